Background: an optimization exercise with open tools, aiming at small area. Do not read the settings as production practice.
RTL that was checked went through simulation tests only; none was proved equivalent to the original.
Runs are listed by start time; runs that overlapped did not see each other's results, and the first one shown may already differ from the original design.
Not every run is shown, and edits may drop behaviour that the tests do not exercise.
Only the layout flow was run in runs 3 and 4; the RTL was not checked for function there.
No driver is modelled on the clock port, so clocking that relies on it looks cheaper here than on a real chip.
Power and IR drop assume default switching activity.

===== design/flow/run.sh =====
#!/bin/bash
# synth_recipe.tcl (not shown) runs the flow's synth.tcl, then flattens the netlist and writes it again
# the make line also repeats each setting of config.mk as NAME=value (left out here)
make -C /OpenROAD-flow-scripts/flow DESIGN_CONFIG=/design/flow/config.mk WORK_HOME=/design/flow/orfs CLKGATE_MAP_FILE= SYNTH_SCRIPT=/design/flow/synth_recipe.tcl finish

===== design/flow/config.mk =====
export PLATFORM = sky130hd
export DESIGN_NAME = rs_alu
export DESIGN_NICKNAME = rs_alu
export VERILOG_FILES = /design/flow/design.v
export SDC_FILE = /design/flow/constraint.sdc
export NUM_CORES = 4
export LEC_CHECK = 0
export CAP_MARGIN = 20
export CORE_MARGIN = 2
export CORE_UTILIZATION = 40
export SLEW_MARGIN = 20

===== design/flow/constraint.sdc =====
create_clock -name core_clock -period 8.0 [get_ports {clk}]
set_input_delay 1.6000 -clock core_clock [delete_from_list [all_inputs] [get_ports {clk}]]
set_output_delay 1.6000 -clock core_clock [all_outputs]
set_load 0.01 [all_outputs]

===== design/flow/design.v =====
module rs_alu(
	input clk,
	input rst,
	output [31:0] PC_out,
	output [3:0] rob_id_out,	
	output [16:0] EX_ctrl_out,  
	output [5:0] p_rs_out,   
	output [5:0] p_rt_out,   
	output [15:0] imm_bits_out,
	output [5:0] p_rd_out,	 
	output stl_dec_rs_alu_full,  
	input [3:0] num_rob_entry,  
	input [31:0] PC_in, 
	input [16:0] EX_ctrl_in,  
	input [5:0] p_rs_in, 	 
	input [5:0] p_rt_in, 	 
	input p_rs_rdy_in,	 
	input p_rt_rdy_in,	 
	input rs_read,
	input rt_read,
	input [15:0] imm_bits_in,
	input [5:0] p_rd_new, 	 
	input alloc_RS_en, 	 
	input stall_issue,	 
	output wire issue_en,	 
	input recover,			
	input [3:0] rec_rob_entry,  
	input stall_hazard,
	input bus_en,
	input [5:0] tag		 
);
	reg [3:0] alloc_index;  
	wire [2:0] alloc_index_3b;
	reg [2:0] issue_index; reg [2:0] flush_index;
	reg flush_hit;  
	reg valid[0:8];
	reg [3:0] rob_id[0:8];  
	reg [5:0] prf_rs[0:8];  
	reg [5:0] prf_rt[0:8];  
	reg [5:0] prf_rd[0:8];  
	reg [15:0] imm_bits[0:8];  
	reg [16:0] ex_ctrl[0:8]; 	
	reg [31:0] PC[0:8];   
	reg prf_rs_rdy[0:8];  
	reg prf_rt_rdy[0:8];  
	always@( posedge clk or negedge rst) begin
		if( ~rst) begin
			alloc_index <= 4'd0;
		end else begin
			if( stall_hazard == 1'b1) 
				alloc_index <= alloc_index;
			else begin
				if( recover==1'b1)
					alloc_index <= flush_hit ? alloc_index - 1 : alloc_index;
				else begin
				case( {alloc_RS_en, issue_en})
				2'b00: alloc_index <= alloc_index;
				2'b01: alloc_index <= alloc_index - 1;
				2'b10: alloc_index <= alloc_index + 1;
				2'b11: alloc_index <= alloc_index;	
				endcase
				end
			end
		end
	end
	assign alloc_index_3b = alloc_index[2:0];
	always@( *) begin
	flush_hit = recover && ((valid[0] && rec_rob_entry == rob_id[0]) || (valid[1] && rec_rob_entry == rob_id[1]) ||
	                        (valid[2] && rec_rob_entry == rob_id[2]) || (valid[3] && rec_rob_entry == rob_id[3]) ||
	                        (valid[4] && rec_rob_entry == rob_id[4]) || (valid[5] && rec_rob_entry == rob_id[5]) ||
	                        (valid[6] && rec_rob_entry == rob_id[6]) || (valid[7] && rec_rob_entry == rob_id[7]));
	end
	always@( *) begin
	if( recover == 1'b1) begin
		if( valid[0] == 1'b1 && rec_rob_entry == rob_id[0]) flush_index = 3'b000;
		else if( valid[1] == 1'b1 && rec_rob_entry == rob_id[1]) flush_index = 3'b001;
		else if( valid[2] == 1'b1 && rec_rob_entry == rob_id[2]) flush_index = 3'b010;
		else if( valid[3] == 1'b1 && rec_rob_entry == rob_id[3]) flush_index = 3'b011;
		else if( valid[4] == 1'b1 && rec_rob_entry == rob_id[4]) flush_index = 3'b100;
		else if( valid[5] == 1'b1 && rec_rob_entry == rob_id[5]) flush_index = 3'b101;
		else if( valid[6] == 1'b1 && rec_rob_entry == rob_id[6]) flush_index = 3'b110;
		else if( valid[7] == 1'b1 && rec_rob_entry == rob_id[7]) flush_index = 3'b111;
		else flush_index = 3'b000;
	end else flush_index = 3'b000;
	end
	always@( posedge clk or negedge rst) begin
			if( ~rst) begin
				valid[8] <= 1'b0;
				for( integer i=0; i<8; i=i+1) valid[i] <= 1'b0;
			end else begin
				valid[8] <= 1'b0;
	   	for( integer i=0; i<8; i=i+1) begin
			if( recover == 1'b1) begin
				if( flush_hit && (i==flush_index || i>flush_index)) begin					
					if( i < alloc_index-1 ) valid[i] <= valid[i+1];
					else valid[i] <= 1'b0;
				end else valid[i] <= valid[i];
			end 	
			else if( ((i == issue_index || i > issue_index) && i < alloc_index) && issue_en == 1'b1) begin
				if( i == alloc_index-1 || i==7) begin 
					if( alloc_RS_en) valid[i] <= 1'b1;
					else valid[i] <= 1'b0;
				end else
					valid[i] <= valid[i+1];
			end else if( i == alloc_index_3b && alloc_index[3] == 1'b0 && alloc_RS_en == 1'b1 && issue_en == 1'b0)
				valid[i] <= 1'b1;
			else
				valid[i] <= valid[i];
	   	end  
			end
	end  
	always@( posedge clk or negedge rst) begin
			if( ~rst) begin
				rob_id[8] <= 4'd0;
				for( integer i=0; i<8; i=i+1) rob_id[i] <= 4'd0;
			end else begin
				rob_id[8] <= 4'd0;
	   	for( integer i=0; i<8; i=i+1) begin
			if( recover == 1'b1) begin
				if( flush_hit && (i == flush_index || i>flush_index)) begin
					if( i < alloc_index-1) rob_id[i] <= rob_id[i+1];
					else rob_id[i] <= 4'd0;
				end else rob_id[i] <= rob_id[i];
			end 	
			else if( ((i == issue_index || i > issue_index) && i < alloc_index) && issue_en == 1'b1) begin
				if( i == alloc_index-1 || i==7)  
					if( alloc_RS_en) rob_id[i] <= num_rob_entry;  
					else rob_id[i] <= 4'd0;
				else
					rob_id[i] <= rob_id[i+1];
			end else if( i == alloc_index_3b && alloc_index[3] == 1'b0 && alloc_RS_en == 1'b1 && issue_en == 1'b0)
				rob_id[i] <= num_rob_entry;  
			else
				rob_id[i] <= rob_id[i];
	   	end  
			end
	end  
	always@( posedge clk or negedge rst) begin
			if( ~rst) begin
				prf_rs[8] <= 6'd00;  
				for( integer i=0; i<8; i=i+1) prf_rs[i] <= 6'd0;
			end else begin
				prf_rs[8] <= 6'd00;
	   	for( integer i=0; i<8; i=i+1) begin
			if( recover == 1'b1) begin
				if( flush_hit && (i == flush_index || i>flush_index)) begin
					if( i < alloc_index-1) prf_rs[i] <= prf_rs[i+1];
					else prf_rs[i] <= 6'd0;
				end else prf_rs[i] <= prf_rs[i];
			end 	
			else if( ((i == issue_index || i > issue_index) && i < alloc_index) && issue_en == 1'b1) begin
				if( i == alloc_index-1 || i==7)  
					if( alloc_RS_en) prf_rs[i] <= p_rs_in;  
					else prf_rs[i] <= 6'd0;
				else
					prf_rs[i] <= prf_rs[i+1];
			end else if( i == alloc_index_3b && alloc_index[3] == 1'b0 && alloc_RS_en == 1'b1 && issue_en == 1'b0)
				prf_rs[i] <= p_rs_in;  
			else
				prf_rs[i] <= prf_rs[i];
	   	end  
			end
	end  
	always@( posedge clk or negedge rst) begin
			if( ~rst) begin
				prf_rt[8] <= 6'd00;  
				for( integer i=0; i<8; i=i+1) prf_rt[i] <= 6'd0;
			end else begin
				prf_rt[8] <= 6'd00;
	   	for( integer i=0; i<8; i=i+1) begin
			if( recover == 1'b1) begin
				if( flush_hit && (i == flush_index || i>flush_index)) begin
					if( i < alloc_index-1) prf_rt[i] <= prf_rt[i+1];
					else prf_rt[i] <= 6'd0;
				end else prf_rt[i] <= prf_rt[i];
			end 	
			else if( ((i == issue_index || i > issue_index) && i < alloc_index) && issue_en == 1'b1) begin
				if( i == alloc_index-1 || i==7)  
					if( alloc_RS_en) prf_rt[i] <= p_rt_in;  
					else prf_rt[i] <= 6'd0;
				else
					prf_rt[i] <= prf_rt[i+1];
			end else if( i == alloc_index_3b && alloc_index[3] == 1'b0 && alloc_RS_en == 1'b1 && issue_en == 1'b0)
				prf_rt[i] <= p_rt_in;  
			else
				prf_rt[i] <= prf_rt[i];
	   	end  
			end
	end  
	always@( posedge clk or negedge rst) begin
			if( ~rst) begin
				prf_rd[8] <= 6'd00;  
				for( integer i=0; i<8; i=i+1) prf_rd[i] <= 4'd0;
			end else begin
				prf_rd[8] <= 6'd00;
	   	for( integer i=0; i<8; i=i+1) begin
			if( recover == 1'b1) begin
				if( flush_hit && (i == flush_index || i>flush_index)) begin
					if( i < alloc_index-1) prf_rd[i] <= prf_rd[i+1];
					else prf_rd[i] <= 4'd0;
				end else prf_rd[i] <= prf_rd[i];
			end 	
			else if( ((i == issue_index || i > issue_index) && i < alloc_index) && issue_en == 1'b1) begin
				if( i == alloc_index-1 || i==7)  
					if( alloc_RS_en) prf_rd[i] <= p_rd_new;
					else prf_rd[i] <= 4'd0;
				else
					prf_rd[i] <= prf_rd[i+1];
			end else if( i == alloc_index_3b && alloc_index[3] == 1'b0 && alloc_RS_en == 1'b1 && issue_en == 1'b0)
				prf_rd[i] <= p_rd_new;
			else
				prf_rd[i] <= prf_rd[i];
	   	end  
			end
	end  
	always@( posedge clk or negedge rst) begin
			if( ~rst) begin
				imm_bits[8] <= 6'd00;  
				for( integer i=0; i<8; i=i+1) imm_bits[i] <= 4'd0;
			end else begin
				imm_bits[8] <= 6'd00;
	   	for( integer i=0; i<8; i=i+1) begin
			if( recover == 1'b1) begin
				if( flush_hit && (i == flush_index || i>flush_index)) begin
					if( i < alloc_index-1) imm_bits[i] <= imm_bits[i+1];
					else imm_bits[i] <= 4'd0;
				end else imm_bits[i] <= imm_bits[i];
			end 	
			else if( ((i == issue_index || i > issue_index) && i < alloc_index) && issue_en == 1'b1) begin
				if( i == alloc_index-1 || i==7)  
					if( alloc_RS_en) imm_bits[i] <= imm_bits_in;
					else imm_bits[i] <= 4'd0;
				else
					imm_bits[i] <= imm_bits[i+1];
			end else if( i == alloc_index_3b && alloc_index[3] == 1'b0 && alloc_RS_en == 1'b1 && issue_en == 1'b0)
				imm_bits[i] <= imm_bits_in;
			else
				imm_bits[i] <= imm_bits[i];
	   	end  
			end
	end  
	always@( posedge clk or negedge rst) begin
			if( ~rst) begin
				ex_ctrl[8] <= 17'd0;  
				for( integer i=0; i<8; i=i+1) ex_ctrl[i] <= 17'd0;
			end else begin
				ex_ctrl[8] <= 17'd0;
	   	for( integer i=0; i<8; i=i+1) begin
			if( recover == 1'b1) begin
				if( flush_hit && (i == flush_index || i>flush_index)) begin
					if( i < alloc_index-1) ex_ctrl[i] <= ex_ctrl[i+1];
					else ex_ctrl[i] <= 17'd0;
				end else ex_ctrl[i] <= ex_ctrl[i];
			end 	
			else if( ((i == issue_index || i > issue_index) && i < alloc_index) && issue_en == 1'b1) begin
				if( i == alloc_index-1 || i==7)  
					if( alloc_RS_en) ex_ctrl[i] <= EX_ctrl_in;
					else ex_ctrl[i] <= 17'd0;
				else
					ex_ctrl[i] <= ex_ctrl[i+1];
			end else if( i == alloc_index_3b && alloc_index[3] == 1'b0 && alloc_RS_en == 1'b1 && issue_en == 1'b0)
				ex_ctrl[i] <= EX_ctrl_in;
			else
				ex_ctrl[i] <= ex_ctrl[i];
	   	end  
			end
	end  
	always@( posedge clk or negedge rst) begin
			if( ~rst) begin
				PC[8] <= 32'd0;  
				for( integer i=0; i<8; i=i+1) PC[i] <= 32'd0;
			end else begin
				PC[8] <= 32'd0;
	   	for( integer i=0; i<8; i=i+1) begin
			if( recover == 1'b1) begin
				if( flush_hit && (i == flush_index || i>flush_index)) begin
					if( i < alloc_index-1) PC[i] <= PC[i+1];
					else PC[i] <= 32'd0;
				end else PC[i] <= PC[i];
			end 	
			else if( ((i == issue_index || i > issue_index) && i < alloc_index) && issue_en == 1'b1) begin
				if( i == alloc_index-1 || i==7)  
					if( alloc_RS_en) PC[i] <= PC_in;
					else PC[i] <= 32'd0;
				else
					PC[i] <= PC[i+1];
			end else if( i == alloc_index_3b && alloc_index[3] == 1'b0 && alloc_RS_en == 1'b1 && issue_en == 1'b0)
				PC[i] <= PC_in;
			else
				PC[i] <= PC[i];
	   	end  
			end
	end  
	always@( posedge clk or negedge rst) begin
			if( ~rst) begin
				prf_rs_rdy[8] <= 1'b0;  
				for( integer i=0; i<8; i=i+1) prf_rs_rdy[i] <= 1'b0;
			end else begin
				prf_rs_rdy[8] <= 1'b0;
	   	for( integer i=0; i<8; i=i+1) begin
			if( recover == 1'b1) begin
				if( flush_hit && (i == flush_index || i>flush_index)) begin
					if( i < alloc_index-1) prf_rs_rdy[i] <= prf_rs_rdy[i+1];
					else prf_rs_rdy[i] <= 1'b0;
				end else prf_rs_rdy[i] <= prf_rs_rdy[i];
			end 
			else if( issue_en == 1'b1) begin	
			    if( i >= issue_index && i < alloc_index) begin
				if( bus_en==1'b1) begin
					if( i != alloc_index-1) begin
						if( tag == prf_rs[i+1]) prf_rs_rdy[i] <= 1'b1;  
						else prf_rs_rdy[i] <= prf_rs_rdy[i+1];  
					end else begin
						if( alloc_RS_en==1'b1) begin
							if( tag == p_rs_in) prf_rs_rdy[i] <= 1'b1;  
							else prf_rs_rdy[i] <= p_rs_rdy_in | (~rs_read);
						end else	
							prf_rs_rdy[i] <= 1'b0;
					end
				end else begin
					if( i != alloc_index-1)
						prf_rs_rdy[i] <= prf_rs_rdy[i+1];  
					else begin
						if( alloc_RS_en==1'b1) prf_rs_rdy[i] <= p_rs_rdy_in | (~rs_read);  
						else prf_rs_rdy[i] <= 1'b0;
					end
				end
			    end else if( i < issue_index) begin
				if(bus_en==1'b1 && tag == prf_rs[i]) prf_rs_rdy[i] <= 1'b1;
				else prf_rs_rdy[i] <= prf_rs_rdy[i]; 								
			    end else begin
				prf_rs_rdy[i] <= prf_rs_rdy[i]; 		
			    end 	
			end else begin  
				if( bus_en==1'b1) begin
					if( i < alloc_index)
						if( tag == prf_rs[i]) prf_rs_rdy[i] <= 1'b1;  
						else prf_rs_rdy[i] <= prf_rs_rdy[i];
					else if( i==alloc_index && alloc_RS_en == 1'b1)
						if( tag == p_rs_in) prf_rs_rdy[i] <= 1'b1;
						else prf_rs_rdy[i] <= p_rs_rdy_in | (~rs_read);  
					else  
						prf_rs_rdy[i] <= prf_rs_rdy[i];	 
				end else begin
					if( i==alloc_index && alloc_RS_en == 1'b1)
						prf_rs_rdy[i] <= p_rs_rdy_in | (~rs_read);  
					else
						prf_rs_rdy[i] <= prf_rs_rdy[i];	 
				end
			end
	   	end  
			end
	end
	always@( posedge clk or negedge rst) begin
			if( ~rst) begin
				prf_rt_rdy[8] <= 1'b0;  
				for( integer i=0; i<8; i=i+1) prf_rt_rdy[i] <= 1'b0;
			end else begin
				prf_rt_rdy[8] <= 1'b0;
	   	for( integer i=0; i<8; i=i+1) begin
			if( recover == 1'b1) begin
				if( flush_hit && (i == flush_index || i>flush_index)) begin
					if( i < alloc_index-1) prf_rt_rdy[i] <= prf_rt_rdy[i+1];
					else prf_rt_rdy[i] <= 1'b0;
				end else prf_rt_rdy[i] <= prf_rt_rdy[i];
			end
			else if( issue_en == 1'b1) begin	
			    if( i >= issue_index && i < alloc_index) begin
				if( bus_en==1'b1) begin
					if( i != alloc_index-1) begin
						if( tag == prf_rt[i+1]) prf_rt_rdy[i] <= 1'b1;  
						else prf_rt_rdy[i] <= prf_rt_rdy[i+1];  
					end else begin
						if( alloc_RS_en==1'b1) begin
							if( tag == p_rt_in) prf_rt_rdy[i] <= 1'b1;  
							else prf_rt_rdy[i] <= p_rt_rdy_in | (~rt_read);
						end else	
							prf_rt_rdy[i] <= 1'b0;
					end
				end else begin
					if( i != alloc_index-1)
						prf_rt_rdy[i] <= prf_rt_rdy[i+1];  
					else begin
						if( alloc_RS_en==1'b1) prf_rt_rdy[i] <= p_rt_rdy_in | (~rt_read);  
						else prf_rt_rdy[i] <= 1'b0;
					end
				end
			    end else if( i < issue_index) begin
				if(bus_en==1'b1 && tag == prf_rt[i]) prf_rt_rdy[i] <= 1'b1;
				else prf_rt_rdy[i] <= prf_rt_rdy[i]; 								
			    end else begin
				prf_rt_rdy[i] <= prf_rt_rdy[i]; 		
			    end 	
			end else begin  
				if( bus_en==1'b1) begin
					if( i < alloc_index)
						if( tag == prf_rt[i]) prf_rt_rdy[i] <= 1'b1;  
						else prf_rt_rdy[i] <= prf_rt_rdy[i];
					else if( i==alloc_index && alloc_RS_en == 1'b1)
						if( tag == p_rt_in) prf_rt_rdy[i] <= 1'b1;
						else prf_rt_rdy[i] <= p_rt_rdy_in | (~rt_read);  
					else  
						prf_rt_rdy[i] <= prf_rt_rdy[i];	 
				end else begin
					if( i==alloc_index && alloc_RS_en == 1'b1)
						prf_rt_rdy[i] <= p_rt_rdy_in | (~rt_read);  
					else
						prf_rt_rdy[i] <= prf_rt_rdy[i];	 
				end
			end
	   	end  
			end
	end
	reg inst_rdy[0:7];  
	wire is_inst_rdy;
	genvar k;
	generate for( k=0; k<8; k=k+1) begin : inst_rdy_block
		always@( valid[k], prf_rs_rdy[k], prf_rt_rdy[k]) begin
			inst_rdy[k] = valid[k] & prf_rs_rdy[k] & prf_rt_rdy[k];
		end
	end
	endgenerate
	assign is_inst_rdy = inst_rdy[0] | inst_rdy[1] | inst_rdy[2] | inst_rdy[3] | inst_rdy[4] | inst_rdy[5] | inst_rdy[6] | inst_rdy[7] ;
	assign issue_en = (recover | stall_hazard | stall_issue) ? (1'b0) : ( is_inst_rdy);
	always@( inst_rdy[0], inst_rdy[1], inst_rdy[2], inst_rdy[3], inst_rdy[4], inst_rdy[5], inst_rdy[6], inst_rdy[7]) begin
		if( inst_rdy[0]) issue_index = 3'b000;
		else if( inst_rdy[1]) issue_index = 3'b001;
		else if( inst_rdy[2]) issue_index = 3'b010;
		else if( inst_rdy[3]) issue_index = 3'b011;
		else if( inst_rdy[4]) issue_index = 3'b100;
		else if( inst_rdy[5]) issue_index = 3'b101;
		else if( inst_rdy[6]) issue_index = 3'b110;
		else if( inst_rdy[7]) issue_index = 3'b111;
		else issue_index = 3'b000;
	end
	assign p_rs_out = prf_rs[issue_index];
	assign p_rt_out = prf_rt[issue_index];
	assign p_rd_out = prf_rd[issue_index];
	assign EX_ctrl_out = ex_ctrl[issue_index];
	assign imm_bits_out = imm_bits[issue_index];
	assign rob_id_out = rob_id[issue_index];
	assign PC_out = PC[issue_index];	
	assign stl_dec_rs_alu_full = valid[0] & valid[1] & valid[2] & valid[3] & valid[4] & valid[5] & valid[6] & valid[7];
endmodule

==> run summary, run 1 <==
# setup viols final: 0
Die Ht: 320.7 um
DR WL met3: 15070 um
max-cap violation count: 0
Seq. cell area: 0.01812 mm2
Avg Inst Size Synth: 8.887 um2
Post-CTS Resized: 0
GR Overflow Total: 0
Setup crit start kind: flip-flop
latest clock arrival within the worst-skew pair: 0.67 ns
initial core utilization: 40.24%
yosys warns: 12
Peak supply drop: 0.3346 mV
CTS HTree Levels: 3
met2 WL post-DR: 71080 um
switch share: 45.50%
first-pass GRT wire length: 236400 um
pwr dens: 512.6 mW/mm2
Layout fillers: 9582
syn_nets: 4635
mux cell area share after synthesis: 5.211%
EDFF count, synth: 0
fraction of layout cells with a size suffix above 1: 8.831%
DIE AREA: 0.1029 mm2
Setup CP Type: reg -> out
postcts setup bufs: 0
hpwl dp: 92790 um
post-synthesis xor/xnor area fraction: 3.121%
DRT met1 WL: 67870 um
CTS tree: built
root buffer cell: clkbuf_16
Post-synth ARST share: 100.0%
combinational family with the most area after synthesis: compound AO/OA/AOI/OAI gates
HP Class: reg -> reg
crit end category: primary output
Syn Inst Count: 4515
layout net count: 4567
Yosys cell types: 84
status: no timing/DRC/antenna violations
Final Wtd Congestion: 0.9821
Iteration-0 DRC Markers: 5003
Post-CTS Hold Buffers: 0
first drt pass iteration count: 10
Clock transition at path regs: 0.05 ns
Num CTS Buffers: 86
RSZ-0062 raised after global routing: false
Hold Vio Cnt, Final: 0
number of I/O pins: 197
Worst Path Arrival: 4.77 ns
crit-path max FO: 55
Final min period: 6.373 ns
clock group share of total power: 18.0%
Slew @ Worst Pin: 1.221 ns
Comb pwr share: 51.6%
synth-to-layout area growth: 14.96%
internal power: 12890 uW
compound-gate portion of the synthesized area: 27.33%
Flop pwr share: 30.4%
post-synthesis adder-cell area fraction: 0.3742%
clk sinks: 724
Seq/Total Area, Yosys: 45.15%
setup TNS: 0 ns
via total after detailed routing: 37340
Post-Synth Simple-Gate Area: 13.17%
Die Span X: 320.7 um
DRC Markers: 0
Slew headroom: 18.61%
Final ANT Viol Nets: 0
largest net degree at the start of global routing: 150
Slew Limit Fails: 0
initial antenna violation count: 5
Post-Syn Area: 0.04012 mm2
final cell count without fillers: 5820
CP required: 6.40 ns
period utilization: 79.67%
vias in the first global route: 35866
top sig layer: met5
PortBufs: 196
synth top area cells: dfrtp_1 (45%), a22oi_1 (9.8%), a21oi_1 (6.1%), nor2_1 (5.5%), nand2_1 (4.7%)
multi-input logic area: 0.02003 mm2
dpl cells: 5657
Synth top area share: 45.15%
Vias per Instance: 6.416
FF+latch count, synth: 724
Routed wire per std cell: 27.35 um
drt total wl: 159200 um
clock skew: 0.02764 ns
fmax: 156.9 MHz
Max Root-Sink Buffers: 3
Rows: 116
core footprint: 0.09971 mm2
Leakage: 0.01869 uW
GRT Total Usage: 30.21%
top_reg_cell synth: dfrtp_1
area leader, netlist: dfrtp_1
P_sw: 10760 uW
## flip-flops by register name, summed over array words and instances (netlist names)
name         cells
PC             256
ex_ctrl        136
imm_bits       128
prf_rd          48
prf_rs          48
prf_rt          48
rob_id          32
prf_rs_rdy       8
prf_rt_rdy       8
valid            8
alloc_index      4
## critical path, stage by stage (launching register included)
cell and delay, ns:
dfrtp_1 0.48, nand3_1 0.36, and4_2 0.37, nand3_1 0.23
a21oi_4 0.19, buf_4 0.84, nand2_1 0.12, a31oi_1 0.80
clkdlybuf4s50_1 0.70
## final timing paths
path | startpoint | depth (start not counted) | endpoint | slack (ns)
setup / recovery | valid[2] | 8 | p_rt_out[5] | 1.63
hold / removal | PC[1][9] | 2 | PC[1][9] | 0.51
setup reg to reg | alloc_index[0] | 10 | rob_id[2][3] | 2.78
hold reg to reg | PC[1][9] | 2 | PC[1][9] | 0.51
max in group asynchronous | rst | 2 | valid[3] | 5.53
min in group asynchronous | rst | 1 | PC[5][6] | 0.97
## synthesized netlist by cell type (6+ instances only)
cell      instances
dfrtp_1         724
nor2_1          587
a22oi_1         526
nand2_1         505
a21oi_1         492
clkbuf_1        278
o21ai_0         112
inv_1           103
a31oi_1         101
mux2_2          100
buf_2            97
mux2i_1          95
a22o_1           89
a221oi_1         88
a222oi_1         87
xnor2_1          80
xor2_1           63
nor2b_1          62
buf_1            50
nor3_1           31
nand3_1          26
nand4_1          24
o21ai_1          20
nor4_1           13
ha_1             12
a21o_1           11
and3_1           10
buf_4             9
a211oi_1          7
and2_1            7
buf_6             7
o211ai_1          7
o22ai_1           6
## layout by cell type, fill, tap and decap left out, types with 5 or more instances in the layout
master,n
o21ai_1,18
clkbuf_1,13
buf_12,18
a21oi_4,6
a22o_1,89
nand3_1,26
clkbuf_8,15
a31oi_1,100
ha_1,12
o22ai_1,6
a221oi_1,88
nor3_1,30
clkdlybuf4s50_1,194
a222oi_1,87
a211oi_1,7
clkbuf_16,89
a21o_1,10
nand4_1,24
and3_1,10
bufinv_16,12
o21ai_0,112
nor2_4,8
inv_1,103
nor2_1,580
a21oi_1,486
buf_4,72
o211ai_1,7
nand2_1,504
mux2_2,100
mux2i_1,95
dfrtp_1,724
xnor2_1,80
nor4_1,12
and2_1,5
clkinv_2,20
xor2_1,63
nor2b_1,62
a22oi_1,526
## per-layer routing
| metal | GRT usage (%) | vias to the layer above |
|---|---|---|
| met5 | 0 | - |
| met4 | 11.06 | 4 |
| met3 | 5.784 | 319 |
| met2 | 46.08 | 2109 |
| met1 | 42.60 | 18595 |
| li1 | - | 16313 |
## kinds of logic (layout without fill, tap and decap cells)
logic type,count (synthesis),count (layout)
AND/OR/NAND/NOR,1289,1289
XOR/XNOR,143,143
multiplexers,196,196
AO/OA/AOI/OAI,1604,1604
adder cells (fa/ha/maj),12,12
other,0,4
buffers and inverters,547,550
flip-flops,724,724
## power groups by stage
stage,Sequential (uW),Clock [uW],Combinational [uW]
6_report,7190,4260,12200
5_1_grt,7420,4460,13000
4_1_cts,7130,4320,12000
3_5_place_dp,7160,0,12000
3_3_place_gp,7150,0,11900
2_1_floorplan,6640,0,7350
## layout make-up
class	count	area share [%]
antenna	4	0.02170
clock buffer	117	5.382
inverter	104	0.8463
tap	1298	3.521
multi-input combinational	3244	43.42
timing repair buffer	287	6.315
clock inverter	42	1.212
sequential	724	39.28
## metrics by stage
stage / power [uW] / hold slack [ns] / worst slack (ns) / cell area, um2 / utilization [%]
2_1_floorplan: 13990 / 0.4723 / 3.611 / 40120 / -
3_3_place_gp: 19010 / 0.4891 / 2.481 / 43010 / 43.14
3_5_place_dp: 19150 / 0.4966 / 2.398 / 43080 / 43.20
4_1_cts: 23490 / 0.5094 / 1.787 / 46120 / 46.25
5_1_grt: 24930 / 0.5369 / 1.622 / 46120 / 46.26
6_report: 23650 / 0.5074 / 1.627 / 46130 / 46.26
==> run 2: changes to the inputs <==
==> design/flow/design.v (replaced) <==
module rs_alu(
	input clk,
	input rst,
	output [31:0] PC_out,
	output [3:0] rob_id_out,
	output [16:0] EX_ctrl_out,
	output [5:0] p_rs_out,
	output [5:0] p_rt_out,
	output [15:0] imm_bits_out,
	output [5:0] p_rd_out,
	output stl_dec_rs_alu_full,
	input [3:0] num_rob_entry,
	input [31:0] PC_in,
	input [16:0] EX_ctrl_in,
	input [5:0] p_rs_in,
	input [5:0] p_rt_in,
	input p_rs_rdy_in,
	input p_rt_rdy_in,
	input rs_read,
	input rt_read,
	input [15:0] imm_bits_in,
	input [5:0] p_rd_new,
	input alloc_RS_en,
	input stall_issue,
	output wire issue_en,
	input recover,
	input [3:0] rec_rob_entry,
	input stall_hazard,
	input bus_en,
	input [5:0] tag
);
	localparam W = 87;
	reg [7:0] valid;
	reg [7:0] rs_rdy;
	reg [7:0] rt_rdy;
	reg [3:0] rob_id [0:7];
	reg [5:0] prf_rs [0:7];
	reg [5:0] prf_rt [0:7];
	reg [W-1:0] payload [0:7];  
	reg [7:0] age [0:7];
	reg [7:0] alloc_sel;
	always @(*) begin
		alloc_sel = 8'd0;
		for (integer i = 7; i >= 0; i = i - 1)
			if (!valid[i]) alloc_sel = 8'd1 << i;
	end
	wire [7:0] alloc_we = alloc_RS_en ? alloc_sel : 8'd0;
	function automatic older(input integer j, input integer k);
		older = (j < k) ? age[j][k] : ~age[k][j];
	endfunction
	wire [7:0] req = valid & rs_rdy & rt_rdy;
	reg [7:0] grant;
	always @(*) begin
		for (integer i = 0; i < 8; i = i + 1) begin
			grant[i] = req[i];
			for (integer j = 0; j < 8; j = j + 1)
				if (j != i && req[j] && older(j, i)) grant[i] = 1'b0;
		end
	end
	wire no_issue = recover | stall_hazard | stall_issue;
	assign issue_en = ~no_issue & (|req);
	wire [7:0] issue_clr = no_issue ? 8'd0 : grant;
	reg [7:0] flush_clr;
	always @(*) begin
		for (integer i = 0; i < 8; i = i + 1)
			flush_clr[i] = recover && valid[i] && (rob_id[i] == rec_rob_entry);
	end
	always @(posedge clk or negedge rst) begin
		if (~rst) valid <= 8'd0;
		else valid <= (valid & ~issue_clr & ~flush_clr) | alloc_we;
	end
	wire rs_rdy_new = p_rs_rdy_in | ~rs_read | (bus_en && tag == p_rs_in);
	wire rt_rdy_new = p_rt_rdy_in | ~rt_read | (bus_en && tag == p_rt_in);
	always @(posedge clk) begin
		for (integer i = 0; i < 8; i = i + 1) begin
			if (alloc_we[i]) begin
				rs_rdy[i] <= rs_rdy_new;
				rt_rdy[i] <= rt_rdy_new;
				rob_id[i] <= num_rob_entry;
				prf_rs[i] <= p_rs_in;
				prf_rt[i] <= p_rt_in;
				payload[i] <= {PC_in, EX_ctrl_in, imm_bits_in, p_rd_new};
			end else begin
				if (bus_en && tag == prf_rs[i]) rs_rdy[i] <= 1'b1;
				if (bus_en && tag == prf_rt[i]) rt_rdy[i] <= 1'b1;
			end
			for (integer k = i + 1; k < 8; k = k + 1) begin
				if (alloc_we[k]) age[i][k] <= 1'b1;
				else if (alloc_we[i]) age[i][k] <= 1'b0;
			end
		end
	end
	reg [W-1:0] pl_out;
	reg [3:0] rob_out;
	reg [5:0] rs_out, rt_out;
	always @(*) begin
		pl_out = {W{1'b0}};
		rob_out = 4'd0;
		rs_out = 6'd0;
		rt_out = 6'd0;
		for (integer i = 0; i < 8; i = i + 1) begin
			pl_out = pl_out | ({W{grant[i]}} & payload[i]);
			rob_out = rob_out | ({4{grant[i]}} & rob_id[i]);
			rs_out = rs_out | ({6{grant[i]}} & prf_rs[i]);
			rt_out = rt_out | ({6{grant[i]}} & prf_rt[i]);
		end
	end
	assign {PC_out, EX_ctrl_out, imm_bits_out, p_rd_out} = pl_out;
	assign rob_id_out = rob_out;
	assign p_rs_out = rs_out;
	assign p_rt_out = rt_out;
	assign stl_dec_rs_alu_full = &valid;
endmodule
==> run summary, run 2 <==
status: no timing/DRC/antenna violations
Num CTS Buffers: 78
initial core utilization: 40.40%
CTS HTree Levels: 3
Die Ht: 280.7 um
Post-CTS Hold Buffers: 0
switch share: 34.35%
dpl cell area: 0.03357 mm2
# setup viols final: 0
Max Root-Sink Buffers: 3
RSZ-0062 raised after global routing: false
Setup CP Type: reg -> out
DIE AREA: 0.07881 mm2
Hold Vio Cnt, Final: 0
Leakage: 0.01244 uW
max-cap violation count: 0
synth top area cells: edfxtp_1 (70%), nor3_1 (4.4%), a22oi_1 (4.3%), inv_1 (3.3%), xor2_1 (2.1%)
Clock transition at path regs: 0.06 ns
Vias per Instance: 5.686
largest register by flop count: payload
combinational family with the most area after synthesis: compound AO/OA/AOI/OAI gates
CP max-delay cell: and3_4
CTS tree: built
crit-path max FO: 45
internal power: 8397 uW
Avg Inst Size Synth: 14.33 um2
postcts setup bufs: 0
Slew headroom: 23.77%
Peak supply drop: 0.2320 mV
initial antenna violation count: 8
area leader, netlist: edfxtp_1
Final ANT Viol Nets: 0
Final min period: 5.888 ns
GR Overflow Total: 0
number of I/O pins: 197
Syn Inst Count: 2137
clk sinks: 748
post-synthesis adder-cell area fraction: 0%
Iteration-0 DRC Markers: 1887
# diodes: 0
Final Power: 12790 uW
Post-synth ARST share: 1.070%
most frequent CP cell: and3_4
FF+latch count, synth: 748
root buffer cell: clkbuf_16
fmax: 169.8 MHz
top flop regs: payload x568, prf_rs x48, prf_rt x48
Rows: 101
first drt pass iteration count: 7
Post-Syn Area: 0.03063 mm2
Routed wire per std cell: 25.74 um
compound-gate portion of the synthesized area: 9.248%
drt total wl: 86510 um
clock skew: 0.01285 ns
PortBufs: 196
design area: 0.03605 mm2
fraction of layout cells with a size suffix above 1: 8.435%
vias in the first global route: 19720
synth-to-layout area growth: 17.70%
Slew @ Worst Pin: 1.129 ns
Post-Synth Simple-Gate Area: 9.113%
Worst Path Arrival: 4.29 ns
worst path cell trace: and3_4, a2111oi_1, and3_4, buf_4, a2111oi_0, nand3_1, clkdlybuf4s50_1
Flop pwr share: 39.6%
core footprint: 0.07582 mm2
critical path buffer and inverter count: 2
Comb pwr share: 32.9%
count leader, synth: edfxtp_1
Setup crit start kind: flip-flop
CP top delay family: simple AND/OR/NAND/NOR gates
CP required: 6.40 ns
max FFs per register: 568
Crit path largest cell delay: 1.03 ns
GRT Total Usage: 21.99%
top_reg_cell synth: edfxtp_1
pwr dens: 354.8 mW/mm2
hpwl dp: 47820 um
latest clock arrival within the worst-skew pair: 0.61 ns
layout net count: 2429
HP Class: reg -> reg
Yosys cell types: 44
Seq. cell area: 0.02214 mm2
setup TNS: 0 ns
Die Span X: 280.7 um
yosys warns: 6
largest net degree at the start of global routing: 66
Slew Limit Fails: 0
commonest non-fill, non-tap cell in the layout: edfxtp_1
Final Wtd Congestion: 0.8891
Layout fillers: 6559
Synth top area share: 69.80%
commonest cells after routing, fill and taps aside: edfxtp_1 (712), nor3_1 (271), inv_1 (261)
clock group share of total power: 27.4%
P_sw: 4394 uW
first-pass GRT wire length: 127500 um
post-synthesis xor/xnor area fraction: 4.003%
Synth top cells by count: edfxtp_1 (712), nor3_1 (271), inv_1 (269)
via total after detailed routing: 19109
syn_nets: 2245
crit end category: primary output
Seq/Total Area, Yosys: 72.28%
Post-CTS Resized: 0
multi-input logic area: 0.006897 mm2
period utilization: 73.61%
EDFF count, synth: 712
mux cell area share after synthesis: 0%
DRC Markers: 0
[run 2: routing by layer]
metal / global-route usage (%) / vias up / part of all wire (%)
met5: 0 / - / 0.11
met1: 29.58 / 9667 / 42
met4: 7.158 / 14 / 2.3
li1: - / 8459 / -
met2: 35.78 / 815 / 48
met3: 4.473 / 154 / 8.0
[run 2: worst register-to-register path: stages (launching register included)]
cell     delay, ns
dfrtp_1       0.61
nand3_1       0.20
or2_2         0.33
or3_1         0.64
inv_4         0.51
buf_4         0.71
[run 2: cell type report]
| cell class | instances | share of cell area, % |
|---|---|---|
| Clock buffer | 104 | 5.886 |
| Clock inverter | 38 | 0.9440 |
| Inverter | 269 | 2.877 |
| Multi-Input combinational cell | 986 | 19.13 |
| Sequential cell | 748 | 61.41 |
| Tap cell | 978 | 3.394 |
| Timing Repair Buffer | 238 | 6.355 |
[run 2: per-stage QoR]
stage / hold slack, ns / util, % / setup WS, ns / cells
4_1_cts: 0.4708 / 47.52 / 2.139 / 3360
3_3_place_gp: 0.4543 / 44.26 / 2.726 / 3217
6_report: 0.4692 / 47.55 / 2.112 / 3361
2_1_floorplan: 0.4262 / - / 3.315 / 2137
3_5_place_dp: 0.4594 / 44.27 / 2.712 / 3218
5_1_grt: 0.4954 / 47.55 / 1.943 / 3361
[run 2: worst paths after layout]
path,startpoint,depth (start not counted),to,slack [ns]
max in group asynchronous,rst,1,valid[3],6.28
min reg2reg,age[2][5],2,age[2][5],0.47
max reg2reg,valid[2],5,payload[7][24],4.55
min,age[2][5],2,age[2][5],0.47
min in group asynchronous,rst,1,valid[6],1.35
max,valid[1],7,EX_ctrl_out[8],2.11
[run 2: cell families (layout without fill, tap and decap cells)]
| kind of cell | after synthesis | count (layout) |
|---|---|---|
| xor gates and xnor gates | 140 | 140 |
| DFF | 748 | 748 |
| buffers and inverters | 403 | 649 |
| AOI/OAI and AO/OA | 303 | 303 |
| and+or+nand+nor | 543 | 543 |
[run 2: power by group through the flow]
stage / registers (uW) / clock network (uW) / logic (uW)
floorplan: 5060 / 0 / 2150
global placement: 5120 / 0 / 4210
detailed placement: 5140 / 0 / 4220
CTS: 5060 / 3580 / 4240
global route: 5100 / 3730 / 4500
finish: 5070 / 3510 / 4210
==> run 3: changes to the inputs <==
--- a/design/flow/design.v
+++ b/design/flow/design.v
@@ -91,19 +91,14 @@
 		end
 	end
-	reg [W-1:0] pl_out;
-	reg [3:0] rob_out;
-	reg [5:0] rs_out, rt_out;
+	reg [2:0] gidx;
 	always @(*) begin
-		pl_out = {W{1'b0}};
-		rob_out = 4'd0;
-		rs_out = 6'd0;
-		rt_out = 6'd0;
-		for (integer i = 0; i < 8; i = i + 1) begin
-			pl_out = pl_out | ({W{grant[i]}} & payload[i]);
-			rob_out = rob_out | ({4{grant[i]}} & rob_id[i]);
-			rs_out = rs_out | ({6{grant[i]}} & prf_rs[i]);
-			rt_out = rt_out | ({6{grant[i]}} & prf_rt[i]);
-		end
+		gidx = 3'd0;
+		for (integer i = 7; i >= 0; i = i - 1)
+			if (grant[i]) gidx = i;
 	end
+	wire [W-1:0] pl_out = payload[gidx];
+	wire [3:0] rob_out = rob_id[gidx];
+	wire [5:0] rs_out = prf_rs[gidx];
+	wire [5:0] rt_out = prf_rt[gidx];
 	assign {PC_out, EX_ctrl_out, imm_bits_out, p_rd_out} = pl_out;
 	assign rob_id_out = rob_out;
--- a/design/flow/config.mk
+++ b/design/flow/config.mk
@@ -9,3 +9,5 @@
 export CORE_MARGIN = 2
 export CORE_UTILIZATION = 40
+export CTS_BUF_LIST = sky130_fd_sc_hd__clkbuf_4 sky130_fd_sc_hd__clkbuf_8 sky130_fd_sc_hd__clkbuf_16
+export GPL_TIMING_DRIVEN = 0
 export SLEW_MARGIN = 20
==> run summary, run 3 <==
Peak supply drop: 0.2380 mV
Iteration-0 DRC Markers: 1994
pwr dens: 398.8 mW/mm2
HP Class: reg -> reg
mux cell area share after synthesis: 2.523%
Slew headroom: 30.64%
Avg Inst Size Synth: 16.55 um2
commonest cells after routing, fill and taps aside: edfxtp_1 (712), a22oi_1 (211), clkdlybuf4s50_1 (184)
Slew Limit Fails: 0
Die Ht: 274.7 um
number of I/O pins: 197
core footprint: 0.07271 mm2
FF+latch count, synth: 748
area leader, netlist: edfxtp_1
synth top area cells: edfxtp_1 (73%), a22oi_1 (5.4%), xnor2_1 (2.9%), mux2_4 (2.4%), dfxtp_1 (1.9%)
Final ANT Viol Nets: 0
EDFF count, synth: 712
Final Wtd Congestion: 0.8569
vias in the first global route: 17646
Layout fillers: 6098
max-cap violation count: 0
clk sinks: 748
design area: 0.03518 mm2
largest register by flop count: payload
post-synthesis xor/xnor area fraction: 4.184%
via total after detailed routing: 17448
Num CTS Buffers: 78
fraction of layout cells with a size suffix above 1: 10.43%
Routed wire per std cell: 26.36 um
first-pass GRT wire length: 117300 um
compound-gate portion of the synthesized area: 10.44%
max FFs per register: 568
Clock transition at path regs: 0.06 ns
Setup CP Type: reg -> out
# setup viols final: 0
count leader, synth: edfxtp_1
Post-CTS Resized: 0
top flop regs: payload x568, prf_rs x48, prf_rt x48
first drt pass iteration count: 8
combinational family with the most area after synthesis: compound AO/OA/AOI/OAI gates
initial antenna violation count: 4
Post-synth ARST share: 1.070%
Hold Vio Cnt, Final: 0
clock skew: 0.02084 ns
DIE AREA: 0.07544 mm2
Seq/Total Area, Yosys: 75.56%
drt total wl: 80910 um
GR Overflow Total: 0
Post-Syn Area: 0.02930 mm2
Rows: 99
postcts setup bufs: 0
crit end category: primary output
FF-to-FF setup slack: 4.58 ns
Leakage: 0.01148 uW
fmax: 154.4 MHz
Synth top area share: 72.96%
crit-path max FO: 10
root buffer cell: clkbuf_16
latest clock arrival within the worst-skew pair: 0.62 ns
top_reg_cell synth: edfxtp_1
CTS HTree Levels: 3
post-synthesis adder-cell area fraction: 0%
Die Span X: 274.7 um
CP required: 6.40 ns
syn_nets: 1879
commonest non-fill, non-tap cell in the layout: edfxtp_1
Synth top cells by count: edfxtp_1 (712), a22oi_1 (211), nand3_1 (110)
largest net degree at the start of global routing: 58
CTS tree: built
synth-to-layout area growth: 20.05%
setup TNS: 0 ns
dpl cell area: 0.03271 mm2
PortBufs: 184
layout net count: 2156
DRC Markers: 0
Setup crit start kind: flip-flop
status: no timing/DRC/antenna violations
GRT Total Usage: 21.23%
period utilization: 80.97%
Max Root-Sink Buffers: 3
Post-Synth Simple-Gate Area: 4.914%
Final min period: 6.477 ns
Vias per Instance: 5.683
Slew @ Worst Pin: 1.037 ns
yosys warns: 6
Worst Path Arrival: 4.88 ns
initial core utilization: 40.30%
Post-CTS Hold Buffers: 0
RSZ-0062 raised after global routing: false
hpwl dp: 50100 um
Syn Inst Count: 1771
Yosys cell types: 44
[run 3: cell count changes after synthesis, sizes merged, moves of 16 or more]
| cell | previous run | this run |
|---|---|---|
| xnor2 | 65 | 98 |
| o21ai | 5 | 21 |
| a222oi | 0 | 50 |
| inv | 269 | 51 |
| a22oi | 175 | 211 |
| buf | 54 | 23 |
| o22a | 0 | 37 |
| xor2 | 75 | 42 |
| nor3 | 274 | 10 |
| mux2 | 0 | 50 |
| a2111oi | 89 | 2 |
| a211oi | 0 | 38 |
[run 3: critical path, stage by stage (launching register included)]
cell and delay [ns]:
dfrtp_1 0.48, nand3_2 0.25, nand4b_1 0.30, nor2_1 0.74, clkbuf_1 0.83, clkbuf_1 0.59
a22oi_1 0.21, nand3_1 0.13, o22a_1 0.18, clkdlybuf4s50_1 0.55
[run 3: cell families (layout without fill, tap and decap cells)]
logic type,count (synthesis),count (layout)
compound gates,386,386
xor+xnor,140,140
buf+inv,165,504
flops,748,748
mux,50,50
other cells,0,1
simple gates,282,282
[run 3: layout make-up]
type	instances	area (um2)	share of cell area (%)
Sequential cell	748	22140	62.94
Multi-Input combinational cell	858	6504	18.49
Clock buffer	99	2186	6.214
Timing Repair Buffer	197	2127	6.046
Tap cell	959	1200	3.411
Buffer	114	508.0	1.444
Clock inverter	43	279.0	0.7931
Inverter	51	231.5	0.6580
Antenna cell	1	2.502	0.007113
[run 3: power by group]
group | leakage, uW | internal [uW] | total, uW | switching [uW]
registers | 0.00677 | 4840 | 5020 | 185
clock network | 0.00123 | 2000 | 3480 | 1470
logic | 0.00348 | 2520 | 5530 | 3010
[run 3: path summary, 6_finish.rpt]
kind,from,endpoint,cells after the start
worst min register to register,age[4][5],age[4][5],2
worst min-delay path,age[4][5],age[4][5],2
worst max register to register,valid[2],valid[2],11
worst max-delay path,valid[6],p_rt_out[2],9
max in group asynchronous,rst,valid[2],1
min in group asynchronous,rst,valid[1],1
[run 3: layer usage]
layer,wire length (um),up-vias,share of wire (%),GRT usage (%)
met5,39,-,0.048,0
met4,1660,6,2.1,6.379
met3,5500,115,6.8,2.924
met2,39220,730,48,34.85
met1,34490,8878,43,29.51
li1,-,7719,-,-
[run 3: through the flow]
step           hold slack (ns)  utilization, %  setup slack, ns  cells  power (uW)
5_1_grt                 0.4815           48.38            1.392   3069       14600
3_3_place_gp            0.4407           44.49           0.8472   2914       10610
2_1_floorplan           0.4306               -            3.417   1771        8004
6_report                0.4604           48.38            1.523   3070       14030
3_5_place_dp            0.4507           44.98            2.198   2927       10670
4_1_cts                 0.4596           48.37            1.520   3069       14150
==> run 4: changes to the inputs <==
--- a/design/flow/config.mk
+++ b/design/flow/config.mk
@@ -9,5 +9,6 @@
 export CORE_MARGIN = 2
 export CORE_UTILIZATION = 40
-export CTS_BUF_LIST = sky130_fd_sc_hd__clkbuf_4 sky130_fd_sc_hd__clkbuf_8 sky130_fd_sc_hd__clkbuf_16
+export CTS_BUF_LIST = sky130_fd_sc_hd__clkbuf_8
+export CTS_CLUSTER_SIZE = 12
 export GPL_TIMING_DRIVEN = 0
 export SLEW_MARGIN = 20
==> run summary, run 4 <==
hpwl dp: 50100 um
top flop regs: payload x568, prf_rs x48, prf_rt x48
vias in the first global route: 18066
final cell count without fillers: 3147
DRC Markers: 0
Worst Path Arrival: 5.02 ns
Num CTS Buffers: 119
first drt pass iteration count: 10
Final ANT Viol Nets: 0
Peak supply drop: 0.2199 mV
PortBufs: 184
Final Wtd Congestion: 0.8569
fraction of layout cells with a size suffix above 1: 11.16%
synth-to-layout area growth: 19.07%
root buffer cell: clkbuf_8
area leader, netlist: edfxtp_1
Seq/Total Area, Yosys: 75.56%
first-pass GRT wire length: 118400 um
largest register by flop count: payload
syn_nets: 1879
Post-Syn Area: 0.02930 mm2
CP required: 6.40 ns
Max Root-Sink Buffers: 3
initial antenna violation count: 6
CTS tree: built
design area: 0.03489 mm2
Syn Inst Count: 1771
Post-synth ARST share: 1.070%
multi-input logic area: 0.006504 mm2
Slew headroom: 31.17%
# setup viols final: 0
EDFF count, synth: 712
Post-CTS Resized: 0
Setup CP Type: reg -> out
DIE AREA: 0.07544 mm2
Vias per Instance: 5.604
layout net count: 2197
Synth top area share: 72.96%
Seq. cell area: 0.02214 mm2
pwr dens: 388.5 mW/mm2
Iteration-0 DRC Markers: 2029
Die Span X: 274.7 um
count leader, synth: edfxtp_1
final core occ: 47.99%
Leakage: 0.01149 uW
Layout fillers: 6192
core footprint: 0.07271 mm2
GR Overflow Total: 0
Rows: 99
GRT Total Usage: 21.43%
dpl cells: 2927
Final Power: 13560 uW
CTS HTree Levels: 3
clk sinks: 748
RSZ-0062 raised after global routing: false
Final min period: 6.616 ns
clock skew: 0.04910 ns
crit end category: primary output
yosys warns: 6
setup TNS: 0 ns
Slew @ Worst Pin: 1.032 ns
Avg Inst Size Synth: 16.55 um2
dpl cell area: 0.03271 mm2
Routed wire per std cell: 25.90 um
drt total wl: 81520 um
Clock transition at path regs: 0.06 ns
commonest non-fill, non-tap cell in the layout: edfxtp_1
top_reg_cell synth: edfxtp_1
largest net degree at the start of global routing: 58
max-cap violation count: 0
number of I/O pins: 197
Slew Limit Fails: 0
max FFs per register: 568
Hold Vio Cnt, Final: 0
synth top area cells: edfxtp_1 (73%), a22oi_1 (5.4%), xnor2_1 (2.9%), mux2_4 (2.4%), dfxtp_1 (1.9%)
via total after detailed routing: 17636
fmax: 151.2 MHz
initial core utilization: 40.30%
Die Ht: 274.7 um
Synth top cells by count: edfxtp_1 (712), a22oi_1 (211), nand3_1 (110)
latest clock arrival within the worst-skew pair: 0.74 ns
Post-CTS Hold Buffers: 0
HP Class: reg -> reg
commonest cells after routing, fill and taps aside: edfxtp_1 (712), a22oi_1 (211), clkdlybuf4s50_1 (184)
period utilization: 82.70%
Setup crit start kind: flip-flop
crit-path max FO: 10
Yosys cell types: 44
status: no timing/DRC/antenna violations
postcts setup bufs: 0
FF+latch count, synth: 748
-- run 4: changes by cell type in the layout (fill, tap and decap cells not counted), sizes merged --
cell	delta
clkinv	+11
inv	+40
clkinvlp	+3
clkbuf	+20
diode	+1
bufinv	+2
-- run 4: report_power, final --
group / internal [uW] / total [uW] / switching (uW)
Sequential: 4840 / 5020 / 184
Combinational: 2520 / 5530 / 3010
Clock: 1520 / 3000 / 1490
Total: 8880 / 13600 / 4680
-- run 4: cell type report --
class | instances | share of cell area (%)
flip-flops and latches | 748 | 63.45
plain buffers | 114 | 1.456
repair buffers | 197 | 6.096
clock inverters | 99 | 1.545
well taps | 959 | 3.439
clock buffers | 119 | 4.694
diodes | 2 | 0.01434
multi-input cells | 858 | 18.64
inverters | 51 | 0.6634
-- run 4: worst max-delay path, stage by stage (launching register included) --
cell and delay [ns]:
dfrtp_1 0.48, nand3_2 0.26, nand4b_1 0.31, nor2_1 0.74, clkbuf_1 0.82, clkbuf_1 0.59, a22oi_1 0.21, nand3_1 0.13
o22a_1 0.18, clkdlybuf4s50_1 0.55
-- run 4: final timing paths --
path	startpoint	end	slack (ns)	cells past startpoint
worst min-delay path	age[1][4]	age[1][4]	0.46	2
max in group asynchronous	rst	valid[7]	6.39	1
worst min register to register	age[1][4]	age[1][4]	0.46	2
worst max register to register	valid[2]	valid[2]	4.59	11
worst max-delay path	valid[6]	p_rt_out[2]	1.38	9
min in group asynchronous	rst	valid[1]	1.23	1
-- run 4: routing by layer --
| layer | wire length, um | part of all wire, % | GRT usage (%) |
|---|---|---|---|
| met3 | 5553 | 6.8 | 3.893 |
| met1 | 34960 | 43 | 29.38 |
| met4 | 1381 | 1.7 | 5.878 |
| met5 | 53 | 0.065 | 0 |
| met2 | 39570 | 49 | 35.18 |
-- run 4: cell families after synthesis --
group                  after synthesis  synth area share [%]
AO/OA/AOI/OAI                      386                 10.44
XOR/XNOR                           140                 4.184
buffers and inverters              165                 2.387
flip-flops                         748                 75.56
multiplexers                        50                 2.523
AND/OR/NAND/NOR                    282                 4.914
-- run 4: through the flow --
stage	setup WS, ns	hold slack, ns
CTS	1.381	0.4601
global route	1.252	0.4821
global placement	0.8472	0.4407
detailed placement	2.198	0.4507
finish	1.384	0.4605
floorplan	3.417	0.4306
==> run 5: changes to the inputs <==
--- a/design/flow/design.v
+++ b/design/flow/design.v
@@ -97,8 +97,20 @@
 			if (grant[i]) gidx = i;
 	end
-	wire [W-1:0] pl_out = payload[gidx];
-	wire [3:0] rob_out = rob_id[gidx];
-	wire [5:0] rs_out = prf_rs[gidx];
-	wire [5:0] rt_out = prf_rt[gidx];
+	wire [7:0] sel = 8'd1 << gidx;
+	reg [W-1:0] pl_out;
+	reg [3:0] rob_out;
+	reg [5:0] rs_out, rt_out;
+	always @(*) begin
+		pl_out = {W{1'b0}};
+		rob_out = 4'd0;
+		rs_out = 6'd0;
+		rt_out = 6'd0;
+		for (integer i = 0; i < 8; i = i + 1) begin
+			pl_out = pl_out | ({W{sel[i]}} & payload[i]);
+			rob_out = rob_out | ({4{sel[i]}} & rob_id[i]);
+			rs_out = rs_out | ({6{sel[i]}} & prf_rs[i]);
+			rt_out = rt_out | ({6{sel[i]}} & prf_rt[i]);
+		end
+	end
 	assign {PC_out, EX_ctrl_out, imm_bits_out, p_rd_out} = pl_out;
 	assign rob_id_out = rob_out;
==> design/flow/flow/run.sh (new file) <==
#!/bin/bash
# Standard ORFS layout with three changes: port buffers use the smallest buffer,
# CTS uses mid-size clock buffers without dummy loads, and non-critical gates are
# downsized after global routing. Full make output goes to flow.log here.
set -euo pipefail
CTS="-sink_clustering_enable -repair_clock_nets -dont_use_dummy_load -buf_list sky130_fd_sc_hd__clkbuf_8 -sink_clustering_size 16"
bash standard.sh \
  "BUFFER_PORTS_ARGS=-buffer_cell sky130_fd_sc_hd__buf_1" \
  "CTS_ARGS=$CTS" \
  RECOVER_POWER=100 \
  finish > flow.log 2>&1
==> design/flow/standard.sh (new file) <==
#!/bin/bash
# synth_recipe.tcl (not shown) runs the flow's synth.tcl, then flattens the netlist and writes it again
# the make line also repeats each setting of config.mk as NAME=value (left out here)
make -C /OpenROAD-flow-scripts/flow DESIGN_CONFIG=/design/flow/config.mk WORK_HOME=/design/flow/orfs CLKGATE_MAP_FILE= SYNTH_SCRIPT=/design/flow/synth_recipe.tcl "${@:-finish}"
--- a/design/flow/config.mk
+++ b/design/flow/config.mk
@@ -9,6 +9,3 @@
 export CORE_MARGIN = 2
 export CORE_UTILIZATION = 40
-export CTS_BUF_LIST = sky130_fd_sc_hd__clkbuf_8
-export CTS_CLUSTER_SIZE = 12
-export GPL_TIMING_DRIVEN = 0
 export SLEW_MARGIN = 20
removed: design/flow/run.sh
==> run summary, run 5 <==
Layout fillers: 6105
first-pass GRT wire length: 108100 um
Clock transition at path regs: 0.06 ns
Routed wire per std cell: 25.79 um
Vias per Instance: 5.820
initial core utilization: 40.47%
compound-gate portion of the synthesized area: 11.43%
critical path buffer and inverter count: 3
clock skew: 0.05981 ns
DRC Markers: 0
Avg Inst Size Synth: 17.06 um2
syn_nets: 1775
max-cap violation count: 14
post-synthesis xor/xnor area fraction: 4.311%
combinational family with the most area after synthesis: compound AO/OA/AOI/OAI gates
max FFs per register: 568
Die Span X: 270.7 um
worst r2r src: valid[1]
latest clock arrival within the worst-skew pair: 0.73 ns
first drt pass iteration count: 7
FF-to-FF setup slack: 1.86 ns
via total after detailed routing: 16599
Post-CTS Hold Buffers: 0
drt total wl: 73570 um
CP max-delay cell: clkbuf_2
fraction of layout cells with a size suffix above 1: 8.639%
post-synthesis adder-cell area fraction: 0%
Worst Hold Path EP: age[0][7]
root buffer cell: clkbuf_8
commonest cells after routing, fill and taps aside: edfxtp_1 (712), a22oi_1 (174), clkbuf_8 (118)
FF+latch count, synth: 748
synth top area cells: edfxtp_1 (75%), a22oi_1 (4.6%), a222oi_1 (3.1%), a21o_1 (2.4%), xor2_1 (2.3%)
Seq/Total Area, Yosys: 77.85%
commonest non-fill, non-tap cell in the layout: edfxtp_1
Slew @ Worst Pin: 3.948 ns
layout net count: 2020
HP Class: reg -> reg
Final ANT Viol Nets: 0
Synth top area share: 75.17%
DIE AREA: 0.07325 mm2
fmax: 144.4 MHz
GRT Total Usage: 19.68%
Max Root-Sink Buffers: 3
period utilization: 86.55%
Post-Synth Simple-Gate Area: 4.778%
largest register by flop count: payload
top_reg_cell synth: edfxtp_1
# setup viols final: 0
Slew headroom: -163.2%
postcts setup bufs: 0
Final min period: 6.924 ns
hold slack: 0.4687 ns
Violated Checks: max-capacitance violations, max-slew violations
min-delay src: age[0][7]
CP required: 6.40 ns
PortBufs: 196
Hold Vio Cnt, Final: 0
GR Overflow Total: 0
Rows: 97
largest net degree at the start of global routing: 64
clk sinks: 748
CP top delay family: buffers and inverters
Post-CTS Resized: 0
yosys warns: 6
number of I/O pins: 197
initial antenna violation count: 1
core footprint: 0.07027 mm2
CTS tree: built
hpwl dp: 39910 um
Num CTS Buffers: 118
worst r2r dst: prf_rt[6][3]
Worst Path Arrival: 5.32 ns
Setup CP Type: reg -> out
mux cell area share after synthesis: 0%
Peak supply drop: 0.2401 mV
Syn Inst Count: 1667
top flop regs: payload x568, prf_rs x48, prf_rt x48
crit-path max FO: 47
Final Wtd Congestion: 0.8866
Crit path largest cell delay: 1.27 ns
worst path cell trace: and3_1, o2111ai_1, nor4b_1, buf_4, clkbuf_2, a222oi_1, nand3_1, a21o_1, buf_1
Synth top cells by count: edfxtp_1 (712), a22oi_1 (174), nand3_1 (112)
setup TNS: 0 ns
synth-to-layout area growth: 11.86%
Post-Syn Area: 0.02844 mm2
RSZ-0062 raised after global routing: false
Post-synth ARST share: 1.070%
count leader, synth: edfxtp_1
Leakage: 0.01035 uW
area leader, netlist: edfxtp_1
crit end category: primary output
EDFF count, synth: 712
WHS Path Cells: 2
Setup crit start kind: flip-flop
Slew Limit Fails: 638
CTS HTree Levels: 3
R2R depth: 5
vias in the first global route: 16876
pwr dens: 347.0 mW/mm2
Die Ht: 270.7 um
Yosys cell types: 44
Iteration-0 DRC Markers: 1735
status: finished with violations
[run 5: cell types whose count changed after synthesis, moves of 9 or more]
cell and change:
xor2_1 +33, a22oi_1 -37, a222oi_1 +37, o22a_1 -36, o21ai_0 -16, clkbuf_1 -12
xnor2_1 -33, mux2_4 -47, a211oi_1 -38, buf_6 -9, a21o_1 +90, nand4_1 -13
inv_1 -42
[run 5: tightest hold or removal path: cells and delay by family, from the launching register on]
family,cells,cell delay [ns]
simple gates,2,0.10
flops,1,0.32
[run 5: logic make-up (layout without fill, tap and decap cells)]
kind of cell	count (synthesis)	after routing
AO/OA/AOI/OAI	396	396
XOR/XNOR	140	140
buffers and inverters	114	357
flip-flops	748	748
other	0	2
AND/OR/NAND/NOR	269	269
[run 5: power breakdown]
group / leakage [uW] / switching, uW / total, uW / internal, uW
clock: 0.000848 / 1290 / 2580 / 1290
sequential: 0.00677 / 213 / 5100 / 4890
combinational: 0.00274 / 2280 / 3360 / 1070
total: 0.0104 / 3790 / 11000 / 7250
[run 5: worst max-delay path by stage]
stage | to | start | slack (ns) | cells past startpoint
after floorplan | payload[5][0] | alloc_RS_en | 3.40 | 4
after global placement | p_rt_out[1] | valid[0] | 2.76 | 9
after detailed placement | p_rd_out[0] | valid[0] | 2.73 | 10
after CTS | p_rd_out[0] | valid[0] | 1.96 | 10
after global routing | p_rt_out[5] | valid[1] | 0.89 | 9
final | p_rt_out[5] | valid[1] | 1.08 | 9
[run 5: layer usage]
metal  vias to the layer above  track usage, %  part of all wire (%)
met1                      8559           27.07                    43
met3                       106           3.390                   6.8
met2                       695           32.21                    48
met4                         0           5.685                   1.9
met5                         -               0                     0
li1                       7239               -                     -
[run 5: layout make-up]
class                           count  area (um2)  area share, %
Inverter                           10       47.55         0.1494
Clock buffer                      118        1624          5.105
Tap cell                          940        1176          3.697
Multi-Input combinational cell    805        5873          18.46
Antenna cell                        2       5.005        0.01573
Sequential cell                   748       22140          69.59
Timing Repair Buffer              229       948.4          2.981
[run 5: stage by stage]
stage	setup WS (ns)	cells	utilization [%]	area, um2	power [uW]
after CTS	1.959	2850	45.39	31890	11140
final	1.076	2852	45.28	31820	11040
after global routing	0.8879	2851	45.27	31810	11590
after detailed placement	2.728	2732	43.07	30270	8562
after floorplan	3.401	1667	-	28440	7203
after global placement	2.762	2732	43.07	30260	8523
==> run 6: changes to the inputs <==
--- a/design/flow/flow/run.sh
+++ b/design/flow/flow/run.sh
@@ -4,5 +4,5 @@
 # downsized after global routing. Full make output goes to flow.log here.
 set -euo pipefail
-CTS="-sink_clustering_enable -repair_clock_nets -dont_use_dummy_load -buf_list sky130_fd_sc_hd__clkbuf_8 -sink_clustering_size 16"
+CTS="-sink_clustering_enable -repair_clock_nets -dont_use_dummy_load -buf_list sky130_fd_sc_hd__clkbuf_4 -sink_clustering_size 10"
 bash standard.sh \
   "BUFFER_PORTS_ARGS=-buffer_cell sky130_fd_sc_hd__buf_1" \
==> run summary, run 6 <==
largest register by flop count: payload
Slew Limit Fails: 671
max-cap violation count: 15
switch share: 35.04%
FF+latch count, synth: 748
initial core utilization: 40.47%
HP Class: reg -> reg
drt total wl: 73890 um
internal power: 7019 uW
min-delay src: age[0][7]
R2R depth: 5
worst r2r src: valid[1]
Iteration-0 DRC Markers: 1609
Rows: 97
Slew headroom: -161.4%
worst path cell trace: and3_1, o2111ai_1, nor4b_4, buf_4, clkbuf_2, a222oi_1, nand3_1, a21o_1, buf_1
GRT Total Usage: 19.87%
synth-to-layout area growth: 11.14%
crit end category: primary output
pwr dens: 341.8 mW/mm2
Comb pwr share: 31.1%
commonest cells after routing, fill and taps aside: edfxtp_1 (712), clkbuf_4 (187), a22oi_1 (174)
status: finished with violations
syn_nets: 1775
Vias per Instance: 5.800
Avg Inst Size Synth: 17.06 um2
CTS tree: built
Hold Vio Cnt, Final: 0
crit-path max FO: 47
Num CTS Buffers: 187
top_reg_cell synth: edfxtp_1
Layout fillers: 6195
Final min period: 6.846 ns
layout net count: 2089
core footprint: 0.07027 mm2
Setup crit start kind: flip-flop
Clock transition at path regs: 0.05 ns
WHS Path Cells: 2
Leakage: 0.01037 uW
count leader, synth: edfxtp_1
first-pass GRT wire length: 108600 um
fraction of layout cells with a size suffix above 1: 11.82%
Seq/Total Area, Yosys: 77.85%
Flop pwr share: 47.2%
vias in the first global route: 17395
FF-to-FF setup slack: 1.63 ns
hpwl dp: 39910 um
# setup viols final: 0
Final Power: 10810 uW
CTS HTree Levels: 4
CP required: 6.40 ns
EDFF count, synth: 712
worst r2r dst: payload[5][39]
setup TNS: 0 ns
Crit path largest cell delay: 1.29 ns
RSZ-0062 raised after global routing: false
CP max-delay cell: clkbuf_2
DRC Markers: 0
fmax: 146.1 MHz
Post-Syn Area: 0.02844 mm2
Max Root-Sink Buffers: 3
Final ANT Viol Nets: 0
Violated Checks: max-capacitance violations, max-slew violations
initial antenna violation count: 1
Worst Path Arrival: 5.25 ns
first drt pass iteration count: 6
P_sw: 3786 uW
clk sinks: 748
PortBufs: 196
area leader, netlist: edfxtp_1
Routed wire per std cell: 25.30 um
Final Wtd Congestion: 0.8866
Slew @ Worst Pin: 3.921 ns
CP startpoint: valid[1]
Die Span X: 270.7 um
synth top area cells: edfxtp_1 (75%), a22oi_1 (4.6%), a222oi_1 (3.1%), a21o_1 (2.4%), xor2_1 (2.3%)
Synth top cells by count: edfxtp_1 (712), a22oi_1 (174), nand3_1 (112)
Post-CTS Resized: 0
largest net degree at the start of global routing: 64
Die Ht: 270.7 um
commonest non-fill, non-tap cell in the layout: edfxtp_1
root buffer cell: clkbuf_4
Yosys cell types: 44
Syn Inst Count: 1667
max FFs per register: 568
number of I/O pins: 197
Synth top area share: 75.17%
top flop regs: payload x568, prf_rs x48, prf_rt x48
postcts setup bufs: 0
via total after detailed routing: 16942
yosys warns: 6
Worst Hold Path EP: age[0][7]
DIE AREA: 0.07325 mm2
Setup CP Type: reg -> out
clock group share of total power: 21.6%
GR Overflow Total: 0
Peak supply drop: 0.2452 mV
Post-synth ARST share: 1.070%
Post-CTS Hold Buffers: 0
clock skew: 0.1060 ns
latest clock arrival within the worst-skew pair: 0.97 ns
period utilization: 85.57%
[run 6: through the flow]
stage          cells  area (um2)  utilization [%]  hold WS, ns  worst slack [ns]
3_3_place_gp    2732       30260            43.07       0.4568             2.762
6_report        2921       31610            44.98       0.4684             1.154
2_1_floorplan   1667       28440                -       0.4299             3.401
5_1_grt         2920       31610            44.98       0.4972            0.7060
3_5_place_dp    2732       30270            43.07       0.4561             2.728
4_1_cts         2919       31670            45.07       0.4476             1.589
[run 6: worst max path at each step]
stage                         end  slack (ns)
finish                p_rt_out[5]        1.15
global route        rob_id_out[2]        0.71
CTS                   p_rd_out[0]        1.59
detailed placement    p_rd_out[0]        2.73
global placement      p_rt_out[1]        2.76
floorplan           payload[5][0]        3.40
[run 6: final cells by class]
class                   count  area (um2)  share of cell area (%)
diodes                      2       5.005                 0.01583
well taps                 940        1176                   3.721
flip-flops and latches    748       22140                   70.05
repair buffers            229       947.2                   2.996
inverters                  10       47.55                  0.1504
clock buffers             187        1404                   4.441
multi-input cells         805        5888                   18.63
[run 6: kinds of logic (layout without fill, tap and decap cells)]
group	after synthesis	count (layout)	synth area share, %
AOI/OAI and AO/OA	396	396	11.43
and+or+nand+nor	269	269	4.778
buffers and inverters	114	426	1.632
other	0	2	0
xor gates and xnor gates	140	140	4.311
DFF	748	748	77.85
[run 6: power groups by stage]
stage               combinational [uW]  clock, uW  sequential, uW
finish                            3370       2340            5100
global placement                  3410          0            5120
global route                      3650       2600            5140
floorplan                         2130          0            5080
detailed placement                3430          0            5130
CTS                               3440       2430            5050
[run 6: layer usage]
layer	vias to the layer above	global-route usage [%]	wire length [um]	share of wire, %
met5	-	0	0	0
met4	0	6.572	1273	1.7
met3	105	4.580	5464	7.4
met2	762	32.13	35660	48
met1	8639	26.57	31490	43
li1	7436	-	-	-
[run 6: critical path, delay by kind of cell, from the launching register on]
family	cells	cell delay, ns
flip-flops	1	0.54
AO/OA/AOI/OAI	3	0.73
AND/OR/NAND/NOR	3	0.85
buffers and inverters	3	2.08
==> run 7: changes to the inputs <==
==> design/flow/flow/run.sh (replaced) <==
#!/bin/bash
# Standard ORFS layout with three changes: port buffers use the smallest buffer,
# CTS uses mid-size clock buffers without dummy loads, and non-critical gates are
# downsized after global routing. Full make output goes to flow.log here.
set -euo pipefail
CTS="-sink_clustering_enable -repair_clock_nets -dont_use_dummy_load -buf_list sky130_fd_sc_hd__clkbuf_4 -sink_clustering_size 9 -sink_clustering_max_diameter 80"
bash standard.sh \
  "BUFFER_PORTS_ARGS=-buffer_cell sky130_fd_sc_hd__buf_1" \
  "CTS_ARGS=$CTS" \
  finish > flow.log 2>&1
--- a/design/flow/config.mk
+++ b/design/flow/config.mk
@@ -8,4 +8,4 @@
 export CAP_MARGIN = 20
 export CORE_MARGIN = 2
-export CORE_UTILIZATION = 40
+export CORE_UTILIZATION = 45
 export SLEW_MARGIN = 20
==> run summary, run 7 <==
commonest non-fill, non-tap cell in the layout: edfxtp_1
status: no timing/DRC/antenna violations
largest register by flop count: payload
Syn Inst Count: 1667
post-synthesis adder-cell area fraction: 0%
GR Overflow Total: 0
setup TNS: 0 ns
Num CTS Buffers: 93
final core occ: 49.27%
Final ANT Viol Nets: 0
Slew Limit Fails: 0
commonest cells after routing, fill and taps aside: edfxtp_1 (712), buf_1 (196), a22oi_1 (174)
multi-input logic area: 0.005893 mm2
syn_nets: 1775
Post-synth ARST share: 1.070%
latest clock arrival within the worst-skew pair: 0.90 ns
layout net count: 1999
Avg Inst Size Synth: 17.06 um2
switch share: 36.74%
CTS HTree Levels: 3
Hold Vio Cnt, Final: 0
RSZ-0062 raised after global routing: false
max FFs per register: 568
Post-CTS Hold Buffers: 0
WHS Path Cells: 2
hpwl dp: 40430 um
initial core utilization: 45.34%
post-synthesis xor/xnor area fraction: 4.311%
Die Ht: 255.4 um
compound-gate portion of the synthesized area: 11.43%
Routed wire per std cell: 26.96 um
CTS tree: built
vias in the first global route: 16909
DRC Markers: 0
Setup crit start kind: flip-flop
yosys warns: 6
Post-Syn Area: 0.02844 mm2
Setup CP Type: reg -> out
CP required: 6.40 ns
period utilization: 74.92%
clk sinks: 748
Flop pwr share: 49.3%
Comb pwr share: 34.0%
Die Span X: 255.4 um
synth top area cells: edfxtp_1 (75%), a22oi_1 (4.6%), a222oi_1 (3.1%), a21o_1 (2.4%), xor2_1 (2.3%)
clock skew: 0.08597 ns
Yosys cell types: 44
top flop regs: payload x568, prf_rs x48, prf_rt x48
Crit path largest cell delay: 0.80 ns
Final min period: 5.993 ns
HP Class: reg -> reg
largest net degree at the start of global routing: 64
Iteration-0 DRC Markers: 1935
area leader, netlist: edfxtp_1
Synth top cells by count: edfxtp_1 (712), a22oi_1 (174), nand3_1 (112)
number of I/O pins: 197
Leakage: 0.01005 uW
design area: 0.03091 mm2
combinational family with the most area after synthesis: compound AO/OA/AOI/OAI gates
first drt pass iteration count: 8
Synth top area share: 75.17%
crit end category: primary output
Worst Path Arrival: 4.39 ns
final cell count without fillers: 2738
top_reg_cell synth: edfxtp_1
Post-Synth Simple-Gate Area: 4.778%
mux cell area share after synthesis: 0%
crit-path max FO: 55
EDFF count, synth: 712
fmax: 166.8 MHz
Max Root-Sink Buffers: 3
R2R depth: 5
Slew headroom: 35.65%
# setup viols final: 0
count leader, synth: edfxtp_1
internal power: 6469 uW
via total after detailed routing: 16460
root buffer cell: clkbuf_4
Layout fillers: 5329
first-pass GRT wire length: 109800 um
drt total wl: 73810 um
dpl cell area: 0.03018 mm2
max-cap violation count: 0
CP max-delay cell: buf_4
initial antenna violation count: 8
hold slack: 0.4710 ns
Rows: 92
Vias per Instance: 6.012
Seq/Total Area, Yosys: 77.85%
core footprint: 0.06274 mm2
Peak supply drop: 0.4361 mV
P_sw: 3757 uW
worst path cell trace: nand3_1, o2111ai_1, a2111oi_4, buf_4, buf_4, a222oi_1, nand3_1, a21o_1, buf_1
clock group share of total power: 16.7%
dpl cells: 2641
Post-CTS Resized: 0
Seq. cell area: 0.02214 mm2
fraction of layout cells with a size suffix above 1: 7.888%
pwr dens: 330.8 mW/mm2
GRT Total Usage: 22.44%
postcts setup bufs: 0
FF+latch count, synth: 748
Slew @ Worst Pin: 0.9653 ns
Clock transition at path regs: 0.12 ns
synth-to-layout area growth: 8.680%
Final Wtd Congestion: 0.9176
PortBufs: 196
DIE AREA: 0.06523 mm2
## run 7: area by class of cell
class,count,area share (%)
Sequential cell,748,71.63
Multi-Input combinational cell,805,19.07
Tap cell,846,3.425
Timing Repair Buffer,233,3.408
Clock buffer,93,2.259
Inverter,10,0.1862
Antenna cell,3,0.02429
## run 7: path summary, 6_finish.rpt
kind / slack, ns / startpoint / endpoint
setup / recovery: 2.01 / valid[7] / p_rd_out[5]
hold / removal: 0.47 / age[0][7] / age[0][7]
setup reg to reg: 4.26 / valid[1] / payload[6][42]
hold reg to reg: 0.47 / age[0][7] / age[0][7]
max in group asynchronous: 7.03 / rst / valid[5]
min in group asynchronous: 0.63 / rst / valid[0]
## run 7: per-stage QoR
| step | setup WS (ns) | power (uW) |
|---|---|---|
| final | 2.007 | 10230 |
| after global routing | 1.756 | 10740 |
| after CTS | 1.966 | 10320 |
| after detailed placement | 2.938 | 8634 |
| after global placement | 2.937 | 8611 |
| after floorplan | 3.401 | 7203 |
## run 7: kinds of logic (layout without fill, tap and decap cells)
group	after synthesis	count (layout)
AOI/OAI and AO/OA	396	396
xor gates and xnor gates	140	140
DFF	748	748
other	0	3
and+or+nand+nor	269	269
buffers and inverters	114	336
## run 7: worst max-delay path, delay by kind of cell (launching register included)
| kind | cells | cell delay, ns |
|---|---|---|
| AND/OR/NAND/NOR | 2 | 0.51 |
| buffers and inverters | 3 | 1.54 |
| AO/OA/AOI/OAI | 4 | 1.06 |
| flip-flops | 1 | 0.42 |
## run 7: power groups by stage
stage          combinational [uW]  clock (uW)  sequential, uW
2_1_floorplan                2130           0            5080
4_1_cts                      3520        1760            5040
5_1_grt                      3760        1910            5080
3_5_place_dp                 3510           0            5130
3_3_place_gp                 3500           0            5110
6_report                     3480        1710            5040
## run 7: per-layer routing
| layer | global-route usage [%] | up-vias | wire length, um | share of wire [%] |
|---|---|---|---|---|
| met2 | 35.87 | 723 | 35200 | 48 |
| met4 | 7.386 | 6 | 1693 | 2.3 |
| li1 | - | 7219 | - | - |
| met3 | 4.246 | 118 | 5774 | 7.8 |
| met5 | 0 | - | 40 | 0.054 |
| met1 | 31.15 | 8394 | 31110 | 42 |
==> run 8: changes to the inputs <==
==> design/flow/flow/run.sh (replaced) <==
#!/bin/bash
# Standard ORFS layout with three changes: port buffers use the smallest buffer,
# CTS uses mid-size clock buffers without dummy loads, and non-critical gates are
# downsized after global routing. Full make output goes to flow.log here.
set -euo pipefail
CTS="-sink_clustering_enable -repair_clock_nets -dont_use_dummy_load -buf_list sky130_fd_sc_hd__clkbuf_8 -sink_clustering_size 16 -sink_clustering_max_diameter 100"
bash standard.sh \
  "BUFFER_PORTS_ARGS=-buffer_cell sky130_fd_sc_hd__buf_1" \
  "CTS_ARGS=$CTS" \
  finish > flow.log 2>&1
==> run summary, run 8 <==
clock skew: 0.08156 ns
Leakage: 0.009999 uW
worst r2r src: valid[1]
dpl cells: 2641
yosys warns: 6
CP startpoint: valid[7]
Post-CTS Hold Buffers: 0
pwr dens: 330.5 mW/mm2
synth-to-layout area growth: 8.750%
Hold Vio Cnt, Final: 0
root buffer cell: clkbuf_8
Setup CP Type: reg -> out
core footprint: 0.06274 mm2
Layout fillers: 5282
Vias per Instance: 6.024
Slew headroom: 35.85%
Final ANT Viol Nets: 0
Avg Inst Size Synth: 17.06 um2
setup TNS: 0 ns
Seq/Total Area, Yosys: 77.85%
max FFs per register: 568
Synth top area share: 75.17%
latest clock arrival within the worst-skew pair: 0.69 ns
Slew @ Worst Pin: 0.9623 ns
min-delay src: age[0][5]
FF+latch count, synth: 748
Peak supply drop: 0.4482 mV
crit-path max FO: 55
clk sinks: 748
hpwl dp: 40430 um
top flop regs: payload x568, prf_rs x48, prf_rt x48
Seq. cell area: 0.02214 mm2
Setup crit start kind: flip-flop
Max Root-Sink Buffers: 3
Worst Path Arrival: 4.19 ns
final core occ: 49.30%
Post-Syn Area: 0.02844 mm2
synth top area cells: edfxtp_1 (75%), a22oi_1 (4.6%), a222oi_1 (3.1%), a21o_1 (2.4%), xor2_1 (2.3%)
multi-input logic area: 0.005893 mm2
commonest cells after routing, fill and taps aside: edfxtp_1 (712), buf_1 (196), a22oi_1 (174)
Iteration-0 DRC Markers: 2054
syn_nets: 1775
Clock transition at path regs: 0.10 ns
initial core utilization: 45.34%
Routed wire per std cell: 27.11 um
first-pass GRT wire length: 109000 um
GR Overflow Total: 0
largest net degree at the start of global routing: 64
top_reg_cell synth: edfxtp_1
max-cap violation count: 0
RSZ-0062 raised after global routing: false
CTS HTree Levels: 2
GRT Total Usage: 22.08%
DRC Markers: 0
DIE AREA: 0.06523 mm2
R2R depth: 5
layout net count: 1958
final cell count without fillers: 2698
Rows: 92
EDFF count, synth: 712
Synth top cells by count: edfxtp_1 (712), a22oi_1 (174), nand3_1 (112)
vias in the first global route: 16541
Yosys cell types: 44
count leader, synth: edfxtp_1
Slew Limit Fails: 0
largest register by flop count: payload
commonest non-fill, non-tap cell in the layout: edfxtp_1
Final Wtd Congestion: 0.9176
first drt pass iteration count: 9
# setup viols final: 0
CP required: 6.40 ns
Syn Inst Count: 1667
fmax: 172.8 MHz
postcts setup bufs: 0
fraction of layout cells with a size suffix above 1: 5.844%
status: no timing/DRC/antenna violations
initial antenna violation count: 8
PortBufs: 196
via total after detailed routing: 16252
Post-synth ARST share: 1.070%
WHS Path Cells: 2
drt total wl: 73150 um
Die Span X: 255.4 um
Post-CTS Resized: 0
Die Ht: 255.4 um
CTS tree: built
number of I/O pins: 197
area leader, netlist: edfxtp_1
HP Class: reg -> reg
Num CTS Buffers: 52
crit end category: primary output
Final min period: 5.786 ns
period utilization: 72.33%
==> run 8: cell type report <==
type | instances | share of cell area [%]
multi-input combinational | 805 | 19.05
clock buffer | 52 | 2.314
sequential | 748 | 71.59
timing repair buffer | 233 | 3.406
inverter | 10 | 0.1861
tap | 846 | 3.422
antenna | 4 | 0.03236
==> run 8: per-stage QoR <==
stage	total power, uW	cell area (um2)	worst slack, ns	hold slack, ns
after CTS	10310	30890	2.204	0.4761
after global placement	8611	30150	2.937	0.4505
after global routing	10720	30920	2.008	0.4887
after detailed placement	8634	30180	2.938	0.4571
after floorplan	7203	28440	3.401	0.4299
final	10220	30930	2.214	0.4747
==> run 8: worst paths after layout <==
check / endpoint / slack (ns)
setup / recovery: imm_bits_out[9] / 2.21
hold / removal: age[0][5] / 0.47
setup reg to reg: payload[6][23] / 4.32
hold reg to reg: age[0][5] / 0.47
max in group asynchronous: valid[5] / 6.83
min in group asynchronous: valid[0] / 0.86
==> run 8: cells by family (layout without fill, tap and decap cells) <==
kind of cell           Yosys count  after routing  share of synthesized area (%)
flip-flops                     748            748                          77.85
AND/OR/NAND/NOR                269            269                          4.778
XOR/XNOR                       140            140                          4.311
buffers and inverters          114            295                          1.632
AO/OA/AOI/OAI                  396            396                          11.43
other                            0              4                              0
==> run 8: where the power goes <==
| part | switching, uW | internal, uW | leakage [uW] | total [uW] |
|---|---|---|---|---|
| Clock | 1120 | 582 | 0.000374 | 1700 |
| Sequential | 212 | 4830 | 0.00677 | 5040 |
| Combinational | 2370 | 1100 | 0.00285 | 3480 |
| Total | 3700 | 6520 | 0.0100 | 10200 |
==> run 8: routing by layer <==
metal | vias to the layer above | global-route usage (%) | wire [um]
met5 | - | 0 | 38
met4 | 6 | 5.327 | 1436
met3 | 107 | 3.343 | 5201
met2 | 645 | 36.28 | 35530
met1 | 8397 | 31.14 | 30950
li1 | 7097 | - | -
==> run 8: critical path, stage by stage, from the launching register on <==
cell and delay [ns]:
dfrtp_1 0.41, nand3_1 0.39, o2111ai_1 0.23, a2111oi_4 0.44
buf_4 0.56, buf_4 0.79, a222oi_1 0.27, nand3_1 0.14
a21o_1 0.15, buf_1 0.17
==> run 9: changes to the inputs <==
==> design/flow/flow/run.sh (replaced) <==
#!/bin/bash
# The standard layout (standard.sh) with these changes:
#  - synthesis maps logic with an area-oriented ABC script (flow/synth_area.tcl,
#    flow/area.abc); registers are mapped exactly as in the standard synthesis;
#  - port buffers use the smallest buffer cell;
#  - CTS uses clkbuf_8 with sink clusters of up to 16 and no dummy loads.
# The full make output goes to flow.log in this folder; ORFS's per-step logs are
# under orfs/logs/.
set -euo pipefail
HERE=$(pwd)
CTS="-sink_clustering_enable -repair_clock_nets -dont_use_dummy_load -buf_list sky130_fd_sc_hd__clkbuf_8 -sink_clustering_size 16 -sink_clustering_max_diameter 100"
export MY_ABC_SCRIPT="$HERE/flow/area.abc"
bash standard.sh \
  "SYNTH_SCRIPT=$HERE/flow/synth_area.tcl" \
  "BUFFER_PORTS_ARGS=-buffer_cell sky130_fd_sc_hd__buf_1" \
  "CTS_ARGS=$CTS" \
  finish > flow.log 2>&1
==> design/flow/flow/area.abc (new file) <==
strash
dc2
dch -f
amap -m
==> design/flow/flow/synth_area.tcl (new file) <==
# The standard synthesis script (synth_recipe.tcl), with one change: Yosys's abc
# step maps the logic with the area-oriented ABC script named by MY_ABC_SCRIPT.
# Flip-flop mapping (dfflibmap) runs before abc and is untouched, so the registers,
# their names and their cell types are the standard synthesis's.
proc synth {args} { yosys synth -nofsm -noshare {*}$args }
proc abc {args} {
  set i [lsearch -exact $args -script]
  if {$i >= 0 && [info exists ::env(MY_ABC_SCRIPT)]} { lset args [expr {$i + 1}] $::env(MY_ABC_SCRIPT) }
  yosys abc {*}$args
}
source $::env(SCRIPTS_DIR)/synth.tcl
# left out here: clear keep_hierarchy, flatten, clean up, hide names made inside functions, write 1_2_yosys.v
--- a/design/flow/config.mk
+++ b/design/flow/config.mk
@@ -6,6 +6,6 @@
 export NUM_CORES = 4
 export LEC_CHECK = 0
-export CAP_MARGIN = 20
+export CAP_MARGIN = 10
 export CORE_MARGIN = 2
 export CORE_UTILIZATION = 45
-export SLEW_MARGIN = 20
+export SLEW_MARGIN = 10
==> run summary, run 9 <==
Setup CP Type: reg -> out
drt total wl: 76740 um
dpl ws: 2.466 ns
Avg Inst Size Synth: 17.13 um2
Rows: 90
CP required: 6.40 ns
fin worst setup slack: 1.735 ns
HP Class: reg -> reg
core footprint: 0.06047 mm2
RSZ-0062 raised after global routing: false
largest net degree at the start of global routing: 68
Leakage: 0.009173 uW
DRC Markers: 0
Worst Path Arrival: 4.66 ns
max FFs per register: 568
post-synthesis xor/xnor area fraction: 0%
root buffer cell: clkbuf_8
design area: 0.03049 mm2
Synth top area share: 77.39%
FF+latch count, synth: 748
commonest cells after routing, fill and taps aside: edfxtp_1 (712), buf_1 (196), a222oi_1 (150)
Post-Synth Simple-Gate Area: 5.394%
Iteration-0 DRC Markers: 2480
final cell count without fillers: 2679
clock skew: 0.02245 ns
synth top area cells: edfxtp_1 (77%), a222oi_1 (5.4%), dfxtp_1 (2.0%), nand2_1 (1.9%), a22oi_1 (1.3%)
Slew headroom: 18.22%
hpwl dp: 42780 um
Syn Inst Count: 1613
combinational family with the most area after synthesis: compound AO/OA/AOI/OAI gates
dpl cells: 2626
via total after detailed routing: 17317
Post-synth ARST share: 1.070%
vias in the first global route: 17031
largest register by flop count: payload
fmax: 159.6 MHz
critical path buffer and inverter count: 5
count leader, synth: edfxtp_1
period utilization: 78.31%
Clock transition at path regs: 0.11 ns
setup TNS: 0 ns
Seq/Total Area, Yosys: 80.15%
layout net count: 2006
area leader, netlist: edfxtp_1
post-synthesis adder-cell area fraction: 0%
clk sinks: 748
top_reg_cell synth: edfxtp_1
fraction of layout cells with a size suffix above 1: 5.432%
CTS HTree Levels: 2
Num CTS Buffers: 52
Final min period: 6.265 ns
Vias per Instance: 6.464
Post-CTS Hold Buffers: 0
Hold Vio Cnt, Final: 0
GR Overflow Total: 0
first drt pass iteration count: 6
postcts setup bufs: 0
initial core utilization: 45.68%
Synth top cells by count: edfxtp_1 (712), a222oi_1 (150), nand2_1 (139)
max-cap violation count: 0
initial antenna violation count: 9
Yosys cell types: 37
# setup viols final: 0
syn_nets: 1721
Routed wire per std cell: 28.64 um
Slew Limit Fails: 0
Post-Syn Area: 0.02763 mm2
final core occ: 50.43%
DIE AREA: 0.06339 mm2
Layout fillers: 5022
Die Ht: 251.8 um
worst path cell trace: nand3_1, clkinv_1, a21oi_1, o221ai_1, a2111oi_4, buf_4, buf_4, clkinv_1, o22ai_1, a221oi_1, o211ai_1, buf_1
GRT Total Usage: 23.91%
Die Span X: 251.8 um
status: no timing/DRC/antenna violations
Final ANT Viol Nets: 0
CP max-delay cell: buf_4
CP startpoint: valid[0]
Post-CTS Resized: 0
CP top delay family: buffers and inverters
Setup crit start kind: flip-flop
crit end category: primary output
compound-gate portion of the synthesized area: 13.36%
latest clock arrival within the worst-skew pair: 0.68 ns
EDFF count, synth: 712
min-delay src: age[2][5]
Final Wtd Congestion: 0.8910
first-pass GRT wire length: 111900 um
yosys warns: 6
Peak supply drop: 0.3226 mV
mux cell area share after synthesis: 0%
number of I/O pins: 197
dpl cell area: 0.02978 mm2
CTS tree: built
Crit path largest cell delay: 0.81 ns
PortBufs: 196
crit-path max FO: 59
worst r2r src: valid[0]
commonest non-fill, non-tap cell in the layout: edfxtp_1
synth-to-layout area growth: 10.39%
Slew @ Worst Pin: 1.196 ns
pwr dens: 331.1 mW/mm2
top flop regs: payload x568, prf_rs x48, prf_rt x48
Max Root-Sink Buffers: 3
[run 9: cell count changes after synthesis, moves of 37 or more]
cell	previous run	this run
a22oi_1	174	49
a21o_1	91	0
clkinv_1	0	81
clkbuf_1	79	0
xor2_1	75	0
nand3_1	112	45
xnor2_1	65	0
a222oi_1	87	150
nor2_1	5	63
nand2_1	87	139
a21oi_1	0	40
a221oi_1	0	38
o21ai_0	4	41
[run 9: kinds of logic (layout without fill, tap and decap cells)]
logic type	count (synthesis)	count (layout)
flip-flops	748	748
AO/OA/AOI/OAI	456	456
AND/OR/NAND/NOR	328	328
buffers and inverters	81	364
other	0	1
[run 9: metal layers]
| metal | global-route usage, % | vias up | part of all wire, % |
|---|---|---|---|
| met1 | 32.86 | 8740 | 41 |
| met2 | 37.94 | 914 | 46 |
| met4 | 8.233 | 16 | 3.2 |
| li1 | - | 7477 | - |
| met3 | 5.323 | 170 | 9.4 |
| met5 | 0 | - | 0.13 |
[run 9: report_power, final]
group / internal [uW] / switching (uW)
sequential: 4830 / 190
combinational: 966 / 2410
clock: 583 / 1120
total: 6380 / 3720
[run 9: worst reg2reg max path, delay by kind of cell (launching register included)]
kind / cells / cell delay, ns
buffers and inverters: 2 / 1.60
DFF: 1 / 0.48
and+or+nand+nor: 4 / 1.30
[run 9: metrics by stage]
step / hold WS [ns] / total power [uW]
after detailed placement: 0.4546 / 8498
after global routing: 0.4896 / 10550
after floorplan: 0.4327 / 6944
final: 0.4722 / 10100
after CTS: 0.4709 / 10170
after global placement: 0.4519 / 8465
[run 9: path summary, 6_finish.rpt]
| check | slack (ns) | endpoint | cells after the start |
|---|---|---|---|
| worst max-delay path | 1.74 | p_rs_out[3] | 12 |
| worst min-delay path | 0.47 | age[2][5] | 2 |
| worst max register to register | 4.18 | payload[6][22] | 6 |
| worst min register to register | 0.47 | age[2][5] | 2 |
| max in group asynchronous | 6.78 | valid[2] | 1 |
| min in group asynchronous | 0.87 | valid[0] | 1 |
[run 9: final cells by class]
| cell class | count | area (um2) | area share (%) |
|---|---|---|---|
| Tap cell | 782 | 978.4 | 3.209 |
| Inverter | 81 | 306.5 | 1.005 |
| Clock buffer | 52 | 715.7 | 2.347 |
| Sequential cell | 748 | 22140 | 72.61 |
| Antenna cell | 1 | 2.502 | 0.008206 |
| Multi-Input combinational cell | 784 | 5351 | 17.55 |
| Timing Repair Buffer | 231 | 998.5 | 3.274 |
==> run 10: changes to the inputs <==
--- a/design/flow/design.v
+++ b/design/flow/design.v
@@ -30,5 +30,5 @@
 	input [5:0] tag
 );
-	localparam W = 87;
+	localparam W = 71;
 	reg [7:0] valid;
 	reg [7:0] rs_rdy;
==> run summary, run 10 <==
top flop regs: payload x568, prf_rs x48, prf_rt x48
largest net degree at the start of global routing: 68
Rows: 90
Die Ht: 251.8 um
Seq/Total Area, Yosys: 80.15%
GRT Total Usage: 23.91%
number of I/O pins: 197
Synth top area share: 77.39%
DRC Markers: 0
Yosys cell types: 37
Peak supply drop: 0.3226 mV
first drt pass iteration count: 6
Final Wtd Congestion: 0.8910
PortBufs: 196
latest clock arrival within the worst-skew pair: 0.68 ns
CTS tree: built
pwr dens: 331.1 mW/mm2
via total after detailed routing: 17317
FF+latch count, synth: 748
DIE AREA: 0.06339 mm2
initial antenna violation count: 9
commonest cells after routing, fill and taps aside: edfxtp_1 (712), buf_1 (196), a222oi_1 (150)
Post-synth ARST share: 1.070%
commonest non-fill, non-tap cell in the layout: edfxtp_1
status: no timing/DRC/antenna violations
Leakage: 0.009173 uW
period utilization: 78.31%
core footprint: 0.06047 mm2
synth top area cells: edfxtp_1 (77%), a222oi_1 (5.4%), dfxtp_1 (2.0%), nand2_1 (1.9%), a22oi_1 (1.3%)
RSZ-0062 raised after global routing: false
HP Class: reg -> reg
Avg Inst Size Synth: 17.13 um2
top_reg_cell synth: edfxtp_1
Setup CP Type: reg -> out
Post-CTS Resized: 0
Slew Limit Fails: 0
design area: 0.03049 mm2
first-pass GRT wire length: 111900 um
dpl cells: 2626
Clock transition at path regs: 0.11 ns
fmax: 159.6 MHz
Hold Vio Cnt, Final: 0
fraction of layout cells with a size suffix above 1: 5.432%
Synth top cells by count: edfxtp_1 (712), a222oi_1 (150), nand2_1 (139)
area leader, netlist: edfxtp_1
yosys warns: 6
root buffer cell: clkbuf_8
Final min period: 6.265 ns
dpl cell area: 0.02978 mm2
initial core utilization: 45.68%
synth-to-layout area growth: 10.39%
crit-path max FO: 59
# setup viols final: 0
clock skew: 0.02245 ns
Layout fillers: 5022
postcts setup bufs: 0
setup TNS: 0 ns
syn_nets: 1721
Slew @ Worst Pin: 1.196 ns
max-cap violation count: 0
Max Root-Sink Buffers: 3
GR Overflow Total: 0
Num CTS Buffers: 52
final cell count without fillers: 2679
Vias per Instance: 6.464
Syn Inst Count: 1613
Crit path largest cell delay: 0.81 ns
CP required: 6.40 ns
hold slack: 0.4722 ns
crit end category: primary output
clk sinks: 748
Die Span X: 251.8 um
EDFF count, synth: 712
Post-CTS Hold Buffers: 0
Worst Path Arrival: 4.66 ns
CP max-delay cell: buf_4
Slew headroom: 18.22%
count leader, synth: edfxtp_1
CTS HTree Levels: 2
Post-Syn Area: 0.02763 mm2
drt total wl: 76740 um
vias in the first global route: 17031
max FFs per register: 568
largest register by flop count: payload
Final ANT Viol Nets: 0
hpwl dp: 42780 um
worst path cell trace: nand3_1, clkinv_1, a21oi_1, o221ai_1, a2111oi_4, buf_4, buf_4, clkinv_1, o22ai_1, a221oi_1, o211ai_1, buf_1
Routed wire per std cell: 28.64 um
Setup crit start kind: flip-flop
Iteration-0 DRC Markers: 2480
layout net count: 2006
[run 10: cell counts in the layout (fill, tap and decap cells not counted)]
Identical to the previous run, type by type.
[run 10: cell type report]
cell class	count	area, um2	share of cell area [%]
Tap cell	782	978.4	3.209
Clock buffer	52	715.7	2.347
Antenna cell	1	2.502	0.008206
Sequential cell	748	22140	72.61
Inverter	81	306.5	1.005
Multi-Input combinational cell	784	5351	17.55
Timing Repair Buffer	231	998.5	3.274
[run 10: cell families after synthesis]
kind of cell | Yosys count | synth area share, %
DFF | 748 | 80.15
buffers and inverters | 81 | 1.101
AOI/OAI and AO/OA | 456 | 13.36
and+or+nand+nor | 328 | 5.394
[run 10: path summary, 6_finish.rpt]
check                      slack, ns       from              to  cells past startpoint
setup / recovery                1.74   valid[0]     p_rs_out[3]                     12
hold reg to reg                 0.47  age[2][5]       age[2][5]                      2
min in group asynchronous       0.87        rst        valid[0]                      1
max in group asynchronous       6.78        rst        valid[2]                      1
hold / removal                  0.47  age[2][5]       age[2][5]                      2
setup reg to reg                4.18   valid[0]  payload[6][22]                      6
[run 10: power breakdown]
part / switching [uW] / internal (uW) / leakage [uW]
clock network: 1120 / 583 / 0.000374
logic: 2410 / 966 / 0.00203
registers: 190 / 4830 / 0.00677
[run 10: worst max-delay path: cells and delay by family (launching register included)]
kind | cells | cell delay, ns
and+or+nand+nor | 1 | 0.27
buffers and inverters | 5 | 2.12
DFF | 1 | 0.47
AOI/OAI and AO/OA | 6 | 1.10
[run 10: through the flow]
| step | util (%) | power [uW] | worst slack [ns] |
|---|---|---|---|
| floorplan | - | 6944 | -2.827 |
| global placement | 49.24 | 8465 | 2.540 |
| detailed placement | 49.24 | 8498 | 2.466 |
| CTS | 50.42 | 10170 | 1.735 |
| global route | 50.43 | 10550 | 1.520 |
| finish | 50.43 | 10100 | 1.735 |
[run 10: routing by layer]
metal	global-route usage [%]	share of wire, %	vias to the layer above
li1	-	-	7477
met4	8.233	3.2	16
met5	0	0.13	-
met1	32.86	41	8740
met3	5.323	9.4	170
met2	37.94	46	914
==> run 11: changes to the inputs <==
==> design/flow/flow/run.sh (replaced) <==
#!/bin/bash
# The standard layout (standard.sh) with these changes:
#  - synthesis maps logic with an area-oriented ABC script (flow/synth_area.tcl,
#    flow/area.abc); registers are mapped exactly as in the standard synthesis;
#  - port buffers use the smallest buffer cell;
#  - CTS uses clkbuf_4 with sink clusters of up to 8 and no dummy loads.
# The full make output goes to flow.log in this folder; ORFS's per-step logs are
# under orfs/logs/.
set -euo pipefail
HERE=$(pwd)
CTS="-sink_clustering_enable -repair_clock_nets -dont_use_dummy_load -buf_list sky130_fd_sc_hd__clkbuf_4 -sink_clustering_size 8 -sink_clustering_max_diameter 70"
export MY_ABC_SCRIPT="$HERE/flow/area.abc"
bash standard.sh \
  "SYNTH_SCRIPT=$HERE/flow/synth_area.tcl" \
  "BUFFER_PORTS_ARGS=-buffer_cell sky130_fd_sc_hd__buf_1" \
  "CTS_ARGS=$CTS" \
  finish > flow.log 2>&1
--- a/design/flow/config.mk
+++ b/design/flow/config.mk
@@ -6,6 +6,6 @@
 export NUM_CORES = 4
 export LEC_CHECK = 0
-export CAP_MARGIN = 10
+export CAP_MARGIN = 0
 export CORE_MARGIN = 2
 export CORE_UTILIZATION = 45
-export SLEW_MARGIN = 10
+export SLEW_MARGIN = 0
==> run summary, run 11 <==
commonest non-fill, non-tap cell in the layout: edfxtp_1
Post-CTS Hold Buffers: 0
latest clock arrival within the worst-skew pair: 0.90 ns
Hold Vio Cnt, Final: 0
Worst Path Arrival: 4.83 ns
R2R depth: 6
CTS HTree Levels: 3
FF-to-FF setup slack: 4.19 ns
largest net degree at the start of global routing: 68
Syn Inst Count: 1613
commonest cells after routing, fill and taps aside: edfxtp_1 (712), buf_1 (196), a222oi_1 (150)
GRT Total Usage: 24.32%
CTS tree: built
Post-synth ARST share: 1.070%
PortBufs: 196
WHS Path Cells: 2
EDFF count, synth: 712
yosys warns: 6
crit-path max FO: 59
via total after detailed routing: 17532
HP Class: reg -> reg
synth top area cells: edfxtp_1 (77%), a222oi_1 (5.4%), dfxtp_1 (2.0%), nand2_1 (1.9%), a22oi_1 (1.3%)
Max Root-Sink Buffers: 3
Setup CP Type: reg -> out
period utilization: 80.41%
mux cell area share after synthesis: 0%
worst r2r dst: payload[6][65]
synth-to-layout area growth: 10.61%
drt total wl: 77580 um
Post-Syn Area: 0.02763 mm2
Vias per Instance: 6.417
Die Ht: 251.8 um
fraction of layout cells with a size suffix above 1: 7.910%
core footprint: 0.06047 mm2
layout net count: 2057
DRC Markers: 0
max FFs per register: 568
Post-CTS Resized: 0
compound-gate portion of the synthesized area: 13.36%
combinational family with the most area after synthesis: compound AO/OA/AOI/OAI gates
Layout fillers: 5067
GR Overflow Total: 0
largest register by flop count: payload
Final min period: 6.433 ns
max-cap violation count: 0
worst r2r src: valid[0]
Slew @ Worst Pin: 1.214 ns
root buffer cell: clkbuf_4
CP required: 6.40 ns
Iteration-0 DRC Markers: 2636
setup TNS: 0 ns
Die Span X: 251.8 um
Final Power: 10150 uW
syn_nets: 1721
initial antenna violation count: 11
Peak supply drop: 0.3199 mV
post-synthesis adder-cell area fraction: 0%
pwr dens: 332.2 mW/mm2
Avg Inst Size Synth: 17.13 um2
min-delay src: age[2][5]
Slew Limit Fails: 0
Routed wire per std cell: 28.40 um
fmax: 155.5 MHz
top_reg_cell synth: edfxtp_1
top flop regs: payload x568, prf_rs x48, prf_rt x48
FF+latch count, synth: 748
# setup viols final: 0
hold slack: 0.4669 ns
area leader, netlist: edfxtp_1
Synth top cells by count: edfxtp_1 (712), a222oi_1 (150), nand2_1 (139)
Seq/Total Area, Yosys: 80.15%
postcts setup bufs: 0
initial core utilization: 45.68%
DIE AREA: 0.06339 mm2
first-pass GRT wire length: 113200 um
Worst Hold Path EP: age[2][5]
clk sinks: 748
RSZ-0062 raised after global routing: false
Leakage: 0.009273 uW
number of I/O pins: 197
Post-Synth Simple-Gate Area: 5.394%
status: no timing/DRC/antenna violations
first drt pass iteration count: 7
Rows: 90
vias in the first global route: 17490
Setup crit start kind: flip-flop
count leader, synth: edfxtp_1
Clock transition at path regs: 0.10 ns
Num CTS Buffers: 103
Slew headroom: 16.96%
post-synthesis xor/xnor area fraction: 0%
crit end category: primary output
Synth top area share: 77.39%
Final Wtd Congestion: 0.8910
clock skew: 0.07911 ns
Yosys cell types: 37
hpwl dp: 42780 um
Final ANT Viol Nets: 0
final cell count without fillers: 2732
dpl cells: 2626
run 11: cell count changes in the layout (fill, tap and decap cells not counted):
cell | before | now
clkbuf_8 | 52 | 0
clkbuf_4 | 0 | 103
diode_2 | 1 | 3
run 11: through the flow:
| step | setup WS, ns | cell area (um2) | util [%] |
|---|---|---|---|
| 2_1_floorplan | -2.827 | 27750 | - |
| 3_3_place_gp | 2.540 | 29780 | 49.24 |
| 3_5_place_dp | 2.466 | 29780 | 49.24 |
| 4_1_cts | 1.521 | 30550 | 50.52 |
| 5_1_grt | 1.313 | 30560 | 50.53 |
| 6_report | 1.567 | 30560 | 50.53 |
run 11: area by class of cell:
| class | instances | area (um2) | area share (%) |
|---|---|---|---|
| Inverter | 81 | 306.5 | 1.003 |
| Tap cell | 782 | 978.4 | 3.202 |
| Multi-Input combinational cell | 784 | 5351 | 17.51 |
| Sequential cell | 748 | 22140 | 72.46 |
| Clock buffer | 103 | 773.2 | 2.531 |
| Timing Repair Buffer | 231 | 998.5 | 3.268 |
| Antenna cell | 3 | 7.507 | 0.02457 |
run 11: metal layers:
layer / part of all wire (%) / track usage [%]
met1: 41 / 32.70
met2: 46 / 38.12
met3: 9.7 / 6.118
met4: 3.4 / 9.975
met5: 0.13 / 0
run 11: critical path: stages, from the launching register on:
cell and delay, ns:
dfrtp_1 0.46, nand3_1 0.28, clkinv_1 0.31, a21oi_1 0.22
o221ai_1 0.18, a2111oi_4 0.30, buf_4 0.48, buf_4 0.80
clkinv_1 0.32, o22ai_1 0.19, a221oi_1 0.07, o211ai_1 0.18
buf_1 0.19
run 11: worst max path at each step:
stage / endpoint / slack, ns / depth (start not counted) / from
after detailed placement: p_rs_out[3] / 2.47 / 12 / valid[0]
after global placement: p_rs_out[3] / 2.54 / 12 / valid[0]
final: p_rs_out[3] / 1.57 / 12 / valid[0]
after CTS: p_rs_out[3] / 1.52 / 12 / valid[0]
after global routing: p_rs_out[5] / 1.31 / 13 / valid[5]
after floorplan: rs_rdy[2] / -2.83 / 4 / alloc_RS_en
run 11: cell families after synthesis:
kind of cell           count (synthesis)
buffers and inverters                 81
flip-flops                           748
AND/OR/NAND/NOR                      328
AO/OA/AOI/OAI                        456
run 11: where the power goes:
group	switching [uW]	internal, uW	total (uW)
registers	190	4830	5020
clock network	1180	588	1760
logic	2400	966	3370
total	3770	6380	10200
==> run 12: changes to the inputs <==
==> design/flow/flow/run.sh (replaced) <==
#!/bin/bash
# The standard layout (standard.sh) with these changes:
#  - synthesis maps logic with an area-oriented ABC script (flow/synth_area.tcl,
#    flow/area.abc); registers are mapped exactly as in the standard synthesis;
#  - port buffers use the smallest buffer cell;
#  - CTS uses clkbuf_8 with sink clusters of up to 16 and no dummy loads.
# The full make output goes to flow.log in this folder; ORFS's per-step logs are
# under orfs/logs/.
set -euo pipefail
HERE=$(pwd)
CTS="-sink_clustering_enable -repair_clock_nets -dont_use_dummy_load -buf_list sky130_fd_sc_hd__clkbuf_8 -sink_clustering_size 16 -sink_clustering_max_diameter 100"
export MY_ABC_SCRIPT="$HERE/flow/area.abc"
bash standard.sh \
  "SYNTH_SCRIPT=$HERE/flow/synth_area.tcl" \
  "BUFFER_PORTS_ARGS=-buffer_cell sky130_fd_sc_hd__buf_1" \
  "CTS_ARGS=$CTS" \
  finish > flow.log 2>&1
--- a/design/flow/config.mk
+++ b/design/flow/config.mk
@@ -6,6 +6,7 @@
 export NUM_CORES = 4
 export LEC_CHECK = 0
-export CAP_MARGIN = 0
+export CAP_MARGIN = 10
 export CORE_MARGIN = 2
 export CORE_UTILIZATION = 45
-export SLEW_MARGIN = 0
+export GPL_TIMING_DRIVEN = 0
+export SLEW_MARGIN = 10
==> run summary, run 12 <==
combinational family with the most area after synthesis: compound AO/OA/AOI/OAI gates
hpwl dp: 53390 um
Vias per Instance: 6.403
number of I/O pins: 197
Synth top area share: 77.39%
top_reg_cell synth: edfxtp_1
PortBufs: 196
dpl ws: 1.886 ns
Max Root-Sink Buffers: 3
Slew headroom: 34.33%
first-pass GRT wire length: 114100 um
fmax: 144.2 MHz
Post-synth ARST share: 1.070%
Yosys cell types: 37
count leader, synth: edfxtp_1
Peak supply drop: 0.1923 mV
Die Span X: 251.8 um
EDFF count, synth: 712
Layout fillers: 4836
DIE AREA: 0.06339 mm2
vias in the first global route: 17382
Post-CTS Hold Buffers: 0
max FFs per register: 568
pwr dens: 331.3 mW/mm2
fraction of layout cells with a size suffix above 1: 10.62%
Post-Synth Simple-Gate Area: 5.394%
Avg Inst Size Synth: 17.13 um2
largest net degree at the start of global routing: 60
syn_nets: 1721
initial core utilization: 45.68%
commonest non-fill, non-tap cell in the layout: edfxtp_1
commonest cells after routing, fill and taps aside: edfxtp_1 (712), buf_1 (196), a222oi_1 (150)
compound-gate portion of the synthesized area: 13.36%
Routed wire per std cell: 27.80 um
yosys warns: 6
HP Class: reg -> reg
CTS tree: built
Synth top cells by count: edfxtp_1 (712), a222oi_1 (150), nand2_1 (139)
Seq/Total Area, Yosys: 80.15%
CP required: 6.40 ns
clock skew: 0.03038 ns
latest clock arrival within the worst-skew pair: 0.68 ns
post-synthesis adder-cell area fraction: 0%
crit end category: primary output
layout net count: 2116
CTS HTree Levels: 2
clk sinks: 748
fin worst setup slack: 1.066 ns
Hold Vio Cnt, Final: 0
Final Power: 10680 uW
Leakage: 0.009999 uW
Slew Limit Fails: 0
initial antenna violation count: 10
top flop regs: payload x568, prf_rs x48, prf_rt x48
Final ANT Viol Nets: 0
Final Wtd Congestion: 0.8689
DRC Markers: 0
first drt pass iteration count: 8
RSZ-0062 raised after global routing: false
area leader, netlist: edfxtp_1
GR Overflow Total: 0
Iteration-0 DRC Markers: 2801
synth top area cells: edfxtp_1 (77%), a222oi_1 (5.4%), dfxtp_1 (2.0%), nand2_1 (1.9%), a22oi_1 (1.3%)
Setup crit start kind: flip-flop
Clock transition at path regs: 0.11 ns
Rows: 90
GRT Total Usage: 24.19%
Worst Path Arrival: 5.33 ns
postcts setup bufs: 0
Syn Inst Count: 1613
core footprint: 0.06047 mm2
max-cap violation count: 0
largest register by flop count: payload
Post-Syn Area: 0.02763 mm2
Final min period: 6.934 ns
drt total wl: 77530 um
# setup viols final: 0
post-synthesis xor/xnor area fraction: 0%
FF+latch count, synth: 748
Slew @ Worst Pin: 0.9790 ns
Post-CTS Resized: 0
crit-path max FO: 15
Die Ht: 251.8 um
Num CTS Buffers: 52
via total after detailed routing: 17858
mux cell area share after synthesis: 0%
status: no timing/DRC/antenna violations
period utilization: 86.67%
root buffer cell: clkbuf_8
Setup CP Type: reg -> out
synth-to-layout area growth: 16.66%
-- run 12: area by class of cell --
type / instances / area (um2) / share of cell area, %
antenna: 1 / 2.502 / 0.007765
clock buffer: 52 / 715.7 / 2.221
inverter: 81 / 309.0 / 0.9590
multi-input combinational: 784 / 5353 / 16.61
sequential: 748 / 22140 / 68.70
tap: 782 / 978.4 / 3.036
timing repair buffer: 341 / 2728 / 8.464
-- run 12: layer usage --
layer	global-route usage [%]	routed length (um)
met4	6.999	2082
met2	39.06	36780
met1	33.33	31470
met3	5.179	7088
met5	0	113
-- run 12: power by group --
part           switching [uW]  internal [uW]  total, uW
Combinational            2530           1430       3960
Clock                    1120            583       1710
Sequential                193           4820       5010
-- run 12: logic make-up after synthesis --
family / count (synthesis)
flip-flops: 748
AND/OR/NAND/NOR: 328
buffers and inverters: 81
AO/OA/AOI/OAI: 456
-- run 12: worst paths after layout --
kind	from	end	slack [ns]	depth (start not counted)
worst max-delay path	valid[2]	imm_bits_out[1]	1.07	19
worst min-delay path	age[2][7]	age[2][7]	0.47	2
worst max register to register	valid[4]	valid[5]	4.68	8
worst min register to register	age[2][7]	age[2][7]	0.47	2
max in group asynchronous	rst	valid[0]	6.87	1
min in group asynchronous	rst	valid[3]	0.82	1
-- run 12: worst max-delay path, stage by stage, from the launching register on --
cell and delay, ns:
dfrtp_1 0.46, nand3_1 0.30, clkinv_1 0.26, a21oi_1 0.25
o221ai_1 0.20, nor3_4 0.51, buf_16 0.23, buf_8 0.20
clkinv_1 0.26, nand2_1 0.18, nor3_1 0.06, nand3_1 0.15
nor4_2 0.13, buf_4 0.26, buf_4 0.18, buf_4 0.18
buf_4 0.18, a222oi_1 0.25, nand4_1 0.19, buf_1 0.18
-- run 12: per-stage QoR --
| stage | hold slack (ns) | cells | utilization [%] | TNS, ns | instance area [um2] |
|---|---|---|---|---|---|
| floorplan | 0.4327 | 1613 | - | -395.34 | 27750 |
| global placement | 0.4463 | 2591 | 48.72 | -5265.61 | 29460 |
| detailed placement | 0.4521 | 2736 | 52.11 | 0 | 31510 |
| CTS | 0.4685 | 2788 | 53.29 | 0 | 32220 |
| global route | 0.4882 | 2789 | 53.29 | 0 | 32230 |
| finish | 0.4717 | 2789 | 53.29 | 0 | 32230 |
==> run 13: changes to the inputs <==
--- a/design/flow/config.mk
+++ b/design/flow/config.mk
@@ -8,5 +8,4 @@
 export CAP_MARGIN = 10
 export CORE_MARGIN = 2
-export CORE_UTILIZATION = 45
-export GPL_TIMING_DRIVEN = 0
+export CORE_UTILIZATION = 35
 export SLEW_MARGIN = 10
==> run summary, run 13 <==
initial core utilization: 35.14%
clk sinks: 748
synth-to-layout area growth: 11.74%
R2R depth: 10
switch share: 37.06%
Routed wire per std cell: 26.85 um
Post-CTS Hold Buffers: 0
Peak supply drop: 0.3615 mV
Comb pwr share: 33.7%
yosys warns: 6
commonest non-fill, non-tap cell in the layout: edfxtp_1
DRC Markers: 0
Flop pwr share: 49.5%
Final min period: 6.521 ns
Slew headroom: 25.51%
Post-synth ARST share: 1.070%
min-delay src: age[2][7]
multi-input logic area: 0.005351 mm2
synth top area cells: edfxtp_1 (77%), a222oi_1 (5.4%), dfxtp_1 (2.0%), nand2_1 (1.9%), a22oi_1 (1.3%)
fraction of layout cells with a size suffix above 1: 5.333%
period utilization: 81.52%
worst r2r dst: valid[4]
final core occ: 39.27%
Post-CTS Resized: 0
Syn Inst Count: 1613
HP Class: reg -> reg
count leader, synth: edfxtp_1
clock skew: 0.05368 ns
drt total wl: 79140 um
first-pass GRT wire length: 115700 um
Final Power: 10140 uW
Rows: 103
Die Span X: 284.9 um
EDFF count, synth: 712
status: no timing/DRC/antenna violations
clock group share of total power: 16.8%
root buffer cell: clkbuf_8
latest clock arrival within the worst-skew pair: 0.68 ns
fin worst setup slack: 1.479 ns
Seq. cell area: 0.02214 mm2
Num CTS Buffers: 52
initial antenna violation count: 9
largest register by flop count: payload
crit-path max FO: 53
Slew @ Worst Pin: 1.117 ns
WHS Path Cells: 2
P_sw: 3758 uW
CTS tree: built
CP required: 6.40 ns
area leader, netlist: edfxtp_1
Avg Inst Size Synth: 17.13 um2
top flop regs: payload x568, prf_rs x48, prf_rt x48
number of I/O pins: 197
DIE AREA: 0.08119 mm2
Seq/Total Area, Yosys: 80.15%
top_reg_cell synth: edfxtp_1
Worst Path Arrival: 4.92 ns
FF+latch count, synth: 748
Iteration-0 DRC Markers: 2555
crit end category: primary output
fmax: 153.3 MHz
worst r2r src: valid[0]
layout net count: 2004
Max Root-Sink Buffers: 3
dpl ws: 2.218 ns
internal power: 6381 uW
pwr dens: 328.4 mW/mm2
Slew Limit Fails: 0
PortBufs: 196
Synth top area share: 77.39%
RSZ-0062 raised after global routing: false
hpwl dp: 43880 um
Synth top cells by count: edfxtp_1 (712), a222oi_1 (150), nand2_1 (139)
Setup CP Type: reg -> out
GRT Total Usage: 18.98%
Post-Syn Area: 0.02763 mm2
# setup viols final: 0
first drt pass iteration count: 8
Final ANT Viol Nets: 0
Leakage: 0.009173 uW
Vias per Instance: 5.925
commonest cells after routing, fill and taps aside: edfxtp_1 (712), buf_1 (196), a222oi_1 (150)
Clock transition at path regs: 0.11 ns
Die Ht: 284.9 um
max-cap violation count: 0
Setup crit start kind: flip-flop
CTS HTree Levels: 2
vias in the first global route: 17275
GR Overflow Total: 0
Hold Vio Cnt, Final: 0
setup TNS: 0 ns
FF-to-FF setup slack: 4.08 ns
largest net degree at the start of global routing: 94
postcts setup bufs: 0
Yosys cell types: 37
via total after detailed routing: 17460
syn_nets: 1721
Worst Hold Path EP: age[2][7]
max FFs per register: 568
core footprint: 0.07861 mm2
Layout fillers: 7282
Final Wtd Congestion: 0.8825
run 13: area by class of cell:
class                      count  area share (%)
antenna                        3         0.02432
timing repair buffer         229           3.348
clock buffer                  52           2.318
tap                         1050           4.256
multi-input combinational    784           17.34
sequential                   748           71.72
inverter                      81          0.9930
run 13: worst max-delay path by stage:
stage,from,end,depth (start not counted)
3_3_place_gp,valid[1],p_rs_out[5],15
2_1_floorplan,alloc_RS_en,rs_rdy[2],4
4_1_cts,valid[1],p_rs_out[5],15
5_1_grt,valid[2],p_rs_out[5],17
6_report,valid[2],p_rs_out[5],17
3_5_place_dp,valid[1],p_rs_out[5],15
run 13: kinds of logic (layout without fill, tap and decap cells):
| family | after synthesis | in the layout | synth area share (%) |
|---|---|---|---|
| flip-flops | 748 | 748 | 80.15 |
| AO/OA/AOI/OAI | 456 | 456 | 13.36 |
| AND/OR/NAND/NOR | 328 | 328 | 5.394 |
| buffers and inverters | 81 | 362 | 1.101 |
| other | 0 | 3 | 0 |
run 13: critical path, stage by stage (launching register included):
cell and delay (ns):
dfrtp_1 0.44, nand3_1 0.24, clkinv_1 0.21, a21oi_1 0.18
o221ai_1 0.18, nor3_4 0.17, buf_4 0.71, clkinv_1 0.29
nand2_1 0.18, nor3_1 0.07, nand3_1 0.12, nor4_2 0.06
buf_4 0.43, clkinv_1 0.16, o22ai_1 0.08, a221oi_1 0.34
o211ai_1 0.17, buf_1 0.21
run 13: per-stage QoR:
step / instance area (um2) / hold slack (ns) / std cells
after global routing: 30870 / 0.5032 / 2946
final: 30870 / 0.4760 / 2947
after detailed placement: 30150 / 0.4644 / 2892
after global placement: 30150 / 0.4648 / 2892
after floorplan: 27750 / 0.4327 / 1613
after CTS: 30860 / 0.4823 / 2944
run 13: layer usage:
metal  GRT usage [%]  wire (um)
met1           26.04      33260
met2           30.98      37430
met3           3.168       6219
met4           5.942       2136
met5               0         92
run 13: power by group through the flow:
| stage | logic [uW] | registers (uW) | clock network (uW) |
|---|---|---|---|
| after floorplan | 1840 | 5110 | 0 |
| after global placement | 3450 | 5080 | 0 |
| after detailed placement | 3460 | 5100 | 0 |
| after CTS | 3480 | 5010 | 1760 |
| after global routing | 3680 | 5060 | 1890 |
| final | 3420 | 5020 | 1700 |
==> run 14: changes to the inputs <==
--- a/design/flow/flow/run.sh
+++ b/design/flow/flow/run.sh
@@ -9,5 +9,5 @@
 set -euo pipefail
 HERE=$(pwd)
-CTS="-sink_clustering_enable -repair_clock_nets -dont_use_dummy_load -buf_list sky130_fd_sc_hd__clkbuf_8 -sink_clustering_size 16 -sink_clustering_max_diameter 100"
+CTS="-sink_clustering_enable -repair_clock_nets -dont_use_dummy_load -buf_list sky130_fd_sc_hd__clkbuf_16 -sink_clustering_size 28 -sink_clustering_max_diameter 120"
 export MY_ABC_SCRIPT="$HERE/flow/area.abc"
 bash standard.sh \
--- a/design/flow/config.mk
+++ b/design/flow/config.mk
@@ -8,4 +8,4 @@
 export CAP_MARGIN = 10
 export CORE_MARGIN = 2
-export CORE_UTILIZATION = 35
+export CORE_UTILIZATION = 45
 export SLEW_MARGIN = 10
==> run summary, run 14 <==
top_reg_cell synth: edfxtp_1
worst r2r src: valid[0]
DRT met1 WL: 31190 um
# setup viols final: 0
Routed wire per std cell: 28.69 um
number of I/O pins: 197
Rows: 90
Seq. cell area: 0.02214 mm2
top flop regs: payload x568, prf_rs x48, prf_rt x48
fraction of layout cells with a size suffix above 1: 4.322%
initial antenna violation count: 9
Peak supply drop: 0.3162 mV
status: no timing/DRC/antenna violations
Seq/Total Area, Yosys: 80.15%
largest register by flop count: payload
postcts setup bufs: 0
period utilization: 77.45%
max-cap violation count: 0
Post-Syn Area: 0.02763 mm2
commonest cells after routing, fill and taps aside: edfxtp_1 (712), buf_1 (196), a222oi_1 (150)
root buffer cell: clkbuf_16
Synth top area share: 77.39%
hold slack: 0.4736 ns
final core occ: 50.49%
Synth top cells by count: edfxtp_1 (712), a222oi_1 (150), nand2_1 (139)
crit-path max FO: 59
Slew headroom: 17.22%
crit end category: primary output
count leader, synth: edfxtp_1
max FFs per register: 568
Setup CP Type: reg -> out
first-pass GRT wire length: 110800 um
synth-to-layout area growth: 10.51%
vias in the first global route: 16769
RSZ-0062 raised after global routing: false
Final Power: 10150 uW
Die Ht: 251.8 um
latest clock arrival within the worst-skew pair: 0.62 ns
CTS HTree Levels: 1
FF+latch count, synth: 748
HP Class: reg -> reg
largest net degree at the start of global routing: 68
CTS tree: built
met2 WL post-DR: 35310 um
fmax: 161.4 MHz
Max Root-Sink Buffers: 3
min-delay src: age[2][5]
clock skew: 0.03597 ns
syn_nets: 1721
Leakage: 0.009169 uW
Vias per Instance: 6.480
PortBufs: 196
via total after detailed routing: 17218
EDFF count, synth: 712
initial core utilization: 45.68%
Num CTS Buffers: 30
Layout fillers: 5008
core footprint: 0.06047 mm2
DIE AREA: 0.06339 mm2
WHS Path Cells: 2
DR WL met3: 7219 um
GRT Total Usage: 23.56%
layout net count: 1984
GR Overflow Total: 0
Clock transition at path regs: 0.12 ns
Post-CTS Resized: 0
Iteration-0 DRC Markers: 2712
multi-input logic area: 0.005351 mm2
commonest non-fill, non-tap cell in the layout: edfxtp_1
yosys warns: 6
pwr dens: 332.4 mW/mm2
Post-synth ARST share: 1.070%
Worst Hold Path EP: age[2][5]
Final ANT Viol Nets: 0
worst r2r dst: payload[6][14]
Yosys cell types: 37
first drt pass iteration count: 7
Setup crit start kind: flip-flop
top sig layer: met5
drt total wl: 76230 um
Avg Inst Size Synth: 17.13 um2
Slew @ Worst Pin: 1.210 ns
clk sinks: 748
R2R depth: 6
DRC Markers: 0
Final min period: 6.196 ns
Post-CTS Hold Buffers: 0
Worst Path Arrival: 4.60 ns
synth top area cells: edfxtp_1 (77%), a222oi_1 (5.4%), dfxtp_1 (2.0%), nand2_1 (1.9%), a22oi_1 (1.3%)
FF-to-FF setup slack: 4.21 ns
setup TNS: 0 ns
Syn Inst Count: 1613
hpwl dp: 42780 um
CP required: 6.40 ns
Final Wtd Congestion: 0.8910
area leader, netlist: edfxtp_1
Hold Vio Cnt, Final: 0
Die Span X: 251.8 um
Slew Limit Fails: 0
-- run 14: cell counts after synthesis --
No cell type changed its count.
-- run 14: cell families after synthesis --
logic type	count (synthesis)	share of synthesized area, %
compound gates	456	13.36
buf+inv	81	1.101
simple gates	328	5.394
flops	748	80.15
-- run 14: worst max path at each step --
stage,depth (start not counted),endpoint,startpoint,slack (ns)
2_1_floorplan,4,rs_rdy[2],alloc_RS_en,-2.83
3_3_place_gp,12,p_rs_out[3],valid[0],2.54
3_5_place_dp,12,p_rs_out[3],valid[0],2.47
4_1_cts,12,p_rs_out[3],valid[0],1.78
5_1_grt,13,p_rs_out[5],valid[5],1.57
6_report,12,p_rs_out[3],valid[0],1.80
-- run 14: through the flow --
step                instances  worst slack [ns]  cell area (um2)
floorplan                1613            -2.827            27750
global placement         2626             2.540            29780
detailed placement       2626             2.466            29780
CTS                      2656             1.780            30530
global route             2657             1.570            30530
finish                   2657             1.804            30530
-- run 14: per-layer routing --
layer	up-vias	global-route usage [%]
li1	7435	-
met1	8692	32.93
met2	925	37.69
met3	150	4.467
met4	16	7.439
met5	-	0
-- run 14: final cells by class --
| cell class | count | area share, % |
|---|---|---|
| well taps | 782 | 3.205 |
| inverters | 81 | 1.004 |
| multi-input cells | 784 | 17.53 |
| diodes | 1 | 0.008197 |
| clock buffers | 30 | 2.459 |
| flip-flops and latches | 748 | 72.52 |
| repair buffers | 231 | 3.270 |
-- run 14: critical path: stages, from the launching register on --
cell	delay [ns]
dfrtp_1	0.47
nand3_1	0.26
clkinv_1	0.30
a21oi_1	0.21
o221ai_1	0.17
a2111oi_4	0.29
buf_4	0.48
buf_4	0.81
clkinv_1	0.32
o22ai_1	0.19
a221oi_1	0.07
o211ai_1	0.17
buf_1	0.19
-- run 14: report_power, final --
part	total, uW	switching (uW)	internal, uW	leakage (uW)
logic	3360	2400	966	0.00203
clock network	1770	1100	672	0.000370
registers	5020	190	4830	0.00677
==> run 15: changes to the inputs <==
==> design/flow/run.sh (new file) <==
#!/bin/bash
# synth_recipe.tcl (not shown) runs the flow's synth.tcl, then flattens the netlist and writes it again
# the make line also repeats each setting of config.mk as NAME=value (left out here)
make -C /OpenROAD-flow-scripts/flow DESIGN_CONFIG=/design/flow/config.mk WORK_HOME=/design/flow/orfs CLKGATE_MAP_FILE= SYNTH_SCRIPT=/design/flow/synth_recipe.tcl finish
--- a/design/flow/config.mk
+++ b/design/flow/config.mk
@@ -6,6 +6,9 @@
 export NUM_CORES = 4
 export LEC_CHECK = 0
-export CAP_MARGIN = 10
+export CAP_MARGIN = 20
 export CORE_MARGIN = 2
 export CORE_UTILIZATION = 45
-export SLEW_MARGIN = 10
+export CTS_BUF_LIST = sky130_fd_sc_hd__clkbuf_8
+export CTS_CLUSTER_DIAMETER = 100
+export CTS_CLUSTER_SIZE = 16
+export SLEW_MARGIN = 20
removed: design/flow/flow/run.sh
removed: design/flow/flow/area.abc
removed: design/flow/flow/synth_area.tcl
removed: design/flow/standard.sh
==> run summary, run 15 <==
HP Class: reg -> reg
Worst Hold Path EP: age[1][4]
worst r2r src: valid[1]
synth-to-layout area growth: 13.13%
Synth top area share: 75.17%
first-pass GRT wire length: 106200 um
crit end category: primary output
synth top area cells: edfxtp_1 (75%), a22oi_1 (4.6%), a222oi_1 (3.1%), a21o_1 (2.4%), xor2_1 (2.3%)
fin worst setup slack: 1.603 ns
FF-to-FF setup slack: 4.48 ns
Leakage: 0.01055 uW
max-cap violation count: 0
Final min period: 6.397 ns
pwr dens: 336.3 mW/mm2
crit-path max FO: 46
Slew headroom: 33.28%
Die Ht: 255.4 um
first drt pass iteration count: 6
WHS Path Cells: 2
GRT Total Usage: 21.54%
Final Wtd Congestion: 0.9285
syn_nets: 1775
hpwl dp: 39690 um
clock skew: 0.03413 ns
R2R depth: 5
largest net degree at the start of global routing: 65
Avg Inst Size Synth: 17.06 um2
CTS tree: built
vias in the first global route: 16245
via total after detailed routing: 16149
Syn Inst Count: 1667
Clock transition at path regs: 0.11 ns
Max Root-Sink Buffers: 3
drt total wl: 71810 um
Post-CTS Hold Buffers: 0
latest clock arrival within the worst-skew pair: 0.70 ns
postcts setup bufs: 0
commonest non-fill, non-tap cell in the layout: edfxtp_1
clk sinks: 748
Post-Syn Area: 0.02844 mm2
largest register by flop count: payload
# setup viols final: 0
initial core utilization: 45.34%
RSZ-0062 raised after global routing: false
Final ANT Viol Nets: 0
Setup crit start kind: flip-flop
Worst Path Arrival: 4.80 ns
commonest cells after routing, fill and taps aside: edfxtp_1 (712), clkdlybuf4s50_1 (196), a22oi_1 (174)
FF+latch count, synth: 748
EDFF count, synth: 712
clock group share of total power: 16.2%
Yosys cell types: 44
PortBufs: 196
max FFs per register: 568
number of I/O pins: 197
core footprint: 0.06274 mm2
root buffer cell: clkbuf_8
GR Overflow Total: 0
Peak supply drop: 0.2301 mV
DRC Markers: 0
Setup CP Type: reg -> out
Slew Limit Fails: 0
layout net count: 1953
fraction of layout cells with a size suffix above 1: 5.927%
worst r2r dst: payload[7][26]
yosys warns: 6
dpl ws: 2.312 ns
CP startpoint: valid[5]
period utilization: 79.97%
design area: 0.03218 mm2
internal power: 7168 uW
Comb pwr share: 37.2%
Post-CTS Resized: 0
Num CTS Buffers: 52
Slew @ Worst Pin: 1.001 ns
initial antenna violation count: 1
final core occ: 51.29%
Routed wire per std cell: 26.57 um
Synth top cells by count: edfxtp_1 (712), a22oi_1 (174), nand3_1 (112)
CTS HTree Levels: 2
Layout fillers: 5132
Flop pwr share: 46.6%
Seq/Total Area, Yosys: 77.85%
DIE AREA: 0.06523 mm2
CP required: 6.40 ns
top flop regs: payload x568, prf_rs x48, prf_rt x48
Seq. cell area: 0.02214 mm2
switch share: 33.75%
multi-input logic area: 0.005908 mm2
Vias per Instance: 5.974
Hold Vio Cnt, Final: 0
Post-synth ARST share: 1.070%
dpl cells: 2637
Iteration-0 DRC Markers: 1721
area leader, netlist: edfxtp_1
setup TNS: 0 ns
top_reg_cell synth: edfxtp_1
final cell count without fillers: 2703
dpl cell area: 0.03138 mm2
Die Span X: 255.4 um
P_sw: 3651 uW
min-delay src: age[1][4]
fmax: 156.3 MHz
Rows: 92
status: no timing/DRC/antenna violations
count leader, synth: edfxtp_1
[run 15: changes by cell type in the layout (fill, tap and decap cells not counted), moves of 55 or more]
cell,before,now
xnor2_1,0,65
a22oi_1,49,174
buf_1,196,0
a21o_1,0,91
nand3_1,45,112
nor2_1,60,5
clkdlybuf4s50_1,0,196
clkinv_1,80,0
xor2_1,0,75
a222oi_1,150,87
[run 15: routing by layer]
layer	wire length, um	up-vias	global-route usage (%)
li1	-	7106	-
met1	30580	8339	29.79
met2	35590	612	36.50
met3	4273	92	2.837
met4	1361	0	4.804
met5	0	-	0
[run 15: kinds of logic (layout without fill, tap and decap cells)]
family / Yosys count / in the layout / synth area share [%]
XOR/XNOR: 140 / 140 / 4.311
AO/OA/AOI/OAI: 396 / 396 / 11.43
flip-flops: 748 / 748 / 77.85
AND/OR/NAND/NOR: 269 / 269 / 4.778
other: 0 / 1 / 0
buffers and inverters: 114 / 303 / 1.632
[run 15: worst max path at each step]
stage                      end  slack, ns  cells past startpoint
6_report           p_rd_out[5]       1.60                      9
5_1_grt        imm_bits_out[8]       1.38                      9
4_1_cts        imm_bits_out[8]       1.57                      9
3_5_place_dp   imm_bits_out[0]       2.31                      9
3_3_place_gp       p_rd_out[5]       2.39                      9
2_1_floorplan    payload[5][0]       3.40                      4
[run 15: area by class of cell]
type | count | share of cell area, %
Sequential cell | 748 | 68.81
Tap cell | 846 | 3.290
Multi-Input combinational cell | 805 | 18.36
Clock inverter | 13 | 0.2178
Inverter | 10 | 0.2411
Timing Repair Buffer | 228 | 6.844
Antenna cell | 1 | 0.007777
Clock buffer | 52 | 2.224
[run 15: power by group through the flow]
stage                     Clock, uW  Sequential, uW  Combinational, uW
final                          1750            5040               4020
after global routing           1930            5080               4320
after CTS                      1800            5040               4110
after detailed placement          0            5130               4090
after global placement            0            5110               4070
after floorplan                   0            5080               2130
[run 15: through the flow]
stage          hold slack [ns]  power [uW]
2_1_floorplan           0.4299        7203
3_3_place_gp            0.4501        9182
3_5_place_dp            0.4508        9218
4_1_cts                 0.4666       10950
5_1_grt                 0.4911       11330
6_report                0.4732       10820
[run 15: critical path, cell delays in order (launching register included)]
cell	delay, ns
dfrtp_1	0.56
nand3_1	0.31
a41o_1	0.32
a2111oi_4	0.40
buf_4	0.65
buf_4	0.67
a222oi_1	0.25
nand3_1	0.24
a21o_1	0.11
clkdlybuf4s50_1	0.54
==> run 16: changes to the inputs <==
==> design/flow/flow/run.sh (new file) <==
#!/bin/bash
# The standard layout (standard.sh) with these changes:
#  - synthesis maps logic with an area-oriented ABC script (flow/synth_area.tcl,
#    flow/area.abc); registers are mapped exactly as in the standard synthesis;
#  - port buffers use the smallest buffer cell;
#  - CTS uses clkbuf_8 with sink clusters of up to 16 and no dummy loads;
#  - after CTS, gates off the critical paths are downsized (flow/post_cts.tcl).
# The full make output goes to flow.log in this folder; ORFS's per-step logs are
# under orfs/logs/.
set -euo pipefail
HERE=$(pwd)
CTS="-sink_clustering_enable -repair_clock_nets -dont_use_dummy_load -buf_list sky130_fd_sc_hd__clkbuf_8 -sink_clustering_size 16 -sink_clustering_max_diameter 100"
export MY_ABC_SCRIPT="$HERE/flow/area.abc"
bash standard.sh \
  "SYNTH_SCRIPT=$HERE/flow/synth_area.tcl" \
  "BUFFER_PORTS_ARGS=-buffer_cell sky130_fd_sc_hd__buf_1" \
  "CTS_ARGS=$CTS" \
  "POST_CTS_TCL=$HERE/flow/post_cts.tcl" \
  finish > flow.log 2>&1
==> design/flow/flow/area.abc (new file) <==
strash
dc2
dch -f
amap -m
==> design/flow/flow/post_cts.tcl (new file) <==
# After CTS: downsize gates off the critical paths, then repair any slew or
# capacitance limit that the downsizing broke, and legalize the placement.
estimate_parasitics -placement
repair_timing -recover_power 100 -verbose
repair_design -slew_margin 10 -cap_margin 10 -verbose
detailed_placement
check_placement -verbose
estimate_parasitics -placement
report_design_area
==> design/flow/flow/synth_area.tcl (new file) <==
# The standard synthesis script (synth_recipe.tcl), with one change: Yosys's abc
# step maps the logic with the area-oriented ABC script named by MY_ABC_SCRIPT.
# Flip-flop mapping (dfflibmap) runs before abc and is untouched, so the registers,
# their names and their cell types are the standard synthesis's.
proc synth {args} { yosys synth -nofsm -noshare {*}$args }
proc abc {args} {
  set i [lsearch -exact $args -script]
  if {$i >= 0 && [info exists ::env(MY_ABC_SCRIPT)]} { lset args [expr {$i + 1}] $::env(MY_ABC_SCRIPT) }
  yosys abc {*}$args
}
source $::env(SCRIPTS_DIR)/synth.tcl
# left out here: clear keep_hierarchy, flatten, clean up, hide names made inside functions, write 1_2_yosys.v
==> design/flow/standard.sh (new file) <==
#!/bin/bash
# synth_recipe.tcl (not shown) runs the flow's synth.tcl, then flattens the netlist and writes it again
# the make line also repeats each setting of config.mk as NAME=value (left out here)
make -C /OpenROAD-flow-scripts/flow DESIGN_CONFIG=/design/flow/config.mk WORK_HOME=/design/flow/orfs CLKGATE_MAP_FILE= SYNTH_SCRIPT=/design/flow/synth_recipe.tcl "${@:-finish}"
==> design/flow/config.mk (replaced) <==
export PLATFORM = sky130hd
export DESIGN_NAME = rs_alu
export DESIGN_NICKNAME = rs_alu
export VERILOG_FILES = /design/flow/design.v
export SDC_FILE = /design/flow/constraint.sdc
export NUM_CORES = 4
export LEC_CHECK = 0
export CAP_MARGIN = 10
export CORE_MARGIN = 2
export CORE_UTILIZATION = 45
export SLEW_MARGIN = 10
removed: design/flow/run.sh
==> run summary, run 16 <==
status: no timing/DRC/antenna violations
Peak supply drop: 0.3130 mV
crit-path max FO: 67
dpl ws: 2.466 ns
largest register by flop count: payload
Slew headroom: 21.80%
yosys warns: 6
Synth top area share: 77.39%
layout net count: 2021
DIE AREA: 0.06339 mm2
Setup CP Type: reg -> out
Seq/Total Area, Yosys: 80.15%
Synth top cells by count: edfxtp_1 (712), a222oi_1 (150), nand2_1 (139)
Leakage: 0.009292 uW
Post-synth ARST share: 1.070%
clock skew: 0.02704 ns
Vias per Instance: 6.425
synth-to-layout area growth: 11.42%
Final Power: 10150 uW
Routed wire per std cell: 28.56 um
CP required: 6.40 ns
WHS Path Cells: 2
Syn Inst Count: 1613
first drt pass iteration count: 7
max-cap violation count: 0
Final ANT Viol Nets: 0
initial core utilization: 45.68%
largest net degree at the start of global routing: 68
Final Wtd Congestion: 0.8910
hpwl dp: 42780 um
Crit path largest cell delay: 0.89 ns
drt total wl: 76930 um
GRT Total Usage: 24.01%
Yosys cell types: 37
Post-Syn Area: 0.02763 mm2
Die Span X: 251.8 um
first-pass GRT wire length: 112400 um
count leader, synth: edfxtp_1
Setup crit start kind: flip-flop
top flop regs: payload x568, prf_rs x48, prf_rt x48
latest clock arrival within the worst-skew pair: 0.67 ns
Worst Path Arrival: 4.76 ns
top_reg_cell synth: edfxtp_1
FF+latch count, synth: 748
EDFF count, synth: 712
crit end category: primary output
core footprint: 0.06047 mm2
number of I/O pins: 197
DRC Markers: 0
Clock transition at path regs: 0.12 ns
hold slack: 0.4725 ns
via total after detailed routing: 17310
PortBufs: 196
Hold Vio Cnt, Final: 0
R2R depth: 10
max FFs per register: 568
worst path cell trace: nand3_1, clkinv_1, a22oi_1, nand2_1, a2111oi_4, clkbuf_2, buf_4, a222oi_1, o2111ai_1, buf_1
fraction of layout cells with a size suffix above 1: 5.913%
clk sinks: 748
HP Class: reg -> reg
Avg Inst Size Synth: 17.13 um2
Layout fillers: 5002
period utilization: 79.52%
fin worst setup slack: 1.638 ns
Die Ht: 251.8 um
syn_nets: 1721
synth top area cells: edfxtp_1 (77%), a222oi_1 (5.4%), dfxtp_1 (2.0%), nand2_1 (1.9%), a22oi_1 (1.3%)
RSZ-0062 raised after global routing: false
GR Overflow Total: 0
initial antenna violation count: 9
fmax: 157.2 MHz
area leader, netlist: edfxtp_1
vias in the first global route: 17117
commonest non-fill, non-tap cell in the layout: edfxtp_1
Slew Limit Fails: 0
Iteration-0 DRC Markers: 2523
Final min period: 6.362 ns
Slew @ Worst Pin: 1.143 ns
CP max-delay cell: buf_4
commonest cells after routing, fill and taps aside: edfxtp_1 (712), a222oi_1 (150), nand2_1 (139)
CTS tree: built
Rows: 90
pwr dens: 329.7 mW/mm2
# setup viols final: 0
run 16: worst paths after layout:
kind | start | endpoint | slack, ns
worst max-delay path | valid[4] | p_rs_out[4] | 1.64
worst min-delay path | age[2][5] | age[2][5] | 0.47
worst max register to register | valid[0] | valid[2] | 4.18
worst min register to register | age[2][5] | age[2][5] | 0.47
max in group asynchronous | rst | valid[2] | 6.75
min in group asynchronous | rst | valid[3] | 0.88
run 16: metrics by stage:
stage,cell area [um2],TNS [ns],utilization (%),cells
final,30780,0,50.90,2694
after global routing,30780,0,50.90,2694
after floorplan,27750,-395.34,-,1613
after global placement,29780,0,49.24,2626
after detailed placement,29780,0,49.24,2626
run 16: power by group:
part | total [uW] | switching (uW) | leakage, uW | internal, uW
Sequential | 5010 | 187 | 0.00677 | 4820
Clock | 1710 | 1120 | 0.000374 | 583
Combinational | 3440 | 2410 | 0.00215 | 1020
Total | 10100 | 3730 | 0.00929 | 6420
run 16: logic make-up after synthesis:
kind of cell           synth area share, %
flip-flops                           80.15
AO/OA/AOI/OAI                        13.36
AND/OR/NAND/NOR                      5.394
buffers and inverters                1.101
run 16: critical path, delay by kind of cell, from the launching register on:
family          cells  cell delay (ns)
buf+inv             4             2.01
compound gates      4             1.05
flops               1             0.48
simple gates        2             0.41
run 16: cell type report:
cell class / count / area, um2 / share of cell area, %
clock buffer: 52 / 715.7 / 2.325
multi-input combinational: 784 / 5319 / 17.28
inverter: 81 / 307.8 / 1.000
sequential: 748 / 22140 / 71.93
timing repair buffer: 246 / 1316 / 4.276
tap: 782 / 978.4 / 3.179
antenna: 1 / 2.502 / 0.008130
run 16: metal layers:
layer | part of all wire, % | vias to the layer above | track usage [%]
li1 | - | 7495 | -
met1 | 41 | 8711 | 33.12
met2 | 46 | 922 | 37.79
met3 | 9.9 | 166 | 5.592
met4 | 3.2 | 16 | 8.233
met5 | 0.14 | - | 0
==> run 17: changes to the inputs <==
--- a/design/flow/flow/run.sh
+++ b/design/flow/flow/run.sh
@@ -4,6 +4,5 @@
 #    flow/area.abc); registers are mapped exactly as in the standard synthesis;
 #  - port buffers use the smallest buffer cell;
-#  - CTS uses clkbuf_8 with sink clusters of up to 16 and no dummy loads;
-#  - after CTS, gates off the critical paths are downsized (flow/post_cts.tcl).
+#  - CTS uses clkbuf_8 with sink clusters of up to 16 and no dummy loads.
 # The full make output goes to flow.log in this folder; ORFS's per-step logs are
 # under orfs/logs/.
@@ -16,4 +15,3 @@
   "BUFFER_PORTS_ARGS=-buffer_cell sky130_fd_sc_hd__buf_1" \
   "CTS_ARGS=$CTS" \
-  "POST_CTS_TCL=$HERE/flow/post_cts.tcl" \
   finish > flow.log 2>&1
==> design/flow/flow/area.abc (replaced) <==
strash
balance
dc2
dch -f
amap -m -F 50
removed: design/flow/flow/post_cts.tcl
==> run summary, run 17 <==
RSZ-0062 raised after global routing: false
layout net count: 2013
Post-Syn Area: 0.02760 mm2
Num CTS Buffers: 52
Post-CTS Resized: 0
max FFs per register: 568
via total after detailed routing: 17546
top_reg_cell synth: edfxtp_1
CP required: 6.40 ns
root buffer cell: clkbuf_8
latest clock arrival within the worst-skew pair: 0.69 ns
DIE AREA: 0.06333 mm2
period utilization: 73.94%
Final ANT Viol Nets: 0
GRT Total Usage: 23.96%
Slew headroom: 29.18%
# setup viols final: 0
Final min period: 5.915 ns
initial core utilization: 45.64%
crit end category: primary output
dpl cells: 2633
synth-to-layout area growth: 10.79%
Synth top cells by count: edfxtp_1 (712), nand2_1 (142), a222oi_1 (139)
core footprint: 0.06047 mm2
Seq/Total Area, Yosys: 80.22%
largest register by flop count: payload
syn_nets: 1724
internal power: 6347 uW
CTS tree: built
GR Overflow Total: 0
Avg Inst Size Synth: 17.08 um2
status: no timing/DRC/antenna violations
Max Root-Sink Buffers: 3
HP Class: reg -> reg
Routed wire per std cell: 28.78 um
Slew @ Worst Pin: 1.062 ns
final cell count without fillers: 2688
R2R depth: 5
yosys warns: 6
CTS HTree Levels: 2
largest net degree at the start of global routing: 64
count leader, synth: edfxtp_1
Clock transition at path regs: 0.11 ns
postcts setup bufs: 0
Post-CTS Hold Buffers: 0
hpwl dp: 42890 um
Die Ht: 251.7 um
fraction of layout cells with a size suffix above 1: 6.411%
Flop pwr share: 49.7%
FF+latch count, synth: 748
hold slack: 0.4977 ns
commonest cells after routing, fill and taps aside: edfxtp_1 (712), buf_1 (196), nand2_1 (142)
vias in the first global route: 17222
clock group share of total power: 16.8%
Synth top area share: 77.46%
Hold Vio Cnt, Final: 0
max-cap violation count: 0
synth top area cells: edfxtp_1 (77%), a222oi_1 (5.0%), a22oi_1 (2.4%), dfxtp_1 (2.0%), nand2_1 (1.9%)
switch share: 36.98%
Worst Path Arrival: 4.31 ns
area leader, netlist: edfxtp_1
Setup crit start kind: flip-flop
number of I/O pins: 197
Die Span X: 251.7 um
P_sw: 3724 uW
Rows: 90
first-pass GRT wire length: 112800 um
top flop regs: payload x568, prf_rs x48, prf_rt x48
Yosys cell types: 35
initial antenna violation count: 8
PortBufs: 196
drt total wl: 77370 um
clk sinks: 748
clock skew: 0.05099 ns
Comb pwr share: 33.5%
Final Wtd Congestion: 0.8843
EDFF count, synth: 712
Leakage: 0.009078 uW
Setup CP Type: reg -> out
Peak supply drop: 0.2124 mV
fmax: 169.1 MHz
Syn Inst Count: 1616
commonest non-fill, non-tap cell in the layout: edfxtp_1
first drt pass iteration count: 8
pwr dens: 329.4 mW/mm2
crit-path max FO: 34
Iteration-0 DRC Markers: 2617
Slew Limit Fails: 0
Post-synth ARST share: 1.070%
WHS Path Cells: 2
DRC Markers: 0
Vias per Instance: 6.528
run 17: cell types whose count changed in the layout (fill, tap and decap cells not counted), moves of 14 or more:
cell	change
a21oi_1	-22
clkbuf_1	-75
nand3_1	-19
o22ai_1	+14
o21ai_0	+30
buf_4	+17
buf_1	+75
a22oi_1	+38
nand4_1	+20
a22o_1	-17
nor2_1	-26
run 17: critical path: stages (launching register included):
cell and delay [ns]:
dfrtp_1 0.49, nand3_1 0.44, o22ai_1 0.51, nor4_4 0.09, clkinv_1 0.16, nand4_1 0.13
nor4_2 0.27, buf_4 0.53, clkinv_1 0.34, o22ai_1 0.21, a221oi_1 0.08, o211ai_1 0.18
buf_1 0.19
run 17: power by group through the flow:
stage          Clock, uW  Sequential, uW  Combinational [uW]
2_1_floorplan          0            5100                1790
3_3_place_gp           0            5070                3390
3_5_place_dp           0            5090                3400
4_1_cts             1740            5000                3410
5_1_grt             1870            5040                3630
6_report            1690            5010                3370
run 17: kinds of logic (layout without fill, tap and decap cells):
logic type / count (synthesis) / after routing / share of synthesized area (%)
AOI/OAI and AO/OA: 463 / 463 / 13.18
DFF: 748 / 748 / 80.22
buffers and inverters: 92 / 379 / 1.251
other: 0 / 3 / 0
and+or+nand+nor: 313 / 313 / 5.354
run 17: final timing paths:
kind	endpoint	slack (ns)	startpoint
setup / recovery	p_rt_out[3]	2.09	valid[1]
hold / removal	age[2][4]	0.50	age[2][4]
setup reg to reg	payload[6][9]	4.71	valid[0]
hold reg to reg	age[2][4]	0.50	age[2][4]
max in group asynchronous	valid[3]	6.78	rst
min in group asynchronous	valid[0]	0.88	rst
run 17: area by class of cell:
cell class / instances / area [um2]
diodes: 3 / 7.507
clock buffers: 52 / 715.7
fillers: 4996 / 29890
inverters: 92 / 345.3
multi-input cells: 776 / 5363
flip-flops and latches: 748 / 22140
well taps: 782 / 978.4
repair buffers: 235 / 1028
run 17: metrics by stage:
stage	TNS (ns)	setup slack (ns)	total power, uW	utilization, %	instance area (um2)
after floorplan	-397.82	-2.675	6891	-	27790
after global placement	0	2.839	8468	49.37	29860
after detailed placement	0	2.853	8490	49.37	29860
after CTS	0	2.124	10160	50.56	30570
after global routing	0	1.931	10540	50.56	30570
final	0	2.085	10070	50.57	30580
run 17: routing by layer:
layer  wire length (um)  track usage (%)
met2              36640            38.90
met3               7316            4.756
met5                 82                0
met4               1777            6.769
met1              31550            33.09
==> run 18: changes to the inputs <==
==> design/flow/flow/area.abc (replaced) <==
&get -n
&st
&dch -f
&nf -a -R 1000
&put
==> run summary, run 18 <==
fraction of layout cells with a size suffix above 1: 5.269%
Num CTS Buffers: 52
Seq/Total Area, Yosys: 79.75%
Post-Syn Area: 0.02776 mm2
Slew Limit Fails: 0
first-pass GRT wire length: 104400 um
commonest non-fill, non-tap cell in the layout: edfxtp_1
switch share: 37.87%
R2R depth: 5
CTS HTree Levels: 2
Hold Vio Cnt, Final: 0
yosys warns: 6
Synth top cells by count: edfxtp_1 (712), nand2_1 (180), a222oi_1 (140)
top flop regs: payload x568, prf_rs x48, prf_rt x48
crit end category: primary output
Comb pwr share: 36.3%
Final ANT Viol Nets: 0
P_sw: 4048 uW
Iteration-0 DRC Markers: 2133
Setup CP Type: reg -> out
Flop pwr share: 47.8%
latest clock arrival within the worst-skew pair: 0.69 ns
largest register by flop count: payload
count leader, synth: edfxtp_1
worst r2r src: valid[0]
FF+latch count, synth: 748
Rows: 91
Setup crit start kind: flip-flop
vias in the first global route: 16081
DRC Markers: 0
initial core utilization: 45.24%
max-cap violation count: 0
WHS Path Cells: 2
EDFF count, synth: 712
# setup viols final: 0
Max Root-Sink Buffers: 3
RSZ-0062 raised after global routing: false
Vias per Instance: 6.097
Post-CTS Resized: 0
Post-synth ARST share: 1.070%
via total after detailed routing: 16073
Slew headroom: 26.68%
syn_nets: 1672
Die Ht: 252.4 um
Slew @ Worst Pin: 1.096 ns
commonest cells after routing, fill and taps aside: edfxtp_1 (712), buf_1 (196), nand2_1 (180)
root buffer cell: clkbuf_8
top_reg_cell synth: edfxtp_1
internal power: 6641 uW
Leakage: 0.009677 uW
HP Class: reg -> reg
GR Overflow Total: 0
CTS tree: built
clock skew: 0.05350 ns
hpwl dp: 38130 um
clk sinks: 748
Clock transition at path regs: 0.10 ns
fmax: 154.9 MHz
Die Span X: 252.4 um
max FFs per register: 568
status: no timing/DRC/antenna violations
Worst Hold Path EP: age[0][1]
largest net degree at the start of global routing: 91
setup TNS: 0 ns
Syn Inst Count: 1564
GRT Total Usage: 22.08%
Worst Path Arrival: 4.86 ns
DIE AREA: 0.06370 mm2
final core occ: 49.78%
initial antenna violation count: 8
crit-path max FO: 44
postcts setup bufs: 0
layout net count: 1951
CP startpoint: valid[0]
Peak supply drop: 0.2889 mV
period utilization: 80.70%
CP required: 6.40 ns
PortBufs: 196
FF-to-FF setup slack: 4.50 ns
min-delay src: age[0][1]
pwr dens: 349.9 mW/mm2
Yosys cell types: 34
worst r2r dst: payload[6][29]
Final Wtd Congestion: 0.8826
Final min period: 6.456 ns
number of I/O pins: 197
synth top area cells: edfxtp_1 (77%), a222oi_1 (5.0%), xor2_1 (3.2%), nand2_1 (2.4%), dfxtp_1 (2.0%)
core footprint: 0.06137 mm2
Post-CTS Hold Buffers: 0
synth-to-layout area growth: 10.04%
Synth top area share: 77.01%
drt total wl: 70970 um
Routed wire per std cell: 26.92 um
Avg Inst Size Synth: 17.75 um2
clock group share of total power: 16.0%
first drt pass iteration count: 9
area leader, netlist: edfxtp_1
## run 18: cell families (layout without fill, tap and decap cells)
group           Yosys count  count (layout)  share of synthesized area, %
compound gates          307             307                         9.865
xor+xnor                135             135                         4.259
buf+inv                  17             294                        0.2298
flops                   748             748                         79.75
other cells               0               5                             0
simple gates            357             357                         5.899
## run 18: worst max-delay path by stage
stage	endpoint	slack, ns	depth (start not counted)
6_report	EX_ctrl_out[9]	1.54	13
5_1_grt	EX_ctrl_out[1]	1.25	13
4_1_cts	EX_ctrl_out[9]	1.49	13
3_5_place_dp	EX_ctrl_out[9]	2.27	13
3_3_place_gp	PC_out[25]	2.40	13
2_1_floorplan	EX_ctrl_out[10]	1.19	8
## run 18: layer usage
layer / global-route usage (%) / vias up / part of all wire (%)
met5: 0 / - / 0.052
met4: 5.731 / 6 / 2.3
met3: 4.099 / 100 / 7.8
met2: 36.46 / 674 / 49
met1: 30.32 / 8210 / 41
li1: - / 7083 / -
## run 18: cell type report
type / instances / area (um2)
Sequential cell: 748 / 22140
Inverter: 17 / 83.83
Antenna cell: 5 / 12.51
Clock buffer: 52 / 715.7
Multi-Input combinational cell: 799 / 5644
Tap cell: 790 / 988.4
Fill cell: 5107 / 30820
Timing Repair Buffer: 225 / 965.9
## run 18: power groups by stage
stage,Sequential [uW],Clock [uW],Combinational [uW]
finish,5110,1710,3880
global route,5150,1870,4220
CTS,5100,1750,3960
detailed placement,5190,0,3940
global placement,5170,0,3930
floorplan,5160,0,2200
## run 18: stage by stage
step	worst slack (ns)	hold slack, ns	cell area, um2	power (uW)	instances
final	1.544	0.4744	30550	10690	2636
after global routing	1.246	0.4972	30550	11240	2634
after CTS	1.494	0.4735	30540	10800	2631
after detailed placement	2.267	0.4579	29820	9128	2579
after global placement	2.400	0.4544	29820	9103	2579
after floorplan	1.186	0.4321	27800	7359	1564
## run 18: worst max-delay path, cell delays in order (launching register included)
cell and delay [ns]:
dfrtp_1 0.45, and3_1 0.30, a221o_1 0.32, a221o_1 0.25
a21oi_1 0.11, o21ai_0 0.18, a41oi_4 0.23, buf_4 0.48
nor4_1 0.14, and3_4 0.46, buf_4 0.46, a222oi_1 0.36
nand3_1 0.22, buf_1 0.19

afterwards: timing with drivers on the ports:
Ports are ideal in the flow. The routed layouts listed here were re-timed in OpenROAD.
Step 1 sets driving cells, clkbuf_16 on the clock port and buf_2 on the other inputs (assumed; they add their load-dependent delay and slew).
Step 2 adds t to the input delays and takes it off the output delays; t is the mean of the earliest and latest rising clock arrival at the registers after step 1. Input paths then give back, and output paths get back, about the clock's delay inside the block.
a / b / c = no drivers / after step 1 / after step 2; a / b = the first two.
run	shift t [ns]	setup slack, ns	worst setup path at the end	worst register clock-pin slew, ns	worst slew at a driven data input, ns
run 1	0.734	1.627 / 1.551 / 2.182	input to register	0.07 / 0.07	0.18
run 2	0.671	2.112 / 2.053 / 2.564	input to output	0.06 / 0.06	0.17
run 3	0.675	1.523 / 1.459 / 2.134	register to output	0.06 / 0.06	0.11
run 4	0.777	1.384 / 1.321 / 2.098	register to output	0.07 / 0.07	0.11
run 5	0.746	1.076 / 1.018 / 0.630	input to register	0.06 / 0.06	0.12
run 6	0.981	1.154 / 1.094 / 0.441	input to register	0.07 / 0.07	0.11
run 7	0.893	2.007 / 1.954 / 2.848	register to output	0.12 / 0.12	0.15
run 8	0.708	2.214 / 2.155 / 2.863	register to output	0.12 / 0.12	0.14
run 9	0.714	1.735 / 1.681 / 2.395	register to output	0.11 / 0.11	0.10
run 10	0.714	1.735 / 1.681 / 2.395	register to output	0.11 / 0.11	0.10
run 11	0.917	1.567 / 1.511 / 2.429	register to output	0.10 / 0.10	0.10
run 12	0.720	1.066 / 1.012 / 1.732	register to output	0.12 / 0.12	0.10
run 13	0.705	1.479 / 1.428 / 2.133	register to output	0.11 / 0.11	0.12
run 14	0.665	1.804 / 1.744 / 2.409	register to output	0.12 / 0.12	0.11
run 15	0.734	1.603 / 1.546 / 2.280	register to output	0.11 / 0.11	0.10
run 16	0.711	1.638 / 1.587 / 2.298	register to output	0.12 / 0.12	0.10
run 17	0.722	2.085 / 2.026 / 2.747	register to output	0.11 / 0.11	0.14
run 18	0.713	1.544 / 1.490 / 2.203	register to output	0.11 / 0.11	0.11
The setup slack of run 6, which loses most, moves by -0.060 ns with the drivers and by -0.713 ns with both steps.
